Source: an optimization exercise on an open RTL-to-GDS flow (aim: a short achievable clock period and few clock cycles). Production flows keep margins and buffers that such runs may drop. RTL that was checked went through simulation tests only; none was proved equivalent to the original. Order is by start time. A run may have started before the one above it ended, and the first run may already hold edits. The series may have gaps, and a smaller design here may also do less where the tests do not look. Function not checked in runs 1 to 8, 10, 12, 13 and 16 to 19: the RTL went through the layout flow alone. The flow treats the clock pin as an ideal source, which a real chip does not have. Power and IR drop assume default switching activity.

==> flow/design.v <==
module w450(mem_wr_data, mem_wr_addr, mem_wr_en, mem_rd_data1, mem_rd_addr1,
	mem_rd_data2, mem_rd_addr2, reset, clk);
	parameter n=8;
	output [n-1:0] mem_wr_data;
	output [n-1:0] mem_wr_addr;
	output mem_wr_en;
	input [n-1:0] mem_rd_data1;
	output [n-1:0] mem_rd_addr1;
	input [n-1:0] mem_rd_data2;
	output [n-1:0] mem_rd_addr2;
	input reset;
	input clk;
	parameter [2:0]
		st_if  = 3'b000,
		st_id  = 3'b001,
		st_l1  = 3'b010,
		st_l2  = 3'b011,
		st_ex  = 3'b100,
		st_wb  = 3'b101;
	reg[2:0] state;
	reg[n-1:0] PC;  
	reg[n-1:0] IR;  
	reg[n-1:0] REG [3:0];  
	reg[2:0] opcode;
	reg[1:0] reg1;
	reg[1:0] reg0;
	reg[0:0] dst;
	reg[n-1:0] dataFromMemory;  
	reg[0:0] memoryRead;  
	reg[n-1:0] dataToMemory;  
	reg[n-1:0] addressToWrite;  
	reg[0:0] memoryWrite;  
	reg[n-1:0] rd_addr;
	reg[n-1:0] wr_addr;
	reg[n-1:0] wr_data;
	reg wr_en;
	assign mem_rd_addr2 = rd_addr;
	assign mem_wr_addr = wr_addr;
	assign mem_wr_data = wr_data;
	assign mem_wr_en = wr_en;
	assign mem_rd_addr1 = PC;  
	parameter add = 3'b000;
	parameter addi = 3'b001;
	parameter sub = 3'b010;
	parameter subi = 3'b011;
	parameter mov = 3'b100;
	parameter movi = 3'b101;
	parameter beq = 3'b110;
	parameter blt = 3'b111;
	parameter ir_opcode_hi = 7;
	parameter ir_opcode_lo = 5;
	parameter ir_reg1_hi = 4;
	parameter ir_reg1_lo = 3;
	parameter ir_reg0_hi = 2;
	parameter ir_dst = 0;
	parameter ir_reg0_lo = 1;
	always@(posedge clk or posedge reset) begin  
		if(reset) begin
			state <= st_if;
			PC <= 8'h 00;
			wr_en <= 0;
			rd_addr <= 0;
		end
		else
		case(state)
			st_if: begin
				IR <= mem_rd_data1;
				PC <= PC + 1;
				memoryRead <= 0;
				memoryWrite <= 0;
				state <= st_id;
				wr_en <= 0;
			end
			st_id: begin
				opcode <= IR[ir_opcode_hi:ir_opcode_lo];
				reg1 <= IR[ir_reg1_hi:ir_reg1_lo];
				reg0 <= IR[ir_reg0_hi:ir_reg0_lo];
				dst <= IR[ir_dst:ir_dst];
				state <= st_l1; 
			end
			st_l1: begin
				if (opcode == add || opcode == sub || opcode == mov) begin
					if (reg0 == 0) begin
						rd_addr <= REG[0];	
						memoryRead <= 1;
					end				
				end
				else begin
					rd_addr <= PC;
					PC <= PC + 1;
					dataFromMemory <= mem_rd_data1;
				end
				state <= st_l2;
			end
			st_l2: begin
				if(memoryRead == 1) begin
					dataFromMemory <= mem_rd_data2;
				end
				state <= st_ex;
			end
			st_ex: begin
				if(opcode == add) begin
					if(dst == 0) begin
						if(reg0 == 0) begin
							dataToMemory <= dataFromMemory + REG[reg1];
							addressToWrite <= REG[0];
							memoryWrite <= 1;
						end
						else begin
							REG[reg0] <= REG[reg0] + REG[reg1];
						end
					end
					else if(dst == 1) begin
						if(reg0 == 0) begin
							REG[reg1] <= REG[reg1] + dataFromMemory;
						end
						else begin
							REG[reg1] <= REG[reg1] + REG[reg0];
						end
					end
				end
				if(opcode == addi) begin
					REG[reg1] <= REG[reg1] + dataFromMemory;
				end
				if(opcode == sub) begin
					if(dst == 0) begin
						if(reg0 == 0) begin
							dataToMemory <= dataFromMemory - REG[reg1];
							addressToWrite <= REG[0];
							memoryWrite <= 1;
						end
						else begin
							REG[reg0] <= REG[reg0] - REG[reg1];
						end
					end
					else if(dst == 1) begin
						if(reg0 == 0) begin
							REG[reg1] <= REG[reg1] - dataFromMemory;
						end
						else begin
							REG[reg1] <= REG[reg1] - REG[reg0];
						end
					end
				end
				if(opcode == subi) begin
					REG[reg1] <= REG[reg1] - dataFromMemory;
				end
				if(opcode == mov) begin
					if(dst == 0) begin
						if(reg0 == 0) begin
							dataToMemory <= REG[reg1];
							addressToWrite <= REG[0];
							memoryWrite <= 1;
						end
						else begin
							REG[reg0] <= REG[reg1];
						end
					end
					else if(dst == 1) begin
						if(reg0 == 0) begin
							REG[reg1] <= dataFromMemory;
						end
						else begin
							REG[reg1] <= REG[reg0];
						end
					end
				end
				if(opcode == movi) begin
					REG[reg1] <= dataFromMemory;
				end
				if(opcode == beq) begin
					if(REG[reg1] == REG[reg0]) begin
						PC <= PC + dataFromMemory;
					end
				end
				if(opcode == blt) begin
					if(REG[reg1] < REG[reg0]) begin
						PC <= PC + dataFromMemory;
					end
				end
				state <= st_wb;
			end
			st_wb: begin
				if(memoryWrite == 1) begin
					wr_en <= 1;
					wr_addr <= addressToWrite;
					wr_data <= dataToMemory;
				end
				state <= st_if;
			end
			default: state <= st_if;
		endcase
	end
endmodule
==> flow/run.sh <==
#!/bin/bash
# synth_recipe.tcl (not shown) runs the flow's synth.tcl, then flattens the netlist and writes it again
# the make line also repeats each setting of config.mk as NAME=value (left out here)
make -C /OpenROAD-flow-scripts/flow DESIGN_CONFIG=/design/flow/config.mk WORK_HOME=/design/flow/orfs CLKGATE_MAP_FILE= SYNTH_SCRIPT=/design/flow/synth_recipe.tcl finish
==> flow/config.mk <==
export PLATFORM = sky130hd
export DESIGN_NAME = w450
export DESIGN_NICKNAME = w450
export VERILOG_FILES = /design/flow/design.v
export SDC_FILE = /design/flow/constraint.sdc
export NUM_CORES = 4
export LEC_CHECK = 0
export CAP_MARGIN = 20
export CORE_MARGIN = 2
export CORE_UTILIZATION = 40
export PLACE_DENSITY = 0.6
export SLEW_MARGIN = 20
==> flow/constraint.sdc <==
create_clock -name core_clock -period 4.5 [get_ports {clk}]
set_input_delay 0.9000 -clock core_clock [delete_from_list [all_inputs] [get_ports {clk}]]
set_output_delay 0.9000 -clock core_clock [all_outputs]
set_load 0.01 [all_outputs]
==> results of run 1 <==
## through the flow
stage               hold slack [ns]  total power [mW]  util [%]  setup WS, ns  instances
floorplan                     0.400              1.42         -         0.251       1420
global placement              0.401              1.58      45.3         0.401       1848
detailed placement            0.405              1.59      45.3         0.407       1848
CTS                           0.424              2.44      46.4         0.394       1864
global route                  0.431              2.51      46.4        0.0666       1864
finish                        0.425              2.43      46.4         0.225       1864
## worst max-delay path: cells and delay by family (launching register included)
family,cells,cell delay (ns)
mux,1,0.51
simple gates,2,0.63
flops,1,0.70
fa+ha+maj,1,0.61
buf+inv,1,0.22
compound gates,6,1.35
## flip-flops by register name, indices dropped and copies added (netlist names), 2 cells and up
name and cells:
PC 8, rd_addr 8, addressToWrite 8, reg1 2, dataFromMemory 8, dataToMemory 8, opcode 3, state 3
reg0 2, IR 8, REG 32, wr_addr 8, wr_data 8
## Yosys cell counts, drive strengths merged, types with 7 or more instances
library cell	number
o21ai	146
mux2	14
edfxtp	90
a211oi	32
inv	50
a221oi	13
xnor2	25
mux2i	21
or3	11
ha	55
o22ai	24
xor2	8
nand4	8
o221ai	13
o21a	17
a22oi	17
a32oi	8
nand2b	13
mux4	8
nand2	188
dfrtp	20
clkbuf	82
a21o	11
a21oi	128
buf	16
nor4b	7
nor3b	7
o211ai	23
a31oi	23
nor2	117
o31ai	10
nand3b	7
fa	7
nor3	30
nor2b	15
nand3	34
and3	8
## cell usage in the layout (no fill, tap or decap), types with 20 or more instances in the layout
cell	count
nand2_1	188
o21ai_0	143
a21oi_1	128
nor2_1	117
buf_4	97
edfxtp_1	90
ha_1	55
inv_1	50
clkdlybuf4s50_1	50
nand3_1	34
a211oi_1	31
nor3_1	29
xnor2_1	25
o22ai_1	24
o211ai_1	23
a31oi_1	23
mux2i_1	21
dfrtp_1	20
## worst paths after layout
check                              from         end  slack [ns]  cells after the start
worst max-delay path            reg1[0]   REG[3][1]        0.23                     11
worst min-delay path              IR[6]   opcode[1]        0.42                      0
worst max register to register  reg1[0]   REG[3][1]        0.23                     11
worst min register to register    IR[6]   opcode[1]        0.42                      0
max in group asynchronous         reset  rd_addr[1]        2.85                      2
min in group asynchronous         reset       wr_en        1.16                      2
## cells by family (layout without fill, tap and decap cells)
group | after synthesis | after routing
and+or+nand+nor | 478 | 478
AOI/OAI and AO/OA | 544 | 544
xor gates and xnor gates | 33 | 33
buffers and inverters | 150 | 216
muxes | 43 | 43
DFF | 110 | 110
adders and majority gates | 62 | 62
## per-layer routing
layer | up-vias | routed length, µm | part of all wire (%)
met2 | 957 | 23200 | 42
met3 | 219 | 6410 | 12
met4 | 0 | 3240 | 5.9
li1 | 5489 | - | -
met1 | 6098 | 21900 | 40
met5 | - | 0 | 0
## cell type report
| class | instances | area, µm² |
|---|---|---|
| inverters | 52 | 195 |
| clock buffers | 9 | 225 |
| repair buffers | 148 | 1250 |
| well taps | 378 | 473 |
| clock inverters | 7 | 77.6 |
| flip-flops and latches | 110 | 3200 |
| fillers | 2763 | 14900 |
| multi-input cells | 1160 | 7430 |
## power breakdown
group	total, mW	leakage, nW	internal (mW)	switching, mW
clock network	0.864	0.149	0.397	0.467
logic	0.343	3.58	0.196	0.146
registers	1.22	1.06	1.14	0.0803
total	2.43	4.79	1.73	0.693
==> summary.txt, run 1 <==
* Worst slew margin at 25.3%
* Clk latency of the worst-skew pair at 0.39 ns
* #FFs+latches synth at 110
* CP Max Fanout at 10
* GRT met3 Usage at 7.66%
* GRT Overall Usage at 37.5%
* Layout Nets at 1561
* Critical Path Sink Type: register
* Ports at 51
* First-pass GRT wire length at 79800 µm
* DR vias at 12.8k
* Largest net degree at the start of global routing at 51
* Vias per inst at 6.85
* Placement-stage cell area at 12500 µm²
* GPL Wtd Cong at 1.07
* Antenna diodes at 0
* ANT nets after route at 0
* Mux cell area share after synthesis at 4.89%
* WL per Instance at 29.4 µm
* Worst EP required at 4.62 ns
* Compound-gate portion of the synthesized area at 31.3%
* Die H at 171 µm
* Worst-margin pin slew at 1.12 ns
* Area contributors post-synth: edfxtp_1, o21ai_0, nand2_1
* Syn Inst Count at 1420
* XOR/XNOR Fraction of Synth Area at 2.58%
* Endpoints failing setup at 0
* Sequential cell area fraction in the yosys report at 28.6%
* Critical Path, Cell by Cell: mux4_2 -> inv_1 -> fa_1 -> or3b_2 -> nand3_1 -> a21oi_1 -> o31ai_1 -> o21ai_0 -> a21oi_1 -> o221ai_1 -> o32a_1
* Clock slew at reported path FFs at 0.08 ns
* Largest family of logic cells by synthesized area: compound AO/OA/AOI/OAI gates
* Setup Fix Bufs, Post-CTS at 0
* Port-buffer cells at 50
* Syn avg cell area at 7.88 µm²
* DR DRC count at 0
* Clock tree root driver cell: clkbuf_16
* First-pass DRT Iterations at 7
* Clk sinks at 110
* Final min period at 4.27 ns
* Clock skew at 0.0214 ns
* WP data arrival at 4.39 ns
* Resize count post-CTS at 0
* Worst path max stage delay at 0.70 ns
* Number of global-route vias before repair at 11.9k
* TNS Setup at 0 ns
* Worst min-delay path category: register to register
* RSZ-0062 raised after global routing: no
* Status: no timing/DRC/antenna violations
* Worst VDD drop at 256 µV
* Distinct cells, synth at 79
* Area share of the largest cell type after synthesis at 24.1%
* Hold Buf Count CTS at 0
* Num CTS Buffers at 9
* H-tree depth at 3
* Post-synth top flop: edfxtp_1
* Most used routing layer: met2
* Category of the worst setup path launch point: register
* Met2 GRT Util at 55.9%
* DP HPWL at 41500 µm
* Post-synth EDFFs at 90
* Critical path class: register to register
* Synthesized area at 11200 µm²
* Yosys warns at 2
* Fmax at 234 MHz
* Initial antenna violation count at 0
* Area delta synth->final at 14.8%
* Routed Wire Length at 54800 µm
* Fin crit share at 95.0%
* Global routing usage on met1 at 51.4%
* Initial core utilization at 40.4%
* Share of cells above drive strength 1 at 10.7%
* Pins Over Slew Limit at 0
* Adder-Cell Fraction of Synth Area at 7.40%
* Chip width at 171 µm
* Synth area leader: edfxtp_1
* Total Die Area at 29300 µm²
* Initial DRC count at 1989
* Cell mode on critical path: a21oi_1
* Leak Pwr at 4.79 nW
* CTS tree: built
* Gr ovfl total at 0
* Power density cells at 189 nW/µm²
* Hold Fails Final Rpt at 0
* Fraction of the mapped netlist area in simple logic gates at 19.9%
* Max cap viols at 0
* Asr flop ratio synth at 18.2%
* CP max-delay cell: edfxtp_1
* Num rows at 61
* Core area at 27700 µm²
* CTS max path bufs at 2
* Fin area at 12900 µm²
==> inputs of run 2 (changes only) <==
==> flow/design.v (replaced) <==
module w450(mem_wr_data, mem_wr_addr, mem_wr_en, mem_rd_data1, mem_rd_addr1,
	mem_rd_data2, mem_rd_addr2, reset, clk);
	output [7:0] mem_wr_data;
	output [7:0] mem_wr_addr;
	output mem_wr_en;
	input [7:0] mem_rd_data1;
	output [7:0] mem_rd_addr1;
	input [7:0] mem_rd_data2;
	output [7:0] mem_rd_addr2;
	input reset;
	input clk;
	reg [7:0] pc, pc1, pc2;    
	reg [7:0] nb;              
	reg       v;
	reg [7:0] r0, r1, r2, r3;
	reg       wen;
	reg [7:0] waddr, wdata;
	assign mem_wr_en = wen;
	assign mem_wr_addr = waddr;
	assign mem_wr_data = wdata;
	wire [2:0] op = nb[7:5];
	wire [1:0] fa = nb[4:3];
	wire [1:0] fb = nb[2:1];
	wire       d  = nb[0];
	wire immop = op[0] | (op[2] & op[1]);
	assign mem_rd_addr1 = v ? pc1 : pc;
	assign mem_rd_addr2 = (immop | ~v) ? pc2 : r0;
	reg [7:0] ra, rb;
	always @* begin
		case (fa)
			2'd0: ra = r0; 2'd1: ra = r1; 2'd2: ra = r2; default: ra = r3;
		endcase
		case (fb)
			2'd0: rb = r0; 2'd1: rb = r1; 2'd2: rb = r2; default: rb = r3;
		endcase
	end
	wire [7:0] mval = wen ? wdata : mem_rd_data2;
	wire [7:0] imm  = mem_rd_data1;
	wire       fb0  = (fb == 2'd0);
	reg [7:0] x, y;
	always @* begin
		if (immop) begin
			x = ra; y = imm;
		end else if (d) begin
			x = ra; y = fb0 ? mval : rb;
		end else begin
			x = fb0 ? mval : rb; y = ra;
		end
	end
	reg [7:0] res;
	always @* begin
		case (op[2:1])
			2'b00: res = x + y;
			2'b01: res = x - y;
			default: res = y;
		endcase
	end
	wire isbr  = op[2] & op[1];
	wire taken = isbr & (op[0] ? (ra < rb) : (ra == rb));
	wire memwr = ~immop & ~d & fb0;
	wire rwe   = ~isbr & ~memwr;
	wire [1:0] rdst = (immop | d) ? fa : fb;
	always @(posedge clk or posedge reset) begin
		if (reset) begin
			pc <= 8'h00; pc1 <= 8'h01; pc2 <= 8'h02;
			v <= 1'b0;
			wen <= 1'b0;
			nb <= 8'h00;
		end else if (!v) begin
			nb <= mem_rd_data1;
			v <= 1'b1;
			pc1 <= pc + 8'd1;
			pc2 <= pc + 8'd2;
			wen <= 1'b0;
		end else begin
			wen <= memwr;
			if (taken) begin
				pc <= pc2 + imm;
				v <= 1'b0;
			end else if (immop) begin
				pc <= pc2;
				pc1 <= pc + 8'd3;
				pc2 <= pc + 8'd4;
				nb <= mem_rd_data2;
			end else begin
				pc <= pc1;
				pc1 <= pc2;
				pc2 <= pc + 8'd3;
				nb <= mem_rd_data1;
			end
		end
	end
	always @(posedge clk) begin
		if (v & memwr) begin
			waddr <= r0;
			wdata <= res;
		end
		if (v & rwe) begin
			case (rdst)
				2'd0: r0 <= res;
				2'd1: r1 <= res;
				2'd2: r2 <= res;
				default: r3 <= res;
			endcase
		end
	end
endmodule
==> run 2 against run 1 <==
  * Still clean
  * Global-route usage down 16 points
  * Core utilization up 4.2 points
  * Synthesized area down 48%
  * Routed wire length down 72%
  * Cell area down 45%
  * Cell count down 57%
  * Register-to-register slack better by 0.13 ns
  * Clock skew down 0.013 ns
  * Critical path depth up 5
==> summary.txt, run 2 <==
* Top sig layer: met4 (unchanged)
* Synthesized area at 5770 µm² (was 11200 µm²)
* Critical Path Sink Type: register (unchanged)
* Num rows at 43 (was 61)
* M1 WL at 6650 µm (was 21900 µm)
* Post-route setup slack at 0.193 ns (was 0.225 ns)
* Final min period at 4.31 ns (was 4.27 ns)
* Cell count after placement at 775 (was 1848)
* Number of global-route vias before repair at 4499 (was 11.9k)
* Die H at 124 µm (was 171 µm)
* Cell mode on critical path: nor2_1 (was a21oi_1)
* Worst min-delay path category: register to register (unchanged)
* DR WL met3 at 646 µm (was 6410 µm)
* DR vias at 4430 (was 12.8k)
* Vias per inst at 5.56 (was 6.85)
* Critical Path, Cell by Cell: clkdlybuf4s50_1 -> mux2_2 -> mux4_2 -> mux2i_1 -> o21ai_1 -> nor4_2 -> buf_4 -> nor2_1 -> xor2_1 -> ha_1 -> nor2_1 -> nor2_1 -> a31oi_2 -> xnor2_2 -> mux2i_1 -> nand4_1 (was mux4_2 -> inv_1 -> fa_1 -> or3b_2 -> nand3_1 -> a21oi_1 -> o31ai_1 -> o21ai_0 -> a21oi_1 -> o221ai_1 -> o32a_1)
* Non-Filler Instances at 797 (was 1864)
* Clock tree root driver cell: clkbuf_16 (unchanged)
* Hold Buf Count CTS at 0 (unchanged)
* Hold Fails Final Rpt at 0 (unchanged)
* CTS max path bufs at 2 (unchanged)
* Status: no timing/DRC/antenna violations (unchanged)
* Count leader, synth: nand2_1 (unchanged)
* Syn avg cell area at 10.6 µm² (was 7.88 µm²)
* Total Die Area at 15400 µm² (was 29300 µm²)
* Hold_ws at 0.513 ns (was 0.425 ns)
* Asr flop ratio synth at 41.5% (was 18.2%)
* GPL Wtd Cong at 0.945 (was 1.07)
* Area share of the largest cell type after synthesis at 25.0% (was 24.1%)
* Pins Over Slew Limit at 0 (unchanged)
* Place WS at -0.356 ns (was 0.407 ns)
* Area delta synth->final at 22.7% (was 14.8%)
* ANT nets after route at 0 (unchanged)
* Fmax at 232 MHz (was 234 MHz)
* First-pass DRT Iterations at 4 (was 7)
* Synth cell count leaders: nand2_1, edfxtp_1, nor2_1 (was nand2_1, o21ai_0, a21oi_1)
* Wire length on met2 at 7620 µm (was 23200 µm)
* Antenna diodes at 0 (unchanged)
* Layout Nets at 657 (was 1561)
* Syn Inst Count at 542 (was 1420)
* Yosys warns at 1 (was 2)
* Worst slew margin at 31.7% (was 25.3%)
* Critical path class: primary input to register (was register to register)
* Fin crit share at 95.7% (was 95.0%)
* Sequential cell area fraction in the yosys report at 39.8% (was 28.6%)
* H-tree depth at 3 (unchanged)
* Area contributors post-synth: edfxtp_1, dfrtp_1, mux4_2 (was edfxtp_1, o21ai_0, nand2_1)
* DP HPWL at 11000 µm (was 41500 µm)
* WP data arrival at 4.35 ns (was 4.39 ns)
* Endpoints failing setup at 0 (unchanged)
* Initial core utilization at 41.2% (was 40.4%)
* Worst EP required at 4.54 ns (was 4.62 ns)
* Gr ovfl total at 0 (unchanged)
* Initial DRC count at 355 (was 1989)
* CP max-delay cell: mux4_2 (was edfxtp_1)
* Post-synth EDFFs at 48 (was 90)
* Clk latency of the worst-skew pair at 0.36 ns (was 0.39 ns)
* Routed Wire Length at 15300 µm (was 54800 µm)
* Commonest cells after routing, fill and taps aside: nand2_1, clkdlybuf4s50_1, edfxtp_1, nor2_1, buf_4 (was nand2_1, o21ai_0, a21oi_1, nor2_1, buf_4)
* GRT Overall Usage at 21.3% (was 37.5%)
* Core area at 14000 µm² (was 27700 µm²)
* Worst path max stage delay at 0.48 ns (was 0.70 ns)
* Clock slew at reported path FFs at 0.06 ns (was 0.08 ns)
* Most common cell after layout, fill and taps aside: nand2_1 (unchanged)
* WL per Instance at 19.1 µm (was 29.4 µm)
* Max cap viols at 0 (unchanged)
* Fillers at 1259 (was 2763)
* First-pass GRT wire length at 24200 µm (was 79800 µm)
* Post-synth top flop: edfxtp_1 (unchanged)
* Chip width at 124 µm (was 171 µm)
* DR DRC count at 0 (unchanged)
* Port-buffer cells at 50 (unchanged)
* #FFs+latches synth at 82 (was 110)
* Ports at 51 (unchanged)
* Synth area leader: edfxtp_1 (unchanged)
* TNS Setup at 0 ns (unchanged)
* Num CTS Buffers at 9 (unchanged)
* Category of the worst setup path launch point: primary input (was register)
* Clock skew at 0.00794 ns (was 0.0214 ns)
* Clk sinks at 82 (was 110)
* Largest net degree at the start of global routing at 59 (was 51)
* CP Max Fanout at 5 (was 10)
* CTS tree: built (unchanged)
* Worst-margin pin slew at 1.02 ns (was 1.12 ns)
* Distinct cells, synth at 50 (was 79)
* Share of cells above drive strength 1 at 22.7% (was 10.7%)
* Initial antenna violation count at 0 (unchanged)
## run 2: cell types whose count changed after synthesis, moves of 31 or more
cell / change
nand2_1: -115
inv_1: -31
o21ai_0: -120
nor2_1: -76
a21oi_1: -109
clkbuf_1: -59
edfxtp_1: -42
## run 2: layout make-up
| type | count | area (µm²) | share of cell area, % |
|---|---|---|---|
| inverters | 19 | 71.3 | 1.01 |
| clock buffers | 11 | 243 | 3.43 |
| repair buffers | 92 | 821 | 11.6 |
| clock inverters | 5 | 101 | 1.43 |
| well taps | 180 | 225 | 3.18 |
| flip-flops and latches | 82 | 2300 | 32.4 |
| multi-input cells | 408 | 3320 | 46.9 |
## run 2: what timing repair did
action / CTS / global route
setup buffers: 0 / 5
endpoints found under the setup margin: 0 / 15
resized for setup: 0 / 21
## run 2: critical path, delay by kind of cell
| family | cells | cell delay, ns |
|---|---|---|
| XOR/XNOR | 2 | 0.39 |
| AO/OA/AOI/OAI | 2 | 0.35 |
| multiplexers | 4 | 1.14 |
| buffers and inverters | 2 | 0.61 |
| adder cells (fa/ha/maj) | 1 | 0.29 |
| AND/OR/NAND/NOR | 5 | 0.66 |
## run 2: path summary, 6_finish.rpt
kind | from | to | slack (ns) | depth (start not counted)
max in group asynchronous | reset | v | 3.17 | 3
min in group asynchronous | reset | pc1[2] | 0.97 | 3
worst min-delay path | r0[7] | waddr[7] | 0.51 | 0
worst max-delay path | mem_rd_data2[4] | r1[7] | 0.19 | 16
worst max register to register | wen | r1[7] | 0.36 | 16
worst min register to register | r0[7] | waddr[7] | 0.51 | 0
## run 2: metrics by stage
| stage | util, % | area, µm² |
|---|---|---|
| global placement | 47.3 | 6620 |
| detailed placement | 47.3 | 6620 |
| global route | 50.6 | 7080 |
| finish | 50.6 | 7080 |
| CTS | 49.8 | 6970 |
| floorplan | - | 5770 |
## run 2: kinds of logic (layout without fill, tap and decap cells)
group	count (synthesis)	count (layout)	share of synthesized area [%]
buffers and inverters	52	127	3.69
AOI/OAI and AO/OA	94	94	10.9
adders and majority gates	27	27	6.12
muxes	83	83	20.7
xor gates and xnor gates	38	38	5.77
DFF	82	82	39.8
and+or+nand+nor	166	166	13.0
## run 2: layer usage
| layer | up-vias | track usage, % |
|---|---|---|
| met1 | 2211 | 26.8 |
| met3 | 26 | 4.26 |
| met5 | - | 0 |
| met2 | 78 | 35.6 |
| li1 | 2115 | - |
| met4 | 0 | 9.41 |
Power of run 2 is not shown: default switching activity piles up to over one toggle a cycle in this logic, so the estimate is an artifact.
==> inputs of run 3 (changes only) <==
--- a/flow/config.mk
+++ b/flow/config.mk
@@ -5,8 +5,10 @@
 export SDC_FILE = /design/flow/constraint.sdc
 export NUM_CORES = 4
 export LEC_CHECK = 0
+export ABC_CLOCK_PERIOD_IN_PS = 1500
 export CAP_MARGIN = 20
 export CORE_MARGIN = 2
 export CORE_UTILIZATION = 40
 export PLACE_DENSITY = 0.6
+export SETUP_SLACK_MARGIN = 2.5
 export SLEW_MARGIN = 20
==> run 3 against run 2 <==
  * Still clean on timing, DRC and antenna
  * Routed wire length is 13% higher
  * Sequential share of layout area down 4.1 points
  * Core utilization rose by 7.7 points
  * Synthesized area is the same
  * Critical path type unchanged
==> summary.txt, run 3 <==
* Most common cell after layout, fill and taps aside: nand2_1 (unchanged)
* Final min period at 4.00 ns (was 4.31 ns)
* Core area at 14000 µm² (unchanged)
* Commonest cells after routing, fill and taps aside: nand2_1, buf_4, edfxtp_1, nor2_1, buf_6 (was nand2_1, clkdlybuf4s50_1, edfxtp_1, nor2_1, buf_4)
* Distinct cells, synth at 50 (unchanged)
* Share of cells above drive strength 1 at 40.2% (was 22.7%)
* CTS tree: built (unchanged)
* Hold path startpoint: r0[1] (was r0[7])
* Placement-stage cell area at 6770 µm² (was 6620 µm²)
* Worst Hold End: waddr[1] (was waddr[7])
* Critical path class: primary input to register (unchanged)
* Ports at 51 (unchanged)
* Clock slew at reported path FFs at 0.06 ns (about the same)
* Area delta synth->final at 41.4% (was 22.7%)
* Antenna diodes at 0 (unchanged)
* #FFs+latches synth at 82 (unchanged)
* Area share of the largest cell type after synthesis at 25.0% (unchanged)
* Post-route setup slack at 0.497 ns (was 0.193 ns)
* Fin crit share at 89.0% (was 95.7%)
* Clock tree root driver cell: clkbuf_16 (unchanged)
* DP HPWL at 11100 µm (was 11000 µm)
* Layout Nets at 716 (was 657)
* Die H at 124 µm (unchanged)
* Vias per inst at 5.55 (was 5.56)
* R2R Setup Slk at 0.53 ns (was 0.36 ns)
* Number of global-route vias before repair at 4807 (was 4499)
* Syn Inst Count at 542 (unchanged)
* Clock skew at 0.00441 ns (was 0.00794 ns)
* Worst EP required at 4.54 ns (about the same)
* H-tree depth at 3 (unchanged)
* Clk latency of the worst-skew pair at 0.36 ns (about the same)
* Category of the worst setup path launch point: primary input (unchanged)
* Critical R2R Capture: wdata[7] (was r1[7])
* Gr ovfl total at 0 (unchanged)
* Fmax at 250 MHz (was 232 MHz)
* Initial core utilization at 41.2% (unchanged)
* Hold path cells at 0 (unchanged)
* Chip width at 124 µm (unchanged)
* Endpoints failing setup at 0 (unchanged)
* Worst slew margin at 60.8% (was 31.7%)
* Largest net degree at the start of global routing at 35 (was 59)
* Initial antenna violation count at 0 (unchanged)
* Status: no timing/DRC/antenna violations (unchanged)
* Count leader, synth: nand2_1 (unchanged)
* GRT Overall Usage at 23.7% (was 21.3%)
* Yosys warns at 1 (unchanged)
* Post-route core utilization at 58.3% (was 50.6%)
* Worst-margin pin slew at 0.582 ns (was 1.02 ns)
* First-pass GRT wire length at 26700 µm (was 24200 µm)
* Total Die Area at 15400 µm² (unchanged)
* RSZ-0062 raised after global routing: yes
* Synth area leader: edfxtp_1 (unchanged)
* Synth cell count leaders: nand2_1, edfxtp_1, nor2_1 (unchanged)
* Max cap viols at 0 (unchanged)
* RR Startpoint: wen (unchanged)
* Place WS at -0.208 ns (was -0.356 ns)
* CP Max Fanout at 5 (unchanged)
* Initial DRC count at 432 (was 355)
* Fin area at 8150 µm² (was 7080 µm²)
* ANT nets after route at 0 (unchanged)
* Post-synth EDFFs at 48 (unchanged)
* Area contributors post-synth: edfxtp_1, dfrtp_1, mux4_2 (unchanged)
* DR vias at 4751 (was 4430)
* Clk sinks at 82 (unchanged)
* Num rows at 43 (unchanged)
* CTS max path bufs at 2 (unchanged)
* WP data arrival at 4.04 ns (was 4.35 ns)
* Num CTS Buffers at 9 (unchanged)
* DR DRC count at 0 (unchanged)
* Post-synth top flop: edfxtp_1 (unchanged)
* WL per Instance at 20.1 µm (was 19.1 µm)
* Asr flop ratio synth at 41.5% (unchanged)
* Routed Wire Length at 17200 µm (was 15300 µm)
* Port-buffer cells at 50 (unchanged)
* Synthesized area at 5770 µm² (unchanged)
* Pins Over Slew Limit at 0 (unchanged)
* Sequential cell area fraction in the yosys report at 39.8% (unchanged)
* First-pass DRT Iterations at 5 (was 4)
* Worst min-delay path category: register to register (unchanged)
* R2R depth at 15 (was 16)
* Critical Path Sink Type: register (unchanged)
* Hold Fails Final Rpt at 0 (unchanged)
* GPL Wtd Cong at 0.914 (was 0.945)
* Syn avg cell area at 10.6 µm² (unchanged)
## run 3: per-layer routing
layer  vias to the layer above  wire, µm  GRT usage [%]
met1                      2369      7290           29.1
met2                       107      8760           40.4
met4                         0       503           10.5
met5                         -         0              0
li1                       2241         -              -
met3                        34       668           4.49
## run 3: cell type report
cell class	instances	area, µm²
fillers	1126	5840
multi-input cells	409	3700
flip-flops and latches	82	2310
repair buffers	150	1510
clock buffers	9	225
well taps	180	225
clock inverters	7	108
inverters	19	71.3
## run 3: worst max-delay path: stages
cell and delay, ns:
buf_6 0.09, mux2_4 0.26, mux4_2 0.48, mux2i_2 0.19, o21ai_2 0.13, or2_4 0.30, o21ai_2 0.14, xor2_1 0.08
ha_1 0.31, nand2_1 0.07, o211ai_1 0.24, a31oi_2 0.16, xnor2_2 0.23, mux2i_1 0.22, nand4_1 0.23
## run 3: worst max-delay path by stage
stage | from | cells past startpoint | to
floorplan | mem_rd_data2[1] | 14 | r0[7]
global placement | mem_rd_data2[4] | 15 | wdata[7]
detailed placement | mem_rd_data2[1] | 15 | wdata[7]
CTS | mem_rd_data2[1] | 15 | wdata[7]
global route | mem_rd_data2[0] | 15 | r1[7]
finish | mem_rd_data2[0] | 15 | wdata[7]
## run 3: cells by family after synthesis
family / after synthesis / synth area share (%)
AO/OA/AOI/OAI: 94 / 10.9
XOR/XNOR: 38 / 5.77
adder cells (fa/ha/maj): 27 / 6.12
buffers and inverters: 52 / 3.69
flip-flops: 82 / 39.8
multiplexers: 83 / 20.7
AND/OR/NAND/NOR: 166 / 13.0
## run 3: timing repair
item / CTS / global route
setup buffers: 44 / 22
gates cloned: 4 / 0
hold buffers: 0 / 0
resized for setup: 144 / 48
pin swaps: 41 / 25
endpoints found under the setup margin: 154 / 129
## run 3: per-stage QoR
stage	hold WS (ns)	TNS [ns]	std cells
2_1_floorplan	0.459	0	542
3_3_place_gp	0.502	-0.419	770
3_5_place_dp	0.507	-1.04	770
4_1_cts	0.519	0	834
5_1_grt	0.544	0	856
6_report	0.527	0	856
Power of run 3 is left out for the same reason.
==> inputs of run 4 (changes only) <==
--- a/flow/design.v
+++ b/flow/design.v
@@ -13,6 +13,15 @@
 	reg [7:0] nb;              
 	reg       v;
 	reg [7:0] r0, r1, r2, r3;
+	localparam BI = 4;
+	localparam BN = 1 << BI;
+	reg [BN-1:0] bt_v;
+	reg [7-BI:0] bt_tag [0:BN-1];
+	reg [7:0]    bt_op  [0:BN-1];
+	reg          fill;         
+	reg [7:0]    bpc;          
+	wire [BI-1:0] bidx = pc[BI-1:0];
+	wire bhit = bt_v[bidx] & (bt_tag[bidx] == pc[7:BI]);
 	reg       wen;
 	reg [7:0] waddr, wdata;
 	assign mem_wr_en = wen;
@@ -66,17 +75,25 @@
 			v <= 1'b0;
 			wen <= 1'b0;
 			nb <= 8'h00;
+			fill <= 1'b0;
+			bt_v <= {BN{1'b0}};
 		end else if (!v) begin
 			nb <= mem_rd_data1;
 			v <= 1'b1;
 			pc1 <= pc + 8'd1;
 			pc2 <= pc + 8'd2;
 			wen <= 1'b0;
+			fill <= 1'b0;
+			if (fill) bt_v[bpc[BI-1:0]] <= 1'b1;
 		end else begin
 			wen <= memwr;
 			if (taken) begin
 				pc <= pc2 + imm;
-				v <= 1'b0;
+				pc1 <= pc + 8'd3 + imm;
+				pc2 <= pc + 8'd4 + imm;
+				v <= bhit;
+				nb <= bt_op[bidx];
+				fill <= ~bhit;
 			end else if (immop) begin
 				pc <= pc2;
 				pc1 <= pc + 8'd3;
@@ -91,6 +108,11 @@
 		end
 	end
 	always @(posedge clk) begin
+		if (v & taken) bpc <= pc;
+		if (!v & fill) begin
+			bt_tag[bpc[BI-1:0]] <= bpc[7:BI];
+			bt_op[bpc[BI-1:0]] <= mem_rd_data1;
+		end
 		if (v & memwr) begin
 			waddr <= r0;
 			wdata <= res;
==> run 4 against run 3 <==
  * Sequential share of layout area is 17 points higher
  * Flip-flop and latch count grew 217
  * Die area grew 150%
  * Routed wire length grew 140%
  * Worst hold slack got worse by 0.073 ns
  * Critical path depth is 1 lower
  * Clock-buffer cell count is 38 higher
  * Worst setup slack gained 0.39 ns
  * Fmax grew 11%
  * Cell count up 99%
  * Synthesized cell count grew 86%
  * Via count is 100% higher
==> summary.txt, run 4 <==
* Hold Fails Final Rpt at 0 (unchanged)
* R2R Setup Slk at 0.89 ns (was 0.53 ns)
* Clock slew at reported path FFs at 0.06 ns (about the same)
* Post-synth top flop: edfxtp_1 (unchanged)
* Chip width at 196 µm (was 124 µm)
* First-pass DRT Iterations at 5 (unchanged)
* Multi-input logic area at 6420 µm² (was 3700 µm²)
* Num CTS Buffers at 35 (was 9)
* Seq. cell area at 8760 µm² (was 2310 µm²)
* TNS Setup at 0 ns (unchanged)
* Largest family of logic cells by synthesized area: multiplexers (unchanged)
* Critical R2R Capture: wdata[7] (unchanged)
* Synth cell count leaders: edfxtp_1, nor2_1, mux4_2 (was nand2_1, edfxtp_1, nor2_1)
* Hold path startpoint: bt_v[14] (was r0[1])
* Syn avg cell area at 14.7 µm² (was 10.6 µm²)
* Synth area leader: edfxtp_1 (unchanged)
* DP HPWL at 25100 µm (was 11100 µm)
* DR DRC count at 0 (unchanged)
* Asr flop ratio synth at 17.1% (was 41.5%)
* Ports at 51 (unchanged)
* Clock skew at 0.0162 ns (was 0.00441 ns)
* Area delta synth->final at 30.1% (was 41.4%)
* Hold path cells at 1 (was 0)
* Die H at 196 µm (was 124 µm)
* Vias per inst at 5.67 (was 5.55)
* Final min period at 3.61 ns (was 4.00 ns)
* Synthesized area at 14800 µm² (was 5770 µm²)
* ANT nets after route at 0 (unchanged)
* Clk latency of the worst-skew pair at 0.52 ns (was 0.36 ns)
* Worst Hold End: bt_v[14] (was waddr[1])
* Commonest cells after routing, fill and taps aside: edfxtp_1, buf_4, mux4_2, nor2_1 (was nand2_1, buf_4, edfxtp_1, nor2_1, buf_6)
* WL per Instance at 23.9 µm (was 20.1 µm)
* Area contributors post-synth: edfxtp_1, mux4_2, dfrtp_1 (was edfxtp_1, dfrtp_1, mux4_2)
* Clk sinks at 299 (was 82)
* Endpoints failing setup at 0 (unchanged)
* XOR/XNOR Fraction of Synth Area at 3.80% (was 5.77%)
* Status: no timing/DRC/antenna violations (unchanged)
* RR Startpoint: wen (unchanged)
* GPL Wtd Cong at 0.844 (was 0.914)
* Antenna diodes at 0 (unchanged)
* Adder-Cell Fraction of Synth Area at 4.50% (was 6.12%)
* DR vias at 9677 (was 4751)
* Clock tree root driver cell: clkbuf_16 (unchanged)
* Area share of the largest cell type after synthesis at 50.4% (was 25.0%)
* Initial antenna violation count at 0 (unchanged)
* Initial DRC count at 835 (was 432)
* Post-route core utilization at 52.7% (was 58.3%)
* Worst-margin pin slew at 0.688 ns (was 0.582 ns)
* Max reg flops at 128
* Compound-gate portion of the synthesized area at 7.86% (was 10.9%)
* Largest net degree at the start of global routing at 32 (was 35)
* Syn Inst Count at 1006 (was 542)
* Fmax at 277 MHz (was 250 MHz)
* Critical path class: primary input to register (unchanged)
* Total Die Area at 38500 µm² (was 15400 µm²)
* Yosys warns at 1 (unchanged)
* Number of global-route vias before repair at 9893 (was 4807)
* Worst EP required at 4.75 ns (was 4.54 ns)
* WP data arrival at 3.87 ns (was 4.04 ns)
* Core area at 36400 µm² (was 14000 µm²)
* Num rows at 70 (was 43)
* Share of cells above drive strength 1 at 39.5% (was 40.2%)
* RSZ-0062 raised after global routing: yes (unchanged)
* CTS tree: built (unchanged)
* CP Max Fanout at 5 (unchanged)
* Gr ovfl total at 0 (unchanged)
* R2R depth at 14 (was 15)
* Distinct cells, synth at 69 (was 50)
* Fin crit share at 80.3% (was 89.0%)
* Initial core utilization at 40.5% (was 41.2%)
* Sequential cell area fraction in the yosys report at 59.1% (was 39.8%)
* First-pass GRT wire length at 61700 µm (was 26700 µm)
* Mux cell area share after synthesis at 15.5% (was 20.7%)
* Routed Wire Length at 40700 µm (was 17200 µm)
* Category of the worst setup path launch point: primary input (unchanged)
* Count leader, synth: edfxtp_1 (was nand2_1)
* Most common cell after layout, fill and taps aside: edfxtp_1 (was nand2_1)
* GRT Overall Usage at 21.6% (was 23.7%)
* Pins Over Slew Limit at 0 (unchanged)
* #FFs+latches synth at 299 (was 82)
* Critical Path Sink Type: register (unchanged)
* Worst slew margin at 54.0% (was 60.8%)
* H-tree depth at 2 (was 3)
* Layout Nets at 1281 (was 716)
* CTS max path bufs at 3 (was 2)
* Fillers at 2976 (was 1126)
* Worst min-delay path category: register to register (unchanged)
* Port-buffer cells at 50 (unchanged)
* Max cap viols at 0 (unchanged)
* Fraction of the mapped netlist area in simple logic gates at 6.79% (was 13.0%)
* Post-synth EDFFs at 248 (was 48)
==> run 4: cell count changes in the layout (fill, tap and decap cells not counted), sizes merged, moves of 18 or more <==
cell,change
a21o,+19
a21oi,+25
buf,+87
clkbuf,+38
edfxtp,+200
ha,+20
mux2,-18
mux4,+60
nor2,+43
xnor2,+23
==> run 4: metrics by stage <==
stage / setup slack (ns) / hold slack (ns) / cell area [µm²] / instances
6_report: 0.885 / 0.455 / 19200 / 1707
2_1_floorplan: 0.532 / 0.423 / 15200 / 1006
5_1_grt: 0.705 / 0.470 / 19200 / 1707
3_5_place_dp: -0.0663 / 0.441 / 16300 / 1529
3_3_place_gp: -0.0188 / 0.433 / 16300 / 1529
4_1_cts: 0.837 / 0.454 / 18900 / 1686
==> run 4: cell families (layout without fill, tap and decap cells) <==
family | after synthesis | after routing
XOR/XNOR | 64 | 64
AO/OA/AOI/OAI | 166 | 166
AND/OR/NAND/NOR | 220 | 223
multiplexers | 122 | 122
adder cells (fa/ha/maj) | 51 | 51
flip-flops | 299 | 299
buffers and inverters | 84 | 314
==> run 4: area by class of cell <==
| class | instances | area share, % |
|---|---|---|
| inverters | 31 | 0.729 |
| multi-input cells | 626 | 33.4 |
| repair buffers | 220 | 11.3 |
| clock inverters | 15 | 0.847 |
| flip-flops and latches | 299 | 45.6 |
| well taps | 468 | 3.05 |
| clock buffers | 47 | 5.00 |
| repair inverters | 1 | 0.0456 |
==> run 4: worst max-delay path by stage <==
stage | cells after the start | from | slack, ns | end
after global placement | 16 | mem_rd_data2[1] | -0.02 | wdata[6]
after global routing | 15 | wen | 0.70 | wdata[7]
final | 14 | mem_rd_data2[0] | 0.89 | r0[4]
after detailed placement | 16 | mem_rd_data2[1] | -0.07 | r3[6]
after CTS | 14 | wen | 0.84 | wdata[7]
after floorplan | 14 | mem_rd_data2[1] | 0.53 | r0[7]
==> run 4: layer usage <==
metal	up-vias	global-route usage [%]	wire length [µm]
met3	70	3.97	2650
met4	0	6.14	1080
met5	-	0	0
met1	5002	30.0	17600
li1	4300	-	-
met2	305	34.9	19400
==> run 4: worst max-delay path: stages <==
cell and delay [ns]:
dlygate4sd2_1 0.24, mux2_4 0.26, mux4_2 0.51, a21oi_4 0.21, buf_4 0.14, inv_1 0.04, ha_1 0.24, fa_1 0.43
nor2b_1 0.13, o21a_1 0.14, nor2_1 0.05, xnor2_1 0.13, nor2_1 0.06, a21oi_1 0.39
==> run 4: what timing repair did <==
action,4_1_cts,5_1_grt
endpoints found under the setup margin,272,173
hold buffers,0,0
gates resized for setup,279,39
cloned,7,0
hold endpoints to repair,0,0
buffers inserted,88,21
pin swaps,53,36
Power of run 4 is not shown: the default activity estimate is doubtful for this run.
==> inputs of run 5 (changes only) <==
==> flow/design.v (replaced) <==
module w450(mem_wr_data, mem_wr_addr, mem_wr_en, mem_rd_data1, mem_rd_addr1,
	mem_rd_data2, mem_rd_addr2, reset, clk);
	output [7:0] mem_wr_data;
	output [7:0] mem_wr_addr;
	output mem_wr_en;
	input [7:0] mem_rd_data1;
	output [7:0] mem_rd_addr1;
	input [7:0] mem_rd_data2;
	output [7:0] mem_rd_addr2;
	input reset;
	input clk;
	reg [7:0] pc, pc1, pc2;    
	reg [7:0] a1;              
	reg       s2;              
	reg [7:0] nb;              
	reg       v;
	reg [7:0] r0, r1, r2, r3;
	reg       wen;
	reg [7:0] waddr, wdata;
	localparam BI = 4;
	localparam BN = 1 << BI;
	reg [BN-1:0] bt_v;
	reg [7-BI:0] bt_tag [0:BN-1];
	reg [7:0]    bt_op  [0:BN-1];
	reg          fill;         
	reg [7:0]    bpc;          
	wire [BI-1:0] bidx = pc[BI-1:0];
	wire bhit = bt_v[bidx] & (bt_tag[bidx] == pc[7:BI]);
	assign mem_wr_en = wen;
	assign mem_wr_addr = waddr;
	assign mem_wr_data = wdata;
	assign mem_rd_addr1 = a1;
	assign mem_rd_addr2 = s2 ? pc2 : r0;
	wire [2:0] op = nb[7:5];
	wire [1:0] fa = nb[4:3];
	wire [1:0] fb = nb[2:1];
	wire       d  = nb[0];
	wire immop = op[0] | (op[2] & op[1]);
	wire isbr  = op[2] & op[1];
	wire fb0   = (fb == 2'd0);
	reg [7:0] ra, rb;
	always @* begin
		case (fa)
			2'd0: ra = r0; 2'd1: ra = r1; 2'd2: ra = r2; default: ra = r3;
		endcase
		case (fb)
			2'd0: rb = r0; 2'd1: rb = r1; 2'd2: rb = r2; default: rb = r3;
		endcase
	end
	wire [7:0] imm = mem_rd_data1;
	wire [7:0] lop = immop ? mem_rd_data1 : wen ? wdata : mem_rd_data2;
	wire isadd = (op[2:1] == 2'b00);
	wire issub = (op[2:1] == 2'b01);
	wire lsub  = issub & ~immop & ~d;      
	wire linv  = issub & (immop | d);      
	wire [7:0] k = isadd ? ra : issub ? ~ra : 8'h00;
	wire [7:0] ls = lop + k + {7'b0, lsub};
	wire [7:0] lres = linv ? ~ls : ls;
	wire [7:0] ex = d ? ra : rb;
	wire [7:0] ey = d ? rb : ra;
	wire [7:0] eres = isadd ? ex + ey : issub ? ex - ey : ey;
	wire uselate = immop | (fb0 & ~(op[2] & ~d));
	wire [7:0] res = uselate ? lres : eres;
	wire taken = isbr & (op[0] ? (ra < rb) : (ra == rb));
	wire memwr = ~immop & ~d & fb0;
	wire rwe   = ~isbr & ~memwr;
	wire [1:0] rdst = (immop | d) ? fa : fb;
	reg [7:0] nb_n;
	reg       v_n;
	always @* begin
		if (!v) begin
			nb_n = mem_rd_data1; v_n = 1'b1;
		end else if (taken) begin
			nb_n = bt_op[bidx]; v_n = bhit;
		end else if (immop) begin
			nb_n = mem_rd_data2; v_n = 1'b1;
		end else begin
			nb_n = mem_rd_data1; v_n = 1'b1;
		end
	end
	wire immop_n = nb_n[5] | (nb_n[7] & nb_n[6]);
	always @(posedge clk or posedge reset) begin
		if (reset) begin
			pc <= 8'h00; pc1 <= 8'h01; pc2 <= 8'h02;
			a1 <= 8'h00;
			s2 <= 1'b1;
			v <= 1'b0;
			wen <= 1'b0;
			nb <= 8'h00;
			fill <= 1'b0;
			bt_v <= {BN{1'b0}};
		end else begin
			nb <= nb_n;
			v <= v_n;
			s2 <= ~v_n | immop_n;
			if (!v) begin
				pc1 <= pc + 8'd1;
				pc2 <= pc + 8'd2;
				a1 <= pc + 8'd1;
				wen <= 1'b0;
				fill <= 1'b0;
				if (fill) bt_v[bpc[BI-1:0]] <= 1'b1;
			end else begin
				wen <= memwr;
				if (taken) begin
					pc <= pc2 + imm;
					pc1 <= pc + 8'd3 + imm;
					pc2 <= pc + 8'd4 + imm;
					a1 <= bhit ? pc + 8'd3 + imm : pc2 + imm;
					fill <= ~bhit;
				end else if (immop) begin
					pc <= pc2;
					pc1 <= pc + 8'd3;
					pc2 <= pc + 8'd4;
					a1 <= pc + 8'd3;
				end else begin
					pc <= pc1;
					pc1 <= pc2;
					pc2 <= pc + 8'd3;
					a1 <= pc2;
				end
			end
		end
	end
	always @(posedge clk) begin
		if (v & taken) bpc <= pc;
		if (!v & fill) begin
			bt_tag[bpc[BI-1:0]] <= bpc[7:BI];
			bt_op[bpc[BI-1:0]] <= mem_rd_data1;
		end
		if (v & memwr) begin
			waddr <= r0;
			wdata <= res;
		end
		if (v & rwe) begin
			case (rdst)
				2'd0: r0 <= res;
				2'd1: r1 <= res;
				2'd2: r2 <= res;
				default: r3 <= res;
			endcase
		end
	end
endmodule
==> run 5 against run 4 <==
  * Register-to-register slack improved by 0.40 ns
  * Clock-buffer cell count down 7
  * Flip-flop and latch count grew 9
  * Synthesized area increased by 5.7%
  * Clock skew rose by 0.016 ns
  * Via count grew 7.1%
  * Die area increased by 5.5%
  * Synthesized cell count grew 13%
==> summary.txt, run 5 <==
* Status: no timing/DRC/antenna violations (unchanged)
* Total Die Area at 40600 µm² (was 38500 µm²)
* Post-synth EDFFs at 248 (unchanged)
* Fin crit share at 71.4% (was 80.3%)
* Commonest cells after routing, fill and taps aside: edfxtp_1, buf_4, nand2_1, mux4_2, nor2_1 (was edfxtp_1, buf_4, mux4_2, nor2_1)
* Category of the worst setup path launch point: register (was primary input)
* DR vias at 10.4k (was 9677)
* Share of cells above drive strength 1 at 34.1% (was 39.5%)
* Worst slew margin at 36.5% (was 54.0%)
* CTS max path bufs at 3 (unchanged)
* Layout Nets at 1387 (was 1281)
* Critical path class: register to register (was primary input to register)
* DR DRC count at 0 (unchanged)
* Count leader, synth: edfxtp_1 (unchanged)
* Max cap viols at 0 (unchanged)
* Multi-input logic area at 7000 µm² (was 6420 µm²)
* Non-Filler Instances at 1847 (was 1707)
* Clock slew at reported path FFs at 0.06 ns (about the same)
* Fmax at 311 MHz (was 277 MHz)
* WL per Instance at 23.0 µm (was 23.9 µm)
* H-tree depth at 2 (unchanged)
* Distinct cells, synth at 60 (was 69)
* Initial core utilization at 40.5% (about the same)
* Worst EP required at 4.85 ns (was 4.75 ns)
* GRT Overall Usage at 21.1% (was 21.6%)
* Hold Buf Count CTS at 0 (unchanged)
* Worst-margin pin slew at 0.951 ns (was 0.688 ns)
* Critical Path Source: nb[3] (was mem_rd_data2[0])
* Number of global-route vias before repair at 10.4k (was 9893)
* Gr ovfl total at 0 (unchanged)
* Die H at 201 µm (was 196 µm)
* Ports at 51 (unchanged)
* Initial DRC count at 915 (was 835)
* Num CTS Buffers at 35 (unchanged)
* ANT nets after route at 0 (unchanged)
* Syn avg cell area at 13.7 µm² (was 14.7 µm²)
* Chip width at 201 µm (was 196 µm)
* CP Max Fanout at 6 (was 5)
* Most common cell after layout, fill and taps aside: edfxtp_1 (unchanged)
* CTS tree: built (unchanged)
* First-pass DRT Iterations at 5 (unchanged)
* Endpoints failing setup at 0 (unchanged)
* Antenna diodes at 0 (unchanged)
* TNS Setup at 0 ns (unchanged)
* Initial antenna violation count at 0 (unchanged)
* Largest net degree at the start of global routing at 62 (was 32)
* Area contributors post-synth: edfxtp_1, mux4_2, dfrtp_1 (unchanged)
* Asr flop ratio synth at 19.5% (was 17.1%)
* Pins Over Slew Limit at 0 (unchanged)
* Synthesized area at 15600 µm² (was 14800 µm²)
* Critical Path Sink Type: register (unchanged)
* Num rows at 72 (was 70)
* Synth area leader: edfxtp_1 (unchanged)
* Area share of the largest cell type after synthesis at 47.7% (was 50.4%)
* RR Startpoint: nb[3] (was wen)
* Post-route core utilization at 51.2% (was 52.7%)
* Syn Inst Count at 1135 (was 1006)
* Hold Fails Final Rpt at 0 (unchanged)
* Seq. cell area at 8980 µm² (was 8760 µm²)
* First-pass GRT wire length at 65000 µm (was 61700 µm)
* Sequential cell area fraction in the yosys report at 57.4% (was 59.1%)
* GPL Wtd Cong at 0.828 (was 0.844)
* Post-synth top flop: edfxtp_1 (unchanged)
* Clk sinks at 308 (was 299)
* Max reg flops at 128 (unchanged)
* WP data arrival at 3.56 ns (was 3.87 ns)
* RSZ-0062 raised after global routing: yes (unchanged)
* DP HPWL at 26900 µm (was 25100 µm)
* Hold path startpoint: bt_v[5] (was bt_v[14])
* Fillers at 3277 (was 2976)
* Final min period at 3.21 ns (was 3.61 ns)
* Cell count after placement at 1681 (was 1529)
* Port-buffer cells at 50 (unchanged)
* Vias per inst at 5.61 (was 5.67)
* Yosys warns at 1 (unchanged)
* Area delta synth->final at 26.6% (was 30.1%)
* Worst min-delay path category: register to register (unchanged)
* Hold_ws at 0.457 ns (was 0.455 ns)
* Clk latency of the worst-skew pair at 0.54 ns (was 0.52 ns)
* Routed Wire Length at 42400 µm (was 40700 µm)
* Core area at 38600 µm² (was 36400 µm²)
* Synth cell count leaders: edfxtp_1, nand2_1, nor2_1 (was edfxtp_1, nor2_1, mux4_2)
* Clock tree root driver cell: clkbuf_16 (unchanged)
* Clock skew at 0.0323 ns (was 0.0162 ns)
* #FFs+latches synth at 308 (was 299)
-- run 5: worst max-delay path, cell delays in order (launching register included) --
cell and delay [ns]:
dfrtp_4 0.49, mux4_2 0.58, mux2i_2 0.23, inv_2 0.07, ha_4 0.29, inv_4 0.05, o31ai_4 0.23, a21o_1 0.14
nand4_1 0.15, buf_4 0.20, a21o_1 0.15, a41o_1 0.25, o22ai_4 0.19
-- run 5: repair_timing --
item	4_1_cts	5_1_grt
cloned	1	0
resized for setup	302	56
endpoints found under the setup margin	327	214
pin swaps	62	32
setup buffers	77	25
-- run 5: kinds of logic after synthesis --
logic type	count (synthesis)	synth area share [%]
adder cells (fa/ha/maj)	66	5.63
multiplexers	120	14.3
flip-flops	308	57.4
buffers and inverters	114	3.15
AO/OA/AOI/OAI	205	8.32
AND/OR/NAND/NOR	253	7.38
XOR/XNOR	69	3.87
-- run 5: cell type report --
type	count	area share, %
sequential	308	45.5
clock buffer	40	4.53
inverter	55	1.20
timing repair buffer	190	8.90
clock inverter	23	1.17
tap	518	3.28
multi-input combinational	713	35.4
-- run 5: worst paths after layout --
path / to / slack (ns) / cells past startpoint
max reg2reg: wdata[7] / 1.29 / 12
max in group asynchronous: v / 2.81 / 3
min reg2reg: bt_v[5] / 0.46 / 1
min in group asynchronous: pc[5] / 0.90 / 2
min: bt_v[5] / 0.46 / 1
max: wdata[7] / 1.29 / 12
-- run 5: layer usage --
layer / vias to the layer above / share of wire [%] / global-route usage [%]
met4: 0 / 2.6 / 6.54
met3: 83 / 5.8 / 3.55
met1: 5260 / 44 / 29.5
met2: 373 / 48 / 34.0
met5: - / 0 / 0
li1: 4648 / - / -
-- run 5: stage by stage --
stage	area, µm²	setup slack [ns]
6_report	19700	1.29
5_1_grt	19700	1.20
2_1_floorplan	16000	1.48
3_5_place_dp	17100	0.678
4_1_cts	19300	1.26
3_3_place_gp	17100	0.751
Power of run 5 is not shown: the default activity estimate is doubtful for this run.
==> inputs of run 6 (changes only) <==
==> flow/design.v (replaced) <==
module w450(mem_wr_data, mem_wr_addr, mem_wr_en, mem_rd_data1, mem_rd_addr1,
	mem_rd_data2, mem_rd_addr2, reset, clk);
	output [7:0] mem_wr_data;
	output [7:0] mem_wr_addr;
	output mem_wr_en;
	input [7:0] mem_rd_data1;
	output [7:0] mem_rd_addr1;
	input [7:0] mem_rd_data2;
	output [7:0] mem_rd_addr2;
	input reset;
	input clk;
	localparam DW = 30;
	function [DW-1:0] dec;
		input [7:0] b;
		reg [2:0] op; reg [1:0] fa, fb; reg d;
		reg immop, isbr, fb0, memwr, rwe, late, add, sub, mov;
		reg [3:0] sa, sb, we;
		reg [1:0] rdst;
		reg [8:0] rs;
		begin
			op = b[7:5]; fa = b[4:3]; fb = b[2:1]; d = b[0];
			immop = op[0] | (op[2] & op[1]);
			isbr = op[2] & op[1];
			fb0 = (fb == 2'd0);
			memwr = ~immop & ~d & fb0;
			rwe = ~isbr & ~memwr;
			rdst = (immop | d) ? fa : fb;
			sa = 4'b0001 << fa;
			sb = 4'b0001 << fb;
			we = rwe ? (4'b0001 << rdst) : 4'b0000;
			add = (op[2:1] == 2'b00);
			sub = (op[2:1] == 2'b01);
			mov = op[2];
			late = immop | (fb0 & ~(mov & ~d));
			rs[0] = late & add;                       
			rs[1] = late & sub & ~immop & ~d;         
			rs[2] = late & sub & (immop | d);         
			rs[3] = late & mov;                       
			rs[4] = ~late & add;                      
			rs[5] = ~late & sub & ~d;                 
			rs[6] = ~late & sub & d;                  
			rs[7] = ~late & mov & ~d;                 
			rs[8] = ~late & mov & d;                  
			dec = {immop, isbr, op[0], memwr, we, sa, sb, rs, 5'b0};
		end
	endfunction
	reg        c_immop, c_isbr, c_blt, c_memwr;
	reg [3:0]  c_we, c_sa, c_sb;
	reg [8:0]  c_rs;
	reg        c_lw, c_lm;      
	reg [7:0] pc;               
	reg [7:0] a1;               
	reg [7:0] pc2;              
	reg [7:0] a2;               
	reg       v;                
	reg [7:0] r0, r1, r2, r3;
	reg       wen;
	reg [7:0] waddr, wdata;
	assign mem_wr_en = wen;
	assign mem_wr_addr = waddr;
	assign mem_wr_data = wdata;
	assign mem_rd_addr1 = a1;
	assign mem_rd_addr2 = a2;
	localparam BI = 4;
	localparam BN = 1 << BI;
	reg [BN-1:0] bt_v;
	reg [7-BI:0] bt_tag [0:BN-1];
	reg [7:0]    bt_op  [0:BN-1];
	reg          fill;          
	reg [7:0]    bpc;           
	reg          bhit;          
	reg [7:0]    btop;          
	wire [7:0] ra = ({8{c_sa[0]}} & r0) | ({8{c_sa[1]}} & r1) |
	                ({8{c_sa[2]}} & r2) | ({8{c_sa[3]}} & r3);
	wire [7:0] rb = ({8{c_sb[0]}} & r0) | ({8{c_sb[1]}} & r1) |
	                ({8{c_sb[2]}} & r2) | ({8{c_sb[3]}} & r3);
	wire [7:0] imm = mem_rd_data1;
	wire [7:0] lop = ({8{c_immop}} & mem_rd_data1) | ({8{c_lw}} & wdata) |
	                 ({8{c_lm}} & mem_rd_data2);
	wire [7:0] res =
		({8{c_rs[0]}} & (lop + ra)) |
		({8{c_rs[1]}} & (lop - ra)) |
		({8{c_rs[2]}} & (ra - lop)) |
		({8{c_rs[3]}} & lop) |
		({8{c_rs[4]}} & (ra + rb)) |
		({8{c_rs[5]}} & (rb - ra)) |
		({8{c_rs[6]}} & (ra - rb)) |
		({8{c_rs[7]}} & ra) |
		({8{c_rs[8]}} & rb);
	wire taken = v & c_isbr & (c_blt ? (ra < rb) : (ra == rb));
	wire [7:0] tgt = pc2 + imm;
	wire       seq1 = ~v | ~c_immop;              
	wire [7:0] nbs = seq1 ? mem_rd_data1 : mem_rd_data2;
	wire [DW-1:0] dn = taken ? dec(btop) : dec(nbs);
	wire       v_n = ~taken | bhit;
	wire       wen_n = v & c_memwr;
	wire [7:0] pc2_n = !v ? pc + 8'd2 : taken ? tgt + 8'd2 :
	                   c_immop ? pc + 8'd4 : pc + 8'd3;
	wire       wr0 = v & c_we[0];
	wire [7:0] r0_n = wr0 ? res : r0;
	wire       s2_n = ~v_n | dn[DW-1];
	wire [7:0] lpc = !v ? pc : c_immop ? pc2 : a1;
	wire [BI-1:0] lidx = lpc[BI-1:0];
	wire lhit = bt_v[lidx] & (bt_tag[lidx] == lpc[7:BI]);
	always @(posedge clk or posedge reset) begin
		if (reset) begin
			pc <= 8'h00;
			a1 <= 8'h00;
			v <= 1'b0;
			wen <= 1'b0;
			fill <= 1'b0;
			bhit <= 1'b0;
			bt_v <= {BN{1'b0}};
		end else begin
			v <= v_n;
			wen <= wen_n;
			bhit <= lhit & ~taken;
			if (!v) begin
				a1 <= pc + 8'd1;
				fill <= 1'b0;
				if (fill) bt_v[bpc[BI-1:0]] <= 1'b1;
			end else if (taken) begin
				pc <= tgt;
				a1 <= bhit ? tgt + 8'd1 : tgt;
				fill <= ~bhit;
			end else if (c_immop) begin
				pc <= pc2;
				a1 <= pc + 8'd3;
			end else begin
				pc <= a1;
				a1 <= pc2;
			end
		end
	end
	always @(posedge clk) begin
		{c_immop, c_isbr, c_blt, c_memwr, c_we, c_sa, c_sb, c_rs} <= dn[DW-1:5];
		c_lw <= wen_n & ~dn[DW-1];
		c_lm <= ~wen_n & ~dn[DW-1];
		pc2 <= pc2_n;
		a2 <= s2_n ? pc2_n : r0_n;
		btop <= bt_op[lidx];
		if (taken) bpc <= pc;
		if (!v & fill) begin
			bt_tag[bpc[BI-1:0]] <= bpc[7:BI];
			bt_op[bpc[BI-1:0]] <= mem_rd_data1;
		end
		if (wen_n) begin
			waddr <= r0;
			wdata <= res;
		end
		if (v & c_we[0]) r0 <= res;
		if (v & c_we[1]) r1 <= res;
		if (v & c_we[2]) r2 <= res;
		if (v & c_we[3]) r3 <= res;
	end
endmodule
==> run 6 against run 5 <==
  * Core utilization grew 2.9 points
  * First-iteration DRC count grew 27%
  * Die area grew 8.3%
  * Worst setup slack lost 0.0099 ns
  * Routed wire length grew 22%
  * Critical path depth grew 1
  * Largest cell class unchanged
==> summary.txt, run 6 <==
* Post-synth EDFFs at 240 (was 248)
* Fraction of the mapped netlist area in simple logic gates at 9.07% (was 7.38%)
* Final min period at 3.22 ns (was 3.21 ns)
* Critical Path Source: c_sa[0] (was nb[3])
* H-tree depth at 2 (unchanged)
* Sequential cell area fraction in the yosys report at 54.9% (was 57.4%)
* Area delta synth->final at 33.8% (was 26.6%)
* Max reg flops at 128 (unchanged)
* Fmax at 310 MHz (was 311 MHz)
* Clock skew at 0.0183 ns (was 0.0323 ns)
* WP data arrival at 3.64 ns (was 3.56 ns)
* Clk sinks at 335 (was 308)
* Gr ovfl total at 0 (unchanged)
* DR vias at 12.5k (was 10.4k)
* #FFs+latches synth at 335 (was 308)
* Ports at 51 (unchanged)
* Worst min-delay path category: register to register (unchanged)
* GRT Overall Usage at 23.2% (was 21.1%)
* Die H at 210 µm (was 201 µm)
* XOR/XNOR Fraction of Synth Area at 3.21% (was 3.87%)
* Mux cell area share after synthesis at 10.7% (was 14.3%)
* Synth area leader: edfxtp_1 (unchanged)
* Worst slew margin at 35.1% (was 36.5%)
* Largest family of logic cells by synthesized area: compound AO/OA/AOI/OAI gates (was multiplexers)
* Worst path max stage delay at 0.39 ns (was 0.58 ns)
* Adder-Cell Fraction of Synth Area at 5.23% (was 5.63%)
* CP Max Fanout at 8 (was 6)
* Largest net degree at the start of global routing at 41 (was 62)
* Port-buffer cells at 50 (unchanged)
* TNS Setup at 0 ns (unchanged)
* Antenna diodes at 0 (unchanged)
* Placement-stage cell area at 18600 µm² (was 17100 µm²)
* Num CTS Buffers at 36 (was 35)
* Routed Wire Length at 51900 µm (was 42400 µm)
* Worst-margin pin slew at 0.974 ns (was 0.951 ns)
* Distinct cells, synth at 85 (was 60)
* Num rows at 75 (was 72)
* CTS max path bufs at 3 (unchanged)
* Area contributors post-synth: edfxtp_1, dfxtp_1, dfrtp_1 (was edfxtp_1, mux4_2, dfrtp_1)
* Hold Fails Final Rpt at 0 (unchanged)
* Critical Path, Cell by Cell: a22o_1 -> a221o_2 -> ha_4 -> nor2_4 -> a221oi_4 -> o31ai_4 -> a31oi_4 -> nor2_4 -> clkinv_4 -> buf_12 -> a31oi_4 -> buf_12 -> mux2_4 (was mux4_2 -> mux2i_2 -> inv_2 -> ha_4 -> inv_4 -> o31ai_4 -> a21o_1 -> nand4_1 -> buf_4 -> a21o_1 -> a41o_1 -> o22ai_4)
* Initial core utilization at 40.4% (was 40.5%)
* Syn avg cell area at 12.4 µm² (was 13.7 µm²)
* Share of cells above drive strength 1 at 39.0% (was 34.1%)
* Yosys warns at 1 (unchanged)
* Most common cell after layout, fill and taps aside: edfxtp_1 (unchanged)
* ANT nets after route at 0 (unchanged)
* Syn Inst Count at 1362 (was 1135)
* GPL Wtd Cong at 0.919 (was 0.828)
* Synth cell count leaders: edfxtp_1, nand2_1, mux2i_1 (was edfxtp_1, nand2_1, nor2_1)
* CTS tree: built (unchanged)
* RSZ-0062 raised after global routing: yes (unchanged)
* Initial DRC count at 1165 (was 915)
* Post-synth top flop: edfxtp_1 (unchanged)
* Clock slew at reported path FFs at 0.06 ns (about the same)
* Compound-gate portion of the synthesized area at 13.3% (was 8.32%)
* Critical Path Sink Type: register (unchanged)
* Max cap viols at 0 (unchanged)
* R2R depth at 13 (was 12)
* Pins Over Slew Limit at 0 (unchanged)
* CP max-delay cell: dfxtp_4 (was mux4_2)
* Asr flop ratio synth at 10.7% (was 19.5%)
* WL per Instance at 24.0 µm (was 23.0 µm)
* Clock tree root driver cell: clkbuf_16 (unchanged)
* Vias per inst at 5.77 (was 5.61)
* Synthesized area at 16900 µm² (was 15600 µm²)
* Hold path startpoint: bt_v[6] (was bt_v[5])
* Area share of the largest cell type after synthesis at 42.6% (was 47.7%)
* Fin area at 22600 µm² (was 19700 µm²)
* DP HPWL at 34000 µm (was 26900 µm)
* Initial antenna violation count at 0 (unchanged)
* Category of the worst setup path launch point: register (unchanged)
* RR Startpoint: c_sa[0] (was nb[3])
* Fin crit share at 71.7% (was 71.4%)
* Chip width at 210 µm (was 201 µm)
* Clk latency of the worst-skew pair at 0.54 ns (about the same)
* Commonest cells after routing, fill and taps aside: edfxtp_1, buf_4, mux2i_1, nor2_1, nand2_1 (was edfxtp_1, buf_4, nand2_1, mux4_2, nor2_1)
* Layout Nets at 1686 (was 1387)
* Total Die Area at 44000 µm² (was 40600 µm²)
* Endpoints failing setup at 0 (unchanged)
* Worst EP required at 4.92 ns (was 4.85 ns)
* First-pass GRT wire length at 76500 µm (was 65000 µm)
* Fillers at 3460 (was 3277)
* Number of global-route vias before repair at 12.3k (was 10.4k)
* Hold path cells at 1 (unchanged)
* DR DRC count at 0 (unchanged)
* First-pass DRT Iterations at 7 (was 5)
* Count leader, synth: edfxtp_1 (unchanged)
* Critical path class: register to register (unchanged)
* Core area at 41900 µm² (was 38600 µm²)
* Status: no timing/DRC/antenna violations (unchanged)
run 6: path summary, 6_finish.rpt:
check                               end  slack, ns
worst max register to register    a2[0]       1.28
worst min-delay path            bt_v[6]       0.46
min in group asynchronous           wen       0.79
max in group asynchronous             v       3.31
worst min register to register  bt_v[6]       0.46
worst max-delay path              a2[0]       1.28
run 6: area by class of cell:
cell class / instances / area (µm²) / share of cell area (%)
sequential: 335 / 9340 / 41.2
multi-input combinational: 888 / 8500 / 37.5
timing repair buffer: 273 / 2680 / 11.8
clock buffer: 51 / 1020 / 4.49
tap: 539 / 674 / 2.98
inverter: 65 / 274 / 1.21
clock inverter: 15 / 163 / 0.718
run 6: cells by family (layout without fill, tap and decap cells):
family | count (synthesis) | after routing
adders and majority gates | 69 | 69
xor gates and xnor gates | 62 | 62
and+or+nand+nor | 314 | 314
buffers and inverters | 140 | 404
muxes | 131 | 131
DFF | 335 | 335
AOI/OAI and AO/OA | 311 | 312
run 6: layer usage:
layer  track usage (%)  wire, µm
met4              7.56      1540
met5                 0         0
met3              3.47      2970
met2              38.3     25100
met1              31.6     22300
run 6: worst max-delay path: cells and delay by family (launching register included):
family                     cells  cell delay [ns]
and+or+nand+nor                2             0.34
DFF                            1             0.39
AOI/OAI and AO/OA              6             1.30
muxes                          1             0.30
adders and majority gates      1             0.31
buffers and inverters          3             0.46
run 6: per-stage QoR:
| stage | setup WS, ns | hold slack [ns] | utilization (%) | std cells |
|---|---|---|---|---|
| 5_1_grt | 1.18 | 0.470 | 54.1 | 2166 |
| 6_report | 1.28 | 0.459 | 54.1 | 2166 |
| 3_3_place_gp | 0.258 | 0.438 | 44.4 | 1934 |
| 3_5_place_dp | 0.247 | 0.439 | 44.4 | 1934 |
| 4_1_cts | 1.32 | 0.457 | 52.4 | 2136 |
| 2_1_floorplan | 1.17 | 0.423 | - | 1362 |
run 6: timing repair:
| action | CTS | global route |
|---|---|---|
| hold buffers | 0 | 0 |
| setup buffers | 130 | 28 |
| gates resized for setup | 405 | 124 |
| endpoints found under the hold margin | 0 | 0 |
| endpoints found under the setup margin | 352 | 212 |
| pin swaps | 74 | 71 |
| cloned | 6 | 2 |
Power of run 6 is left out: the tool's default activity adds up to more than one toggle a clock period on the data nets, which glitch-free logic cannot reach.
==> inputs of run 7 (changes only) <==
==> flow/design.v (replaced) <==
module w450(mem_wr_data, mem_wr_addr, mem_wr_en, mem_rd_data1, mem_rd_addr1,
	mem_rd_data2, mem_rd_addr2, reset, clk);
	output [7:0] mem_wr_data;
	output [7:0] mem_wr_addr;
	output mem_wr_en;
	input [7:0] mem_rd_data1;
	output [7:0] mem_rd_addr1;
	input [7:0] mem_rd_data2;
	output [7:0] mem_rd_addr2;
	input reset;
	input clk;
	localparam DW = 4 + 4 + 4 + 4 + 8 + 9;
	function [DW-1:0] dec;
		input [7:0] b;
		input fw;
		reg [2:0] op; reg [1:0] fa, fb; reg d;
		reg immop, isbr, fb0, memwr, rwe, late, add, sub, mov;
		reg [3:0] sa, sb, we;
		reg [1:0] rdst;
		reg [7:0] rt;
		reg [8:0] es;
		begin
			op = b[7:5]; fa = b[4:3]; fb = b[2:1]; d = b[0];
			immop = op[0] | (op[2] & op[1]);
			isbr = op[2] & op[1];
			fb0 = (fb == 2'd0);
			memwr = ~immop & ~d & fb0;
			rwe = ~isbr & ~memwr;
			rdst = (immop | d) ? fa : fb;
			sa = 4'b0001 << fa;
			sb = 4'b0001 << fb;
			we = rwe ? (4'b0001 << rdst) : 4'b0000;
			add = (op[2:1] == 2'b00);
			sub = (op[2:1] == 2'b01);
			mov = op[2];
			late = ~immop & fb0 & ~(mov & ~d);        
			rt[0] = immop & add;
			rt[1] = immop & sub;
			rt[2] = immop & mov;
			rt[3] = late & ~fw & add;
			rt[4] = late & ~fw & sub & ~d;
			rt[5] = late & ~fw & sub & d;
			rt[6] = late & ~fw & mov;
			rt[7] = ~immop & ~(late & ~fw);
			es[0] = late & fw & add;
			es[1] = late & fw & sub & ~d;
			es[2] = late & fw & sub & d;
			es[3] = late & fw & mov;
			es[4] = ~late & add;
			es[5] = ~late & sub & ~d;
			es[6] = ~late & sub & d;
			es[7] = ~late & mov & ~d;
			es[8] = ~late & mov & d;
			dec = {immop, isbr, op[0], memwr, we, sa, sb, rt, es};
		end
	endfunction
	reg        c_immop, c_isbr, c_blt, c_memwr;
	reg [3:0]  c_we, c_sa, c_sb;
	reg [7:0]  c_rt;
	reg [8:0]  c_es;
	reg [7:0]  c_s0, c_s1, c_s2, c_s3;    
	reg [7:0] pc;               
	reg [7:0] a1;               
	reg [7:0] pc2;              
	reg [7:0] a2;               
	reg       v;                
	reg [7:0] r0, r1, r2, r3;
	reg       wen;
	reg [7:0] waddr, wdata;
	assign mem_wr_en = wen;
	assign mem_wr_addr = waddr;
	assign mem_wr_data = wdata;
	assign mem_rd_addr1 = a1;
	assign mem_rd_addr2 = a2;
	localparam BI = 4;
	localparam BN = 1 << BI;
	reg [BN-1:0] bt_v;
	reg [7-BI:0] bt_tag [0:BN-1];
	reg [7:0]    bt_op  [0:BN-1];
	reg          fill;          
	reg [7:0]    bpc;           
	reg          bhit;          
	reg [7:0]    btop;          
	wire [7:0] ra = ({8{c_sa[0]}} & r0) | ({8{c_sa[1]}} & r1) |
	                ({8{c_sa[2]}} & r2) | ({8{c_sa[3]}} & r3);
	wire [7:0] rb = ({8{c_sb[0]}} & r0) | ({8{c_sb[1]}} & r1) |
	                ({8{c_sb[2]}} & r2) | ({8{c_sb[3]}} & r3);
	wire [7:0] d1 = mem_rd_data1;
	wire [7:0] d2 = mem_rd_data2;
	wire [7:0] ev =
		({8{c_es[0]}} & (wdata + ra)) |
		({8{c_es[1]}} & (wdata - ra)) |
		({8{c_es[2]}} & (ra - wdata)) |
		({8{c_es[3]}} & wdata) |
		({8{c_es[4]}} & (ra + rb)) |
		({8{c_es[5]}} & (rb - ra)) |
		({8{c_es[6]}} & (ra - rb)) |
		({8{c_es[7]}} & ra) |
		({8{c_es[8]}} & rb);
	wire [7:0] t0 = d1 + ra;
	wire [7:0] t1 = ra - d1;
	wire [7:0] t3 = d2 + ra;
	wire [7:0] t4 = d2 - ra;
	wire [7:0] t5 = ra - d2;
	function [7:0] pick;
		input [7:0] s;
		input [7:0] a0, a1, a2, a3, a4, a5, a6, a7;
		pick = ({8{s[0]}} & a0) | ({8{s[1]}} & a1) | ({8{s[2]}} & a2) |
		       ({8{s[3]}} & a3) | ({8{s[4]}} & a4) | ({8{s[5]}} & a5) |
		       ({8{s[6]}} & a6) | ({8{s[7]}} & a7);
	endfunction
	wire [7:0] res  = pick(c_rt, t0, t1, d1, t3, t4, t5, d2, ev);
	wire [7:0] r0_n = pick(c_s0 & {8{v}}, t0, t1, d1, t3, t4, t5, d2, ev) |
	                  ({8{~(v & c_we[0])}} & r0);
	wire [7:0] r1_n = pick(c_s1 & {8{v}}, t0, t1, d1, t3, t4, t5, d2, ev) |
	                  ({8{~(v & c_we[1])}} & r1);
	wire [7:0] r2_n = pick(c_s2 & {8{v}}, t0, t1, d1, t3, t4, t5, d2, ev) |
	                  ({8{~(v & c_we[2])}} & r2);
	wire [7:0] r3_n = pick(c_s3 & {8{v}}, t0, t1, d1, t3, t4, t5, d2, ev) |
	                  ({8{~(v & c_we[3])}} & r3);
	wire taken = v & c_isbr & (c_blt ? (ra < rb) : (ra == rb));
	wire [7:0] tgt = pc2 + d1;
	wire       seq1 = ~v | ~c_immop;              
	wire [7:0] nbs = seq1 ? mem_rd_data1 : mem_rd_data2;
	wire       wen_n = v & c_memwr;
	wire [DW-1:0] dn = taken ? dec(btop, 1'b0) : dec(nbs, wen_n);
	wire       v_n = ~taken | bhit;
	wire [7:0] pc2_n = !v ? pc + 8'd2 : taken ? tgt + 8'd2 :
	                   c_immop ? pc + 8'd4 : pc + 8'd3;
	wire       s2_n = ~v_n | dn[DW-1];
	wire [3:0] we_n = dn[DW-5:DW-8];
	wire [7:0] rt_n = dn[16:9];
	wire [7:0] lpc = !v ? pc : c_immop ? pc2 : a1;
	wire [BI-1:0] lidx = lpc[BI-1:0];
	wire lhit = bt_v[lidx] & (bt_tag[lidx] == lpc[7:BI]);
	always @(posedge clk or posedge reset) begin
		if (reset) begin
			pc <= 8'h00;
			a1 <= 8'h00;
			v <= 1'b0;
			wen <= 1'b0;
			fill <= 1'b0;
			bhit <= 1'b0;
			bt_v <= {BN{1'b0}};
		end else begin
			v <= v_n;
			wen <= wen_n;
			bhit <= lhit & ~taken;
			if (!v) begin
				a1 <= pc + 8'd1;
				fill <= 1'b0;
				if (fill) bt_v[bpc[BI-1:0]] <= 1'b1;
			end else if (taken) begin
				pc <= tgt;
				a1 <= bhit ? tgt + 8'd1 : tgt;
				fill <= ~bhit;
			end else if (c_immop) begin
				pc <= pc2;
				a1 <= pc + 8'd3;
			end else begin
				pc <= a1;
				a1 <= pc2;
			end
		end
	end
	always @(posedge clk) begin
		{c_immop, c_isbr, c_blt, c_memwr, c_we, c_sa, c_sb, c_rt, c_es} <= dn;
		c_s0 <= rt_n & {8{we_n[0]}};
		c_s1 <= rt_n & {8{we_n[1]}};
		c_s2 <= rt_n & {8{we_n[2]}};
		c_s3 <= rt_n & {8{we_n[3]}};
		pc2 <= pc2_n;
		a2 <= s2_n ? pc2_n : r0_n;
		btop <= bt_op[lidx];
		if (taken) bpc <= pc;
		if (!v & fill) begin
			bt_tag[bpc[BI-1:0]] <= bpc[7:BI];
			bt_op[bpc[BI-1:0]] <= mem_rd_data1;
		end
		waddr <= r0;
		wdata <= res;
		r0 <= r0_n;
		r1 <= r1_n;
		r2 <= r2_n;
		r3 <= r3_n;
	end
endmodule
==> run 7 against run 6 <==
  * Flip-flop and latch count grew 38
  * Global-route usage is 6.2 points higher
  * Cell count is 36% higher
  * Cell area up 24%
  * Die area rose by 25%
  * Critical path type unchanged
==> summary.txt, run 7 <==
* Status: no timing/DRC/antenna violations (unchanged)
* Num CTS Buffers at 41 (was 36)
* Final min period at 3.61 ns (was 3.22 ns)
* Share of cells above drive strength 1 at 34.5% (was 39.0%)
* CP delay by family, top: compound AO/OA/AOI/OAI gates (unchanged)
* Syn Inst Count at 2007 (was 1362)
* Post-route setup slack at 0.894 ns (was 1.28 ns)
* Hold Buf Count CTS at 0 (unchanged)
* Category of the worst setup path launch point: register (unchanged)
* Worst EP required at 4.98 ns (was 4.92 ns)
* Fmax at 277 MHz (was 310 MHz)
* Commonest cells after routing, fill and taps aside: edfxtp_1, nand2_1, buf_4, dfxtp_1, nor2_1 (was edfxtp_1, buf_4, mux2i_1, nor2_1, nand2_1)
* Die H at 235 µm (was 210 µm)
* Placement-stage cell area at 23200 µm² (was 18600 µm²)
* Syn avg cell area at 10.6 µm² (was 12.4 µm²)
* Yosys warns at 1 (unchanged)
* DR vias at 18.7k (was 12.5k)
* Asr flop ratio synth at 9.65% (was 10.7%)
* GRT Overall Usage at 29.4% (was 23.2%)
* Critical Path Sink Type: register (unchanged)
* Routed Wire Length at 85700 µm (was 51900 µm)
* TNS Setup at 0 ns (unchanged)
* Port-buffer cells at 50 (unchanged)
* RSZ-0062 raised after global routing: yes (unchanged)
* Initial core utilization at 40.5% (was 40.4%)
* Clk latency of the worst-skew pair at 0.59 ns (was 0.54 ns)
* Vias per inst at 6.35 (was 5.77)
* #FFs+latches synth at 373 (was 335)
* Initial DRC count at 2222 (was 1165)
* Number of global-route vias before repair at 17.9k (was 12.3k)
* First-pass DRT Iterations at 9 (was 7)
* DR DRC count at 0 (unchanged)
* Worst slew margin at 40.2% (was 35.1%)
* CTS tree: built (unchanged)
* Fin area at 28000 µm² (was 22600 µm²)
* Sequential cell area fraction in the yosys report at 45.3% (was 54.9%)
* Fin crit share at 80.1% (was 71.7%)
* Clk sinks at 373 (was 335)
* H-tree depth at 2 (unchanged)
* GPL Wtd Cong at 0.962 (was 0.919)
* Count leader, synth: edfxtp_1 (unchanged)
* Worst path max stage delay at 0.55 ns (was 0.39 ns)
* Endpoints failing setup at 0 (unchanged)
* Num rows at 84 (was 75)
* CTS max path bufs at 3 (unchanged)
* Synthesized area at 21300 µm² (was 16900 µm²)
* Total Die Area at 55100 µm² (was 44000 µm²)
* Max cap viols at 0 (unchanged)
* CP Buf/Inv Count at 1 (was 3)
* Critical Path, Cell by Cell: a22oi_2 -> nand2_4 -> ha_4 -> inv_2 -> fa_2 -> nor3b_4 -> o21ai_2 -> mux2i_2 -> or4_4 -> a221oi_4 -> o2111ai_4 -> a221o_1 -> mux2_4 (was a22o_1 -> a221o_2 -> ha_4 -> nor2_4 -> a221oi_4 -> o31ai_4 -> a31oi_4 -> nor2_4 -> clkinv_4 -> buf_12 -> a31oi_4 -> buf_12 -> mux2_4)
* WP data arrival at 4.08 ns (was 3.64 ns)
* Clock tree root driver cell: clkbuf_16 (unchanged)
* Post-route core utilization at 53.2% (was 54.1%)
* Post-synth EDFFs at 200 (was 240)
* Max reg flops at 128 (unchanged)
* ANT nets after route at 0 (unchanged)
* First-pass GRT wire length at 121000 µm (was 76500 µm)
* Worst min-delay path category: register to register (unchanged)
* Post-synth top flop: edfxtp_1 (unchanged)
* Distinct cells, synth at 92 (was 85)
* Area share of the largest cell type after synthesis at 28.2% (was 42.6%)
* WL per Instance at 29.2 µm (was 24.0 µm)
* Pins Over Slew Limit at 0 (unchanged)
* CP Max Fanout at 8 (unchanged)
* Initial antenna violation count at 2 (was 0)
* Ports at 51 (unchanged)
* Chip width at 235 µm (was 210 µm)
* Layout Nets at 2346 (was 1686)
* Area contributors post-synth: edfxtp_1, dfxtp_1, ha_1 (was edfxtp_1, dfxtp_1, dfrtp_1)
* Hold Fails Final Rpt at 0 (unchanged)
* Place WS at 0.143 ns (was 0.247 ns)
* Area delta synth->final at 31.3% (was 33.8%)
* Critical path class: register to register (unchanged)
* Synth area leader: edfxtp_1 (unchanged)
* Gr ovfl total at 0 (unchanged)
* Largest net degree at the start of global routing at 65 (was 41)
* Clock skew at 0.0276 ns (was 0.0183 ns)
* Synth cell count leaders: edfxtp_1, nand2_1, dfxtp_1 (was edfxtp_1, nand2_1, mux2i_1)
* Core area at 52600 µm² (was 41900 µm²)
* Most common cell after layout, fill and taps aside: edfxtp_1 (unchanged)
* Worst-margin pin slew at 0.896 ns (was 0.974 ns)
* CP max-delay cell: or4_4 (was dfxtp_4)
* Clock slew at reported path FFs at 0.06 ns (about the same)
* DP HPWL at 57500 µm (was 34000 µm)
-- run 7: repair_timing --
action,4_1_cts,5_1_grt
buffers inserted,83,58
hold endpoints to repair,0,0
gates resized for setup,436,225
pin swaps,58,58
setup endpoints to repair,269,341
gates cloned,8,9
-- run 7: cell families (layout without fill, tap and decap cells) --
group	after synthesis	after routing	synth area share [%]
multiplexers	110	110	7.43
XOR/XNOR	85	85	3.50
other	1	6	0.0176
AND/OR/NAND/NOR	513	521	11.6
flip-flops	373	373	45.3
buffers and inverters	241	471	5.38
AO/OA/AOI/OAI	573	574	19.9
adder cells (fa/ha/maj)	111	111	6.91
-- run 7: worst paths after layout --
path | start | endpoint | slack, ns | cells after the start
max | c_sa[2] | a2[6] | 0.89 | 13
min | r0[5] | waddr[5] | 0.39 | 0
max reg2reg | c_sa[2] | a2[6] | 0.89 | 13
min reg2reg | r0[5] | waddr[5] | 0.39 | 0
max in group asynchronous | reset | v | 3.36 | 3
min in group asynchronous | reset | a1[1] | 0.75 | 3
-- run 7: layer usage --
metal  share of wire (%)  global-route usage (%)
met1                  40                    39.0
met2                  46                    46.8
met3                 9.3                    6.54
met4                 4.3                    11.3
met5               0.010                       0
-- run 7: final cells by class --
class                           count  area, µm²
Clock buffer                       54       1120
Tap cell                          688        861
Sequential cell                   373       9720
Antenna cell                        2       5.00
Inverter                          114        493
Clock inverter                     21        141
Timing Repair Buffer              281       2810
Timing Repair inverter              1       16.3
Fill cell                        4541      24600
Multi-Input combinational cell   1405      12800
-- run 7: per-stage QoR --
step / std cells / hold WS, ns
6_report: 2939 / 0.389
5_1_grt: 2938 / 0.400
4_1_cts: 2870 / 0.391
3_5_place_dp: 2704 / 0.391
3_3_place_gp: 2704 / 0.394
2_1_floorplan: 2010 / 0.360
Power of run 7 is left out for the same reason.
==> inputs of run 8 (changes only) <==
--- a/flow/design.v
+++ b/flow/design.v
@@ -59,7 +59,6 @@
 	reg [7:0]  c_rt;
 	reg [8:0]  c_es;
 	reg [7:0]  c_s0, c_s1, c_s2, c_s3;    
-	reg [7:0] pc;               
 	reg [7:0] a1;               
 	reg [7:0] pc2;              
 	reg [7:0] a2;               
@@ -118,24 +117,29 @@
 	                  ({8{~(v & c_we[2])}} & r2);
 	wire [7:0] r3_n = pick(c_s3 & {8{v}}, t0, t1, d1, t3, t4, t5, d2, ev) |
 	                  ({8{~(v & c_we[3])}} & r3);
-	wire taken = v & c_isbr & (c_blt ? (ra < rb) : (ra == rb));
+	wire cond = c_blt ? (ra < rb) : (ra == rb);
+	wire taken = v & c_isbr & cond;
+	wire pt = v & c_isbr & bhit;                
 	wire [7:0] tgt = pc2 + d1;
 	wire       seq1 = ~v | ~c_immop;              
 	wire [7:0] nbs = seq1 ? mem_rd_data1 : mem_rd_data2;
 	wire       wen_n = v & c_memwr;
-	wire [DW-1:0] dn = taken ? dec(btop, 1'b0) : dec(nbs, wen_n);
-	wire       v_n = ~taken | bhit;
-	wire [7:0] pc2_n = !v ? pc + 8'd2 : taken ? tgt + 8'd2 :
-	                   c_immop ? pc + 8'd4 : pc + 8'd3;
-	wire       s2_n = ~v_n | dn[DW-1];
+	wire [DW-1:0] dn = pt ? dec(btop, 1'b0) : dec(nbs, wen_n);
+	wire       v_n = ~v | ~c_isbr | (cond == bhit);
+	wire [7:0] pc2_n = !v ? a1 + 8'd2 : pt ? tgt + 8'd2 :
+	                   c_immop ? pc2 + 8'd2 : pc2 + 8'd1;
+	wire       s2_n = dn[DW-1];
+	wire [7:0] a1_t = bhit ? tgt + 8'd1 : tgt;
+	wire [7:0] a1_s = !v ? a1 + 8'd1 : (c_isbr & bhit) ? pc2 :
+	                  c_immop ? pc2 + 8'd1 : pc2;
+	wire [7:0] a1_n = taken ? a1_t : a1_s;
 	wire [3:0] we_n = dn[DW-5:DW-8];
 	wire [7:0] rt_n = dn[16:9];
-	wire [7:0] lpc = !v ? pc : c_immop ? pc2 : a1;
+	wire [7:0] lpc = !v ? a1 + 8'd1 : c_immop ? pc2 + 8'd1 : pc2;
 	wire [BI-1:0] lidx = lpc[BI-1:0];
 	wire lhit = bt_v[lidx] & (bt_tag[lidx] == lpc[7:BI]);
 	always @(posedge clk or posedge reset) begin
 		if (reset) begin
-			pc <= 8'h00;
 			a1 <= 8'h00;
 			v <= 1'b0;
 			wen <= 1'b0;
@@ -145,22 +149,10 @@
 		end else begin
 			v <= v_n;
 			wen <= wen_n;
-			bhit <= lhit & ~taken;
-			if (!v) begin
-				a1 <= pc + 8'd1;
-				fill <= 1'b0;
-				if (fill) bt_v[bpc[BI-1:0]] <= 1'b1;
-			end else if (taken) begin
-				pc <= tgt;
-				a1 <= bhit ? tgt + 8'd1 : tgt;
-				fill <= ~bhit;
-			end else if (c_immop) begin
-				pc <= pc2;
-				a1 <= pc + 8'd3;
-			end else begin
-				pc <= a1;
-				a1 <= pc2;
-			end
+			a1 <= a1_n;
+			bhit <= lhit & ~pt;
+			fill <= taken & ~bhit;
+			if (!v & fill) bt_v[bpc[BI-1:0]] <= 1'b1;
 		end
 	end
 	always @(posedge clk) begin
@@ -172,7 +164,7 @@
 		pc2 <= pc2_n;
 		a2 <= s2_n ? pc2_n : r0_n;
 		btop <= bt_op[lidx];
-		if (taken) bpc <= pc;
+		if (v & c_isbr) bpc <= a1;
 		if (!v & fill) begin
 			bt_tag[bpc[BI-1:0]] <= bpc[7:BI];
 			bt_op[bpc[BI-1:0]] <= mem_rd_data1;
==> run 8 against run 7 <==
  * Synthesized area is 2.3% lower
  * Cell area is 3.4% higher
  * Fmax is 5.3% higher
  * Worst setup slack better by 0.18 ns
  * Critical endpoint is now a2[7]
  * Highest routed layer unchanged
==> summary.txt, run 8 <==
* Status: no timing/DRC/antenna violations (unchanged)
* Chip width at 232 µm (was 235 µm)
* Count leader, synth: edfxtp_1 (unchanged)
* Clock tree root driver cell: clkbuf_16 (unchanged)
* Clk latency of the worst-skew pair at 0.60 ns (was 0.59 ns)
* Synthesized area at 20800 µm² (was 21300 µm²)
* Clock slew at reported path FFs at 0.06 ns (about the same)
* CP Max Fanout at 5 (was 8)
* Worst EP required at 4.98 ns (about the same)
* R2R depth at 14 (was 13)
* Gr ovfl total at 0 (unchanged)
* RSZ-0062 raised after global routing: yes (unchanged)
* Ports at 51 (unchanged)
* Share of cells above drive strength 1 at 39.0% (was 34.5%)
* Area share of the largest cell type after synthesis at 28.9% (was 28.2%)
* Worst setup path end: a2[7] (was a2[6])
* Post-synth EDFFs at 200 (unchanged)
* Syn avg cell area at 10.5 µm² (was 10.6 µm²)
* First-pass DRT Iterations at 10 (was 9)
* Synth area leader: edfxtp_1 (unchanged)
* Compound-gate portion of the synthesized area at 19.3% (was 19.9%)
* Clock skew at 0.0486 ns (was 0.0276 ns)
* Syn Inst Count at 1974 (was 2007)
* Largest net degree at the start of global routing at 52 (was 65)
* Worst slew margin at 42.7% (was 40.2%)
* ANT nets after route at 0 (unchanged)
* Sequential cell area fraction in the yosys report at 45.4% (was 45.3%)
* Critical Path Sink Type: register (unchanged)
* Distinct cells, synth at 93 (was 92)
* Routed Wire Length at 84900 µm (was 85700 µm)
* Critical path class: register to register (unchanged)
* Worst-margin pin slew at 0.853 ns (was 0.896 ns)
* Critical Path Source: c_sa[0] (was c_sa[2])
* DP HPWL at 55100 µm (was 57500 µm)
* Antenna diodes at 0 (was 2)
* Category of the worst setup path launch point: register (unchanged)
* GRT Overall Usage at 31.0% (was 29.4%)
* Layout Nets at 2375 (was 2346)
* Hold path cells at 0 (unchanged)
* First-pass GRT wire length at 122000 µm (was 121000 µm)
* CTS tree: built (unchanged)
* Number of global-route vias before repair at 18.2k (was 17.9k)
* Die H at 232 µm (was 235 µm)
* Worst min-delay path category: register to register (unchanged)
* Num rows at 83 (was 84)
* Commonest cells after routing, fill and taps aside: edfxtp_1, buf_4, nand2_1, dfxtp_1, inv_1 (was edfxtp_1, nand2_1, buf_4, dfxtp_1, nor2_1)
* Fmax at 292 MHz (was 277 MHz)
* Pins Over Slew Limit at 0 (unchanged)
* WL per Instance at 28.7 µm (was 29.2 µm)
* Max reg flops at 128 (unchanged)
* Area contributors post-synth: edfxtp_1, dfxtp_1, ha_1 (unchanged)
* Port-buffer cells at 50 (unchanged)
* Fillers at 4220 (was 4541)
* Final min period at 3.43 ns (was 3.61 ns)
* Total Die Area at 53900 µm² (was 55100 µm²)
* R2R Setup Slk at 1.07 ns (was 0.89 ns)
* Critical R2R Capture: a2[7] (was a2[6])
* CTS max path bufs at 3 (unchanged)
* Post-synth top flop: edfxtp_1 (unchanged)
* Fraction of the mapped netlist area in simple logic gates at 11.0% (was 11.6%)
* Vias per inst at 6.28 (was 6.35)
* Initial core utilization at 40.5% (about the same)
* Area delta synth->final at 39.0% (was 31.3%)
* XOR/XNOR Fraction of Synth Area at 3.83% (was 3.50%)
* Asr flop ratio synth at 7.67% (was 9.65%)
* Hold Fails Final Rpt at 0 (unchanged)
* Fin crit share at 76.1% (was 80.1%)
* Clk sinks at 365 (was 373)
* TNS Setup at 0 ns (unchanged)
* Hold path startpoint: r0[1] (was r0[5])
* #FFs+latches synth at 365 (was 373)
* Largest family of logic cells by synthesized area: compound AO/OA/AOI/OAI gates (unchanged)
* GPL Wtd Cong at 1.03 (was 0.962)
* Num CTS Buffers at 40 (was 41)
* H-tree depth at 2 (unchanged)
* Endpoints failing setup at 0 (unchanged)
* Yosys warns at 1 (unchanged)
* DR vias at 18.6k (was 18.7k)
* Synth cell count leaders: edfxtp_1, nand2_1, dfxtp_1 (unchanged)
* Initial antenna violation count at 1 (was 2)
* Mux cell area share after synthesis at 8.20% (was 7.43%)
* Max cap viols at 0 (unchanged)
* DR DRC count at 0 (unchanged)
* Most common cell after layout, fill and taps aside: edfxtp_1 (unchanged)
* Hold Buf Count CTS at 0 (unchanged)
* Initial DRC count at 2193 (was 2222)
* Core area at 51400 µm² (was 52600 µm²)
* RR Startpoint: c_sa[0] (was c_sa[2])
* Adder-Cell Fraction of Synth Area at 7.01% (was 6.91%)
* WP data arrival at 3.91 ns (was 4.08 ns)
## run 8: metal layers
layer | GRT usage, % | share of wire (%) | wire, µm
met1 | 40.9 | 40 | 34000
met2 | 48.8 | 45 | 38100
met3 | 7.00 | 9.8 | 8290
met4 | 13.6 | 5.4 | 4550
met5 | 0 | 0.015 | 13
## run 8: worst min path at each step
stage               end  slack (ns)
2_1_floorplan  waddr[4]        0.36
3_3_place_gp   waddr[0]        0.43
3_5_place_dp   waddr[1]        0.44
4_1_cts        waddr[1]        0.41
5_1_grt        waddr[0]        0.42
6_report       waddr[1]        0.41
## run 8: area by class of cell
class | count | area, µm² | area share, %
inverter | 121 | 498 | 1.72
sequential | 365 | 9540 | 33.0
clock buffer | 56 | 1150 | 3.98
tap | 680 | 851 | 2.94
multi-input combinational | 1365 | 12800 | 44.4
clock inverter | 18 | 220 | 0.761
timing repair buffer | 354 | 3810 | 13.2
## run 8: repair_timing
action | in CTS | in global routing
endpoints found under the setup margin | 361 | 173
pin swaps | 163 | 65
gates resized for setup | 605 | 119
cloned | 12 | 1
buffers inserted | 186 | 48
hold endpoints to repair | 0 | 0
## run 8: kinds of logic after synthesis
| logic type | count (synthesis) |
|---|---|
| AO/OA/AOI/OAI | 557 |
| buffers and inverters | 249 |
| flip-flops | 365 |
| adder cells (fa/ha/maj) | 110 |
| XOR/XNOR | 91 |
| multiplexers | 121 |
| other | 1 |
| AND/OR/NAND/NOR | 480 |
## run 8: stage by stage
stage / area, µm² / utilization, % / std cells / worst slack [ns] / hold WS (ns)
2_1_floorplan: 21800 / - / 1977 / 1.40 / 0.364
3_3_place_gp: 22800 / 44.3 / 2638 / 0.479 / 0.433
3_5_place_dp: 22800 / 44.3 / 2638 / 0.432 / 0.438
4_1_cts: 28000 / 54.4 / 2910 / 1.11 / 0.411
5_1_grt: 28900 / 56.3 / 2959 / 0.986 / 0.425
6_report: 28900 / 56.3 / 2959 / 1.07 / 0.414
## run 8: critical path, stage by stage (launching register included)
cell and delay, ns:
dfxtp_4 0.36, a22oi_2 0.24, nand2_4 0.15, buf_12 0.17
buf_8 0.12, buf_6 0.11, ha_4 0.23, nor2b_4 0.13
o21ai_4 0.16, a21oi_2 0.10, a2111oi_4 0.51, xor2_2 0.17
a221o_1 0.36, o31a_1 0.28, a211o_1 0.24
Power of run 8 is left out for the same reason.
==> inputs of run 9 (changes only) <==
==> flow/design.v (replaced) <==
module w450(mem_wr_data, mem_wr_addr, mem_wr_en, mem_rd_data1, mem_rd_addr1,
	mem_rd_data2, mem_rd_addr2, reset, clk);
	output [7:0] mem_wr_data;
	output [7:0] mem_wr_addr;
	output mem_wr_en;
	input [7:0] mem_rd_data1;
	output [7:0] mem_rd_addr1;
	input [7:0] mem_rd_data2;
	output [7:0] mem_rd_addr2;
	input reset;
	input clk;
	localparam DW = 4 + 4 + 4 + 4 + 16;
	function [DW-1:0] dec;
		input [7:0] b;
		input fw;
		reg [2:0] op; reg [1:0] fa, fb; reg d;
		reg immop, isbr, fb0, memwr, rwe, late, add, sub, mov, lm, lw;
		reg [3:0] sa, sb, we;
		reg [1:0] rdst;
		reg [15:0] rt;
		begin
			op = b[7:5]; fa = b[4:3]; fb = b[2:1]; d = b[0];
			immop = op[0] | (op[2] & op[1]);
			isbr = op[2] & op[1];
			fb0 = (fb == 2'd0);
			memwr = ~immop & ~d & fb0;
			rwe = ~isbr & ~memwr;
			rdst = (immop | d) ? fa : fb;
			sa = 4'b0001 << fa;
			sb = 4'b0001 << fb;
			we = rwe ? (4'b0001 << rdst) : 4'b0000;
			add = (op[2:1] == 2'b00);
			sub = (op[2:1] == 2'b01);
			mov = op[2];
			late = ~immop & fb0 & ~(mov & ~d);        
			lm = late & ~fw;
			lw = late & fw;
			rt[0]  = immop & add;
			rt[1]  = immop & sub;
			rt[2]  = immop & mov;
			rt[3]  = lm & add;
			rt[4]  = lm & sub & ~d;
			rt[5]  = lm & sub & d;
			rt[6]  = lm & mov;
			rt[7]  = lw & add;
			rt[8]  = lw & sub & ~d;
			rt[9]  = lw & sub & d;
			rt[10] = lw & mov;
			rt[11] = ~immop & ~late & add;
			rt[12] = ~immop & ~late & sub & ~d;
			rt[13] = ~immop & ~late & sub & d;
			rt[14] = ~immop & ~late & mov & ~d;
			rt[15] = ~immop & ~late & mov & d;
			dec = {immop, isbr, op[0], memwr, we, sa, sb, rt};
		end
	endfunction
	reg        c_immop, c_isbr, c_blt, c_memwr;
	reg [3:0]  c_we;
	reg [15:0] c_rt;
	reg [15:0] c_s0, c_s1, c_s2, c_s3;   
	reg [7:0] a1;               
	reg [7:0] pc2, pc3, pc4;    
	reg [7:0] a2;               
	reg       v;                
	reg [7:0] r0, r1, r2, r3;
	reg [7:0] ra_q, rb_q;       
	reg       wen;
	reg [7:0] waddr, wdata;
	assign mem_wr_en = wen;
	assign mem_wr_addr = waddr;
	assign mem_wr_data = wdata;
	assign mem_rd_addr1 = a1;
	assign mem_rd_addr2 = a2;
	localparam BI = 4;
	localparam BN = 1 << BI;
	reg [BN-1:0] bt_v;
	reg [7-BI:0] bt_tag [0:BN-1];
	reg [7:0]    bt_op  [0:BN-1];
	reg          fill;          
	reg [7:0]    bpc;           
	reg          bhit;          
	reg [7:0]    btop;          
	wire [7:0] d1 = mem_rd_data1;
	wire [7:0] d2 = mem_rd_data2;
	wire [7:0] ra = ra_q;
	wire [7:0] rb = rb_q;
	wire [7:0] wd = wdata;
	wire [7:0] tv [0:15];
	assign tv[0]  = d1 + ra;
	assign tv[1]  = ra - d1;
	assign tv[2]  = d1;
	assign tv[3]  = d2 + ra;
	assign tv[4]  = d2 - ra;
	assign tv[5]  = ra - d2;
	assign tv[6]  = d2;
	assign tv[7]  = wd + ra;
	assign tv[8]  = wd - ra;
	assign tv[9]  = ra - wd;
	assign tv[10] = wd;
	assign tv[11] = ra + rb;
	assign tv[12] = rb - ra;
	assign tv[13] = ra - rb;
	assign tv[14] = ra;
	assign tv[15] = rb;
	function [7:0] pick;
		input [15:0] s;
		input [127:0] t;
		integer i;
		begin
			pick = 8'h00;
			for (i = 0; i < 16; i = i + 1)
				pick = pick | ({8{s[i]}} & t[8*i +: 8]);
		end
	endfunction
	wire [127:0] tvv = {tv[15], tv[14], tv[13], tv[12], tv[11], tv[10], tv[9],
	                    tv[8], tv[7], tv[6], tv[5], tv[4], tv[3], tv[2], tv[1],
	                    tv[0]};
	wire [7:0] res = pick(c_rt, tvv);
	wire [3:0] wv = c_we & {4{v}};
	wire [7:0] r0_n = pick(c_s0 & {16{v}}, tvv) | ({8{~wv[0]}} & r0);
	wire [7:0] r1_n = pick(c_s1 & {16{v}}, tvv) | ({8{~wv[1]}} & r1);
	wire [7:0] r2_n = pick(c_s2 & {16{v}}, tvv) | ({8{~wv[2]}} & r2);
	wire [7:0] r3_n = pick(c_s3 & {16{v}}, tvv) | ({8{~wv[3]}} & r3);
	wire cond = c_blt ? (ra < rb) : (ra == rb);
	wire taken = v & c_isbr & cond;
	wire pt = v & c_isbr & bhit;                
	wire [7:0] tgt  = pc2 + d1;
	wire [7:0] tgt1 = pc3 + d1;
	wire [7:0] tgt2 = pc4 + d1;
	wire       seq1 = ~v | ~c_immop;              
	wire [7:0] nbs = seq1 ? d1 : d2;
	wire       wen_n = v & c_memwr;
	wire [DW-1:0] dn = pt ? dec(btop, 1'b0) : dec(nbs, wen_n);
	wire       n_immop = dn[DW-1];
	wire [3:0] n_we = dn[DW-5:DW-8];
	wire [3:0] n_sa = dn[DW-9:DW-12];
	wire [3:0] n_sb = dn[DW-13:DW-16];
	wire [15:0] n_rt = dn[15:0];
	wire       v_n = ~v | ~c_isbr | (cond == bhit);
	wire [3:0] fa_w = n_sa & wv;
	wire [3:0] fb_w = n_sb & wv;
	wire       fwa = |fa_w;
	wire       fwb = |fb_w;
	wire [7:0] ra_n = pick(c_rt & {16{fwa}}, tvv) |
		({8{n_sa[0] & ~fwa}} & r0) | ({8{n_sa[1] & ~fwa}} & r1) |
		({8{n_sa[2] & ~fwa}} & r2) | ({8{n_sa[3] & ~fwa}} & r3);
	wire [7:0] rb_n = pick(c_rt & {16{fwb}}, tvv) |
		({8{n_sb[0] & ~fwb}} & r0) | ({8{n_sb[1] & ~fwb}} & r1) |
		({8{n_sb[2] & ~fwb}} & r2) | ({8{n_sb[3] & ~fwb}} & r3);
	wire [7:0] pc2_n = !v ? a1 + 8'd2 : pt ? tgt2 :
	                   c_immop ? pc4 : pc3;
	wire [7:0] pc3_n = !v ? a1 + 8'd3 : pt ? tgt2 + 8'd1 :
	                   c_immop ? pc4 + 8'd1 : pc4;
	wire [7:0] pc4_n = !v ? a1 + 8'd4 : pt ? tgt2 + 8'd2 :
	                   c_immop ? pc4 + 8'd2 : pc4 + 8'd1;
	wire [7:0] a2_n = ({8{n_immop}} & pc2_n) |
		pick(c_s0 & {16{v & ~n_immop}}, tvv) | ({8{~n_immop & ~wv[0]}} & r0);
	wire [7:0] a1_t = bhit ? tgt1 : tgt;
	wire [7:0] a1_s = !v ? a1 + 8'd1 : (c_isbr & bhit) ? pc2 :
	                  c_immop ? pc3 : pc2;
	wire [7:0] a1_n = taken ? a1_t : a1_s;
	wire [7:0] lpc = !v ? a1 + 8'd1 : c_immop ? pc3 : pc2;
	wire [BI-1:0] lidx = lpc[BI-1:0];
	wire lhit = bt_v[lidx] & (bt_tag[lidx] == lpc[7:BI]);
	always @(posedge clk or posedge reset) begin
		if (reset) begin
			a1 <= 8'h00;
			v <= 1'b0;
			wen <= 1'b0;
			fill <= 1'b0;
			bhit <= 1'b0;
			bt_v <= {BN{1'b0}};
		end else begin
			v <= v_n;
			wen <= wen_n;
			a1 <= a1_n;
			bhit <= lhit & ~pt;
			fill <= taken & ~bhit;
			if (!v & fill) bt_v[bpc[BI-1:0]] <= 1'b1;
		end
	end
	always @(posedge clk) begin
		c_immop <= n_immop;
		c_isbr <= dn[DW-2];
		c_blt <= dn[DW-3];
		c_memwr <= dn[DW-4];
		c_we <= n_we;
		c_rt <= n_rt;
		c_s0 <= n_rt & {16{n_we[0]}};
		c_s1 <= n_rt & {16{n_we[1]}};
		c_s2 <= n_rt & {16{n_we[2]}};
		c_s3 <= n_rt & {16{n_we[3]}};
		ra_q <= ra_n;
		rb_q <= rb_n;
		pc2 <= pc2_n;
		pc3 <= pc3_n;
		pc4 <= pc4_n;
		a2 <= a2_n;
		btop <= bt_op[lidx];
		if (v & c_isbr) bpc <= a1;
		if (!v & fill) begin
			bt_tag[bpc[BI-1:0]] <= bpc[7:BI];
			bt_op[bpc[BI-1:0]] <= d1;
		end
		waddr <= r0;
		wdata <= res;
		r0 <= r0_n;
		r1 <= r1_n;
		r2 <= r2_n;
		r3 <= r3_n;
	end
endmodule
--- a/flow/config.mk
+++ b/flow/config.mk
@@ -5,7 +5,7 @@
 export SDC_FILE = /design/flow/constraint.sdc
 export NUM_CORES = 4
 export LEC_CHECK = 0
-export ABC_CLOCK_PERIOD_IN_PS = 1500
+export ABC_AREA = 1
 export CAP_MARGIN = 20
 export CORE_MARGIN = 2
 export CORE_UTILIZATION = 40
==> run 9 against run 8 <==
  * Worst setup slack better by 0.82 ns
  * Cell area up 41%
  * Synthesized area increased by 22%
  * Flip-flop and latch count is 55 higher
==> summary.txt, run 9 <==
* Final min period at 2.60 ns (was 3.43 ns)
* Clock tree root driver cell: clkbuf_16 (unchanged)
* CP Max Fanout at 7 (was 5)
* Largest net degree at the start of global routing at 37 (was 52)
* Critical Path, Cell by Cell: buf_12 -> buf_16 -> nor2_4 -> inv_2 -> o21ai_4 -> buf_4 -> buf_12 -> nand3_1 -> nand3_2 -> nand3_4 -> nand3_1 -> nand2_1 -> nor2_1 -> nand2_1 -> nor2_1 (was a22oi_2 -> nand2_4 -> buf_12 -> buf_8 -> buf_6 -> ha_4 -> nor2b_4 -> o21ai_4 -> a21oi_2 -> a2111oi_4 -> xor2_2 -> a221o_1 -> o31a_1 -> a211o_1)
* Endpoints failing setup at 0 (unchanged)
* Syn avg cell area at 7.72 µm² (was 10.5 µm²)
* Clk sinks at 420 (was 365)
* Area delta synth->final at 61.3% (was 39.0%)
* DR vias at 30.5k (was 18.6k)
* First-pass DRT Iterations at 9 (was 10)
* Most common cell after layout, fill and taps aside: nand2_1 (was edfxtp_1)
* GPL Wtd Cong at 1.10 (was 1.03)
* Port-buffer cells at 50 (unchanged)
* H-tree depth at 2 (unchanged)
* Layout Nets at 4092 (was 2375)
* First-pass GRT wire length at 219000 µm (was 122000 µm)
* Count leader, synth: nand2_1 (was edfxtp_1)
* Worst min-delay path category: register to register (unchanged)
* Post-synth top flop: edfxtp_1 (unchanged)
* Pins Over Slew Limit at 0 (unchanged)
* Distinct cells, synth at 65 (was 93)
* RSZ-0062 raised after global routing: yes (unchanged)
* CTS max path bufs at 3 (unchanged)
* Syn Inst Count at 3283 (was 1974)
* Total Die Area at 65400 µm² (was 53900 µm²)
* TNS Setup at 0 ns (unchanged)
* Fin crit share at 57.9% (was 76.1%)
* GRT Overall Usage at 47.8% (was 31.0%)
* #FFs+latches synth at 420 (was 365)
* Initial antenna violation count at 5 (was 1)
* Critical Path Sink Type: register (unchanged)
* CTS tree: built (unchanged)
* Num CTS Buffers at 48 (was 40)
* Clock skew at 0.0435 ns (was 0.0486 ns)
* Worst-margin pin slew at 1.16 ns (was 0.853 ns)
* DP HPWL at 110000 µm (was 55100 µm)
* Critical path class: register to register (unchanged)
* Number of global-route vias before repair at 28.0k (was 18.2k)
* Routed Wire Length at 167000 µm (was 84900 µm)
* Worst slew margin at 22.7% (was 42.7%)
* Die H at 256 µm (was 232 µm)
* Core area at 62900 µm² (was 51400 µm²)
* CP max-delay cell: dfrtp_4 (was a2111oi_4)
* Initial core utilization at 40.3% (was 40.5%)
* Area contributors post-synth: edfxtp_1, dfxtp_1, nand2_1 (was edfxtp_1, dfxtp_1, ha_1)
* Initial DRC count at 4463 (was 2193)
* Area share of the largest cell type after synthesis at 23.8% (was 28.9%)
* Fmax at 384 MHz (was 292 MHz)
* Synthesized area at 25300 µm² (was 20800 µm²)
* WL per Instance at 34.4 µm (was 28.7 µm)
* Share of cells above drive strength 1 at 44.9% (was 39.0%)
* WP data arrival at 3.15 ns (was 3.91 ns)
* Commonest cells after routing, fill and taps aside: nand2_1, buf_4, nor2_1, inv_1, edfxtp_1 (was edfxtp_1, buf_4, nand2_1, dfxtp_1, inv_1)
* Chip width at 256 µm (was 232 µm)
* DR DRC count at 0 (unchanged)
* ANT nets after route at 0 (unchanged)
* Num rows at 92 (was 83)
* Ports at 51 (unchanged)
* Clock slew at reported path FFs at 0.06 ns (about the same)
* Status: no timing/DRC/antenna violations (unchanged)
* Gr ovfl total at 0 (unchanged)
* Vias per inst at 6.30 (was 6.28)
* Asr flop ratio synth at 6.67% (was 7.67%)
* Post-synth EDFFs at 201 (was 200)
* Category of the worst setup path launch point: register (unchanged)
* Max cap viols at 0 (unchanged)
* Worst path max stage delay at 0.56 ns (was 0.51 ns)
* Hold Fails Final Rpt at 0 (unchanged)
* Clk latency of the worst-skew pair at 0.64 ns (was 0.60 ns)
* Max reg flops at 128 (unchanged)
* Cell count after placement at 4215 (was 2638)
* Non-Filler Instances at 4843 (was 2959)
* Yosys warns at 1 (unchanged)
* Synth cell count leaders: nand2_1, inv_1, nor2_1 (was edfxtp_1, nand2_1, dfxtp_1)
* Fillers at 5005 (was 4220)
* Sequential cell area fraction in the yosys report at 41.7% (was 45.4%)
* Post-route core utilization at 65.1% (was 56.3%)
* Synth area leader: edfxtp_1 (unchanged)
* Worst EP required at 5.05 ns (was 4.98 ns)
-- run 9: per-stage QoR --
stage | worst slack, ns | instance area [µm²] | hold slack [ns]
after global placement | 0.613 | 28300 | 0.392
final | 1.90 | 40900 | 0.403
after global routing | 1.90 | 40900 | 0.395
after CTS | 2.07 | 36700 | 0.397
after detailed placement | 0.558 | 28300 | 0.397
after floorplan | 1.93 | 26500 | 0.331
-- run 9: logic make-up after synthesis --
group                    count (synthesis)  share of synthesized area, %
XOR/XNOR                                66                          2.28
flip-flops                             420                          41.7
AND/OR/NAND/NOR                       1560                          26.0
adder cells (fa/ha/maj)                120                          6.31
buffers and inverters                  490                          8.03
AO/OA/AOI/OAI                          626                          15.7
other                                    1                        0.0148
-- run 9: worst max-delay path: cells and delay by family, from the launching register on --
kind                   cells  cell delay (ns)
flip-flops                 1             0.56
AO/OA/AOI/OAI              1             0.16
buffers and inverters      5             0.73
AND/OR/NAND/NOR            9             1.06
-- run 9: final timing paths --
path,start,end,slack [ns],depth (start not counted)
setup / recovery,v,bhit,1.90,15
hold / removal,r0[0],waddr[0],0.40,0
setup reg to reg,v,bhit,1.90,15
hold reg to reg,r0[0],waddr[0],0.40,0
max in group asynchronous,reset,bhit,3.04,3
min in group asynchronous,reset,bt_v[0],0.75,2
-- run 9: layout make-up --
class | instances | area, µm² | area share, %
inverters | 394 | 1900 | 4.64
multi-input cells | 2388 | 18200 | 44.4
well taps | 846 | 1060 | 2.59
clock inverters | 22 | 275 | 0.673
diodes | 3 | 7.51 | 0.0184
repair inverters | 6 | 62.6 | 0.153
clock buffers | 68 | 1370 | 3.35
repair buffers | 696 | 7390 | 18.1
flip-flops and latches | 420 | 10700 | 26.1
-- run 9: metal layers --
metal  vias up  GRT usage, %  wire length [µm]
met2      2472          68.8             67700
met1     14660          58.1             58800
met5         -          1.75               326
li1      12554             -                 -
met3       819          17.0             22800
met4        14          36.6             16900
-- run 9: timing repair --
action / in CTS / in global routing
resized for setup: 1124 / 602
gates cloned: 25 / 12
pin swaps: 209 / 270
hold buffers: 0 / 0
endpoints found under the setup margin: 415 / 358
buffers inserted: 320 / 178
Testbench counts for the RTL of run 9, summed over its fixed seeds: cycles 21,021.
Power of run 9 is not shown: the default activity estimate is doubtful for this run.
==> inputs of run 10 (changes only) <==
==> flow/design.v (replaced) <==
module w450(mem_wr_data, mem_wr_addr, mem_wr_en, mem_rd_data1, mem_rd_addr1,
	mem_rd_data2, mem_rd_addr2, reset, clk);
	output [7:0] mem_wr_data;
	output [7:0] mem_wr_addr;
	output mem_wr_en;
	input [7:0] mem_rd_data1;
	output [7:0] mem_rd_addr1;
	input [7:0] mem_rd_data2;
	output [7:0] mem_rd_addr2;
	input reset;
	input clk;
	localparam DW = 4 + 4 + 4 + 4 + 4 + 5;
	function [DW-1:0] dec;
		input [7:0] b;
		input fw;
		reg [2:0] op; reg [1:0] fa, fb; reg d;
		reg immop, isbr, fb0, memwr, rwe, late, add, sub, mov;
		reg [3:0] sa, sb, we, xs;
		reg [1:0] rdst;
		reg [4:0] rt;
		begin
			op = b[7:5]; fa = b[4:3]; fb = b[2:1]; d = b[0];
			immop = op[0] | (op[2] & op[1]);
			isbr = op[2] & op[1];
			fb0 = (fb == 2'd0);
			memwr = ~immop & ~d & fb0;
			rwe = ~isbr & ~memwr;
			rdst = (immop | d) ? fa : fb;
			sa = 4'b0001 << fa;
			sb = 4'b0001 << fb;
			we = rwe ? (4'b0001 << rdst) : 4'b0000;
			add = (op[2:1] == 2'b00);
			sub = (op[2:1] == 2'b01);
			mov = op[2];
			late = ~immop & fb0;                  
			xs[0] = immop;
			xs[1] = late & ~fw;
			xs[2] = late & fw;
			xs[3] = ~immop & ~fb0;
			rt[0] = add;
			rt[1] = sub & ~immop & ~d;
			rt[2] = sub & (immop | d);
			rt[3] = mov & (immop | d);
			rt[4] = mov & ~immop & ~d;
			dec = {immop, isbr, op[0], memwr, we, sa, sb, xs, rt};
		end
	endfunction
	reg        c_immop, c_isbr, c_blt, c_memwr;
	reg        c_nimm;          
	reg [3:0]  c_we;
	reg [3:0]  c_xs;
	reg [4:0]  c_rt;
	reg [4:0]  c_s0, c_s1, c_s2, c_s3;   
	reg [7:0] a1;               
	reg [7:0] lpr;              
	reg [7:0] pc2, pc3, pc4;    
	reg [7:0] pc5, pc6;         
	reg [7:0] a2;               
	reg       v;                
	reg [7:0] r0, r1, r2, r3;
	reg [7:0] ra_q, rb_q;       
	reg       wen;
	reg [7:0] waddr, wdata;
	assign mem_wr_en = wen;
	assign mem_wr_addr = waddr;
	assign mem_wr_data = wdata;
	assign mem_rd_addr1 = a1;
	assign mem_rd_addr2 = a2;
	localparam BI = 4;
	localparam BN = 1 << BI;
	reg [BN-1:0] bt_v;
	reg [7-BI:0] bt_tag [0:BN-1];
	reg [7:0]    bt_op  [0:BN-1];
	reg          fill;          
	reg [7:0]    bpc;           
	reg          bhit;          
	reg [7:0]    btop;          
	wire [7:0] d1 = mem_rd_data1;
	wire [7:0] d2 = mem_rd_data2;
	wire [7:0] ra = ra_q;
	wire [7:0] rb = rb_q;
	wire [7:0] wd = wdata;
	wire [7:0] x = ({8{c_xs[0]}} & d1) | ({8{c_xs[1]}} & d2) |
	               ({8{c_xs[2]}} & wd) | ({8{c_xs[3]}} & rb);
	function [15:0] gp;
		input [3:0] s;
		input [7:0] a0, a1, a2, a3, y;
		input xi, yi;
		reg [7:0] yy, g, p;
		begin
			yy = yi ? ~y : y;
			if (xi) begin
				g = (({8{s[0]}} & ~a0) & yy) | (({8{s[1]}} & ~a1) & yy) |
				    (({8{s[2]}} & ~a2) & yy) | (({8{s[3]}} & ~a3) & yy);
				p = ({8{s[0]}} & ~(a0 ^ yy)) | ({8{s[1]}} & ~(a1 ^ yy)) |
				    ({8{s[2]}} & ~(a2 ^ yy)) | ({8{s[3]}} & ~(a3 ^ yy));
			end else begin
				g = (({8{s[0]}} & a0) & yy) | (({8{s[1]}} & a1) & yy) |
				    (({8{s[2]}} & a2) & yy) | (({8{s[3]}} & a3) & yy);
				p = ({8{s[0]}} & (a0 ^ yy)) | ({8{s[1]}} & (a1 ^ yy)) |
				    ({8{s[2]}} & (a2 ^ yy)) | ({8{s[3]}} & (a3 ^ yy));
			end
			gp = {g, p};
		end
	endfunction
	function [7:0] ks;
		input [15:0] gpi;
		input ci;
		reg [7:0] g, p, gg, pp, g2, p2;
		integer i, k;
		begin
			g = gpi[15:8]; p = gpi[7:0];
			gg = g; pp = p;
			gg[0] = g[0] | (p[0] & ci);
			for (k = 1; k < 8; k = k * 2) begin
				g2 = gg; p2 = pp;
				for (i = k; i < 8; i = i + 1) begin
					g2[i] = gg[i] | (pp[i] & gg[i-k]);
					p2[i] = pp[i] & pp[i-k];
				end
				gg = g2; pp = p2;
			end
			ks = p ^ {gg[6:0], ci};
		end
	endfunction
	wire [7:0] sa_ = ks(gp(c_xs, d1, d2, wd, rb, ra, 1'b0, 1'b0), 1'b0);
	wire [7:0] sb_ = ks(gp(c_xs, d1, d2, wd, rb, ra, 1'b0, 1'b1), 1'b1);
	wire [7:0] sc_ = ks(gp(c_xs, d1, d2, wd, rb, ra, 1'b1, 1'b0), 1'b1);
	function [7:0] pick;
		input [4:0] s;
		input [7:0] h;
		input [7:0] ta, tb, tc, tx, tr;
		pick = ((({8{s[0]}} & ta) | ({8{s[1]}} & tb)) | ({8{s[2]}} & tc)) |
		       ((({8{s[3]}} & tx) | ({8{s[4]}} & tr)) | h);
	endfunction
	wire [7:0] res = pick(c_rt, 8'h00, sa_, sb_, sc_, x, ra);
	wire [3:0] wv = c_we;
	wire [7:0] r0_n = pick(c_s0, {8{~wv[0]}} & r0, sa_, sb_, sc_, x, ra);
	wire [7:0] r1_n = pick(c_s1, {8{~wv[1]}} & r1, sa_, sb_, sc_, x, ra);
	wire [7:0] r2_n = pick(c_s2, {8{~wv[2]}} & r2, sa_, sb_, sc_, x, ra);
	wire [7:0] r3_n = pick(c_s3, {8{~wv[3]}} & r3, sa_, sb_, sc_, x, ra);
	function [1:0] cmp;
		input [7:0] a, b;
		reg [7:0] g, e;
		reg [3:0] g1, e1;
		reg [1:0] g2, e2;
		integer i;
		begin
			g = ~a & b;
			e = ~(a ^ b);
			for (i = 0; i < 4; i = i + 1) begin
				g1[i] = g[2*i+1] | (e[2*i+1] & g[2*i]);
				e1[i] = e[2*i+1] & e[2*i];
			end
			for (i = 0; i < 2; i = i + 1) begin
				g2[i] = g1[2*i+1] | (e1[2*i+1] & g1[2*i]);
				e2[i] = e1[2*i+1] & e1[2*i];
			end
			cmp = {g2[1] | (e2[1] & g2[0]), e2[1] & e2[0]};
		end
	endfunction
	wire [1:0] lteq = cmp(ra, rb);
	wire cond = c_blt ? lteq[1] : lteq[0];
	wire taken = c_isbr & cond;
	wire [7:0] tgt  = pc2 + d1;
	wire [7:0] tgt1 = pc3 + d1;
	wire [7:0] tgt2 = pc4 + d1;
	wire       seq1 = ~v | c_nimm;                
	wire [7:0] nbs = seq1 ? d1 : d2;
	wire       wen_n = c_memwr;
	wire [DW-1:0] dsq = dec(nbs, wen_n);
	wire [DW-1:0] dbt = dec(btop, 1'b0);
	wire       v_n = ~taken | bhit;
	wire [3:0] sq_sa = dsq[DW-9:DW-12];
	wire [3:0] sq_sb = dsq[DW-13:DW-16];
	wire [3:0] bt_sa = dbt[DW-9:DW-12];
	wire [3:0] bt_sb = dbt[DW-13:DW-16];
	wire [3:0] wv_ = c_we;
	wire       fwa = |(sq_sa & wv_);
	wire       fwb = |(sq_sb & wv_);
	wire [7:0] ra_sq = pick(c_rt & {5{fwa}},
		({8{sq_sa[0] & ~fwa}} & r0) | ({8{sq_sa[1] & ~fwa}} & r1) |
		({8{sq_sa[2] & ~fwa}} & r2) | ({8{sq_sa[3] & ~fwa}} & r3),
		sa_, sb_, sc_, x, ra);
	wire [7:0] rb_sq = pick(c_rt & {5{fwb}},
		({8{sq_sb[0] & ~fwb}} & r0) | ({8{sq_sb[1] & ~fwb}} & r1) |
		({8{sq_sb[2] & ~fwb}} & r2) | ({8{sq_sb[3] & ~fwb}} & r3),
		sa_, sb_, sc_, x, ra);
	wire [7:0] ra_bt = ({8{bt_sa[0]}} & r0) | ({8{bt_sa[1]}} & r1) |
	                   ({8{bt_sa[2]}} & r2) | ({8{bt_sa[3]}} & r3);
	wire [7:0] rb_bt = ({8{bt_sb[0]}} & r0) | ({8{bt_sb[1]}} & r1) |
	                   ({8{bt_sb[2]}} & r2) | ({8{bt_sb[3]}} & r3);
	wire [7:0] ra_n = taken ? ra_bt : ra_sq;
	wire [7:0] rb_n = taken ? rb_bt : rb_sq;
	wire [7:0] tgt3 = pc5 + d1;
	wire [7:0] tgt4 = pc6 + d1;
	wire [7:0] pc2_s = !v ? a1 + 8'd2 : c_nimm ? pc3 : pc4;
	wire [7:0] pc3_s = !v ? a1 + 8'd3 : c_nimm ? pc4 : pc5;
	wire [7:0] pc4_s = !v ? a1 + 8'd4 : c_nimm ? pc5 : pc6;
	wire [7:0] pc5_s = !v ? a1 + 8'd5 : c_nimm ? pc6 : pc6 + 8'd1;
	wire [7:0] pc6_s = !v ? a1 + 8'd6 : c_nimm ? pc6 + 8'd1 : pc6 + 8'd2;
	wire [7:0] pc2_n = taken ? tgt2 : pc2_s;
	wire [7:0] pc3_n = taken ? tgt3 : pc3_s;
	wire [7:0] pc4_n = taken ? tgt4 : pc4_s;
	wire [7:0] pc5_n = taken ? tgt4 + 8'd1 : pc5_s;
	wire [7:0] pc6_n = taken ? tgt4 + 8'd2 : pc6_s;
	wire       sq_imm = dsq[DW-1];
	wire       bt_imm = dbt[DW-1];
	wire [7:0] a2_sq = pick(c_s0 & {5{~sq_imm}},
		({8{sq_imm}} & pc2_s) | ({8{~sq_imm & ~wv_[0]}} & r0),
		sa_, sb_, sc_, x, ra);
	wire [7:0] a2_n = taken ? (bt_imm ? tgt2 : r0) : a2_sq;
	wire [7:0] a1_t = bhit ? tgt1 : tgt;
	wire [7:0] a1_s = !v ? a1 + 8'd1 : c_nimm ? pc2 : pc3;
	wire [7:0] a1_n = taken ? a1_t : a1_s;
	function lk;
		input [7:0] p;
		input [BN-1:0] bv;
		input [(8-BI)*BN-1:0] bt;
		lk = bv[p[BI-1:0]] & (bt[(8-BI)*p[BI-1:0] +: 8-BI] == p[7:BI]);
	endfunction
	wire [(8-BI)*BN-1:0] btt;
	wire [8*BN-1:0] bto;
	genvar gk;
	generate
		for (gk = 0; gk < BN; gk = gk + 1) begin : g_bt
			assign btt[(8-BI)*gk +: 8-BI] = bt_tag[gk];
			assign bto[8*gk +: 8] = bt_op[gk];
		end
	endgenerate
	wire lhit = !v ? lk(lpr, bt_v, btt) : c_nimm ? lk(pc2, bt_v, btt) :
	            lk(pc3, bt_v, btt);
	wire [7:0] lop = !v ? bto[8*lpr[BI-1:0] +: 8] :
	                 c_nimm ? bto[8*pc2[BI-1:0] +: 8] : bto[8*pc3[BI-1:0] +: 8];
	always @(posedge clk or posedge reset) begin
		if (reset) begin
			a1 <= 8'h00;
			lpr <= 8'h01;
			v <= 1'b0;
			wen <= 1'b0;
			fill <= 1'b0;
			bhit <= 1'b0;
			bt_v <= {BN{1'b0}};
			c_isbr <= 1'b0;
			c_memwr <= 1'b0;
			c_we <= 4'b0;
			c_s0 <= 5'b0; c_s1 <= 5'b0; c_s2 <= 5'b0; c_s3 <= 5'b0;
		end else begin
			c_isbr <= taken ? dbt[DW-2] & bhit : dsq[DW-2];
			c_memwr <= taken ? dbt[DW-4] & bhit : dsq[DW-4];
			c_we <= taken ? dbt[DW-5:DW-8] & {4{bhit}} : dsq[DW-5:DW-8];
			c_s0 <= taken ? dbt[4:0] & {5{dbt[DW-8] & bhit}} : dsq[4:0] & {5{dsq[DW-8]}};
			c_s1 <= taken ? dbt[4:0] & {5{dbt[DW-7] & bhit}} : dsq[4:0] & {5{dsq[DW-7]}};
			c_s2 <= taken ? dbt[4:0] & {5{dbt[DW-6] & bhit}} : dsq[4:0] & {5{dsq[DW-6]}};
			c_s3 <= taken ? dbt[4:0] & {5{dbt[DW-5] & bhit}} : dsq[4:0] & {5{dsq[DW-5]}};
			v <= v_n;
			wen <= wen_n;
			a1 <= a1_n;
			lpr <= taken ? tgt1 : pc3;
			bhit <= lhit & ~taken;
			fill <= taken & ~bhit;
			if (!v & fill) bt_v[bpc[BI-1:0]] <= 1'b1;
		end
	end
	always @(posedge clk) begin
		c_immop <= taken ? bt_imm : sq_imm;
		c_nimm <= taken ? ~bt_imm : ~sq_imm;
		c_blt <= taken ? dbt[DW-3] : dsq[DW-3];
		c_rt <= taken ? dbt[4:0] : dsq[4:0];
		c_xs <= taken ? dbt[8:5] : dsq[8:5];
		ra_q <= ra_n;
		rb_q <= rb_n;
		pc2 <= pc2_n;
		pc3 <= pc3_n;
		pc4 <= pc4_n;
		pc5 <= pc5_n;
		pc6 <= pc6_n;
		a2 <= a2_n;
		btop <= lop;
		if (v & c_isbr) bpc <= a1;
		if (!v & fill) begin
			bt_tag[bpc[BI-1:0]] <= bpc[7:BI];
			bt_op[bpc[BI-1:0]] <= d1;
		end
		waddr <= r0;
		wdata <= res;
		r0 <= r0_n;
		r1 <= r1_n;
		r2 <= r2_n;
		r3 <= r3_n;
	end
endmodule
==> run 10 against run 9 <==
  * Still clean on timing, DRC and antenna
  * Fmax is 2.6% higher
  * Critical path type unchanged
  * Via count fell by 13%
  * Sequential share of layout area increased by 3.6 points
  * Worst hold slack improved by 0.0072 ns
  * Critical endpoint is now a2[3]
  * Flip-flop and latch count fell by 27
  * Register-to-register slack gained 0.07 ns
  * Critical path depth is 1 lower
  * Synthesized area decreased by 6.2%
  * Die area is 6.1% lower
  * Cell count shrank 12%
  * Non-clock buffer count shrank 305
==> summary.txt, run 10 <==
* Status: no timing/DRC/antenna violations (unchanged)
* ANT nets after route at 0 (unchanged)
* DR vias at 26.6k (was 30.5k)
* Asr flop ratio synth at 15.8% (was 6.67%)
* CP Max Fanout at 7 (unchanged)
* Syn avg cell area at 7.62 µm² (was 7.72 µm²)
* Most common cell after layout, fill and taps aside: nand2_1 (unchanged)
* Max cap viols at 0 (unchanged)
* Core area at 58900 µm² (was 62900 µm²)
* Final min period at 2.54 ns (was 2.60 ns)
* Worst slew margin at 17.0% (was 22.7%)
* #FFs+latches synth at 393 (was 420)
* Area contributors post-synth: edfxtp_1, dfxtp_1, nand2_1 (unchanged)
* Clock tree root driver cell: clkbuf_16 (unchanged)
* First-pass DRT Iterations at 7 (was 9)
* Hold Fails Final Rpt at 0 (unchanged)
* RSZ-0062 raised after global routing: yes (unchanged)
* H-tree depth at 2 (unchanged)
* Worst EP required at 5.00 ns (was 5.05 ns)
* Critical Path Sink Type: register (unchanged)
* Initial DRC count at 3448 (was 4463)
* Hold Buf Count CTS at 0 (unchanged)
* Pins Over Slew Limit at 0 (unchanged)
* DR DRC count at 0 (unchanged)
* Critical path class: register to register (unchanged)
* Fmax at 394 MHz (was 384 MHz)
* Max reg flops at 128 (unchanged)
* Area share of the largest cell type after synthesis at 25.4% (was 23.8%)
* Layout Nets at 3520 (was 4092)
* Distinct cells, synth at 64 (was 65)
* Commonest cells after routing, fill and taps aside: nand2_1, inv_1, nand3_1, edfxtp_1, o21ai_0 (was nand2_1, buf_4, nor2_1, inv_1, edfxtp_1)
* DP HPWL at 74200 µm (was 110000 µm)
* Share of cells above drive strength 1 at 33.5% (was 44.9%)
* Clk latency of the worst-skew pair at 0.62 ns (was 0.64 ns)
* Synth area leader: edfxtp_1 (unchanged)
* Synth cell count leaders: nand2_1, inv_1, nand3_1 (was nand2_1, inv_1, nor2_1)
* Gr ovfl total at 0 (unchanged)
* Routed Wire Length at 117000 µm (was 167000 µm)
* WP data arrival at 3.03 ns (was 3.15 ns)
* Area delta synth->final at 45.5% (was 61.3%)
* Num rows at 89 (was 92)
* Initial antenna violation count at 3 (was 5)
* Yosys warns at 1 (unchanged)
* Clock skew at 0.0280 ns (was 0.0435 ns)
* Synthesized area at 23800 µm² (was 25300 µm²)
* Sequential cell area fraction in the yosys report at 42.9% (was 41.7%)
* Clock slew at reported path FFs at 0.06 ns (about the same)
* Worst min-delay path category: register to register (unchanged)
* First-pass GRT wire length at 164000 µm (was 219000 µm)
* Num CTS Buffers at 45 (was 48)
* Initial core utilization at 40.4% (was 40.3%)
* CTS tree: built (unchanged)
* Worst-margin pin slew at 1.24 ns (was 1.16 ns)
* Category of the worst setup path launch point: register (unchanged)
* Clk sinks at 393 (was 420)
* CTS max path bufs at 3 (unchanged)
* Fin crit share at 56.4% (was 57.9%)
* Total Die Area at 61400 µm² (was 65400 µm²)
* Largest net degree at the start of global routing at 73 (was 37)
* Die H at 248 µm (was 256 µm)
* Post-synth EDFFs at 201 (unchanged)
* WL per Instance at 27.6 µm (was 34.4 µm)
* Ports at 51 (unchanged)
* Port-buffer cells at 50 (unchanged)
* Syn Inst Count at 3119 (was 3283)
* Number of global-route vias before repair at 24.9k (was 28.0k)
* GRT Overall Usage at 36.4% (was 47.8%)
* Endpoints failing setup at 0 (unchanged)
* Post-synth top flop: edfxtp_1 (unchanged)
* Count leader, synth: nand2_1 (unchanged)
* TNS Setup at 0 ns (unchanged)
* GPL Wtd Cong at 1.07 (was 1.10)
* Vias per inst at 6.26 (was 6.30)
* Chip width at 248 µm (was 256 µm)
[run 10: cell count changes after synthesis, sizes merged, moves of 61 or more]
cell / before / now
nor2: 392 / 231
dfxtp: 191 / 130
o21ai: 192 / 281
nand2: 781 / 689
a21oi: 119 / 228
o211ai: 32 / 97
[run 10: logic make-up (layout without fill, tap and decap cells)]
kind of cell | after synthesis | count (layout) | share of synthesized area (%)
simple gates | 1314 | 1318 | 23.5
compound gates | 781 | 781 | 19.5
other cells | 1 | 5 | 0.0158
buf+inv | 508 | 853 | 8.37
xor+xnor | 52 | 52 | 1.92
fa+ha+maj | 69 | 69 | 3.79
mux | 1 | 1 | 0.0474
flops | 393 | 393 | 42.9
[run 10: worst max-delay path: stages (launching register included)]
cell        delay, ns
dfxtp_4          0.39
clkinvlp_4       0.13
ha_4             0.31
nand2_4          0.05
nor3_4           0.28
a31oi_4          0.14
nor2_4           0.19
nand2_8          0.10
buf_12           0.14
buf_12           0.14
buf_4            0.14
nor2_4           0.12
nor2_4           0.07
a21oi_4          0.16
nor2_1           0.06
[run 10: worst paths after layout]
path	from	endpoint	slack, ns	cells past startpoint
min	r0[2]	waddr[2]	0.41	0
min reg2reg	r0[2]	waddr[2]	0.41	0
min in group asynchronous	reset	c_s1[4]	0.85	2
max	ra_q[6]	a2[3]	1.96	14
max in group asynchronous	reset	a1[4]	2.87	4
max reg2reg	ra_q[6]	a2[3]	1.96	14
[run 10: final cells by class]
cell class	instances	area [µm²]
diodes	3	7.51
clock buffers	62	1240
clock inverters	21	349
fillers	5015	24300
inverters	377	1560
multi-input cells	2223	15300
flip-flops and latches	393	10300
well taps	773	967
repair buffers	391	4900
repair inverters	2	17.5
[run 10: per-layer routing]
metal  global-route usage [%]  routed length, µm
met5                    0.477                  0
met1                     47.4              44700
met4                     23.5               9140
met3                     7.52              12500
met2                     54.8              50600
[run 10: timing repair]
action | CTS | global route
setup buffers | 175 | 63
gates cloned | 29 | 17
setup endpoints to repair | 392 | 273
pin swaps | 185 | 156
gates resized for setup | 900 | 320
[run 10: metrics by stage]
step / setup WS [ns] / hold WS, ns / instances / area (µm²) / utilization, %
CTS: 2.02 / 0.395 / 4161 / 32400 / 55.1
finish: 1.96 / 0.410 / 4245 / 34600 / 58.7
floorplan: 1.92 / 0.331 / 3120 / 24500 / -
global route: 1.93 / 0.406 / 4244 / 34600 / 58.7
detailed placement: 0.725 / 0.387 / 3874 / 25800 / 43.9
global placement: 0.722 / 0.383 / 3874 / 25800 / 43.9
Power of run 10 is not shown: the default activity estimate is doubtful for this run.
==> inputs of run 11 (changes only) <==
--- a/flow/design.v
+++ b/flow/design.v
@@ -46,7 +46,6 @@
 		end
 	endfunction
 	reg        c_immop, c_isbr, c_blt, c_memwr;
-	reg        c_nimm;          
 	reg [3:0]  c_we;
 	reg [3:0]  c_xs;
 	reg [4:0]  c_rt;
@@ -54,7 +53,6 @@
 	reg [7:0] a1;               
 	reg [7:0] lpr;              
 	reg [7:0] pc2, pc3, pc4;    
-	reg [7:0] pc5, pc6;         
 	reg [7:0] a2;               
 	reg       v;                
 	reg [7:0] r0, r1, r2, r3;
@@ -162,56 +160,45 @@
 	wire [1:0] lteq = cmp(ra, rb);
 	wire cond = c_blt ? lteq[1] : lteq[0];
 	wire taken = c_isbr & cond;
+	wire pt = c_isbr & bhit;                    
 	wire [7:0] tgt  = pc2 + d1;
 	wire [7:0] tgt1 = pc3 + d1;
 	wire [7:0] tgt2 = pc4 + d1;
-	wire       seq1 = ~v | c_nimm;                
+	wire       seq1 = ~v | ~c_immop;              
 	wire [7:0] nbs = seq1 ? d1 : d2;
 	wire       wen_n = c_memwr;
-	wire [DW-1:0] dsq = dec(nbs, wen_n);
-	wire [DW-1:0] dbt = dec(btop, 1'b0);
-	wire       v_n = ~taken | bhit;
-	wire [3:0] sq_sa = dsq[DW-9:DW-12];
-	wire [3:0] sq_sb = dsq[DW-13:DW-16];
-	wire [3:0] bt_sa = dbt[DW-9:DW-12];
-	wire [3:0] bt_sb = dbt[DW-13:DW-16];
-	wire [3:0] wv_ = c_we;
-	wire       fwa = |(sq_sa & wv_);
-	wire       fwb = |(sq_sb & wv_);
-	wire [7:0] ra_sq = pick(c_rt & {5{fwa}},
-		({8{sq_sa[0] & ~fwa}} & r0) | ({8{sq_sa[1] & ~fwa}} & r1) |
-		({8{sq_sa[2] & ~fwa}} & r2) | ({8{sq_sa[3] & ~fwa}} & r3),
+	wire [DW-1:0] dn = pt ? dec(btop, 1'b0) : dec(nbs, wen_n);
+	wire       n_immop = dn[DW-1];
+	wire [3:0] n_we = dn[DW-5:DW-8];
+	wire [3:0] n_sa = dn[DW-9:DW-12];
+	wire [3:0] n_sb = dn[DW-13:DW-16];
+	wire [3:0] n_xs = dn[8:5];
+	wire [4:0] n_rt = dn[4:0];
+	wire       v_n = ~c_isbr | (cond == bhit);
+	wire [3:0] fa_w = n_sa & wv;
+	wire [3:0] fb_w = n_sb & wv;
+	wire       fwa = |fa_w;
+	wire       fwb = |fb_w;
+	wire [7:0] ra_n = pick(c_rt & {5{fwa}},
+		({8{n_sa[0] & ~fwa}} & r0) | ({8{n_sa[1] & ~fwa}} & r1) |
+		({8{n_sa[2] & ~fwa}} & r2) | ({8{n_sa[3] & ~fwa}} & r3),
 		sa_, sb_, sc_, x, ra);
-	wire [7:0] rb_sq = pick(c_rt & {5{fwb}},
-		({8{sq_sb[0] & ~fwb}} & r0) | ({8{sq_sb[1] & ~fwb}} & r1) |
-		({8{sq_sb[2] & ~fwb}} & r2) | ({8{sq_sb[3] & ~fwb}} & r3),
+	wire [7:0] rb_n = pick(c_rt & {5{fwb}},
+		({8{n_sb[0] & ~fwb}} & r0) | ({8{n_sb[1] & ~fwb}} & r1) |
+		({8{n_sb[2] & ~fwb}} & r2) | ({8{n_sb[3] & ~fwb}} & r3),
 		sa_, sb_, sc_, x, ra);
-	wire [7:0] ra_bt = ({8{bt_sa[0]}} & r0) | ({8{bt_sa[1]}} & r1) |
-	                   ({8{bt_sa[2]}} & r2) | ({8{bt_sa[3]}} & r3);
-	wire [7:0] rb_bt = ({8{bt_sb[0]}} & r0) | ({8{bt_sb[1]}} & r1) |
-	                   ({8{bt_sb[2]}} & r2) | ({8{bt_sb[3]}} & r3);
-	wire [7:0] ra_n = taken ? ra_bt : ra_sq;
-	wire [7:0] rb_n = taken ? rb_bt : rb_sq;
-	wire [7:0] tgt3 = pc5 + d1;
-	wire [7:0] tgt4 = pc6 + d1;
-	wire [7:0] pc2_s = !v ? a1 + 8'd2 : c_nimm ? pc3 : pc4;
-	wire [7:0] pc3_s = !v ? a1 + 8'd3 : c_nimm ? pc4 : pc5;
-	wire [7:0] pc4_s = !v ? a1 + 8'd4 : c_nimm ? pc5 : pc6;
-	wire [7:0] pc5_s = !v ? a1 + 8'd5 : c_nimm ? pc6 : pc6 + 8'd1;
-	wire [7:0] pc6_s = !v ? a1 + 8'd6 : c_nimm ? pc6 + 8'd1 : pc6 + 8'd2;
-	wire [7:0] pc2_n = taken ? tgt2 : pc2_s;
-	wire [7:0] pc3_n = taken ? tgt3 : pc3_s;
-	wire [7:0] pc4_n = taken ? tgt4 : pc4_s;
-	wire [7:0] pc5_n = taken ? tgt4 + 8'd1 : pc5_s;
-	wire [7:0] pc6_n = taken ? tgt4 + 8'd2 : pc6_s;
-	wire       sq_imm = dsq[DW-1];
-	wire       bt_imm = dbt[DW-1];
-	wire [7:0] a2_sq = pick(c_s0 & {5{~sq_imm}},
-		({8{sq_imm}} & pc2_s) | ({8{~sq_imm & ~wv_[0]}} & r0),
+	wire [7:0] pc2_n = !v ? a1 + 8'd2 : pt ? tgt2 :
+	                   c_immop ? pc4 : pc3;
+	wire [7:0] pc3_n = !v ? a1 + 8'd3 : pt ? tgt2 + 8'd1 :
+	                   c_immop ? pc4 + 8'd1 : pc4;
+	wire [7:0] pc4_n = !v ? a1 + 8'd4 : pt ? tgt2 + 8'd2 :
+	                   c_immop ? pc4 + 8'd2 : pc4 + 8'd1;
+	wire [7:0] a2_n = pick(c_s0 & {5{~n_immop}},
+		({8{n_immop}} & pc2_n) | ({8{~n_immop & ~wv[0]}} & r0),
 		sa_, sb_, sc_, x, ra);
-	wire [7:0] a2_n = taken ? (bt_imm ? tgt2 : r0) : a2_sq;
 	wire [7:0] a1_t = bhit ? tgt1 : tgt;
-	wire [7:0] a1_s = !v ? a1 + 8'd1 : c_nimm ? pc2 : pc3;
+	wire [7:0] a1_s = !v ? a1 + 8'd1 : pt ? pc2 :
+	                  c_immop ? pc3 : pc2;
 	wire [7:0] a1_n = taken ? a1_t : a1_s;
 	function lk;
 		input [7:0] p;
@@ -228,10 +215,10 @@
 			assign bto[8*gk +: 8] = bt_op[gk];
 		end
 	endgenerate
-	wire lhit = !v ? lk(lpr, bt_v, btt) : c_nimm ? lk(pc2, bt_v, btt) :
-	            lk(pc3, bt_v, btt);
+	wire lhit = !v ? lk(lpr, bt_v, btt) : c_immop ? lk(pc3, bt_v, btt) :
+	            lk(pc2, bt_v, btt);
 	wire [7:0] lop = !v ? bto[8*lpr[BI-1:0] +: 8] :
-	                 c_nimm ? bto[8*pc2[BI-1:0] +: 8] : bto[8*pc3[BI-1:0] +: 8];
+	                 c_immop ? bto[8*pc3[BI-1:0] +: 8] : bto[8*pc2[BI-1:0] +: 8];
 	always @(posedge clk or posedge reset) begin
 		if (reset) begin
 			a1 <= 8'h00;
@@ -246,35 +233,32 @@
 			c_we <= 4'b0;
 			c_s0 <= 5'b0; c_s1 <= 5'b0; c_s2 <= 5'b0; c_s3 <= 5'b0;
 		end else begin
-			c_isbr <= taken ? dbt[DW-2] & bhit : dsq[DW-2];
-			c_memwr <= taken ? dbt[DW-4] & bhit : dsq[DW-4];
-			c_we <= taken ? dbt[DW-5:DW-8] & {4{bhit}} : dsq[DW-5:DW-8];
-			c_s0 <= taken ? dbt[4:0] & {5{dbt[DW-8] & bhit}} : dsq[4:0] & {5{dsq[DW-8]}};
-			c_s1 <= taken ? dbt[4:0] & {5{dbt[DW-7] & bhit}} : dsq[4:0] & {5{dsq[DW-7]}};
-			c_s2 <= taken ? dbt[4:0] & {5{dbt[DW-6] & bhit}} : dsq[4:0] & {5{dsq[DW-6]}};
-			c_s3 <= taken ? dbt[4:0] & {5{dbt[DW-5] & bhit}} : dsq[4:0] & {5{dsq[DW-5]}};
+			c_isbr <= dn[DW-2] & v_n;
+			c_memwr <= dn[DW-4] & v_n;
+			c_we <= n_we & {4{v_n}};
+			c_s0 <= n_rt & {5{n_we[0] & v_n}};
+			c_s1 <= n_rt & {5{n_we[1] & v_n}};
+			c_s2 <= n_rt & {5{n_we[2] & v_n}};
+			c_s3 <= n_rt & {5{n_we[3] & v_n}};
 			v <= v_n;
 			wen <= wen_n;
 			a1 <= a1_n;
 			lpr <= taken ? tgt1 : pc3;
-			bhit <= lhit & ~taken;
+			bhit <= lhit & ~pt;
 			fill <= taken & ~bhit;
 			if (!v & fill) bt_v[bpc[BI-1:0]] <= 1'b1;
 		end
 	end
 	always @(posedge clk) begin
-		c_immop <= taken ? bt_imm : sq_imm;
-		c_nimm <= taken ? ~bt_imm : ~sq_imm;
-		c_blt <= taken ? dbt[DW-3] : dsq[DW-3];
-		c_rt <= taken ? dbt[4:0] : dsq[4:0];
-		c_xs <= taken ? dbt[8:5] : dsq[8:5];
+		c_immop <= n_immop;
+		c_blt <= dn[DW-3];
+		c_rt <= n_rt;
+		c_xs <= n_xs;
 		ra_q <= ra_n;
 		rb_q <= rb_n;
 		pc2 <= pc2_n;
 		pc3 <= pc3_n;
 		pc4 <= pc4_n;
-		pc5 <= pc5_n;
-		pc6 <= pc6_n;
 		a2 <= a2_n;
 		btop <= lop;
 		if (v & c_isbr) bpc <= a1;
==> run 11 against run 10 <==
  * Still clean on timing, DRC and antenna
  * Die area is 5.1% lower
  * Cell area is 9.3% lower
  * Global-route usage is 3.0 points lower
==> summary.txt, run 11 <==
* Fmax at 424 MHz (was 394 MHz)
* Worst Hold End: waddr[0] (was waddr[2])
* WL per Instance at 24.5 µm (was 27.6 µm)
* Clock slew at reported path FFs at 0.06 ns (about the same)
* #FFs+latches synth at 376 (was 393)
* Max reg flops at 128 (unchanged)
* Initial DRC count at 2820 (was 3448)
* Gr ovfl total at 0 (unchanged)
* Hold Buf Count CTS at 0 (unchanged)
* Category of the worst setup path launch point: register (unchanged)
* Synth cell count leaders: nand2_1, inv_1, nand3_1 (unchanged)
* Clock skew at 0.0213 ns (was 0.0280 ns)
* DR vias at 24.0k (was 26.6k)
* R2R depth at 15 (was 14)
* Core area at 56100 µm² (was 58900 µm²)
* Area contributors post-synth: edfxtp_1, nand2_1, dfxtp_1 (was edfxtp_1, dfxtp_1, nand2_1)
* CP max-delay cell: dfxtp_4 (unchanged)
* Hold path startpoint: r0[0] (was r0[2])
* CTS tree: built (unchanged)
* Hold path cells at 0 (unchanged)
* Total Die Area at 58300 µm² (was 61400 µm²)
* CP Max Fanout at 3 (was 7)
* Worst EP required at 4.91 ns (was 5.00 ns)
* Layout Nets at 3332 (was 3520)
* RR Startpoint: ra_q[1] (was ra_q[6])
* Number of global-route vias before repair at 23.1k (was 24.9k)
* CTS max path bufs at 3 (unchanged)
* H-tree depth at 2 (unchanged)
* Critical path class: register to register (unchanged)
* Distinct cells, synth at 60 (was 64)
* Routed Wire Length at 99400 µm (was 117000 µm)
* Post-synth top flop: edfxtp_1 (unchanged)
* First-pass GRT wire length at 145000 µm (was 164000 µm)
* RSZ-0062 raised after global routing: yes (unchanged)
* Die H at 241 µm (was 248 µm)
* DP HPWL at 64100 µm (was 74200 µm)
* Chip width at 241 µm (was 248 µm)
* Vias per inst at 5.92 (was 6.26)
* Pins Over Slew Limit at 0 (unchanged)
* Hold Fails Final Rpt at 0 (unchanged)
* CP delay by family, top: simple AND/OR/NAND/NOR gates (unchanged)
* First-pass DRT Iterations at 9 (was 7)
* Worst slew margin at 34.2% (was 17.0%)
* Num rows at 87 (was 89)
* Worst min-delay path category: register to register (unchanged)
* Syn avg cell area at 7.54 µm² (was 7.62 µm²)
* Largest net degree at the start of global routing at 45 (was 73)
* Post-synth EDFFs at 201 (unchanged)
* Commonest cells after routing, fill and taps aside: nand2_1, inv_1, nand3_1, edfxtp_1, buf_4 (was nand2_1, inv_1, nand3_1, edfxtp_1, o21ai_0)
* Worst path max stage delay at 0.37 ns (was 0.39 ns)
* WP data arrival at 2.76 ns (was 3.03 ns)
* Port-buffer cells at 50 (unchanged)
* Clk sinks at 376 (was 393)
* Status: no timing/DRC/antenna violations (unchanged)
* Antenna diodes at 0 (was 3)
* Cell mode on critical path: nand2_2 (was nor2_4)
* Area share of the largest cell type after synthesis at 26.8% (was 25.4%)
* Worst-margin pin slew at 0.987 ns (was 1.24 ns)
* Max cap viols at 0 (unchanged)
* Fin crit share at 52.4% (was 56.4%)
* Initial antenna violation count at 0 (was 3)
* Initial core utilization at 40.2% (was 40.4%)
* Clk latency of the worst-skew pair at 0.62 ns (about the same)
* Share of cells above drive strength 1 at 32.1% (was 33.5%)
* Global routing usage on met1 at 43.7% (was 47.4%)
* TNS Setup at 0 ns (unchanged)
* Met2 GRT Util at 52.7% (was 54.8%)
* Most used routing layer: met2 (unchanged)
* Critical Path Sink Type: register (unchanged)
* Asr flop ratio synth at 16.5% (was 15.8%)
* Num CTS Buffers at 43 (was 45)
* Final min period at 2.36 ns (was 2.54 ns)
* Critical Path, Cell by Cell: clkinvlp_4 -> ha_4 -> nand2_2 -> nand2_2 -> nor2_4 -> buf_4 -> buf_6 -> nor2_4 -> nand2_4 -> buf_4 -> nand3_1 -> nand2_2 -> inv_2 -> nand2_1 -> nand4_1 (was clkinvlp_4 -> ha_4 -> nand2_4 -> nor3_4 -> a31oi_4 -> nor2_4 -> nand2_8 -> buf_12 -> buf_12 -> buf_4 -> nor2_4 -> nor2_4 -> a21oi_4 -> nor2_1)
* Yosys warns at 1 (unchanged)
* Synthesized area at 22600 µm² (was 23800 µm²)
* GRT Overall Usage at 33.4% (was 36.4%)
* Count leader, synth: nand2_1 (unchanged)
* GPL Wtd Cong at 1.02 (was 1.07)
* Synth area leader: edfxtp_1 (unchanged)
* DR DRC count at 0 (unchanged)
* Critical R2R Capture: a2[3] (unchanged)
* Area delta synth->final at 39.1% (was 45.5%)
* Ports at 51 (unchanged)
* CP Buf/Inv Count at 5 (was 4)
* ANT nets after route at 0 (unchanged)
* Syn Inst Count at 2992 (was 3119)
* Clock tree root driver cell: clkbuf_16 (unchanged)
* Endpoints failing setup at 0 (unchanged)
* Most common cell after layout, fill and taps aside: nand2_1 (unchanged)
* GRT met3 Usage at 5.49% (was 7.52%)
* R2R Setup Slk at 2.14 ns (was 1.96 ns)
* Sequential cell area fraction in the yosys report at 43.7% (was 42.9%)
run 11: cell types whose count changed after synthesis, sizes merged, moves of 10 or more:
| cell | delta |
|---|---|
| a21oi | -84 |
| a22oi | -13 |
| dfxtp | -17 |
| ha | -17 |
| nand2 | +93 |
| nand3 | +21 |
| nand4 | +24 |
| nor3 | -11 |
| o21ai | -77 |
| o22ai | -40 |
| or2 | +10 |
| xor2 | -11 |
run 11: cells by family after synthesis:
family	after synthesis	share of synthesized area (%)
flops	376	43.7
compound gates	561	15.2
other cells	1	0.0166
simple gates	1453	27.7
buf+inv	518	9.20
fa+ha+maj	50	2.87
xor+xnor	33	1.31
run 11: per-stage QoR:
step           area (µm²)  worst slack (ns)  std cells  util (%)  hold slack, ns
2_1_floorplan       23100              1.92       2993         -           0.351
3_3_place_gp        24500             0.669       3728      43.6           0.404
3_5_place_dp        24500             0.598       3728      43.6           0.402
4_1_cts             30100              2.28       4005      53.8           0.417
5_1_grt             31400              2.12       4051      56.0           0.447
6_report            31400              2.14       4051      56.0           0.433
run 11: final cells by class:
class                   instances  area, µm²
fillers                      4958      24700
multi-input cells            2101      13500
flip-flops and latches        376       9960
repair buffers                354       3960
inverters                     383       1570
clock buffers                  52       1120
well taps                     756        946
clock inverters                24        312
repair inverters                5       56.3
run 11: routing by layer:
| metal | vias up | wire [µm] |
|---|---|---|
| met5 | - | 0 |
| met4 | 0 | 6470 |
| met3 | 425 | 9000 |
| met2 | 1467 | 44300 |
| met1 | 11411 | 39600 |
| li1 | 10684 | - |
run 11: what timing repair did:
action                                  4_1_cts  5_1_grt
endpoints found under the hold margin         0        0
setup buffers                               176       39
endpoints found under the setup margin      374      239
pin swaps                                   190      137
gates cloned                                 25        7
resized for setup                           776      217
run 11: worst max-delay path by stage:
stage	start	end	slack, ns	cells past startpoint
after floorplan	mem_rd_data1[0]	pc3[5]	1.92	11
after detailed placement	mem_rd_data1[0]	a2[2]	0.60	18
after global routing	ra_q[2]	a2[2]	2.12	14
after CTS	ra_q[2]	wdata[7]	2.28	13
final	ra_q[1]	a2[3]	2.14	15
after global placement	mem_rd_data1[0]	a2[2]	0.67	16
Testbench counts for the RTL of run 11, summed over its fixed seeds: cycles 21,021.
Power of run 11 is not shown: the default activity estimate is doubtful for this run.
==> inputs of run 12 (changes only) <==
--- a/flow/design.v
+++ b/flow/design.v
@@ -46,19 +46,23 @@
 		end
 	endfunction
 	reg        c_immop, c_isbr, c_blt, c_memwr;
+	reg        c_nimm;          
 	reg [3:0]  c_we;
 	reg [3:0]  c_xs;
 	reg [4:0]  c_rt;
 	reg [4:0]  c_s0, c_s1, c_s2, c_s3;   
 	reg [7:0] a1;               
 	reg [7:0] lpr;              
+	reg [7:0] a1n;              
 	reg [7:0] pc2, pc3, pc4;    
+	reg [7:0] pc5, pc6;         
 	reg [7:0] a2;               
 	reg       v;                
 	reg [7:0] r0, r1, r2, r3;
 	reg [7:0] ra_q, rb_q;       
 	reg       wen;
 	reg [7:0] waddr, wdata;
+	reg [7:0] wdn;              
 	assign mem_wr_en = wen;
 	assign mem_wr_addr = waddr;
 	assign mem_wr_data = wdata;
@@ -77,7 +81,8 @@
 	wire [7:0] d2 = mem_rd_data2;
 	wire [7:0] ra = ra_q;
 	wire [7:0] rb = rb_q;
-	wire [7:0] wd = wdata;
+	wire [7:0] wd = ~wdn;
+	wire [7:0] a1i = ~a1n;
 	wire [7:0] x = ({8{c_xs[0]}} & d1) | ({8{c_xs[1]}} & d2) |
 	               ({8{c_xs[2]}} & wd) | ({8{c_xs[3]}} & rb);
 	function [15:0] gp;
@@ -101,15 +106,12 @@
 			gp = {g, p};
 		end
 	endfunction
-	function [7:0] ks;
+	function [15:0] pfx;
 		input [15:0] gpi;
-		input ci;
-		reg [7:0] g, p, gg, pp, g2, p2;
+		reg [7:0] gg, pp, g2, p2;
 		integer i, k;
 		begin
-			g = gpi[15:8]; p = gpi[7:0];
-			gg = g; pp = p;
-			gg[0] = g[0] | (p[0] & ci);
+			gg = gpi[15:8]; pp = gpi[7:0];
 			for (k = 1; k < 8; k = k * 2) begin
 				g2 = gg; p2 = pp;
 				for (i = k; i < 8; i = i + 1) begin
@@ -118,12 +120,16 @@
 				end
 				gg = g2; pp = p2;
 			end
-			ks = p ^ {gg[6:0], ci};
-		end
-	endfunction
-	wire [7:0] sa_ = ks(gp(c_xs, d1, d2, wd, rb, ra, 1'b0, 1'b0), 1'b0);
-	wire [7:0] sb_ = ks(gp(c_xs, d1, d2, wd, rb, ra, 1'b0, 1'b1), 1'b1);
-	wire [7:0] sc_ = ks(gp(c_xs, d1, d2, wd, rb, ra, 1'b1, 1'b0), 1'b1);
+			pfx = {gg, pp};
+		end
+	endfunction
+	wire [15:0] gpa = gp(c_xs, d1, d2, wd, rb, ra, 1'b0, 1'b0);
+	wire [15:0] pxa = pfx(gpa);
+	wire [7:0] sa_ = gpa[7:0] ^ {pxa[14:8], 1'b0};
+	wire [15:0] gpb = gp(c_xs, d1, d2, wd, rb, ra, 1'b0, 1'b1);
+	wire [15:0] pxb = pfx(gpb);
+	wire [7:0] sb_ = gpb[7:0] ^ {pxb[14:8] | pxb[6:0], 1'b1};
+	wire [7:0] sc_ = ~(gpb[7:0] ^ {pxb[14:8], 1'b0});
 	function [7:0] pick;
 		input [4:0] s;
 		input [7:0] h;
@@ -164,7 +170,7 @@
 	wire [7:0] tgt  = pc2 + d1;
 	wire [7:0] tgt1 = pc3 + d1;
 	wire [7:0] tgt2 = pc4 + d1;
-	wire       seq1 = ~v | ~c_immop;              
+	wire       seq1 = ~v | c_nimm;                
 	wire [7:0] nbs = seq1 ? d1 : d2;
 	wire       wen_n = c_memwr;
 	wire [DW-1:0] dn = pt ? dec(btop, 1'b0) : dec(nbs, wen_n);
@@ -187,18 +193,21 @@
 		({8{n_sb[0] & ~fwb}} & r0) | ({8{n_sb[1] & ~fwb}} & r1) |
 		({8{n_sb[2] & ~fwb}} & r2) | ({8{n_sb[3] & ~fwb}} & r3),
 		sa_, sb_, sc_, x, ra);
-	wire [7:0] pc2_n = !v ? a1 + 8'd2 : pt ? tgt2 :
-	                   c_immop ? pc4 : pc3;
-	wire [7:0] pc3_n = !v ? a1 + 8'd3 : pt ? tgt2 + 8'd1 :
-	                   c_immop ? pc4 + 8'd1 : pc4;
-	wire [7:0] pc4_n = !v ? a1 + 8'd4 : pt ? tgt2 + 8'd2 :
-	                   c_immop ? pc4 + 8'd2 : pc4 + 8'd1;
+	wire [7:0] tgt3 = pc5 + d1;
+	wire [7:0] tgt4 = pc6 + d1;
+	wire [7:0] pc2_n = !v ? a1i + 8'd2 : pt ? tgt2 : c_nimm ? pc3 : pc4;
+	wire [7:0] pc3_n = !v ? a1i + 8'd3 : pt ? tgt3 : c_nimm ? pc4 : pc5;
+	wire [7:0] pc4_n = !v ? a1i + 8'd4 : pt ? tgt4 : c_nimm ? pc5 : pc6;
+	wire [7:0] pc5_n = !v ? a1i + 8'd5 : pt ? tgt4 + 8'd1 :
+	                   c_nimm ? pc6 : pc6 + 8'd1;
+	wire [7:0] pc6_n = !v ? a1i + 8'd6 : pt ? tgt4 + 8'd2 :
+	                   c_nimm ? pc6 + 8'd1 : pc6 + 8'd2;
 	wire [7:0] a2_n = pick(c_s0 & {5{~n_immop}},
 		({8{n_immop}} & pc2_n) | ({8{~n_immop & ~wv[0]}} & r0),
 		sa_, sb_, sc_, x, ra);
 	wire [7:0] a1_t = bhit ? tgt1 : tgt;
-	wire [7:0] a1_s = !v ? a1 + 8'd1 : pt ? pc2 :
-	                  c_immop ? pc3 : pc2;
+	wire [7:0] a1_s = !v ? a1i + 8'd1 : pt ? pc2 :
+	                  c_nimm ? pc2 : pc3;
 	wire [7:0] a1_n = taken ? a1_t : a1_s;
 	function lk;
 		input [7:0] p;
@@ -215,13 +224,14 @@
 			assign bto[8*gk +: 8] = bt_op[gk];
 		end
 	endgenerate
-	wire lhit = !v ? lk(lpr, bt_v, btt) : c_immop ? lk(pc3, bt_v, btt) :
-	            lk(pc2, bt_v, btt);
+	wire lhit = !v ? lk(lpr, bt_v, btt) : c_nimm ? lk(pc2, bt_v, btt) :
+	            lk(pc3, bt_v, btt);
 	wire [7:0] lop = !v ? bto[8*lpr[BI-1:0] +: 8] :
-	                 c_immop ? bto[8*pc3[BI-1:0] +: 8] : bto[8*pc2[BI-1:0] +: 8];
+	                 c_nimm ? bto[8*pc2[BI-1:0] +: 8] : bto[8*pc3[BI-1:0] +: 8];
 	always @(posedge clk or posedge reset) begin
 		if (reset) begin
 			a1 <= 8'h00;
+			a1n <= 8'hff;
 			lpr <= 8'h01;
 			v <= 1'b0;
 			wen <= 1'b0;
@@ -243,6 +253,7 @@
 			v <= v_n;
 			wen <= wen_n;
 			a1 <= a1_n;
+			a1n <= ~a1_n;
 			lpr <= taken ? tgt1 : pc3;
 			bhit <= lhit & ~pt;
 			fill <= taken & ~bhit;
@@ -251,6 +262,7 @@
 	end
 	always @(posedge clk) begin
 		c_immop <= n_immop;
+		c_nimm <= ~n_immop;
 		c_blt <= dn[DW-3];
 		c_rt <= n_rt;
 		c_xs <= n_xs;
@@ -259,15 +271,18 @@
 		pc2 <= pc2_n;
 		pc3 <= pc3_n;
 		pc4 <= pc4_n;
+		pc5 <= pc5_n;
+		pc6 <= pc6_n;
 		a2 <= a2_n;
 		btop <= lop;
-		if (v & c_isbr) bpc <= a1;
+		if (v & c_isbr) bpc <= a1i;
 		if (!v & fill) begin
 			bt_tag[bpc[BI-1:0]] <= bpc[7:BI];
 			bt_op[bpc[BI-1:0]] <= d1;
 		end
 		waddr <= r0;
 		wdata <= res;
+		wdn <= ~res;
 		r0 <= r0_n;
 		r1 <= r1_n;
 		r2 <= r2_n;
==> run 12 against run 11 <==
  * Worst hold slack lost 0.070 ns
  * Clock skew grew 0.015 ns
  * Cell area up 8.0%
  * Fmax shrank 0.18%
  * Synthesized area rose by 6.4%
  * Worst setup slack worse by 0.0042 ns
  * Critical path type unchanged
  * Largest cell class unchanged
==> summary.txt, run 12 <==
* Layout Nets at 3492 (was 3332)
* Worst path max stage delay at 0.53 ns (was 0.37 ns)
* Syn avg cell area at 7.72 µm² (was 7.54 µm²)
* Ports at 51 (unchanged)
* Hold Buf Count CTS at 0 (unchanged)
* TNS Setup at 0 ns (unchanged)
* RR Startpoint: rb_q[3] (was ra_q[1])
* Critical Path, Cell by Cell: ha_4 -> nand2_1 -> nand2_2 -> nor2_4 -> nor2_1 -> nor2_2 -> nand2_4 -> nand2_8 -> nand4_4 -> nand3_2 -> nand3_2 -> nor2_1 (was clkinvlp_4 -> ha_4 -> nand2_2 -> nand2_2 -> nor2_4 -> buf_4 -> buf_6 -> nor2_4 -> nand2_4 -> buf_4 -> nand3_1 -> nand2_2 -> inv_2 -> nand2_1 -> nand4_1)
* DR DRC count at 0 (unchanged)
* H-tree depth at 2 (unchanged)
* Count leader, synth: nand2_1 (unchanged)
* Clk latency of the worst-skew pair at 0.63 ns (was 0.62 ns)
* Chip width at 249 µm (was 241 µm)
* Port-buffer cells at 50 (unchanged)
* First-pass GRT wire length at 147000 µm (was 145000 µm)
* Num CTS Buffers at 48 (was 43)
* Critical Path Sink Type: register (unchanged)
* Fin crit share at 52.5% (was 52.4%)
* Initial core utilization at 40.6% (was 40.2%)
* Worst EP required at 5.07 ns (was 4.91 ns)
* Max reg flops at 128 (unchanged)
* Total Die Area at 62000 µm² (was 58300 µm²)
* Pins Over Slew Limit at 0 (unchanged)
* Initial antenna violation count at 2 (was 0)
* WL per Instance at 24.8 µm (was 24.5 µm)
* CP Max Fanout at 8 (was 3)
* GRT Overall Usage at 31.0% (was 33.4%)
* Final min period at 2.36 ns (about the same)
* Fillers at 4980 (was 4958)
* Vias per inst at 6.02 (was 5.92)
* Status: no timing/DRC/antenna violations (unchanged)
* Synth area leader: edfxtp_1 (unchanged)
* Max cap viols at 0 (unchanged)
* Clock slew at reported path FFs at 0.06 ns (about the same)
* Distinct cells, synth at 65 (was 60)
* Worst slew margin at 45.6% (was 34.2%)
* ANT nets after route at 0 (unchanged)
* Critical path class: register to register (unchanged)
* DP HPWL at 65100 µm (was 64100 µm)
* Antenna diodes at 0 (unchanged)
* Category of the worst setup path launch point: register (unchanged)
* Sequential cell area fraction in the yosys report at 44.0% (was 43.7%)
* Clock tree root driver cell: clkbuf_16 (unchanged)
* Area delta synth->final at 41.2% (was 39.1%)
* Die H at 249 µm (was 241 µm)
* Syn Inst Count at 3107 (was 2992)
* Share of cells above drive strength 1 at 32.7% (was 32.1%)
* Post-synth EDFFs at 201 (unchanged)
* Gr ovfl total at 0 (unchanged)
* Area contributors post-synth: edfxtp_1, dfxtp_1, nand2_1 (was edfxtp_1, nand2_1, dfxtp_1)
* Number of global-route vias before repair at 23.8k (was 23.1k)
* Commonest cells after routing, fill and taps aside: nand2_1, inv_1, nand3_1, edfxtp_1, buf_4 (unchanged)
* Synthesized area at 24000 µm² (was 22600 µm²)
* Core area at 59100 µm² (was 56100 µm²)
* Largest net degree at the start of global routing at 74 (was 45)
* Routed Wire Length at 105000 µm (was 99400 µm)
* Worst-margin pin slew at 0.815 ns (was 0.987 ns)
* Endpoints failing setup at 0 (unchanged)
* DR vias at 25.4k (was 24.0k)
* CTS max path bufs at 3 (unchanged)
* Initial DRC count at 2832 (was 2820)
* RSZ-0062 raised after global routing: yes (unchanged)
* Area share of the largest cell type after synthesis at 25.2% (was 26.8%)
* Worst min-delay path category: register to register (unchanged)
* Synth cell count leaders: nand2_1, inv_1, nand3_1 (unchanged)
* Num rows at 89 (was 87)
* Fmax at 423 MHz (was 424 MHz)
* GPL Wtd Cong at 1.00 (was 1.02)
* WP data arrival at 2.93 ns (was 2.76 ns)
* Yosys warns at 1 (unchanged)
* First-pass DRT Iterations at 6 (was 9)
* Hold Fails Final Rpt at 0 (unchanged)
* #FFs+latches synth at 409 (was 376)
* Hold path startpoint: r0[0] (unchanged)
* Clk sinks at 409 (was 376)
* Clock skew at 0.0359 ns (was 0.0213 ns)
* CP max-delay cell: dfxtp_1 (was dfxtp_4)
* CTS tree: built (unchanged)
* Asr flop ratio synth at 17.1% (was 16.5%)
* Most common cell after layout, fill and taps aside: nand2_1 (unchanged)
* Critical Path Source: rb_q[3] (was ra_q[1])
* Post-synth top flop: edfxtp_1 (unchanged)
## run 12: cell count changes after synthesis, sizes merged, moves of 16 or more
| cell | change |
|---|---|
| nand2 | -43 |
| a21oi | +29 |
| nand3 | -19 |
| xor2 | +17 |
| dfxtp | +25 |
| ha | +16 |
## run 12: metal layers
layer | share of wire (%) | vias up | GRT usage, %
li1 | - | 11202 | -
met5 | 0.023 | - | 0
met2 | 45 | 1597 | 49.5
met3 | 9.8 | 389 | 5.99
met1 | 39 | 12202 | 40.8
met4 | 5.7 | 4 | 13.4
## run 12: kinds of logic (layout without fill, tap and decap cells)
kind of cell / Yosys count / in the layout / synth area share [%]
AND/OR/NAND/NOR: 1422 / 1423 / 25.6
XOR/XNOR: 60 / 60 / 2.22
other: 1 / 2 / 0.0156
adder cells (fa/ha/maj): 68 / 68 / 3.70
flip-flops: 409 / 409 / 44.0
buffers and inverters: 513 / 850 / 8.44
AO/OA/AOI/OAI: 634 / 634 / 16.0
## run 12: what timing repair did
item / 4_1_cts / 5_1_grt
buffers inserted: 146 / 99
gates resized for setup: 740 / 428
setup endpoints to repair: 404 / 222
cloned: 17 / 14
pin swaps: 141 / 244
## run 12: worst paths after layout
path	end	slack [ns]	cells after the start
max	wdn[6]	2.14	12
min	waddr[0]	0.36	0
max reg2reg	wdn[6]	2.14	12
min reg2reg	waddr[0]	0.36	0
max in group asynchronous	lpr[0]	2.81	3
min in group asynchronous	c_s0[1]	0.78	2
## run 12: worst max-delay path, delay by kind of cell (launching register included)
| family | cells | cell delay, ns |
|---|---|---|
| DFF | 1 | 0.53 |
| adders and majority gates | 1 | 0.28 |
| and+or+nand+nor | 11 | 1.47 |
## run 12: cell type report
class | count | area, µm² | area share, %
inverter | 374 | 1570 | 4.62
tap | 773 | 967 | 2.85
clock inverter | 28 | 299 | 0.883
clock buffer | 62 | 1310 | 3.85
timing repair inverter | 2 | 13.8 | 0.0406
timing repair buffer | 384 | 4330 | 12.8
multi-input combinational | 2187 | 14800 | 43.5
sequential | 409 | 10700 | 31.4
## run 12: metrics by stage
stage,instance area (µm²),util (%),setup WS (ns),std cells,hold slack [ns]
detailed placement,25900,43.8,0.606,3853,0.360
floorplan,24600,-,2.00,3108,0.331
global placement,25900,43.8,0.634,3853,0.351
global route,33900,57.3,2.08,4219,0.372
CTS,31200,52.7,2.27,4106,0.370
finish,33900,57.3,2.14,4219,0.363
Power of run 12 is not shown: the default activity estimate is doubtful for this run.
==> inputs of run 13 (changes only) <==
==> flow/flow/run.sh (new file) <==
#!/bin/bash
# The standard layout, with one more timing repair pass after clock tree
# synthesis: standard.sh runs up to cts, repair.tcl repairs setup timing
# again on the clock-tree placement and legalizes it, then standard.sh
# goes on from there to the final layout.
set -euo pipefail
bash standard.sh cts > standard_cts.log 2>&1
R=$PWD/orfs/results/sky130hd/w450/base
RESULTS=$R openroad -no_init -exit flow/repair.tcl > repair.log 2>&1
bash standard.sh > standard_finish.log 2>&1
==> flow/flow/repair.tcl (new file) <==
# One more setup repair on the clock-tree placement (4_cts.odb), in place.
set r $::env(RESULTS)
read_liberty $::env(FLOW_HOME)/platforms/sky130hd/lib/sky130_fd_sc_hd__tt_025C_1v80.lib
read_db $r/4_cts.odb
read_sdc $r/4_cts.sdc
source $::env(FLOW_HOME)/platforms/sky130hd/setRC.tcl
set_dont_use [get_lib_cells {
  sky130_fd_sc_hd__probe_p_8
  sky130_fd_sc_hd__probec_p_8
  sky130_fd_sc_hd__lpflow_bleeder_1
  sky130_fd_sc_hd__lpflow_clkbufkapwr_1
  sky130_fd_sc_hd__lpflow_clkbufkapwr_16
  sky130_fd_sc_hd__lpflow_clkbufkapwr_2
  sky130_fd_sc_hd__lpflow_clkbufkapwr_4
  sky130_fd_sc_hd__lpflow_clkbufkapwr_8
  sky130_fd_sc_hd__lpflow_clkinvkapwr_1
  sky130_fd_sc_hd__lpflow_clkinvkapwr_16
  sky130_fd_sc_hd__lpflow_clkinvkapwr_2
  sky130_fd_sc_hd__lpflow_clkinvkapwr_4
  sky130_fd_sc_hd__lpflow_clkinvkapwr_8
  sky130_fd_sc_hd__lpflow_decapkapwr_12
  sky130_fd_sc_hd__lpflow_decapkapwr_3
  sky130_fd_sc_hd__lpflow_decapkapwr_4
  sky130_fd_sc_hd__lpflow_decapkapwr_6
  sky130_fd_sc_hd__lpflow_decapkapwr_8
  sky130_fd_sc_hd__lpflow_inputiso0n_1
  sky130_fd_sc_hd__lpflow_inputiso0p_1
  sky130_fd_sc_hd__lpflow_inputiso1n_1
  sky130_fd_sc_hd__lpflow_inputiso1p_1
  sky130_fd_sc_hd__lpflow_inputisolatch_1
  sky130_fd_sc_hd__lpflow_isobufsrc_1
  sky130_fd_sc_hd__lpflow_isobufsrc_16
  sky130_fd_sc_hd__lpflow_isobufsrc_2
  sky130_fd_sc_hd__lpflow_isobufsrc_4
  sky130_fd_sc_hd__lpflow_isobufsrc_8
  sky130_fd_sc_hd__lpflow_isobufsrckapwr_16
  sky130_fd_sc_hd__lpflow_lsbuf_lh_hl_isowell_tap_1
  sky130_fd_sc_hd__lpflow_lsbuf_lh_hl_isowell_tap_2
  sky130_fd_sc_hd__lpflow_lsbuf_lh_hl_isowell_tap_4
  sky130_fd_sc_hd__lpflow_lsbuf_lh_isowell_4
  sky130_fd_sc_hd__lpflow_lsbuf_lh_isowell_tap_1
  sky130_fd_sc_hd__lpflow_lsbuf_lh_isowell_tap_2
  sky130_fd_sc_hd__lpflow_lsbuf_lh_isowell_tap_4
}]
set_propagated_clock [all_clocks]
estimate_parasitics -placement
report_worst_slack -max
repair_timing -setup -setup_margin 2.5 -repair_tns 100 -verbose
report_worst_slack -max
set_placement_padding -global -left 0 -right 0
detailed_placement
check_placement -verbose
estimate_parasitics -placement
report_worst_slack -max
report_worst_slack -min
write_db $r/4_cts.odb
==> flow/standard.sh (new file) <==
#!/bin/bash
# synth_recipe.tcl (not shown) runs the flow's synth.tcl, then flattens the netlist and writes it again
# the make line also repeats each setting of config.mk as NAME=value (left out here)
make -C /OpenROAD-flow-scripts/flow DESIGN_CONFIG=/design/flow/config.mk WORK_HOME=/design/flow/orfs CLKGATE_MAP_FILE= SYNTH_SCRIPT=/design/flow/synth_recipe.tcl "${@:-finish}"
removed: flow/run.sh
==> run 13 against run 12 <==
  * Register-to-register slack worse by 0.06 ns
  * Highest routed layer is now met4
  * Via count is 2.4% higher
  * Critical path depth is 3 higher
  * Still clean
  * Critical path type unchanged
==> summary.txt, run 13 <==
* Worst min-delay path category: register to register (unchanged)
* Fin crit share at 53.8% (was 52.5%)
* Synth cell count leaders: nand2_1, inv_1, nand3_1 (unchanged)
* Clk sinks at 409 (unchanged)
* Num CTS Buffers at 48 (unchanged)
* Post-synth top flop: edfxtp_1 (unchanged)
* Synth area leader: edfxtp_1 (unchanged)
* Worst-margin pin slew at 0.822 ns (was 0.815 ns)
* Pins Over Slew Limit at 0 (unchanged)
* Count leader, synth: nand2_1 (unchanged)
* Initial antenna violation count at 0 (was 2)
* #FFs+latches synth at 409 (unchanged)
* Sequential cell area fraction in the yosys report at 44.0% (unchanged)
* Initial DRC count at 2898 (was 2832)
* Worst slew margin at 45.1% (was 45.6%)
* Num rows at 89 (unchanged)
* CTS max path bufs at 3 (unchanged)
* Max reg flops at 128 (unchanged)
* Yosys warns at 1 (unchanged)
* DP HPWL at 65100 µm (unchanged)
* Worst EP required at 5.01 ns (was 5.07 ns)
* GRT Overall Usage at 32.4% (was 31.0%)
* Commonest cells after routing, fill and taps aside: nand2_1, inv_1, nand3_1, buf_4, edfxtp_1 (was nand2_1, inv_1, nand3_1, edfxtp_1, buf_4)
* Critical path class: register to register (unchanged)
* Clk latency of the worst-skew pair at 0.65 ns (was 0.63 ns)
* Asr flop ratio synth at 17.1% (unchanged)
* Status: no timing/DRC/antenna violations (unchanged)
* CTS tree: built (unchanged)
* CP max-delay cell: dfxtp_4 (was dfxtp_1)
* Endpoints failing setup at 0 (unchanged)
* TNS Setup at 0 ns (unchanged)
* Area contributors post-synth: edfxtp_1, dfxtp_1, nand2_1 (unchanged)
* Post-synth EDFFs at 201 (unchanged)
* Clock skew at 0.0398 ns (was 0.0359 ns)
* Chip width at 249 µm (unchanged)
* CP Buf/Inv Count at 3 (was 0)
* DR vias at 26.0k (was 25.4k)
* WP data arrival at 2.93 ns (about the same)
* Initial core utilization at 40.6% (unchanged)
* First-pass GRT wire length at 154000 µm (was 147000 µm)
* GPL Wtd Cong at 1.00 (unchanged)
* Ports at 51 (unchanged)
* Clock slew at reported path FFs at 0.06 ns (about the same)
* Area share of the largest cell type after synthesis at 25.2% (unchanged)
* ANT nets after route at 0 (unchanged)
* Clock tree root driver cell: clkbuf_16 (unchanged)
* CP delay by family, top: simple AND/OR/NAND/NOR gates (unchanged)
* Most common cell after layout, fill and taps aside: nand2_1 (unchanged)
* First-pass DRT Iterations at 7 (was 6)
* Largest net degree at the start of global routing at 49 (was 74)
* Routed Wire Length at 108000 µm (was 105000 µm)
* Number of global-route vias before repair at 24.9k (was 23.8k)
* Syn Inst Count at 3107 (unchanged)
* Critical Path, Cell by Cell: inv_8 -> ha_4 -> or2_4 -> nand2_4 -> nor2_4 -> inv_2 -> ha_4 -> nor2_4 -> nand2_1 -> nand2_2 -> inv_4 -> nand2_2 -> nand3b_1 -> nor3_2 -> o21ai_2 (was ha_4 -> nand2_1 -> nand2_2 -> nor2_4 -> nor2_1 -> nor2_2 -> nand2_4 -> nand2_8 -> nand4_4 -> nand3_2 -> nand3_2 -> nor2_1)
* Antenna diodes at 0 (unchanged)
* Hold Fails Final Rpt at 0 (unchanged)
* Max cap viols at 0 (unchanged)
* Critical Path Sink Type: register (unchanged)
* Total Die Area at 62000 µm² (unchanged)
* H-tree depth at 2 (unchanged)
* Core area at 59100 µm² (unchanged)
* Worst path max stage delay at 0.39 ns (was 0.53 ns)
* Fmax at 413 MHz (was 423 MHz)
* Final min period at 2.42 ns (was 2.36 ns)
* Distinct cells, synth at 65 (unchanged)
* Syn avg cell area at 7.72 µm² (unchanged)
* DR DRC count at 0 (unchanged)
* Synthesized area at 24000 µm² (unchanged)
* CP Max Fanout at 5 (was 8)
* Gr ovfl total at 0 (unchanged)
* Share of cells above drive strength 1 at 34.8% (was 32.7%)
* Layout Nets at 3553 (was 3492)
* RSZ-0062 raised after global routing: yes (unchanged)
* Die H at 249 µm (unchanged)
* WL per Instance at 25.3 µm (was 24.8 µm)
* Vias per inst at 6.07 (was 6.02)
* Port-buffer cells at 50 (unchanged)
* Category of the worst setup path launch point: register (unchanged)
* Area delta synth->final at 45.1% (was 41.2%)
## run 13: path summary, 6_finish.rpt
check                           startpoint  endpoint  slack, ns  cells past startpoint
max in group asynchronous            reset    lpr[0]       2.81                      3
min in group asynchronous            reset   c_s0[1]       0.76                      2
worst max register to register     ra_q[1]     a2[2]       2.08                     15
worst min register to register       r0[0]  waddr[0]       0.37                      0
worst max-delay path               ra_q[1]     a2[2]       2.08                     15
worst min-delay path                 r0[0]  waddr[0]       0.37                      0
## run 13: what timing repair did
action	4_1_cts	5_1_grt
setup endpoints to repair	404	271
setup buffers	146	87
pin swaps	141	196
hold buffers	0	0
endpoints found under the hold margin	0	0
cloned	17	16
resized for setup	740	266
## run 13: cells by family after synthesis
| group | count (synthesis) | synth area share [%] |
|---|---|---|
| adders and majority gates | 68 | 3.70 |
| DFF | 409 | 44.0 |
| xor gates and xnor gates | 60 | 2.22 |
| and+or+nand+nor | 1422 | 25.6 |
| buffers and inverters | 513 | 8.44 |
| other | 1 | 0.0156 |
| AOI/OAI and AO/OA | 634 | 16.0 |
## run 13: layout make-up
type | count | area (µm²)
sequential | 409 | 10600
multi-input combinational | 2187 | 14900
timing repair inverter | 3 | 25.0
clock inverter | 28 | 299
fill | 4873 | 24300
tap | 773 | 967
inverter | 374 | 1580
timing repair buffer | 444 | 5030
clock buffer | 62 | 1310
## run 13: stage by stage
step	cells	instance area, µm²	hold WS [ns]	worst slack, ns	util, %
after floorplan	3108	24600	0.331	2.00	-
after CTS	4106	31200	0.370	2.27	52.7
after global routing	4280	34800	0.371	2.00	58.9
after detailed placement	3853	25900	0.360	0.606	43.8
after global placement	3853	25900	0.351	0.634	43.8
final	4280	34800	0.366	2.08	58.9
## run 13: layer usage
layer / vias up / global-route usage, % / part of all wire [%]
met2: 1746 / 51.3 / 45
met4: 0 / 16.3 / 6.0
met3: 451 / 6.23 / 10
li1: 11340 / - / -
met5: - / 0 / 0
met1: 12459 / 42.3 / 39
Power of run 13 is not shown: the default activity estimate is doubtful for this run.
==> inputs of run 14 (changes only) <==
==> flow/design.v: back to that of run 11 <==
==> flow/run.sh (new file) <==
#!/bin/bash
# synth_recipe.tcl (not shown) runs the flow's synth.tcl, then flattens the netlist and writes it again
# the make line also repeats each setting of config.mk as NAME=value (left out here)
make -C /OpenROAD-flow-scripts/flow DESIGN_CONFIG=/design/flow/config.mk WORK_HOME=/design/flow/orfs CLKGATE_MAP_FILE= SYNTH_SCRIPT=/design/flow/synth_recipe.tcl finish
--- a/flow/config.mk
+++ b/flow/config.mk
@@ -8,7 +8,7 @@
 export ABC_AREA = 1
 export CAP_MARGIN = 20
 export CORE_MARGIN = 2
-export CORE_UTILIZATION = 40
-export PLACE_DENSITY = 0.6
+export CORE_UTILIZATION = 60
+export PLACE_DENSITY = 0.8
 export SETUP_SLACK_MARGIN = 2.5
 export SLEW_MARGIN = 20
removed: flow/flow/run.sh
removed: flow/flow/repair.tcl
removed: flow/standard.sh
==> run 14 against run 13 <==
  * The flow now stops in global routing (5_1_grt)
  * Synthesized area is 6.0% lower
  * Synthesized cell count is 3.7% lower
==> summary.txt, run 14 <==
* Yosys warns at 1 (unchanged)
* GRT Overall Usage at 74.5%
* Ports at 51 (unchanged)
* GPL Wtd Cong at 1.07 (was 1.00)
* Post-synth top flop: edfxtp_1 (unchanged)
* Count leader, synth: nand2_1 (unchanged)
* Synthesized area at 22600 µm² (was 24000 µm²)
* Tool error: [ERROR GRT-0232] Routing congestion too high. Check the congestion heatmap in the GUI.
* Gr ovfl total at 8
* Syn avg cell area at 7.54 µm² (was 7.72 µm²)
* Die H at 198 µm (was 249 µm)
* Synth cell count leaders: nand2_1, inv_1, nand3_1 (unchanged)
* Adder-Cell Fraction of Synth Area at 2.87% (was 3.70%)
* Sequential cell area fraction in the yosys report at 43.7% (was 44.0%)
* Area contributors post-synth: edfxtp_1, nand2_1, dfxtp_1 (was edfxtp_1, dfxtp_1, nand2_1)
* DP HPWL at 58900 µm (was 65100 µm)
* Mux cell area share after synthesis at 0% (unchanged)
* Compound-gate portion of the synthesized area at 15.2% (was 16.0%)
* H-tree depth at 2 (unchanged)
* Status: stopped before the end (was no timing/DRC/antenna violations)
* Syn Inst Count at 2992 (was 3107)
* Fail Step: global routing (5_1_grt)
* Area share of the largest cell type after synthesis at 26.8% (was 25.2%)
* Num rows at 71 (was 89)
* Kind of the worst endpoint: register data pin
* Distinct cells, synth at 60 (was 65)
* CTS max path bufs at 3 (unchanged)
* Post-synth EDFFs at 201 (unchanged)
* Port-buffer cells at 50 (unchanged)
* XOR/XNOR Fraction of Synth Area at 1.31% (was 2.22%)
* Fraction of the mapped netlist area in simple logic gates at 27.7% (was 25.6%)
* Clk sinks at 376 (was 409)
* Clock tree root driver cell: clkbuf_16 (unchanged)
* Place WS at 0.697 ns (was 0.606 ns)
* Num CTS Buffers at 41 (was 48)
* Initial core utilization at 60.5% (was 40.6%)
* Largest family of logic cells by synthesized area: simple AND/OR/NAND/NOR gates (unchanged)
* #FFs+latches synth at 376 (was 409)
* Synth area leader: edfxtp_1 (unchanged)
* Grt repair worst endpoint: pc3[6]$_DFF_P_/D
* Largest net degree at the start of global routing at 42
* Asr flop ratio synth at 16.5% (was 17.1%)
* Chip width at 198 µm (was 249 µm)
run 14: repair_timing:
action / in CTS
gates resized for setup: 812
pin swaps: 220
setup buffers: 208
gates cloned: 25
endpoints found under the setup margin: 373
hold buffers: 0
run 14: metal layers:
layer / GRT overflow / GRT usage, %
met4: 4 / 66.6
met3: 0 / 62.6
met1: 0 / 75.8
met5: 0 / 42.3
met2: 4 / 89.0
run 14: through the flow:
| step | instances | instance area [µm²] | hold slack (ns) | utilization [%] |
|---|---|---|---|---|
| 2_1_floorplan | 2993 | 23100 | 0.351 | - |
| 3_3_place_gp | 3425 | 24000 | 0.388 | 64.2 |
| 4_1_cts | 3734 | 30000 | 0.402 | 80.5 |
| 3_5_place_dp | 3426 | 24000 | 0.398 | 64.3 |
run 14: how the worst max path moves through the flow:
stage | cells after the start | from | end
2_1_floorplan | 11 | mem_rd_data1[0] | pc3[5]
3_3_place_gp | 13 | mem_rd_data1[0] | wdata[6]
3_5_place_dp | 15 | mem_rd_data1[0] | a2[2]
4_1_cts | 10 | pc4[0] | pc3[5]
run 14: cell families after synthesis:
| family | after synthesis |
|---|---|
| AO/OA/AOI/OAI | 561 |
| XOR/XNOR | 33 |
| adder cells (fa/ha/maj) | 50 |
| buffers and inverters | 518 |
| flip-flops | 376 |
| other | 1 |
| AND/OR/NAND/NOR | 1453 |
Testbench counts for the RTL of run 14, summed over its fixed seeds: cycles 21,021.
==> inputs of run 15 (changes only) <==
--- a/flow/design.v
+++ b/flow/design.v
@@ -46,12 +46,13 @@
 		end
 	endfunction
 	reg        c_immop, c_isbr, c_blt, c_memwr;
+	reg        c_nimm;          
 	reg [3:0]  c_we;
 	reg [3:0]  c_xs;
 	reg [4:0]  c_rt;
 	reg [4:0]  c_s0, c_s1, c_s2, c_s3;   
 	reg [7:0] a1;               
-	reg [7:0] lpr;              
+	reg [7:0] a1n;              
 	reg [7:0] pc2, pc3, pc4;    
 	reg [7:0] a2;               
 	reg       v;                
@@ -59,6 +60,7 @@
 	reg [7:0] ra_q, rb_q;       
 	reg       wen;
 	reg [7:0] waddr, wdata;
+	reg [7:0] wdn;              
 	assign mem_wr_en = wen;
 	assign mem_wr_addr = waddr;
 	assign mem_wr_data = wdata;
@@ -77,7 +79,8 @@
 	wire [7:0] d2 = mem_rd_data2;
 	wire [7:0] ra = ra_q;
 	wire [7:0] rb = rb_q;
-	wire [7:0] wd = wdata;
+	wire [7:0] wd = ~wdn;
+	wire [7:0] a1i = ~a1n;
 	wire [7:0] x = ({8{c_xs[0]}} & d1) | ({8{c_xs[1]}} & d2) |
 	               ({8{c_xs[2]}} & wd) | ({8{c_xs[3]}} & rb);
 	function [15:0] gp;
@@ -101,15 +104,12 @@
 			gp = {g, p};
 		end
 	endfunction
-	function [7:0] ks;
+	function [15:0] pfx;
 		input [15:0] gpi;
-		input ci;
-		reg [7:0] g, p, gg, pp, g2, p2;
+		reg [7:0] gg, pp, g2, p2;
 		integer i, k;
 		begin
-			g = gpi[15:8]; p = gpi[7:0];
-			gg = g; pp = p;
-			gg[0] = g[0] | (p[0] & ci);
+			gg = gpi[15:8]; pp = gpi[7:0];
 			for (k = 1; k < 8; k = k * 2) begin
 				g2 = gg; p2 = pp;
 				for (i = k; i < 8; i = i + 1) begin
@@ -118,12 +118,16 @@
 				end
 				gg = g2; pp = p2;
 			end
-			ks = p ^ {gg[6:0], ci};
-		end
-	endfunction
-	wire [7:0] sa_ = ks(gp(c_xs, d1, d2, wd, rb, ra, 1'b0, 1'b0), 1'b0);
-	wire [7:0] sb_ = ks(gp(c_xs, d1, d2, wd, rb, ra, 1'b0, 1'b1), 1'b1);
-	wire [7:0] sc_ = ks(gp(c_xs, d1, d2, wd, rb, ra, 1'b1, 1'b0), 1'b1);
+			pfx = {gg, pp};
+		end
+	endfunction
+	wire [15:0] gpa = gp(c_xs, d1, d2, wd, rb, ra, 1'b0, 1'b0);
+	wire [15:0] pxa = pfx(gpa);
+	wire [7:0] sa_ = gpa[7:0] ^ {pxa[14:8], 1'b0};
+	wire [15:0] gpb = gp(c_xs, d1, d2, wd, rb, ra, 1'b0, 1'b1);
+	wire [15:0] pxb = pfx(gpb);
+	wire [7:0] sb_ = gpb[7:0] ^ {pxb[14:8] | pxb[6:0], 1'b1};
+	wire [7:0] sc_ = ~(gpb[7:0] ^ {pxb[14:8], 1'b0});
 	function [7:0] pick;
 		input [4:0] s;
 		input [7:0] h;
@@ -161,10 +165,30 @@
 	wire cond = c_blt ? lteq[1] : lteq[0];
 	wire taken = c_isbr & cond;
 	wire pt = c_isbr & bhit;                    
-	wire [7:0] tgt  = pc2 + d1;
-	wire [7:0] tgt1 = pc3 + d1;
-	wire [7:0] tgt2 = pc4 + d1;
-	wire       seq1 = ~v | ~c_immop;              
+	function [7:0] ksa;
+		input [7:0] x, y;
+		reg [7:0] g, p, gg, pp, g2, p2;
+		integer i, k;
+		begin
+			g = x & y; p = x ^ y;
+			gg = g; pp = p;
+			for (k = 1; k < 8; k = k * 2) begin
+				g2 = gg; p2 = pp;
+				for (i = k; i < 8; i = i + 1) begin
+					g2[i] = gg[i] | (pp[i] & gg[i-k]);
+					p2[i] = pp[i] & pp[i-k];
+				end
+				gg = g2; pp = p2;
+			end
+			ksa = p ^ {gg[6:0], 1'b0};
+		end
+	endfunction
+	wire [7:0] pc5 = pc4 + 8'd1;
+	wire [7:0] pc6 = pc4 + 8'd2;
+	wire [7:0] tgt  = ksa(pc2, d1);
+	wire [7:0] tgt1 = ksa(pc3, d1);
+	wire [7:0] tgt2 = ksa(pc4, d1);
+	wire       seq1 = ~v | c_nimm;                
 	wire [7:0] nbs = seq1 ? d1 : d2;
 	wire       wen_n = c_memwr;
 	wire [DW-1:0] dn = pt ? dec(btop, 1'b0) : dec(nbs, wen_n);
@@ -187,18 +211,17 @@
 		({8{n_sb[0] & ~fwb}} & r0) | ({8{n_sb[1] & ~fwb}} & r1) |
 		({8{n_sb[2] & ~fwb}} & r2) | ({8{n_sb[3] & ~fwb}} & r3),
 		sa_, sb_, sc_, x, ra);
-	wire [7:0] pc2_n = !v ? a1 + 8'd2 : pt ? tgt2 :
-	                   c_immop ? pc4 : pc3;
-	wire [7:0] pc3_n = !v ? a1 + 8'd3 : pt ? tgt2 + 8'd1 :
-	                   c_immop ? pc4 + 8'd1 : pc4;
-	wire [7:0] pc4_n = !v ? a1 + 8'd4 : pt ? tgt2 + 8'd2 :
-	                   c_immop ? pc4 + 8'd2 : pc4 + 8'd1;
+	wire [7:0] tgt3 = ksa(pc5, d1);
+	wire [7:0] tgt4 = ksa(pc6, d1);
+	wire [7:0] pc2_n = !v ? a1i + 8'd2 : pt ? tgt2 : c_nimm ? pc3 : pc4;
+	wire [7:0] pc3_n = !v ? a1i + 8'd3 : pt ? tgt3 : c_nimm ? pc4 : pc5;
+	wire [7:0] pc4_n = !v ? a1i + 8'd4 : pt ? tgt4 : c_nimm ? pc5 : pc6;
 	wire [7:0] a2_n = pick(c_s0 & {5{~n_immop}},
 		({8{n_immop}} & pc2_n) | ({8{~n_immop & ~wv[0]}} & r0),
 		sa_, sb_, sc_, x, ra);
 	wire [7:0] a1_t = bhit ? tgt1 : tgt;
-	wire [7:0] a1_s = !v ? a1 + 8'd1 : pt ? pc2 :
-	                  c_immop ? pc3 : pc2;
+	wire [7:0] a1_s = !v ? a1i + 8'd1 : pt ? pc2 :
+	                  c_nimm ? pc2 : pc3;
 	wire [7:0] a1_n = taken ? a1_t : a1_s;
 	function lk;
 		input [7:0] p;
@@ -215,14 +238,13 @@
 			assign bto[8*gk +: 8] = bt_op[gk];
 		end
 	endgenerate
-	wire lhit = !v ? lk(lpr, bt_v, btt) : c_immop ? lk(pc3, bt_v, btt) :
-	            lk(pc2, bt_v, btt);
-	wire [7:0] lop = !v ? bto[8*lpr[BI-1:0] +: 8] :
-	                 c_immop ? bto[8*pc3[BI-1:0] +: 8] : bto[8*pc2[BI-1:0] +: 8];
+	wire lhit = (!v | c_nimm) ? lk(a1i, bt_v, btt) : lk(pc2, bt_v, btt);
+	wire [7:0] lop = (!v | c_nimm) ? bto[8*a1i[BI-1:0] +: 8] :
+	                 bto[8*pc2[BI-1:0] +: 8];
 	always @(posedge clk or posedge reset) begin
 		if (reset) begin
 			a1 <= 8'h00;
-			lpr <= 8'h01;
+			a1n <= 8'hff;
 			v <= 1'b0;
 			wen <= 1'b0;
 			fill <= 1'b0;
@@ -243,7 +265,7 @@
 			v <= v_n;
 			wen <= wen_n;
 			a1 <= a1_n;
-			lpr <= taken ? tgt1 : pc3;
+			a1n <= ~a1_n;
 			bhit <= lhit & ~pt;
 			fill <= taken & ~bhit;
 			if (!v & fill) bt_v[bpc[BI-1:0]] <= 1'b1;
@@ -251,6 +273,7 @@
 	end
 	always @(posedge clk) begin
 		c_immop <= n_immop;
+		c_nimm <= ~n_immop;
 		c_blt <= dn[DW-3];
 		c_rt <= n_rt;
 		c_xs <= n_xs;
@@ -261,13 +284,14 @@
 		pc4 <= pc4_n;
 		a2 <= a2_n;
 		btop <= lop;
-		if (v & c_isbr) bpc <= a1;
+		if (v & c_isbr) bpc <= pc2 - 8'd2;
 		if (!v & fill) begin
 			bt_tag[bpc[BI-1:0]] <= bpc[7:BI];
 			bt_op[bpc[BI-1:0]] <= d1;
 		end
 		waddr <= r0;
 		wdata <= res;
+		wdn <= ~res;
 		r0 <= r0_n;
 		r1 <= r1_n;
 		r2 <= r2_n;
--- a/flow/config.mk
+++ b/flow/config.mk
@@ -8,7 +8,7 @@
 export ABC_AREA = 1
 export CAP_MARGIN = 20
 export CORE_MARGIN = 2
-export CORE_UTILIZATION = 60
-export PLACE_DENSITY = 0.8
+export CORE_UTILIZATION = 40
+export PLACE_DENSITY = 0.6
 export SETUP_SLACK_MARGIN = 2.5
 export SLEW_MARGIN = 20
==> run 15 against run 14 <==
  * Now clean on timing, DRC and antenna
  * Synthesized cell count fell by 9.6%
  * Synthesized area fell by 4.3%
==> summary.txt, run 15 <==
* Area share of the largest cell type after synthesis at 28.0% (was 26.8%)
* DR vias at 22.2k
* Num rows at 85 (was 71)
* Fillers at 4673
* Status: no timing/DRC/antenna violations (was stopped before the end)
* Asr flop ratio synth at 16.1% (was 16.5%)
* Chip width at 236 µm (was 198 µm)
* Fmax at 426 MHz
* Share of cells above drive strength 1 at 34.1%
* Clock slew at reported path FFs at 0.07 ns
* Worst EP required at 4.97 ns
* Worst path max stage delay at 0.40 ns
* Syn avg cell area at 7.98 µm² (was 7.54 µm²)
* Layout Nets at 3046
* R2R Setup Slk at 2.15 ns
* Core area at 53600 µm²
* CTS tree: built
* Wire length on met2 at 40200 µm
* WL per Instance at 24.5 µm
* Initial antenna violation count at 3
* Hold path startpoint: r0[5]
* Critical R2R Capture: r2[6]
* Max reg flops at 128
* CP Buf/Inv Count at 5
* Synthesized area at 21600 µm² (was 22600 µm²)
* DP HPWL at 58200 µm (was 58900 µm)
* DR WL met3 at 9810 µm
* #FFs+latches synth at 385 (was 376)
* First-pass GRT wire length at 131000 µm
* Initial core utilization at 40.3% (was 60.5%)
* Category of the worst setup path launch point: register
* Critical Path Source: ra_q[1]
* Hold path cells at 0
* CTS max path bufs at 3 (unchanged)
* Post-route setup slack at 2.15 ns
* CP Max Fanout at 8
* Largest net degree at the start of global routing at 45
* Critical path class: register to register
* CP delay by family, top: simple AND/OR/NAND/NOR gates
* Endpoints failing setup at 0
* Syn Inst Count at 2706 (was 2992)
* Clock tree root driver cell: clkbuf_16 (unchanged)
* Clock skew at 0.0249 ns
* Num CTS Buffers at 43 (was 41)
* Worst slew margin at 47.4%
* Worst min-delay path category: register to register
* Commonest cells after routing, fill and taps aside: nand2_1, nor2_1, inv_1, edfxtp_1, o21ai_0
* Area delta synth->final at 40.0%
* Total Die Area at 55900 µm²
* Sequential cell area fraction in the yosys report at 46.5% (was 43.7%)
* Post-synth top flop: edfxtp_1 (unchanged)
* Hold Fails Final Rpt at 0
* M1 WL at 37100 µm
* Hold Buf Count CTS at 0 (unchanged)
* Synth area leader: edfxtp_1 (unchanged)
* H-tree depth at 2 (unchanged)
* Final min period at 2.35 ns
* Most common cell after layout, fill and taps aside: nand2_1
* First-pass DRT Iterations at 7
* Gr ovfl total at 0
* CP max-delay cell: dfxtp_4
* Ports at 51 (unchanged)
* CP Depth at 15
* R2R depth at 15
* Count leader, synth: nand2_1 (unchanged)
* Port-buffer cells at 50 (unchanged)
* GRT Overall Usage at 30.7%
* Max cap viols at 0
* Vias per inst at 6.01
* Die H at 236 µm (was 198 µm)
* TNS Setup at 0 ns
* RSZ-0062 raised after global routing: yes
* Critical Path Sink Type: register
* Initial DRC count at 2608
* Clk latency of the worst-skew pair at 0.61 ns
* Routed Wire Length at 90700 µm
* Area contributors post-synth: edfxtp_1, dfxtp_1, nand2_1 (was edfxtp_1, nand2_1, dfxtp_1)
* RR Startpoint: ra_q[1]
* Critical Path, Cell by Cell: inv_8 -> ha_4 -> inv_4 -> nand2_1 -> nand2_1 -> nor2_1 -> inv_1 -> ha_2 -> o21bai_4 -> buf_6 -> nand3_4 -> nand4_4 -> buf_6 -> nand3_2 -> nand4_1
* ANT nets after route at 0
* Pins Over Slew Limit at 0
* WP data arrival at 2.82 ns
* Number of global-route vias before repair at 20.8k
* Top sig layer: met4
* Synth cell count leaders: nand2_1, nor2_1, inv_1 (was nand2_1, inv_1, nand3_1)
* Post-synth EDFFs at 201 (unchanged)
* Distinct cells, synth at 64 (was 60)
* Place WS at 0.591 ns (was 0.697 ns)
* DR DRC count at 0
* Fin crit share at 52.2%
* GPL Wtd Cong at 1.02 (was 1.07)
* Worst-margin pin slew at 0.789 ns
* Yosys warns at 1 (unchanged)
* Clk sinks at 385 (was 376)
* Worst setup path end: r2[6]
[run 15: changes by cell type after synthesis, sizes merged, moves of 10 or more]
cell,previous run,this run
nand3,344,214
o21ai,204,258
ha,47,58
xor2,25,35
nor2,234,314
inv,378,288
o211ai,98,41
a21oi,144,155
buf,62,41
nand2,782,612
[run 15: layout make-up]
cell class / count / area, µm² / share of cell area [%]
timing repair buffer: 315 / 3310 / 11.0
antenna: 2 / 5.00 / 0.0166
inverter: 291 / 1280 / 4.25
clock inverter: 19 / 244 / 0.807
clock buffer: 60 / 1260 / 4.18
timing repair inverter: 4 / 30.0 / 0.0993
sequential: 385 / 10100 / 33.5
multi-input combinational: 1925 / 13100 / 43.3
tap: 696 / 871 / 2.88
[run 15: kinds of logic (layout without fill, tap and decap cells)]
kind of cell,Yosys count,count (layout),share of synthesized area [%]
other,1,4,0.0174
flip-flops,385,385,46.5
XOR/XNOR,43,43,1.92
buffers and inverters,399,689,7.25
multiplexers,2,2,0.0927
AND/OR/NAND/NOR,1218,1220,24.1
adder cells (fa/ha/maj),63,63,3.82
AO/OA/AOI/OAI,595,595,16.3
[run 15: worst min path at each step]
stage / endpoint / slack [ns]
2_1_floorplan: waddr[5] / 0.33
3_3_place_gp: waddr[5] / 0.34
3_5_place_dp: waddr[5] / 0.35
4_1_cts: waddr[5] / 0.36
5_1_grt: waddr[5] / 0.36
6_report: waddr[5] / 0.35
[run 15: worst register-to-register path, cell delays in order, from the launching register on]
cell and delay, ns:
dfxtp_4 0.40, inv_8 0.05, ha_4 0.28, inv_4 0.03, nand2_1 0.04, nand2_1 0.04, nor2_1 0.11, inv_1 0.08
ha_2 0.19, o21bai_4 0.19, buf_6 0.13, nand3_4 0.08, nand4_4 0.23, buf_6 0.22, nand3_2 0.04, nand4_1 0.08
[run 15: what timing repair did]
action / in CTS / in global routing
gates cloned: 10 / 7
setup endpoints to repair: 383 / 272
resized for setup: 730 / 314
hold endpoints to repair: 0 / 0
setup buffers: 145 / 70
pin swaps: 169 / 163
[run 15: metrics by stage]
stage	hold WS [ns]	util, %	cells	area (µm²)
final	0.354	56.4	3697	30200
after global routing	0.361	56.4	3695	30200
after CTS	0.357	52.8	3618	28300
after detailed placement	0.347	43.6	3384	23400
after global placement	0.341	43.6	3384	23400
after floorplan	0.331	-	2707	22200
[run 15: layer usage]
metal  vias up  global-route usage [%]
met1     10801                    43.1
li1       9775                       -
met4         0                    10.0
met2      1374                    47.6
met3       264                    6.09
met5         -                       0
Testbench counts for the RTL of run 15, summed over its fixed seeds: cycles 21,021.
Power of run 15 is not shown: the default activity estimate is doubtful for this run.
==> inputs of run 16 (changes only) <==
--- a/flow/design.v
+++ b/flow/design.v
@@ -113,7 +113,7 @@
 			for (k = 1; k < 8; k = k * 2) begin
 				g2 = gg; p2 = pp;
 				for (i = k; i < 8; i = i + 1) begin
-					g2[i] = gg[i] | (pp[i] & gg[i-k]);
+					g2[i] = pp[i] ? gg[i-k] : gg[i];
 					p2[i] = pp[i] & pp[i-k];
 				end
 				gg = g2; pp = p2;
@@ -143,22 +143,22 @@
 	wire [7:0] r3_n = pick(c_s3, {8{~wv[3]}} & r3, sa_, sb_, sc_, x, ra);
 	function [1:0] cmp;
 		input [7:0] a, b;
-		reg [7:0] g, e;
-		reg [3:0] g1, e1;
-		reg [1:0] g2, e2;
+		reg [7:0] d, l;
+		reg [3:0] d1_, l1;
+		reg [1:0] d2_, l2;
 		integer i;
 		begin
-			g = ~a & b;
-			e = ~(a ^ b);
+			d = a ^ b; l = b;
 			for (i = 0; i < 4; i = i + 1) begin
-				g1[i] = g[2*i+1] | (e[2*i+1] & g[2*i]);
-				e1[i] = e[2*i+1] & e[2*i];
+				l1[i] = d[2*i+1] ? l[2*i+1] : l[2*i];
+				d1_[i] = d[2*i+1] | d[2*i];
 			end
 			for (i = 0; i < 2; i = i + 1) begin
-				g2[i] = g1[2*i+1] | (e1[2*i+1] & g1[2*i]);
-				e2[i] = e1[2*i+1] & e1[2*i];
+				l2[i] = d1_[2*i+1] ? l1[2*i+1] : l1[2*i];
+				d2_[i] = d1_[2*i+1] | d1_[2*i];
 			end
-			cmp = {g2[1] | (e2[1] & g2[0]), e2[1] & e2[0]};
+			cmp = {(d2_[1] ? l2[1] : l2[0]) & (d2_[1] | d2_[0]),
+			       ~(d2_[1] | d2_[0])};
 		end
 	endfunction
 	wire [1:0] lteq = cmp(ra, rb);
@@ -175,7 +175,7 @@
 			for (k = 1; k < 8; k = k * 2) begin
 				g2 = gg; p2 = pp;
 				for (i = k; i < 8; i = i + 1) begin
-					g2[i] = gg[i] | (pp[i] & gg[i-k]);
+					g2[i] = pp[i] ? gg[i-k] : gg[i];
 					p2[i] = pp[i] & pp[i-k];
 				end
 				gg = g2; pp = p2;
==> run 16 against run 15 <==
  * Highest routed layer unchanged
  * Via count is 9.5% higher
  * Flip-flop and latch count stayed put
  * Routed wire length up 12%
  * Cell count rose by 8.0%
  * Fmax shrank 1.8%
  * Non-clock buffer count increased by 158
  * Still clean on timing, DRC and antenna
  * Sequential share of layout area down 3.2 points
  * First-iteration DRC count up 11%
==> summary.txt, run 16 <==
* Status: no timing/DRC/antenna violations (unchanged)
* Post-synth EDFFs at 201 (unchanged)
* Post-route setup slack at 2.11 ns (was 2.15 ns)
* Hold path startpoint: r0[1] (was r0[5])
* Die H at 238 µm (was 236 µm)
* Compound-gate portion of the synthesized area at 15.9% (was 16.3%)
* R2R depth at 17 (was 15)
* WP data arrival at 2.88 ns (was 2.82 ns)
* Max cap viols at 0 (unchanged)
* Commonest cells after routing, fill and taps aside: nand2_1, buf_4, inv_1, edfxtp_1, nor2_1 (was nand2_1, nor2_1, inv_1, edfxtp_1, o21ai_0)
* RSZ-0062 raised after global routing: yes (unchanged)
* Num rows at 85 (unchanged)
* Clk sinks at 385 (unchanged)
* Critical Path Sink Type: register (unchanged)
* TNS Setup at 0 ns (unchanged)
* Syn Inst Count at 2837 (was 2706)
* Global routing usage on met1 at 42.5% (was 43.1%)
* Num CTS Buffers at 45 (was 43)
* Ports at 51 (unchanged)
* Critical path class: register to register (unchanged)
* Mux cell area share after synthesis at 0% (was 0.0927%)
* Synth cell count leaders: nand2_1, inv_1, nor2_1 (was nand2_1, nor2_1, inv_1)
* Fin crit share at 53.1% (was 52.2%)
* Gr ovfl total at 0 (unchanged)
* Post-synth top flop: edfxtp_1 (unchanged)
* Distinct cells, synth at 58 (was 64)
* DP HPWL at 61300 µm (was 58200 µm)
* Place WS at 0.597 ns (was 0.591 ns)
* Yosys warns at 1 (unchanged)
* Count leader, synth: nand2_1 (unchanged)
* Multi-input logic area at 14600 µm² (was 13100 µm²)
* Area delta synth->final at 52.8% (was 40.0%)
* Hold Buf Count CTS at 0 (unchanged)
* Asr flop ratio synth at 16.1% (unchanged)
* R2R Setup Slk at 2.11 ns (was 2.15 ns)
* Hold path cells at 0 (unchanged)
* Fraction of the mapped netlist area in simple logic gates at 25.8% (was 24.1%)
* Fillers at 4345 (was 4673)
* Met2 GRT Util at 53.6% (was 47.6%)
* Area contributors post-synth: edfxtp_1, nand2_1, dfxtp_1 (was edfxtp_1, dfxtp_1, nand2_1)
* Share of cells above drive strength 1 at 42.0% (was 34.1%)
* Number of global-route vias before repair at 23.1k (was 20.8k)
* Max reg flops at 128 (unchanged)
* Critical R2R Capture: pc4[7] (was r2[6])
* Adder-Cell Fraction of Synth Area at 3.19% (was 3.82%)
* Post-route core utilization at 62.1% (was 56.4%)
* Chip width at 238 µm (was 236 µm)
* CP Max Fanout at 5 (was 8)
* DR vias at 24.3k (was 22.2k)
* Fmax at 418 MHz (was 426 MHz)
* Pins Over Slew Limit at 0 (unchanged)
* CTS max path bufs at 3 (unchanged)
* Vias per inst at 6.09 (was 6.01)
* Area share of the largest cell type after synthesis at 27.5% (was 28.0%)
* GPL Wtd Cong at 0.957 (was 1.02)
* Most used routing layer: met2 (unchanged)
* Clock tree root driver cell: clkbuf_16 (unchanged)
* Clock skew at 0.0261 ns (was 0.0249 ns)
* XOR/XNOR Fraction of Synth Area at 1.52% (was 1.92%)
* Clock slew at reported path FFs at 0.06 ns (was 0.07 ns)
* Initial DRC count at 2884 (was 2608)
* Worst min-delay path category: register to register (unchanged)
* GRT met3 Usage at 5.74% (was 6.09%)
* CTS tree: built (unchanged)
* Worst Hold End: waddr[1] (was waddr[5])
* Seq. cell area at 10200 µm² (was 10100 µm²)
* Cell count after placement at 3522 (was 3384)
* Largest family of logic cells by synthesized area: simple AND/OR/NAND/NOR gates (unchanged)
* Non-Filler Instances at 3994 (was 3697)
* Final min period at 2.39 ns (was 2.35 ns)
* Routed Wire Length at 102000 µm (was 90700 µm)
* Endpoints failing setup at 0 (unchanged)
* DR DRC count at 0 (unchanged)
* Worst EP required at 4.99 ns (was 4.97 ns)
* ANT nets after route at 0 (unchanged)
* Most common cell after layout, fill and taps aside: nand2_1 (unchanged)
* Sequential cell area fraction in the yosys report at 45.7% (was 46.5%)
* Synthesized area at 22000 µm² (was 21600 µm²)
* #FFs+latches synth at 385 (unchanged)
* Syn avg cell area at 7.74 µm² (was 7.98 µm²)
* Port-buffer cells at 50 (unchanged)
* Total Die Area at 56800 µm² (was 55900 µm²)
* Category of the worst setup path launch point: register (unchanged)
* Clk latency of the worst-skew pair at 0.61 ns (about the same)
* GRT Overall Usage at 33.4% (was 30.7%)
* Worst-margin pin slew at 0.760 ns (was 0.789 ns)
* Synth area leader: edfxtp_1 (unchanged)
* Largest net degree at the start of global routing at 39 (was 45)
* Hold Fails Final Rpt at 0 (unchanged)
* First-pass DRT Iterations at 6 (was 7)
* Initial core utilization at 40.6% (was 40.3%)
* WL per Instance at 25.4 µm (was 24.5 µm)
* First-pass GRT wire length at 143000 µm (was 131000 µm)
* Initial antenna violation count at 2 (was 3)
* Layout Nets at 3333 (was 3046)
* H-tree depth at 2 (unchanged)
* RR Startpoint: pc4[2] (was ra_q[1])
* Core area at 54000 µm² (was 53600 µm²)
* Worst slew margin at 49.3% (was 47.4%)
run 16: cell types whose count changed in the layout (fill, tap and decap cells not counted), sizes merged, moves of 7 or more:
cell and change:
nand3b +7, a21oi -42, xor2 -9, ha -10, buf +159, clkinv +7, o22ai +31, nand3 +35
o21ai +16, inv +32, nand2 +66, a22oi -10, nor2 +11
run 16: cells by family after synthesis:
| family | Yosys count |
|---|---|
| xor+xnor | 38 |
| flops | 385 |
| fa+ha+maj | 53 |
| simple gates | 1335 |
| buf+inv | 433 |
| compound gates | 592 |
| other cells | 1 |
run 16: worst max path at each step:
stage	start	to	slack, ns	depth (start not counted)
floorplan	mem_rd_data1[0]	a1[6]	2.16	14
global placement	mem_rd_data1[0]	a2[6]	0.65	12
detailed placement	mem_rd_data1[0]	a2[6]	0.60	12
CTS	pc4[2]	pc3[7]	2.19	18
global route	pc4[2]	pc4[7]	1.95	17
finish	pc4[2]	pc4[7]	2.11	17
run 16: through the flow:
step / hold slack, ns / area [µm²]
2_1_floorplan: 0.331 / 22700
3_3_place_gp: 0.341 / 23900
3_5_place_dp: 0.339 / 23900
4_1_cts: 0.352 / 31200
5_1_grt: 0.362 / 33500
6_report: 0.351 / 33500
run 16: per-layer routing:
metal / vias up / wire length, µm
met2: 1476 / 45600
met1: 11800 / 38700
met4: 0 / 7960
li1: 10551 / -
met3: 502 / 9360
met5: - / 0
run 16: layout make-up:
class                           instances  share of cell area, %
Tap cell                              696                   2.60
Multi-Input combinational cell       2024                   43.5
Clock inverter                         20                  0.407
Sequential cell                       385                   30.3
Clock buffer                           61                   3.75
Inverter                              325                   4.20
Timing Repair inverter                  8                  0.175
Antenna cell                            2                 0.0149
Timing Repair Buffer                  473                   15.1
run 16: critical path, stage by stage (launching register included):
cell and delay (ns):
dfxtp_4 0.39, inv_4 0.05, nor4_4 0.30, nand2_1 0.13
xor2_2 0.22, inv_2 0.07, ha_4 0.30, nand2_2 0.05
o21ai_2 0.05, nand2_1 0.06, o21ai_1 0.07, nand2_1 0.07
o21ai_2 0.08, a21oi_1 0.08, o21ai_1 0.10, o221ai_1 0.13
nand2_1 0.07, nand2_1 0.05
run 16: what timing repair did:
item / in CTS / in global routing
buffers inserted: 269 / 91
gates cloned: 25 / 4
pin swaps: 266 / 260
setup endpoints to repair: 384 / 334
gates resized for setup: 1036 / 403
Power of run 16 is not shown: the default activity estimate is doubtful for this run.
==> inputs of run 17 (changes only) <==
--- a/flow/design.v
+++ b/flow/design.v
@@ -54,6 +54,8 @@
 	reg [7:0] a1;               
 	reg [7:0] a1n;              
 	reg [7:0] pc2, pc3, pc4;    
+	reg       c_seq1;           
+	reg [7:0] rp1, rp2, rp3, rp4;  
 	reg [7:0] a2;               
 	reg       v;                
 	reg [7:0] r0, r1, r2, r3;
@@ -165,13 +167,15 @@
 	wire cond = c_blt ? lteq[1] : lteq[0];
 	wire taken = c_isbr & cond;
 	wire pt = c_isbr & bhit;                    
-	function [7:0] ksa;
+	function [7:0] addk;
 		input [7:0] x, y;
+		input ci;
 		reg [7:0] g, p, gg, pp, g2, p2;
 		integer i, k;
 		begin
 			g = x & y; p = x ^ y;
 			gg = g; pp = p;
+			gg[0] = g[0] | (p[0] & ci);
 			for (k = 1; k < 8; k = k * 2) begin
 				g2 = gg; p2 = pp;
 				for (i = k; i < 8; i = i + 1) begin
@@ -180,15 +184,17 @@
 				end
 				gg = g2; pp = p2;
 			end
-			ksa = p ^ {gg[6:0], 1'b0};
+			addk = p ^ {gg[6:0], ci};
 		end
 	endfunction
-	wire [7:0] pc5 = pc4 + 8'd1;
-	wire [7:0] pc6 = pc4 + 8'd2;
-	wire [7:0] tgt  = ksa(pc2, d1);
-	wire [7:0] tgt1 = ksa(pc3, d1);
-	wire [7:0] tgt2 = ksa(pc4, d1);
-	wire       seq1 = ~v | c_nimm;                
+	wire [7:0] pc5 = addk(pc4, 8'd0, 1'b1);
+	wire [7:0] pc6 = addk(pc4, 8'd1, 1'b1);
+	wire [7:0] tgt  = addk(pc2, d1, 1'b0);
+	wire [7:0] tgt1 = addk(pc2, d1, 1'b1);
+	wire [7:0] tgt2 = addk(pc4, d1, 1'b0);
+	wire [7:0] tgt3 = addk(pc4, d1, 1'b1);
+	wire [7:0] tgt4 = addk(pc5, d1, 1'b1);
+	wire       seq1 = c_seq1;                     
 	wire [7:0] nbs = seq1 ? d1 : d2;
 	wire       wen_n = c_memwr;
 	wire [DW-1:0] dn = pt ? dec(btop, 1'b0) : dec(nbs, wen_n);
@@ -211,16 +217,14 @@
 		({8{n_sb[0] & ~fwb}} & r0) | ({8{n_sb[1] & ~fwb}} & r1) |
 		({8{n_sb[2] & ~fwb}} & r2) | ({8{n_sb[3] & ~fwb}} & r3),
 		sa_, sb_, sc_, x, ra);
-	wire [7:0] tgt3 = ksa(pc5, d1);
-	wire [7:0] tgt4 = ksa(pc6, d1);
-	wire [7:0] pc2_n = !v ? a1i + 8'd2 : pt ? tgt2 : c_nimm ? pc3 : pc4;
-	wire [7:0] pc3_n = !v ? a1i + 8'd3 : pt ? tgt3 : c_nimm ? pc4 : pc5;
-	wire [7:0] pc4_n = !v ? a1i + 8'd4 : pt ? tgt4 : c_nimm ? pc5 : pc6;
+	wire [7:0] pc2_n = !v ? rp2 : pt ? tgt2 : c_nimm ? pc3 : pc4;
+	wire [7:0] pc3_n = !v ? rp3 : pt ? tgt3 : c_nimm ? pc4 : pc5;
+	wire [7:0] pc4_n = !v ? rp4 : pt ? tgt4 : c_nimm ? pc5 : pc6;
 	wire [7:0] a2_n = pick(c_s0 & {5{~n_immop}},
 		({8{n_immop}} & pc2_n) | ({8{~n_immop & ~wv[0]}} & r0),
 		sa_, sb_, sc_, x, ra);
 	wire [7:0] a1_t = bhit ? tgt1 : tgt;
-	wire [7:0] a1_s = !v ? a1i + 8'd1 : pt ? pc2 :
+	wire [7:0] a1_s = !v ? rp1 : pt ? pc2 :
 	                  c_nimm ? pc2 : pc3;
 	wire [7:0] a1_n = taken ? a1_t : a1_s;
 	function lk;
@@ -245,6 +249,11 @@
 		if (reset) begin
 			a1 <= 8'h00;
 			a1n <= 8'hff;
+			c_seq1 <= 1'b1;
+			rp1 <= 8'd1;
+			rp2 <= 8'd2;
+			rp3 <= 8'd3;
+			rp4 <= 8'd4;
 			v <= 1'b0;
 			wen <= 1'b0;
 			fill <= 1'b0;
@@ -266,6 +275,11 @@
 			wen <= wen_n;
 			a1 <= a1_n;
 			a1n <= ~a1_n;
+			c_seq1 <= ~v_n | ~dn[DW-1];
+			rp1 <= taken ? tgt1 : pc3;
+			rp2 <= taken ? tgt2 : pc4;
+			rp3 <= taken ? tgt3 : pc5;
+			rp4 <= taken ? tgt4 : pc6;
 			bhit <= lhit & ~pt;
 			fill <= taken & ~bhit;
 			if (!v & fill) bt_v[bpc[BI-1:0]] <= 1'b1;
@@ -284,7 +298,7 @@
 		pc4 <= pc4_n;
 		a2 <= a2_n;
 		btop <= lop;
-		if (v & c_isbr) bpc <= pc2 - 8'd2;
+		if (v & c_isbr) bpc <= addk(pc2, 8'hfe, 1'b0);
 		if (!v & fill) begin
 			bt_tag[bpc[BI-1:0]] <= bpc[7:BI];
 			bt_op[bpc[BI-1:0]] <= d1;
==> run 17 against run 16 <==
  * Global-route usage shrank 2.3 points
  * Non-clock buffer count is 69 lower
  * Critical path depth is 4 lower
  * Fmax fell by 0.18%
  * Via count shrank 3.8%
  * Sequential share of layout area up 2.4 points
  * Worst hold slack gained 0.033 ns
  * Synthesized area increased by 4.3%
  * Highest routed layer unchanged
  * Die area up 4.2%
  * Worst setup slack got worse by 0.0043 ns
==> summary.txt, run 17 <==
* Initial DRC count at 2552 (was 2884)
* Worst EP required at 5.05 ns (was 4.99 ns)
* Fillers at 4603 (was 4345)
* GPL Wtd Cong at 0.972 (was 0.957)
* Fmax at 417 MHz (was 418 MHz)
* TNS Setup at 0 ns (unchanged)
* CTS tree: built (unchanged)
* Ports at 51 (unchanged)
* Initial antenna violation count at 0 (was 2)
* Post-synth EDFFs at 201 (unchanged)
* Clock skew at 0.0375 ns (was 0.0261 ns)
* DR DRC count at 0 (unchanged)
* Total Die Area at 59200 µm² (was 56800 µm²)
* R2R Setup Slk at 2.10 ns (was 2.11 ns)
* H-tree depth at 2 (unchanged)
* Area delta synth->final at 46.3% (was 52.8%)
* Hold Buf Count CTS at 0 (unchanged)
* Die H at 243 µm (was 238 µm)
* Commonest cells after routing, fill and taps aside: nand2_1, inv_1, edfxtp_1, nor2_1, buf_4 (was nand2_1, buf_4, inv_1, edfxtp_1, nor2_1)
* Max cap viols at 0 (unchanged)
* Worst-margin pin slew at 0.743 ns (was 0.760 ns)
* Yosys warns at 1 (unchanged)
* Num CTS Buffers at 48 (was 45)
* Initial core utilization at 40.5% (was 40.6%)
* Layout Nets at 3246 (was 3333)
* Largest net degree at the start of global routing at 66 (was 39)
* Max reg flops at 128 (unchanged)
* CP max-delay cell: dfxtp_4 (unchanged)
* WL per Instance at 24.7 µm (was 25.4 µm)
* Synth area leader: edfxtp_1 (unchanged)
* Area contributors post-synth: edfxtp_1, nand2_1, dfxtp_1 (unchanged)
* First-pass DRT Iterations at 6 (unchanged)
* Fin crit share at 53.2% (was 53.1%)
* Worst min-delay path category: register to register (unchanged)
* Worst path max stage delay at 0.40 ns (was 0.39 ns)
* Clk sinks at 417 (was 385)
* WP data arrival at 2.94 ns (was 2.88 ns)
* Share of cells above drive strength 1 at 40.2% (was 42.0%)
* RSZ-0062 raised after global routing: yes (unchanged)
* Synth cell count leaders: nand2_1, inv_1, nor2_1 (unchanged)
* Vias per inst at 5.87 (was 6.09)
* #FFs+latches synth at 417 (was 385)
* Sequential cell area fraction in the yosys report at 47.4% (was 45.7%)
* Synthesized area at 22900 µm² (was 22000 µm²)
* Asr flop ratio synth at 22.5% (was 16.1%)
* Port-buffer cells at 50 (unchanged)
* Post-synth top flop: edfxtp_1 (unchanged)
* Most common cell after layout, fill and taps aside: nand2_1 (unchanged)
* ANT nets after route at 0 (unchanged)
* CP Max Fanout at 5 (unchanged)
* GRT Overall Usage at 31.1% (was 33.4%)
* DR vias at 23.4k (was 24.3k)
* Syn Inst Count at 2849 (was 2837)
* Core area at 56500 µm² (was 54000 µm²)
* CTS max path bufs at 3 (unchanged)
* Endpoints failing setup at 0 (unchanged)
* Num rows at 87 (was 85)
* Critical Path Sink Type: register (unchanged)
* Seq. cell area at 11000 µm² (was 10200 µm²)
* Status: no timing/DRC/antenna violations (unchanged)
* Distinct cells, synth at 63 (was 58)
* Number of global-route vias before repair at 22.2k (was 23.1k)
* Clock slew at reported path FFs at 0.06 ns (about the same)
* Syn avg cell area at 8.04 µm² (was 7.74 µm²)
* Clock tree root driver cell: clkbuf_16 (unchanged)
* Gr ovfl total at 0 (unchanged)
* Worst slew margin at 50.4% (was 49.3%)
* Count leader, synth: nand2_1 (unchanged)
* Hold Fails Final Rpt at 0 (unchanged)
* DP HPWL at 58200 µm (was 61300 µm)
* Critical path class: register to register (unchanged)
* Final min period at 2.40 ns (was 2.39 ns)
* First-pass GRT wire length at 139000 µm (was 143000 µm)
* Pins Over Slew Limit at 0 (unchanged)
* Multi-input logic area at 13800 µm² (was 14600 µm²)
* Area share of the largest cell type after synthesis at 26.4% (was 27.5%)
* Routed Wire Length at 98600 µm (was 102000 µm)
* Clk latency of the worst-skew pair at 0.64 ns (was 0.61 ns)
* Category of the worst setup path launch point: register (unchanged)
* Critical Path, Cell by Cell: ha_4 -> nand3_1 -> xor2_2 -> o21ai_2 -> inv_2 -> ha_4 -> nand2_1 -> o21ai_1 -> nand2_1 -> o21ai_2 -> xor2_1 -> nor2_1 -> o21ai_1 (was inv_4 -> nor4_4 -> nand2_1 -> xor2_2 -> inv_2 -> ha_4 -> nand2_2 -> o21ai_2 -> nand2_1 -> o21ai_1 -> nand2_1 -> o21ai_2 -> a21oi_1 -> o21ai_1 -> o221ai_1 -> nand2_1 -> nand2_1)
* Antenna diodes at 0 (was 2)
* Chip width at 243 µm (was 238 µm)
==> run 17: routing by layer <==
metal / global-route usage, % / share of wire [%]
met5: 0 / 0
met4: 14.7 / 5.7
met3: 5.56 / 9.1
met2: 49.8 / 46
met1: 40.8 / 39
==> run 17: cells by family (layout without fill, tap and decap cells) <==
| kind of cell | count (synthesis) | after routing | share of synthesized area (%) |
|---|---|---|---|
| AOI/OAI and AO/OA | 578 | 578 | 14.6 |
| xor gates and xnor gates | 55 | 55 | 2.32 |
| adders and majority gates | 38 | 38 | 2.24 |
| buffers and inverters | 440 | 817 | 8.06 |
| DFF | 417 | 417 | 47.4 |
| muxes | 1 | 1 | 0.0437 |
| other | 1 | 2 | 0.0164 |
| and+or+nand+nor | 1319 | 1322 | 25.3 |
==> run 17: what timing repair did <==
item / in CTS / in global routing
gates resized for setup: 928 / 368
gates cloned: 26 / 5
setup endpoints to repair: 415 / 309
setup buffers: 205 / 72
pin swaps: 270 / 243
==> run 17: through the flow <==
step | util, % | cell area [µm²] | hold WS [ns] | setup WS [ns] | std cells
6_report | 59.3 | 33500 | 0.384 | 2.10 | 3986
5_1_grt | 59.3 | 33500 | 0.389 | 2.00 | 3986
4_1_cts | 55.7 | 31500 | 0.381 | 2.22 | 3909
3_5_place_dp | 44.0 | 24900 | 0.369 | 0.775 | 3588
3_3_place_gp | 44.0 | 24900 | 0.374 | 0.774 | 3588
2_1_floorplan | - | 23700 | 0.351 | 2.19 | 2850
==> run 17: final cells by class <==
class | instances | share of cell area (%)
multi-input combinational | 1996 | 41.3
sequential | 417 | 32.7
timing repair buffer | 404 | 13.7
inverter | 319 | 4.34
clock buffer | 64 | 4.07
tap | 756 | 2.82
clock inverter | 26 | 0.896
timing repair inverter | 4 | 0.205
==> run 17: worst max-delay path: cells and delay by family, from the launching register on <==
family / cells / cell delay (ns)
AO/OA/AOI/OAI: 4 / 0.58
XOR/XNOR: 2 / 0.40
adder cells (fa/ha/maj): 2 / 0.49
buffers and inverters: 1 / 0.08
flip-flops: 1 / 0.40
AND/OR/NAND/NOR: 4 / 0.38
==> run 17: worst paths after layout <==
path                        start       end  cells past startpoint
setup reg to reg           pc4[1]    pc4[7]                     13
min in group asynchronous   reset   c_s3[2]                      2
hold reg to reg             r0[0]  waddr[0]                      0
setup / recovery           pc4[1]    pc4[7]                     13
max in group asynchronous   reset      bhit                      3
hold / removal              r0[0]  waddr[0]                      0
Power of run 17 is not shown: the default activity estimate is doubtful for this run.
==> inputs of run 18 (changes only) <==
--- a/flow/design.v
+++ b/flow/design.v
@@ -54,8 +54,6 @@
 	reg [7:0] a1;               
 	reg [7:0] a1n;              
 	reg [7:0] pc2, pc3, pc4;    
-	reg       c_seq1;           
-	reg [7:0] rp1, rp2, rp3, rp4;  
 	reg [7:0] a2;               
 	reg       v;                
 	reg [7:0] r0, r1, r2, r3;
@@ -167,34 +165,30 @@
 	wire cond = c_blt ? lteq[1] : lteq[0];
 	wire taken = c_isbr & cond;
 	wire pt = c_isbr & bhit;                    
-	function [7:0] addk;
+	function [7:0] ksa;
 		input [7:0] x, y;
-		input ci;
 		reg [7:0] g, p, gg, pp, g2, p2;
 		integer i, k;
 		begin
 			g = x & y; p = x ^ y;
 			gg = g; pp = p;
-			gg[0] = g[0] | (p[0] & ci);
 			for (k = 1; k < 8; k = k * 2) begin
 				g2 = gg; p2 = pp;
 				for (i = k; i < 8; i = i + 1) begin
-					g2[i] = pp[i] ? gg[i-k] : gg[i];
+					g2[i] = gg[i] | (pp[i] & gg[i-k]);
 					p2[i] = pp[i] & pp[i-k];
 				end
 				gg = g2; pp = p2;
 			end
-			addk = p ^ {gg[6:0], ci};
+			ksa = p ^ {gg[6:0], 1'b0};
 		end
 	endfunction
-	wire [7:0] pc5 = addk(pc4, 8'd0, 1'b1);
-	wire [7:0] pc6 = addk(pc4, 8'd1, 1'b1);
-	wire [7:0] tgt  = addk(pc2, d1, 1'b0);
-	wire [7:0] tgt1 = addk(pc2, d1, 1'b1);
-	wire [7:0] tgt2 = addk(pc4, d1, 1'b0);
-	wire [7:0] tgt3 = addk(pc4, d1, 1'b1);
-	wire [7:0] tgt4 = addk(pc5, d1, 1'b1);
-	wire       seq1 = c_seq1;                     
+	wire [7:0] pc5 = pc4 + 8'd1;
+	wire [7:0] pc6 = pc4 + 8'd2;
+	wire [7:0] tgt  = ksa(pc2, d1);
+	wire [7:0] tgt1 = ksa(pc3, d1);
+	wire [7:0] tgt2 = ksa(pc4, d1);
+	wire       seq1 = ~v | c_nimm;                
 	wire [7:0] nbs = seq1 ? d1 : d2;
 	wire       wen_n = c_memwr;
 	wire [DW-1:0] dn = pt ? dec(btop, 1'b0) : dec(nbs, wen_n);
@@ -217,14 +211,16 @@
 		({8{n_sb[0] & ~fwb}} & r0) | ({8{n_sb[1] & ~fwb}} & r1) |
 		({8{n_sb[2] & ~fwb}} & r2) | ({8{n_sb[3] & ~fwb}} & r3),
 		sa_, sb_, sc_, x, ra);
-	wire [7:0] pc2_n = !v ? rp2 : pt ? tgt2 : c_nimm ? pc3 : pc4;
-	wire [7:0] pc3_n = !v ? rp3 : pt ? tgt3 : c_nimm ? pc4 : pc5;
-	wire [7:0] pc4_n = !v ? rp4 : pt ? tgt4 : c_nimm ? pc5 : pc6;
+	wire [7:0] tgt3 = ksa(pc5, d1);
+	wire [7:0] tgt4 = ksa(pc6, d1);
+	wire [7:0] pc2_n = !v ? a1i + 8'd2 : pt ? tgt2 : c_nimm ? pc3 : pc4;
+	wire [7:0] pc3_n = !v ? a1i + 8'd3 : pt ? tgt3 : c_nimm ? pc4 : pc5;
+	wire [7:0] pc4_n = !v ? a1i + 8'd4 : pt ? tgt4 : c_nimm ? pc5 : pc6;
 	wire [7:0] a2_n = pick(c_s0 & {5{~n_immop}},
 		({8{n_immop}} & pc2_n) | ({8{~n_immop & ~wv[0]}} & r0),
 		sa_, sb_, sc_, x, ra);
 	wire [7:0] a1_t = bhit ? tgt1 : tgt;
-	wire [7:0] a1_s = !v ? rp1 : pt ? pc2 :
+	wire [7:0] a1_s = !v ? a1i + 8'd1 : pt ? pc2 :
 	                  c_nimm ? pc2 : pc3;
 	wire [7:0] a1_n = taken ? a1_t : a1_s;
 	function lk;
@@ -249,11 +245,6 @@
 		if (reset) begin
 			a1 <= 8'h00;
 			a1n <= 8'hff;
-			c_seq1 <= 1'b1;
-			rp1 <= 8'd1;
-			rp2 <= 8'd2;
-			rp3 <= 8'd3;
-			rp4 <= 8'd4;
 			v <= 1'b0;
 			wen <= 1'b0;
 			fill <= 1'b0;
@@ -275,11 +266,6 @@
 			wen <= wen_n;
 			a1 <= a1_n;
 			a1n <= ~a1_n;
-			c_seq1 <= ~v_n | ~dn[DW-1];
-			rp1 <= taken ? tgt1 : pc3;
-			rp2 <= taken ? tgt2 : pc4;
-			rp3 <= taken ? tgt3 : pc5;
-			rp4 <= taken ? tgt4 : pc6;
 			bhit <= lhit & ~pt;
 			fill <= taken & ~bhit;
 			if (!v & fill) bt_v[bpc[BI-1:0]] <= 1'b1;
@@ -298,7 +284,7 @@
 		pc4 <= pc4_n;
 		a2 <= a2_n;
 		btop <= lop;
-		if (v & c_isbr) bpc <= addk(pc2, 8'hfe, 1'b0);
+		if (v & c_isbr) bpc <= pc2 - 8'd2;
 		if (!v & fill) begin
 			bt_tag[bpc[BI-1:0]] <= bpc[7:BI];
 			bt_op[bpc[BI-1:0]] <= d1;
==> run 18 against run 17 <==
  * Cell count decreased by 4.1%
  * Worst hold slack improved by 0.023 ns
  * Synthesized area decreased by 5.8%
  * Worst setup slack improved by 0.036 ns
  * First-iteration DRC count increased by 5.3%
  * Non-clock buffer count decreased by 8
  * Clock skew decreased by 0.016 ns
  * Synthesized cell count decreased by 3.6%
  * Critical endpoint is now a1[0]
  * Highest routed layer is now met5
==> summary.txt, run 18 <==
* Status: no timing/DRC/antenna violations (unchanged)
* Vias per inst at 5.90 (was 5.87)
* GRT Overall Usage at 32.0% (was 31.1%)
* Largest net degree at the start of global routing at 68 (was 66)
* Endpoints failing setup at 0 (unchanged)
* #FFs+latches synth at 385 (was 417)
* Synthesized area at 21600 µm² (was 22900 µm²)
* Number of global-route vias before repair at 22.0k (was 22.2k)
* Ports at 51 (unchanged)
* Initial antenna violation count at 1 (was 0)
* DR vias at 22.5k (was 23.4k)
* Syn avg cell area at 7.86 µm² (was 8.04 µm²)
* Synth cell count leaders: nand2_1, inv_1, nor2_1 (unchanged)
* Area contributors post-synth: edfxtp_1, dfxtp_1, nand2_1 (was edfxtp_1, nand2_1, dfxtp_1)
* DP HPWL at 58700 µm (was 58200 µm)
* Worst EP required at 5.04 ns (was 5.05 ns)
* Chip width at 236 µm (was 243 µm)
* CP Buf/Inv Count at 4 (was 1)
* Routed Wire Length at 93800 µm (was 98600 µm)
* H-tree depth at 2 (unchanged)
* Initial DRC count at 2686 (was 2552)
* First-pass GRT wire length at 135000 µm (was 139000 µm)
* Critical path class: register to register (unchanged)
* Clock slew at reported path FFs at 0.07 ns (was 0.06 ns)
* WP data arrival at 2.90 ns (was 2.94 ns)
* CTS max path bufs at 3 (unchanged)
* Yosys warns at 1 (unchanged)
* Num rows at 85 (was 87)
* DR DRC count at 0 (unchanged)
* Max reg flops at 128 (unchanged)
* Final min period at 2.36 ns (was 2.40 ns)
* Count leader, synth: nand2_1 (unchanged)
* First-pass DRT Iterations at 5 (was 6)
* GPL Wtd Cong at 0.999 (was 0.972)
* Most common cell after layout, fill and taps aside: nand2_1 (unchanged)
* Fin crit share at 52.4% (was 53.2%)
* Num CTS Buffers at 44 (was 48)
* Clk latency of the worst-skew pair at 0.60 ns (was 0.64 ns)
* Syn Inst Count at 2747 (was 2849)
* CP Max Fanout at 4 (was 5)
* CTS tree: built (unchanged)
* RSZ-0062 raised after global routing: yes (unchanged)
* Worst path max stage delay at 0.39 ns (was 0.40 ns)
* Clock tree root driver cell: clkbuf_16 (unchanged)
* Worst min-delay path category: register to register (unchanged)
* Critical Path Sink Type: register (unchanged)
* Antenna diodes at 0 (unchanged)
* Critical Path, Cell by Cell: clkinvlp_4 -> nand2_2 -> nand4_1 -> nor2_4 -> nand4_1 -> nand2_2 -> nand2_4 -> nor2_4 -> clkinvlp_4 -> buf_6 -> o211ai_1 -> nand2_1 -> inv_1 (was ha_4 -> nand3_1 -> xor2_2 -> o21ai_2 -> inv_2 -> ha_4 -> nand2_1 -> o21ai_1 -> nand2_1 -> o21ai_2 -> xor2_1 -> nor2_1 -> o21ai_1)
* Clock skew at 0.0218 ns (was 0.0375 ns)
* Share of cells above drive strength 1 at 38.1% (was 40.2%)
* Post-synth top flop: edfxtp_1 (unchanged)
* CP delay by family, top: simple AND/OR/NAND/NOR gates (was compound AO/OA/AOI/OAI gates)
* Port-buffer cells at 50 (unchanged)
* Hold Buf Count CTS at 0 (unchanged)
* Area share of the largest cell type after synthesis at 28.0% (was 26.4%)
* Worst-margin pin slew at 0.777 ns (was 0.743 ns)
* Max cap viols at 0 (unchanged)
* TNS Setup at 0 ns (unchanged)
* Worst slew margin at 48.2% (was 50.4%)
* ANT nets after route at 0 (unchanged)
* WL per Instance at 24.5 µm (was 24.7 µm)
* Die H at 236 µm (was 243 µm)
* Distinct cells, synth at 58 (was 63)
* Synth area leader: edfxtp_1 (unchanged)
* Fmax at 424 MHz (was 417 MHz)
* Asr flop ratio synth at 16.1% (was 22.5%)
* Fillers at 4577 (was 4603)
* Gr ovfl total at 0 (unchanged)
* Initial core utilization at 40.3% (was 40.5%)
* Commonest cells after routing, fill and taps aside: nand2_1, inv_1, edfxtp_1, buf_4, nor2_1 (was nand2_1, inv_1, edfxtp_1, nor2_1, buf_4)
* Clk sinks at 385 (was 417)
* CP max-delay cell: dfxtp_4 (unchanged)
* Post-synth EDFFs at 201 (unchanged)
* Total Die Area at 55800 µm² (was 59200 µm²)
* Hold Fails Final Rpt at 0 (unchanged)
* Pins Over Slew Limit at 0 (unchanged)
* Area delta synth->final at 47.4% (was 46.3%)
* Category of the worst setup path launch point: register (unchanged)
* Core area at 53600 µm² (was 56500 µm²)
* Layout Nets at 3161 (was 3246)
* Sequential cell area fraction in the yosys report at 46.5% (was 47.4%)
==> run 18: cell count changes after synthesis, sizes merged, moves of 6 or more <==
cell / change
nor2: +9
o21ai: -55
buf: -16
nand4: +13
a211oi: +6
dfstp: -6
nand3: -7
nand2: -63
ha: +15
o2111ai: +9
xor2: -6
a21oi: +15
a221oi: +9
dfrtp: -26
==> run 18: worst register-to-register path: cells and delay by family, from the launching register on <==
kind | cells | cell delay (ns)
buffers and inverters | 4 | 0.55
AOI/OAI and AO/OA | 1 | 0.07
and+or+nand+nor | 8 | 1.31
DFF | 1 | 0.39
==> run 18: through the flow <==
stage | hold slack (ns) | setup WS [ns] | area, µm² | utilization [%] | cells
3_5_place_dp | 0.388 | 0.583 | 23800 | 44.4 | 3437
6_report | 0.407 | 2.14 | 31800 | 59.3 | 3821
4_1_cts | 0.400 | 2.24 | 29600 | 55.2 | 3739
2_1_floorplan | 0.331 | 2.14 | 22600 | - | 2748
3_3_place_gp | 0.395 | 0.606 | 23800 | 44.4 | 3437
5_1_grt | 0.414 | 2.05 | 31800 | 59.3 | 3821
==> run 18: cells by family (layout without fill, tap and decap cells) <==
| family | count (synthesis) | after routing | synth area share [%] |
|---|---|---|---|
| xor+xnor | 48 | 48 | 1.98 |
| fa+ha+maj | 53 | 53 | 3.25 |
| flops | 385 | 385 | 46.5 |
| other cells | 1 | 2 | 0.0174 |
| simple gates | 1270 | 1271 | 24.8 |
| buf+inv | 418 | 794 | 7.62 |
| compound gates | 572 | 572 | 15.8 |
==> run 18: final timing paths <==
path,from,end,slack [ns],cells past startpoint
setup / recovery,ra_q[4],a1[0],2.14,13
hold / removal,r0[0],waddr[0],0.41,0
setup reg to reg,ra_q[4],a1[0],2.14,13
hold reg to reg,r0[0],waddr[0],0.41,0
max in group asynchronous,reset,v,2.81,3
min in group asynchronous,reset,c_s1[0],0.69,2
==> run 18: layer usage <==
metal,routed length [µm],up-vias,track usage (%)
met4,5320,2,16.1
li1,-,10071,-
met1,37100,10913,41.7
met2,42700,1252,50.4
met5,13,-,0
met3,8680,300,6.75
==> run 18: area by class of cell <==
| class | instances | area [µm²] | share of cell area [%] |
|---|---|---|---|
| Multi-Input combinational cell | 1946 | 13600 | 42.7 |
| Sequential cell | 385 | 10100 | 31.8 |
| Timing Repair Buffer | 396 | 4380 | 13.8 |
| Inverter | 314 | 1400 | 4.39 |
| Clock buffer | 60 | 1210 | 3.81 |
| Tap cell | 696 | 871 | 2.74 |
| Clock inverter | 21 | 210 | 0.661 |
| Timing Repair inverter | 3 | 38.8 | 0.122 |
==> run 18: timing repair <==
| item | in CTS | in global routing |
|---|---|---|
| cloned | 17 | 7 |
| gates resized for setup | 813 | 380 |
| buffers inserted | 204 | 75 |
| pin swaps | 202 | 186 |
| endpoints found under the setup margin | 386 | 220 |
Power of run 18 is not shown: the default activity estimate is doubtful for this run.
==> inputs of run 19 (changes only) <==
--- a/flow/design.v
+++ b/flow/design.v
@@ -46,6 +46,7 @@
 		end
 	endfunction
 	reg        c_immop, c_isbr, c_blt, c_memwr;
+	reg        c_movst;         
 	reg        c_nimm;          
 	reg [3:0]  c_we;
 	reg [3:0]  c_xs;
@@ -59,11 +60,14 @@
 	reg [7:0] r0, r1, r2, r3;
 	reg [7:0] ra_q, rb_q;       
 	reg       wen;
-	reg [7:0] waddr, wdata;
+	reg [7:0] wdata;
 	reg [7:0] wdn;              
-	assign mem_wr_en = wen;
-	assign mem_wr_addr = waddr;
-	assign mem_wr_data = wdata;
+	reg        wsdn;
+	reg  [7:0] rao;
+	wire       wnow = c_movst & ~wen;
+	assign mem_wr_en = wen | c_movst;
+	assign mem_wr_addr = r0;
+	assign mem_wr_data = wsdn ? ~rao : wdata;
 	assign mem_rd_addr1 = a1;
 	assign mem_rd_addr2 = a2;
 	localparam BI = 4;
@@ -113,7 +117,7 @@
 			for (k = 1; k < 8; k = k * 2) begin
 				g2 = gg; p2 = pp;
 				for (i = k; i < 8; i = i + 1) begin
-					g2[i] = pp[i] ? gg[i-k] : gg[i];
+					g2[i] = gg[i] | (pp[i] & gg[i-k]);
 					p2[i] = pp[i] & pp[i-k];
 				end
 				gg = g2; pp = p2;
@@ -143,22 +147,22 @@
 	wire [7:0] r3_n = pick(c_s3, {8{~wv[3]}} & r3, sa_, sb_, sc_, x, ra);
 	function [1:0] cmp;
 		input [7:0] a, b;
-		reg [7:0] d, l;
-		reg [3:0] d1_, l1;
-		reg [1:0] d2_, l2;
+		reg [7:0] g, e;
+		reg [3:0] g1, e1;
+		reg [1:0] g2, e2;
 		integer i;
 		begin
-			d = a ^ b; l = b;
+			g = ~a & b;
+			e = ~(a ^ b);
 			for (i = 0; i < 4; i = i + 1) begin
-				l1[i] = d[2*i+1] ? l[2*i+1] : l[2*i];
-				d1_[i] = d[2*i+1] | d[2*i];
+				g1[i] = g[2*i+1] | (e[2*i+1] & g[2*i]);
+				e1[i] = e[2*i+1] & e[2*i];
 			end
 			for (i = 0; i < 2; i = i + 1) begin
-				l2[i] = d1_[2*i+1] ? l1[2*i+1] : l1[2*i];
-				d2_[i] = d1_[2*i+1] | d1_[2*i];
+				g2[i] = g1[2*i+1] | (e1[2*i+1] & g1[2*i]);
+				e2[i] = e1[2*i+1] & e1[2*i];
 			end
-			cmp = {(d2_[1] ? l2[1] : l2[0]) & (d2_[1] | d2_[0]),
-			       ~(d2_[1] | d2_[0])};
+			cmp = {g2[1] | (e2[1] & g2[0]), e2[1] & e2[0]};
 		end
 	endfunction
 	wire [1:0] lteq = cmp(ra, rb);
@@ -252,18 +256,20 @@
 			bt_v <= {BN{1'b0}};
 			c_isbr <= 1'b0;
 			c_memwr <= 1'b0;
+			c_movst <= 1'b0;
 			c_we <= 4'b0;
 			c_s0 <= 5'b0; c_s1 <= 5'b0; c_s2 <= 5'b0; c_s3 <= 5'b0;
 		end else begin
 			c_isbr <= dn[DW-2] & v_n;
 			c_memwr <= dn[DW-4] & v_n;
+			c_movst <= dn[DW-4] & dn[4] & v_n;
 			c_we <= n_we & {4{v_n}};
 			c_s0 <= n_rt & {5{n_we[0] & v_n}};
 			c_s1 <= n_rt & {5{n_we[1] & v_n}};
 			c_s2 <= n_rt & {5{n_we[2] & v_n}};
 			c_s3 <= n_rt & {5{n_we[3] & v_n}};
 			v <= v_n;
-			wen <= wen_n;
+			wen <= wen_n & ~wnow;
 			a1 <= a1_n;
 			a1n <= ~a1_n;
 			bhit <= lhit & ~pt;
@@ -278,6 +284,8 @@
 		c_rt <= n_rt;
 		c_xs <= n_xs;
 		ra_q <= ra_n;
+		rao <= ~ra_n;
+		wsdn <= ~(wen_n & ~wnow);
 		rb_q <= rb_n;
 		pc2 <= pc2_n;
 		pc3 <= pc3_n;
@@ -289,7 +297,6 @@
 			bt_tag[bpc[BI-1:0]] <= bpc[7:BI];
 			bt_op[bpc[BI-1:0]] <= d1;
 		end
-		waddr <= r0;
 		wdata <= res;
 		wdn <= ~res;
 		r0 <= r0_n;
==> run 19 against run 18 <==
  * Still clean on timing, DRC and antenna
  * Fmax down 4.1%
  * Via count increased by 4.5%
  * Worst setup slack lost 0.10 ns
  * Die area is 1.6% higher
  * Global-route usage rose by 2.0 points
  * Sequential share of layout area down 1.1 points
  * Routed wire length rose by 8.1%
  * Cell area grew 4.3%
  * Register-to-register slack lost 0.10 ns
  * Synthesized cell count rose by 0.73%
  * First-iteration DRC count fell by 0.26%
  * Core utilization grew 2.1 points
==> summary.txt, run 19 <==
* Number of global-route vias before repair at 22.8k (was 22.0k)
* Post-synth EDFFs at 201 (unchanged)
* Multi-input logic area at 14400 µm² (was 13600 µm²)
* GPL Wtd Cong at 1.05 (was 0.999)
* Sequential cell area fraction in the yosys report at 46.0% (was 46.5%)
* Area contributors post-synth: edfxtp_1, dfxtp_1, nand2_1 (unchanged)
* Initial core utilization at 40.6% (was 40.3%)
* RR Startpoint: pc4[0] (was ra_q[4])
* WL per Instance at 26.0 µm (was 24.5 µm)
* Worst Hold End: bt_v[2] (was waddr[0])
* Layout Nets at 3247 (was 3161)
* Num CTS Buffers at 44 (unchanged)
* Fmax at 407 MHz (was 424 MHz)
* Pins Over Slew Limit at 0 (unchanged)
* CP Max Fanout at 3 (was 4)
* Hold Fails Final Rpt at 0 (unchanged)
* Hold path cells at 2 (was 0)
* Place WS at 0.595 ns (was 0.583 ns)
* GRT Overall Usage at 34.0% (was 32.0%)
* Commonest cells after routing, fill and taps aside: nand2_1, buf_4, inv_1, nor2_1, edfxtp_1 (was nand2_1, inv_1, edfxtp_1, buf_4, nor2_1)
* DP HPWL at 62200 µm (was 58700 µm)
* Ports at 51 (unchanged)
* Port-buffer cells at 50 (unchanged)
* Share of cells above drive strength 1 at 42.8% (was 38.1%)
* RSZ-0062 raised after global routing: yes (unchanged)
* Clock skew at 0.0228 ns (was 0.0218 ns)
* Syn avg cell area at 7.93 µm² (was 7.86 µm²)
* Critical Path Sink Type: register (unchanged)
* Status: no timing/DRC/antenna violations (unchanged)
* Critical path class: register to register (unchanged)
* Chip width at 238 µm (was 236 µm)
* Seq. cell area at 10200 µm² (was 10100 µm²)
* Total Die Area at 56700 µm² (was 55800 µm²)
* Most common cell after layout, fill and taps aside: nand2_1 (unchanged)
* Post-synth top flop: edfxtp_1 (unchanged)
* Area delta synth->final at 51.3% (was 47.4%)
* Initial DRC count at 2679 (was 2686)
* Vias per inst at 6.04 (was 5.90)
* Synth area leader: edfxtp_1 (unchanged)
* Die H at 238 µm (was 236 µm)
* Syn Inst Count at 2767 (was 2747)
* Core area at 54000 µm² (was 53600 µm²)
* Area share of the largest cell type after synthesis at 27.5% (was 28.0%)
* Max reg flops at 128 (unchanged)
* ANT nets after route at 0 (unchanged)
* TNS Setup at 0 ns (unchanged)
* Clk sinks at 387 (was 385)
* Synth cell count leaders: nand2_1, nor2_1, inv_1 (was nand2_1, inv_1, nor2_1)
* Fillers at 4325 (was 4577)
* Gr ovfl total at 0 (unchanged)
* CTS tree: built (unchanged)
* Initial antenna violation count at 1 (unchanged)
* Cell count after placement at 3473 (was 3437)
* Worst-margin pin slew at 0.801 ns (was 0.777 ns)
* R2R Setup Slk at 2.04 ns (was 2.14 ns)
* Yosys warns at 1 (unchanged)
* Synthesized area at 21900 µm² (was 21600 µm²)
* Critical R2R Capture: a2[6] (was a1[0])
* R2R depth at 14 (was 13)
* Hold path startpoint: bt_v[2] (was r0[0])
* Fin crit share at 54.7% (was 52.4%)
* Distinct cells, synth at 60 (was 58)
* Antenna diodes at 0 (unchanged)
* H-tree depth at 2 (unchanged)
* Max cap viols at 0 (unchanged)
* Num rows at 85 (unchanged)
* Asr flop ratio synth at 16.3% (was 16.1%)
* Worst EP required at 4.98 ns (was 5.04 ns)
* WP data arrival at 2.94 ns (was 2.90 ns)
* Endpoints failing setup at 0 (unchanged)
* #FFs+latches synth at 387 (was 385)
* Clock tree root driver cell: clkbuf_16 (unchanged)
* Hold Buf Count CTS at 0 (unchanged)
* Worst min-delay path category: register to register (unchanged)
* CTS max path bufs at 3 (unchanged)
* DR vias at 23.6k (was 22.5k)
* Clock slew at reported path FFs at 0.07 ns (about the same)
* Clk latency of the worst-skew pair at 0.60 ns (about the same)
* Worst slew margin at 46.6% (was 48.2%)
* First-pass GRT wire length at 144000 µm (was 135000 µm)
* Category of the worst setup path launch point: register (unchanged)
* DR DRC count at 0 (unchanged)
* Count leader, synth: nand2_1 (unchanged)
* Largest net degree at the start of global routing at 46 (was 68)
* First-pass DRT Iterations at 8 (was 5)
* Non-Filler Instances at 3897 (was 3821)
* Final min period at 2.46 ns (was 2.36 ns)
* Post-route setup slack at 2.04 ns (was 2.14 ns)
* Routed Wire Length at 101000 µm (was 93800 µm)
==> run 19: cell types whose count changed after synthesis, sizes merged, moves of 4 or more <==
cell    before  now
a21oi      137  158
o211ai      33   44
a221oi      28   21
nand2      647  593
o21ai      254  268
nor3         8   13
nand4       57   53
nor2       314  340
xnor2       12    8
or2          8   12
buf         36   42
ha          48   58
nand3      229  222
==> run 19: layout make-up <==
class                      instances  area share (%)
clock buffer                      59            3.73
clock inverter                    22           0.784
sequential                       387            30.7
tap                              696            2.62
timing repair inverter             4          0.0905
inverter                         315            4.20
timing repair buffer             457            14.5
multi-input combinational       1957            43.4
==> run 19: timing repair <==
action / CTS / global route
pin swaps: 297 / 249
buffers inserted: 268 / 52
cloned: 14 / 8
setup endpoints to repair: 383 / 283
resized for setup: 1029 / 349
==> run 19: routing by layer <==
metal,vias to the layer above,part of all wire [%],GRT usage [%]
met5,-,0,0
met4,0,5.7,16.0
met3,389,9.9,6.51
met2,1433,44,52.9
met1,11445,40,45.6
li1,10283,-,-
==> run 19: worst max path at each step <==
stage                     from              to  slack, ns  cells after the start
5_1_grt                 pc4[0]           a2[6]       1.98                     14
2_1_floorplan  mem_rd_data1[0]           a1[6]       2.09                     13
4_1_cts                   wsdn  mem_wr_data[3]       2.11                      4
3_3_place_gp   mem_rd_data1[0]           a2[6]       0.62                     14
3_5_place_dp   mem_rd_data1[0]           a2[6]       0.60                     14
6_report                pc4[0]           a2[6]       2.04                     14
==> run 19: cell families after synthesis <==
| group | count (synthesis) | synth area share (%) |
|---|---|---|
| simple gates | 1239 | 24.3 |
| flops | 387 | 46.0 |
| compound gates | 609 | 16.3 |
| xor+xnor | 43 | 1.75 |
| other cells | 1 | 0.0171 |
| buf+inv | 425 | 7.87 |
| fa+ha+maj | 63 | 3.77 |
==> run 19: through the flow <==
step | instance area [µm²] | utilization (%) | hold WS, ns
6_report | 33200 | 61.4 | 0.473
5_1_grt | 33200 | 61.4 | 0.498
4_1_cts | 31300 | 58.0 | 0.474
3_5_place_dp | 24200 | 44.8 | 0.461
3_3_place_gp | 24200 | 44.8 | 0.459
2_1_floorplan | 22900 | - | 0.427
==> run 19: critical path: stages, from the launching register on <==
cell,delay [ns]
edfxtp_1,0.45
buf_4,0.17
buf_6,0.11
ha_4,0.17
fa_2,0.43
nand4_1,0.11
nand3_2,0.11
nand2_2,0.08
nand2_2,0.06
o21ai_4,0.19
nand2_4,0.11
nand2_4,0.10
nand2_4,0.06
nor2_4,0.09
nand4_1,0.09
Power of run 19 is not shown: the default activity estimate is doubtful for this run.

-- what the ideal ports hide --
The flow's constraints put no driver on any port. The routed layouts listed below were extracted and timed again, unchanged, in two steps.
Step 1: set_driving_cell puts a clkbuf_16 on clk and a buf_2 on each other input, an assumption about the parent block.
Step 2 also shifts input and output timing later by t, the mid clock arrival at the registers, as if the neighbouring blocks saw the same clock.
a / b / c = ideal / step 1 / step 2; a / b = the first two.
| run | t, ns | slack for setup (ns) | cell pins on the clock port's net |
|---|---|---|---|
| run 1 | 0.428 | 0.225 / 0.225 / 0.225 | 1 |
| run 2 | 0.391 | 0.193 / 0.210 / -0.181 | 1 |
| run 3 | 0.393 | 0.497 / 0.502 / 0.109 | 1 |
| run 4 | 0.561 | 0.885 / 0.893 / 0.352 | 1 |
| run 5 | 0.575 | 1.286 / 1.286 / 0.878 | 1 |
| run 6 | 0.581 | 1.276 / 1.276 / 0.841 | 1 |
| run 7 | 0.629 | 0.894 / 0.894 / 0.337 | 1 |
| run 8 | 0.639 | 1.074 / 1.074 / 0.730 | 1 |
| run 9 | 0.685 | 1.897 / 1.897 / 1.215 | 1 |
| run 10 | 0.673 | 1.963 / 1.922 / 1.249 | 1 |
| run 11 | 0.673 | 2.143 / 2.143 / 1.504 | 1 |
| run 12 | 0.685 | 2.139 / 2.139 / 1.490 | 1 |
| run 13 | 0.700 | 2.080 / 2.080 / 1.467 | 1 |
| run 15 | 0.651 | 2.151 / 2.036 / 1.385 | 1 |
| run 16 | 0.665 | 2.109 / 2.109 / 1.497 | 1 |
| run 17 | 0.678 | 2.104 / 2.104 / 1.537 | 1 |
| run 18 | 0.643 | 2.141 / 2.141 / 1.623 | 1 |
| run 19 | 0.645 | 2.040 / 2.040 / 1.559 | 1 |
Met with ideal ports but missed after step 2: setup timing in run 2. For run 15, which loses most, drivers alone change the setup slack by -0.115 ns; drivers and shift together by -0.766 ns.
